This design comes from an exercise in tuning for small area on the open sky130 flow, not from production work.
RTL that was checked went through simulation tests only; none was proved equivalent to the original.
The runs stand in the order in which they began. Some may have run side by side, so a run need not build on the results above it, and the first need not be the original design.
Not every run is shown, and edits may drop behaviour that the tests do not exercise.
Only the layout flow was run in runs 8 and 9; the RTL was not checked for function there.
Power is estimated from default activity; no workload was simulated.

==> design/flow/design.v <==
`timescale 1ns/1ps
module font8x8_basic (
    input  wire [7:0] char_code,    
    input  wire [2:0] row,          
    output reg  [7:0] row_bits      
);
    always @* begin
        row_bits = 8'b0000_0000;
        case (char_code)
            "0": begin
                case (row)
                    3'd1: row_bits = 8'b0011_1100;
                    3'd2: row_bits = 8'b0100_0010;
                    3'd3: row_bits = 8'b0100_0010;
                    3'd4: row_bits = 8'b0100_0010;
                    3'd5: row_bits = 8'b0100_0010;
                    3'd6: row_bits = 8'b0011_1100;
                    default: ;
                endcase
            end
            "1": begin
                case (row)
                    3'd1: row_bits = 8'b0001_1000;
                    3'd2: row_bits = 8'b0010_1000;
                    3'd3: row_bits = 8'b0000_1000;
                    3'd4: row_bits = 8'b0000_1000;
                    3'd5: row_bits = 8'b0000_1000;
                    3'd6: row_bits = 8'b0011_1110;
                    default: ;
                endcase
            end
            "2": begin
                case (row)
                    3'd1: row_bits = 8'b0011_1100;
                    3'd2: row_bits = 8'b0100_0010;
                    3'd3: row_bits = 8'b0000_0100;
                    3'd4: row_bits = 8'b0000_1000;
                    3'd5: row_bits = 8'b0001_0000;
                    3'd6: row_bits = 8'b0111_1110;
                    default: ;
                endcase
            end
            "3": begin
                case (row)
                    3'd1: row_bits = 8'b0011_1100;
                    3'd2: row_bits = 8'b0100_0010;
                    3'd3: row_bits = 8'b0000_1100;
                    3'd4: row_bits = 8'b0000_1100;
                    3'd5: row_bits = 8'b0100_0010;
                    3'd6: row_bits = 8'b0011_1100;
                    default: ;
                endcase
            end
            "5": begin
                case (row)
                    3'd1: row_bits = 8'b0111_1110;
                    3'd2: row_bits = 8'b0100_0000;
                    3'd3: row_bits = 8'b0111_1100;
                    3'd4: row_bits = 8'b0000_0010;
                    3'd5: row_bits = 8'b0100_0010;
                    3'd6: row_bits = 8'b0011_1100;
                    default: ;
                endcase
            end
            "6": begin
                case (row)
                    3'd1: row_bits = 8'b0011_1100;
                    3'd2: row_bits = 8'b0100_0000;
                    3'd3: row_bits = 8'b0111_1100;
                    3'd4: row_bits = 8'b0100_0010;
                    3'd5: row_bits = 8'b0100_0010;
                    3'd6: row_bits = 8'b0011_1100;
                    default: ;
                endcase
            end
            "7": begin
                case (row)
                    3'd1: row_bits = 8'b0111_1110;
                    3'd2: row_bits = 8'b0000_0010;
                    3'd3: row_bits = 8'b0000_0100;
                    3'd4: row_bits = 8'b0000_1000;
                    3'd5: row_bits = 8'b0001_0000;
                    3'd6: row_bits = 8'b0001_0000;
                    default: ;
                endcase
            end
            "8": begin
                case (row)
                    3'd1: row_bits = 8'b0011_1100;
                    3'd2: row_bits = 8'b0100_0010;
                    3'd3: row_bits = 8'b0011_1100;
                    3'd4: row_bits = 8'b0100_0010;
                    3'd5: row_bits = 8'b0100_0010;
                    3'd6: row_bits = 8'b0011_1100;
                    default: ;
                endcase
            end
            "9": begin
                case (row)
                    3'd1: row_bits = 8'b0011_1100;
                    3'd2: row_bits = 8'b0100_0010;
                    3'd3: row_bits = 8'b0100_0010;
                    3'd4: row_bits = 8'b0011_1110;
                    3'd5: row_bits = 8'b0000_0010;
                    3'd6: row_bits = 8'b0011_1100;
                    default: ;
                endcase
            end
            "T": begin
                case (row)
                    3'd1: row_bits = 8'b0111_1110;
                    3'd2: row_bits = 8'b0001_1000;
                    3'd3: row_bits = 8'b0001_1000;
                    3'd4: row_bits = 8'b0001_1000;
                    3'd5: row_bits = 8'b0001_1000;
                    3'd6: row_bits = 8'b0001_1000;
                    default: ;
                endcase
            end
            "E": begin
                case (row)
                    3'd1: row_bits = 8'b0111_1110;
                    3'd2: row_bits = 8'b0100_0000;
                    3'd3: row_bits = 8'b0111_1100;
                    3'd4: row_bits = 8'b0100_0000;
                    3'd5: row_bits = 8'b0100_0000;
                    3'd6: row_bits = 8'b0111_1110;
                    default: ;
                endcase
            end
            "M": begin
                case (row)
                    3'd1: row_bits = 8'b0100_0010;
                    3'd2: row_bits = 8'b0110_0110;
                    3'd3: row_bits = 8'b0101_1010;
                    3'd4: row_bits = 8'b0100_0010;
                    3'd5: row_bits = 8'b0100_0010;
                    3'd6: row_bits = 8'b0100_0010;
                    default: ;
                endcase
            end
            "P": begin
                case (row)
                    3'd1: row_bits = 8'b0111_1100;
                    3'd2: row_bits = 8'b0100_0010;
                    3'd3: row_bits = 8'b0111_1100;
                    3'd4: row_bits = 8'b0100_0000;
                    3'd5: row_bits = 8'b0100_0000;
                    3'd6: row_bits = 8'b0100_0000;
                    default: ;
                endcase
            end
            "A": begin
                case (row)
                    3'd1: row_bits = 8'b0011_1100;
                    3'd2: row_bits = 8'b0100_0010;
                    3'd3: row_bits = 8'b0100_0010;
                    3'd4: row_bits = 8'b0111_1110;
                    3'd5: row_bits = 8'b0100_0010;
                    3'd6: row_bits = 8'b0100_0010;
                    default: ;
                endcase
            end
            "N": begin
                case (row)
                    3'd1: row_bits = 8'b0100_0010;
                    3'd2: row_bits = 8'b0110_0010;
                    3'd3: row_bits = 8'b0101_0010;
                    3'd4: row_bits = 8'b0100_1010;
                    3'd5: row_bits = 8'b0100_0110;
                    3'd6: row_bits = 8'b0100_0010;
                    default: ;
                endcase
            end
            "I": begin
                case (row)
                    3'd1: row_bits = 8'b0011_1100;
                    3'd2: row_bits = 8'b0001_1000;
                    3'd3: row_bits = 8'b0001_1000;
                    3'd4: row_bits = 8'b0001_1000;
                    3'd5: row_bits = 8'b0001_1000;
                    3'd6: row_bits = 8'b0011_1100;
                    default: ;
                endcase
            end
            "R": begin
                case (row)
                    3'd1: row_bits = 8'b0111_1100;
                    3'd2: row_bits = 8'b0100_0010;
                    3'd3: row_bits = 8'b0111_1100;
                    3'd4: row_bits = 8'b0100_1000;
                    3'd5: row_bits = 8'b0100_0100;
                    3'd6: row_bits = 8'b0100_0010;
                    default: ;
                endcase
            end
            "F": begin
                case (row)
                    3'd1: row_bits = 8'b0111_1110;
                    3'd2: row_bits = 8'b0100_0000;
                    3'd3: row_bits = 8'b0111_1100;
                    3'd4: row_bits = 8'b0100_0000;
                    3'd5: row_bits = 8'b0100_0000;
                    3'd6: row_bits = 8'b0100_0000;
                    default: ;
                endcase
            end
            "O": begin
                case (row)
                    3'd1: row_bits = 8'b0011_1100;
                    3'd2: row_bits = 8'b0100_0010;
                    3'd3: row_bits = 8'b0100_0010;
                    3'd4: row_bits = 8'b0100_0010;
                    3'd5: row_bits = 8'b0100_0010;
                    3'd6: row_bits = 8'b0011_1100;
                    default: ;
                endcase
            end
            "S": begin
                case (row)
                    3'd1: row_bits = 8'b0011_1110;
                    3'd2: row_bits = 8'b0100_0000;
                    3'd3: row_bits = 8'b0011_1100;
                    3'd4: row_bits = 8'b0000_0010;
                    3'd5: row_bits = 8'b0000_0010;
                    3'd6: row_bits = 8'b0111_1100;
                    default: ;
                endcase
            end
            "V": begin
                case (row)
                    3'd1: row_bits = 8'b0100_0010;
                    3'd2: row_bits = 8'b0100_0010;
                    3'd3: row_bits = 8'b0100_0010;
                    3'd4: row_bits = 8'b0010_0100;
                    3'd5: row_bits = 8'b0010_0100;
                    3'd6: row_bits = 8'b0001_1000;
                    default: ;
                endcase
            end
            "Y": begin
                case (row)
                    3'd1: row_bits = 8'b0100_0010;
                    3'd2: row_bits = 8'b0010_0100;
                    3'd3: row_bits = 8'b0001_1000;
                    3'd4: row_bits = 8'b0001_1000;
                    3'd5: row_bits = 8'b0001_1000;
                    3'd6: row_bits = 8'b0001_1000;
                    default: ;
                endcase
            end
           "4": begin
                case (row)
                    3'd1: row_bits = 8'b0000_1100;
                    3'd2: row_bits = 8'b0001_0100;
                    3'd3: row_bits = 8'b0010_0100;
                    3'd4: row_bits = 8'b0111_1110;
                    3'd5: row_bits = 8'b0000_0100;
                    3'd6: row_bits = 8'b0000_0100;
                    default: ;
                endcase
            end
            " ": begin
            end
            default: begin
            end
        endcase
    end
endmodule
`timescale 1ns/1ps
module vga_char_glyph #(
    parameter integer CH_W = 8,
    parameter integer CH_H = 8
)(
    input  wire       clk_pix,
    input  wire       rst_pix,
    input  wire [9:0] hcount,        
    input  wire [9:0] vcount,
    input  wire       active_video,  
    input  wire [9:0] x0,            
    input  wire [9:0] y0,            
    input  wire [7:0] char_code,     
    output reg        pixel_on       
);
    wire in_box =
        active_video &&
        (hcount >= x0) && (hcount < x0 + CH_W) &&
        (vcount >= y0) && (vcount < y0 + CH_H);
    wire [9:0] rel_x = hcount - x0;
    wire [9:0] rel_y = vcount - y0;
    wire [2:0] col = rel_x[2:0];    
    wire [2:0] row = rel_y[2:0];    
    wire [7:0] row_bits;
    font8x8_basic u_font (
        .char_code(char_code),
        .row      (row),
        .row_bits (row_bits)
    );
    wire font_bit = row_bits[7 - col];
    always @(posedge clk_pix) begin
        if (rst_pix) begin
            pixel_on <= 1'b0;
        end else begin
            pixel_on <= in_box && font_bit;
        end
    end
endmodule
`timescale 1ns/1ps
module vga_status_overlay #(
    parameter signed [15:0] TEMP_Q15_COLD = 16'sd4096,    
    parameter signed [15:0] TEMP_Q15_HOT  = 16'sd16384    
)(
    input  wire        pix_clk,
    input  wire        rst,
    input  wire [9:0]  hcount,
    input  wire [9:0]  vcount,
    input  wire        active_video,
    input  wire        frame_tick,    
    input  wire [11:0] rgb_bg,
    input  wire  signed [15:0] sample_q15,    
    input  wire  signed [15:0] duty_q15,      
    input  wire         fan_temp_on,          
    input  wire         fan_manual_on,        
    input  wire         fan_pir_on,           
    input  wire         fan_on,               
    input  wire [7:0]   uart_tx_byte,         
    input  wire         uart_tx_vld,          
    input  wire         byte_accepted,        
    input  wire  signed [15:0] theta_q15,     
    input  wire         pir_active,           
    input  wire         pir_rise,             
    input  wire  signed [15:0] enc_pos,          
    input  wire                enc_step_pulse,   
    input  wire                enc_dir,          
    input  wire        sw_temp_en,       
    input  wire        sw_manual_en,     
    input  wire        sw_pir_en,        
    output reg  [11:0] rgb_out
);
    reg fan_temp_s0,   fan_temp_s1;
    reg fan_manual_s0, fan_manual_s1;
    reg fan_pir_s0,    fan_pir_s1;
    reg fan_on_s0,     fan_on_s1;
    reg sw_temp_s0,   sw_temp_s1,   sw_temp_pix;
    reg sw_manual_s0, sw_manual_s1, sw_manual_pix;
    reg sw_pir_s0,    sw_pir_s1,    sw_pir_pix;
    reg fan_temp_pix;
    reg fan_manual_pix;
    reg fan_pir_pix;
    reg fan_on_pix;
    reg signed [15:0] sample_s0;
    reg signed [15:0] sample_s1;
    reg signed [15:0] sample_q15_pix;
    reg signed [15:0] duty_s0;
    reg signed [15:0] duty_s1;
    reg signed [15:0] duty_q15_pix;
    reg        tx_vld_s0, tx_vld_s1;
    reg        tx_vld_prev;
    wire       tx_vld_sync;
    wire       tx_vld_rise;
    reg  [7:0] tx_byte_s0, tx_byte_s1;
    reg  [7:0] uart_byte_pix;             
    reg  [7:0] uart_byte_accepted_pix;    
    assign tx_vld_sync = tx_vld_s1;
    assign tx_vld_rise = tx_vld_sync & ~tx_vld_prev;   
    reg signed [15:0] theta_s0;
    reg signed [15:0] theta_s1;
    reg signed [15:0] theta_q15_pix;
    reg [8:0]        theta_deg_pix;
    reg pir_act_s0, pir_act_s1;
    reg pir_rise_s0, pir_rise_s1;
    reg pir_rise_prev;
    wire pir_rise_pix;
    assign pir_rise_pix = pir_rise_s1 & ~pir_rise_prev;
    reg ba_s0, ba_s1, ba_prev;
    wire ba_sync  = ba_s1;
    wire ba_rise  = ba_sync & ~ba_prev;
    reg [31:0] uart_byte_count;
    reg [7:0] temp_code_pix;
    reg [7:0] pir_level;
    reg  signed [15:0] enc_pos_s0, enc_pos_s1, enc_pos_pix, enc_pos_prev;
    reg                enc_dir_s0, enc_dir_s1, enc_dir_pix;
    reg                enc_step_s0, enc_step_s1, enc_step_prev;
    wire               enc_step_pix_pulse;
    assign enc_step_pix_pulse = enc_step_s1 & ~enc_step_prev;
    reg [7:0] rot_level;
    function [8:0] q15_to_deg;
        input signed [15:0] th_in;
        reg   signed [15:0] th_clamped;
        reg   [31:0]        mult;
        begin
            th_clamped = th_in;
            if (th_clamped < 0)
                th_clamped = 16'sd0;
            else if (th_clamped > 16'sh7FFF)
                th_clamped = 16'sh7FFF;
            mult       = th_clamped * 9'd360;    
            q15_to_deg = mult >> 15;             
        end
    endfunction
    always @(posedge pix_clk) begin
        if (rst) begin
            fan_temp_s0    <= 1'b0; fan_temp_s1    <= 1'b0;
            fan_manual_s0  <= 1'b0; fan_manual_s1  <= 1'b0;
            fan_pir_s0     <= 1'b0; fan_pir_s1     <= 1'b0;
            fan_on_s0      <= 1'b0; fan_on_s1      <= 1'b0;
            fan_temp_pix   <= 1'b0;
            fan_manual_pix <= 1'b0;
            fan_pir_pix    <= 1'b0;
            fan_on_pix     <= 1'b0;
            sample_s0       <= 16'sd0;
            sample_s1       <= 16'sd0;
            sample_q15_pix  <= 16'sd0;
            temp_code_pix   <= 8'd0;
            duty_s0         <= 16'sd0;
            duty_s1         <= 16'sd0;
            duty_q15_pix    <= 16'sd0;
            tx_vld_s0    <= 1'b0;
            tx_vld_s1    <= 1'b0;
            tx_vld_prev  <= 1'b0;
            tx_byte_s0   <= 8'h00;
            tx_byte_s1   <= 8'h00;
            uart_byte_pix<= 8'h00;
            theta_s0       <= 16'sd0;
            theta_s1       <= 16'sd0;
            theta_q15_pix  <= 16'sd0;
            theta_deg_pix  <= 9'd0;
            pir_act_s0     <= 1'b0;
            pir_act_s1     <= 1'b0;
            pir_rise_s0    <= 1'b0;
            pir_rise_s1    <= 1'b0;
            pir_rise_prev  <= 1'b0;
            pir_level      <= 8'd0;
            ba_s0          <= 1'b0;
            ba_s1          <= 1'b0;
            ba_prev        <= 1'b0;
            uart_byte_count<= 32'd0;
            uart_byte_accepted_pix <= 8'h00;
            enc_pos_s0     <= 16'sd0;
            enc_pos_s1     <= 16'sd0;
            enc_pos_pix    <= 16'sd0;
            enc_pos_prev   <= 16'sd0;
            enc_dir_s0     <= 1'b0;
            enc_dir_s1     <= 1'b0;
            enc_dir_pix    <= 1'b0;
            enc_step_s0    <= 1'b0;
            enc_step_s1    <= 1'b0;
            enc_step_prev  <= 1'b0;
            rot_level      <= 8'd0;
            sw_temp_s0     <= 1'b0; sw_temp_s1   <= 1'b0; sw_temp_pix   <= 1'b0;
            sw_manual_s0   <= 1'b0; sw_manual_s1 <= 1'b0; sw_manual_pix <= 1'b0;
            sw_pir_s0      <= 1'b0; sw_pir_s1    <= 1'b0; sw_pir_pix    <= 1'b0;
        end else begin
            fan_temp_s0   <= fan_temp_on;
            fan_temp_s1   <= fan_temp_s0;
            fan_manual_s0 <= fan_manual_on;
            fan_manual_s1 <= fan_manual_s0;
            fan_pir_s0    <= fan_pir_on;
            fan_pir_s1    <= fan_pir_s0;
            fan_on_s0     <= fan_on;
            fan_on_s1     <= fan_on_s0;
            if (frame_tick) begin
                fan_temp_pix   <= fan_temp_s1;
                fan_manual_pix <= fan_manual_s1;
                fan_pir_pix    <= fan_pir_s1;
                fan_on_pix     <= fan_on_s1;
            end
            sw_temp_s0   <= sw_temp_en;
            sw_temp_s1   <= sw_temp_s0;
            sw_manual_s0 <= sw_manual_en;
            sw_manual_s1 <= sw_manual_s0;
            sw_pir_s0    <= sw_pir_en;
            sw_pir_s1    <= sw_pir_s0;
            if (frame_tick) begin
                sw_temp_pix   <= sw_temp_s1;
                sw_manual_pix <= sw_manual_s1;
                sw_pir_pix    <= sw_pir_s1;
            end
            sample_s0 <= sample_q15;
            sample_s1 <= sample_s0;
            if (frame_tick) begin
                sample_q15_pix <= sample_s1;
                temp_code_pix  <= sample_s1[15:8];  
            end
            duty_s0 <= duty_q15;
            duty_s1 <= duty_s0;
            if (frame_tick) begin
                duty_q15_pix <= duty_s1;
            end
            tx_vld_s0   <= uart_tx_vld;
            tx_vld_s1   <= tx_vld_s0;
            tx_vld_prev <= tx_vld_sync;
            tx_byte_s0  <= uart_tx_byte;
            tx_byte_s1  <= tx_byte_s0;
            if (tx_vld_rise) begin
                uart_byte_pix <= tx_byte_s1;
            end
            theta_s0 <= theta_q15;
            theta_s1 <= theta_s0;
            if (frame_tick) begin
                theta_q15_pix <= theta_s1;
                theta_deg_pix <= q15_to_deg(theta_s1);
            end
            pir_act_s0    <= pir_active;
            pir_act_s1    <= pir_act_s0;
            pir_rise_s0   <= pir_rise;
            pir_rise_s1   <= pir_rise_s0;
            pir_rise_prev <= pir_rise_s1;
            if (pir_rise_pix) begin
                pir_level <= 8'hFF;
            end else if (frame_tick && pir_level != 8'd0) begin
                pir_level <= pir_level - 8'd4;  
            end
            ba_s0   <= byte_accepted;
            ba_s1   <= ba_s0;
            ba_prev <= ba_sync;
            if (ba_rise) begin
                uart_byte_count        <= uart_byte_count + 32'd1;
                uart_byte_accepted_pix <= tx_byte_s1;
            end
            enc_pos_s0    <= enc_pos;
            enc_pos_s1    <= enc_pos_s0;
            enc_pos_pix   <= enc_pos_s1;
            enc_dir_s0    <= enc_dir;
            enc_dir_s1    <= enc_dir_s0;
            enc_dir_pix   <= enc_dir_s1;
            enc_step_s0   <= enc_step_pulse;
            enc_step_s1   <= enc_step_s0;
            enc_step_prev <= enc_step_s1;
            if ((enc_pos_pix != enc_pos_prev) || enc_step_pix_pulse) begin
                rot_level <= 8'hFF;
            end else if (frame_tick && rot_level != 8'd0) begin
                rot_level <= rot_level - 8'd4;    
            end
            enc_pos_prev <= enc_pos_pix;
        end
    end
    localparam [11:0] COL_BLACK   = 12'h000;
    localparam [11:0] COL_RED     = 12'hF00;
    localparam [11:0] COL_DARKRED = 12'h400;
    localparam [11:0] COL_GREEN   = 12'h0F0;
    localparam [11:0] COL_DARKGRN = 12'h060;
    localparam [11:0] COL_GRAY    = 12'h444;
    localparam [11:0] COL_LIGHT   = 12'h888;
    localparam [11:0] COL_TEXT    = 12'hFFF;  
    localparam [11:0] COL_CYAN    = 12'h0FF;  
    localparam [11:0] COL_YELLOW  = 12'hFF0;
    localparam [11:0] COL_BLUE    = 12'h00F;
    localparam [11:0] COL_MAGENTA = 12'hF0F;
    localparam [11:0] COL_DIMGRAY   = 12'h222;
    localparam [11:0] COL_ORANGE    = 12'hF80;
    localparam [11:0] COL_DARKORNG  = 12'h630;
    localparam [11:0] COL_BLUEBRITE = 12'h04F;
    localparam [11:0] COL_BLUEDIM   = 12'h027;
    localparam [11:0] COL_GREENDIM  = 12'h050;
    localparam [9:0] PANEL_X_L = 10'd320;
    localparam [9:0] PANEL_X_R = 10'd639;
    localparam [9:0] PANEL_Y_T = 10'd16;
    localparam [9:0] CELL_H    = 10'd32;    
    localparam [9:0] LEGEND_H  = 10'd16;    
    localparam [9:0] CELL_W    = 10'd80;
    localparam [9:0] COL0_L = PANEL_X_L + 10'd0*CELL_W;
    localparam [9:0] COL0_R = PANEL_X_L + 10'd1*CELL_W - 1;
    localparam [9:0] COL1_L = PANEL_X_L + 10'd1*CELL_W;
    localparam [9:0] COL1_R = PANEL_X_L + 10'd2*CELL_W - 1;
    localparam [9:0] COL2_L = PANEL_X_L + 10'd2*CELL_W;
    localparam [9:0] COL2_R = PANEL_X_L + 10'd3*CELL_W - 1;
    localparam [9:0] COL3_L = PANEL_X_L + 10'd3*CELL_W;
    localparam [9:0] COL3_R = PANEL_X_L + 10'd4*CELL_W - 1;
    localparam [9:0] ROW0_T = PANEL_Y_T;
    localparam [9:0] ROW0_B = PANEL_Y_T + LEGEND_H - 1;   
    localparam [9:0] ROW1_T = ROW0_B + 1;
    localparam [9:0] ROW1_B = ROW1_T + CELL_H - 1;        
    localparam [9:0] ROW2_T = ROW1_B + 1;
    localparam [9:0] ROW2_B = ROW2_T + CELL_H - 1;        
    localparam [9:0] ROW3_T = ROW2_B + 1;
    localparam [9:0] ROW3_B = ROW3_T + CELL_H - 1;        
    localparam [9:0] ROW4_T = ROW3_B + 1;
    localparam [9:0] ROW4_B = ROW4_T + CELL_H - 1;        
    localparam [9:0] ROW5_T = ROW4_B + 1;
    localparam [9:0] ROW5_B = ROW5_T + CELL_H - 1;        
    localparam [9:0] ROW6_T = ROW5_B + 1;
    localparam [9:0] ROW6_B = ROW6_T + CELL_H - 1;        
    wire in_col0 = (hcount >= COL0_L) && (hcount <= COL0_R);
    wire in_col1 = (hcount >= COL1_L) && (hcount <= COL1_R);
    wire in_col2 = (hcount >= COL2_L) && (hcount <= COL2_R);
    wire in_col3 = (hcount >= COL3_L) && (hcount <= COL3_R);
    reg [7:0] uart_level;
    always @(posedge pix_clk) begin
        if (rst) begin
            uart_level <= 8'd0;
        end else begin
            if (tx_vld_rise) begin
                uart_level <= 8'hFF;
            end else if (frame_tick && (uart_level != 8'd0)) begin
                uart_level <= uart_level - 8'd1;
            end
        end
    end
    localparam [9:0] BAR_BOTTOM_Y = 10'd440;   
    localparam integer TEMP_BAR_H      = 10'd160;                
    localparam [9:0]   TEMP_AXIS_TOP_Y = BAR_BOTTOM_Y - TEMP_BAR_H + 1;
    wire signed [16:0] temp_range_q15 = TEMP_Q15_HOT - TEMP_Q15_COLD;
    wire signed [16:0] temp_delta_raw =
        $signed(sample_q15_pix) - $signed(TEMP_Q15_COLD);
    wire [16:0] temp_delta_clamped =
        (temp_delta_raw <= 0)              ? 17'd0 :
        (temp_delta_raw >= temp_range_q15) ? temp_range_q15[16:0] :
                                             temp_delta_raw[16:0];
    wire [31:0] temp_mult = temp_delta_clamped * TEMP_BAR_H;
    wire [7:0] temp_height_raw =
        (temp_range_q15 != 0) ? temp_mult / temp_range_q15[16:0] : 8'd0;
    wire [7:0] temp_height =
        (temp_height_raw > (TEMP_BAR_H-1)) ? (TEMP_BAR_H-1) : temp_height_raw;
    wire [9:0] temp_bar_top_y = BAR_BOTTOM_Y - temp_height;
    localparam integer TEMP_SEG = TEMP_BAR_H / 3;
    wire [7:0] temp_fraction = temp_height;   
    wire       temp_cold  = (temp_fraction < TEMP_SEG);
    wire       temp_mid   = (temp_fraction >= TEMP_SEG) &&
                            (temp_fraction < 2*TEMP_SEG);
    wire       temp_hot   = (temp_fraction >= 2*TEMP_SEG);
    wire signed [15:0] q15_duty_raw = duty_q15_pix;
    wire [15:0] q15_duty_clamped =
        q15_duty_raw[15]           ? 16'd0    :
        (q15_duty_raw > 16'h7FFF)  ? 16'h7FFF :
                                     q15_duty_raw;
    wire [7:0] duty_pix = q15_duty_clamped[14:7];
    wire [9:0] duty_bar_top_y = (BAR_BOTTOM_Y > {2'b00, duty_pix}) ?
                                (BAR_BOTTOM_Y - {2'b00, duty_pix}) :
                                TEMP_AXIS_TOP_Y;
    wire [7:0] duty_pct_raw = q15_duty_clamped[15:8];
    wire [6:0] duty_pct_0_100 =
        (duty_pct_raw > 8'd100) ? 7'd100 : duty_pct_raw[6:0];
    wire in_fan_row = (vcount >= ROW1_T) && (vcount <= ROW1_B);
    wire in_box_temp = in_fan_row && in_col1;    
    wire in_box_man  = in_fan_row && in_col0;    
    wire in_box_pir  = in_fan_row && in_col2;    
    wire in_box_fan  = in_fan_row && in_col3;    
    localparam [9:0] FAN_LABEL_Y = ROW1_T + 10'd8;
    wire temp_lbl_T, temp_lbl_E, temp_lbl_M, temp_lbl_P;
    vga_char_glyph u_lbl_temp_T (
        .clk_pix      (pix_clk),
        .rst_pix      (rst),
        .hcount       (hcount),
        .vcount       (vcount),
        .active_video (active_video),
        .x0           (COL1_L + 10'd8),
        .y0           (FAN_LABEL_Y),
        .char_code    ("T"),
        .pixel_on     (temp_lbl_T)
    );
    vga_char_glyph u_lbl_temp_E (
        .clk_pix      (pix_clk),
        .rst_pix      (rst),
        .hcount       (hcount),
        .vcount       (vcount),
        .active_video (active_video),
        .x0           (COL1_L + 10'd16),
        .y0           (FAN_LABEL_Y),
        .char_code    ("E"),
        .pixel_on     (temp_lbl_E)
    );
    vga_char_glyph u_lbl_temp_M (
        .clk_pix      (pix_clk),
        .rst_pix      (rst),
        .hcount       (hcount),
        .vcount       (vcount),
        .active_video (active_video),
        .x0           (COL1_L + 10'd24),
        .y0           (FAN_LABEL_Y),
        .char_code    ("M"),
        .pixel_on     (temp_lbl_M)
    );
    vga_char_glyph u_lbl_temp_P (
        .clk_pix      (pix_clk),
        .rst_pix      (rst),
        .hcount       (hcount),
        .vcount       (vcount),
        .active_video (active_video),
        .x0           (COL1_L + 10'd32),
        .y0           (FAN_LABEL_Y),
        .char_code    ("P"),
        .pixel_on     (temp_lbl_P)
    );
    wire man_lbl_M, man_lbl_A, man_lbl_N;
    vga_char_glyph u_lbl_man_M (
        .clk_pix      (pix_clk),
        .rst_pix      (rst),
        .hcount       (hcount),
        .vcount       (vcount),
        .active_video (active_video),
        .x0           (COL0_L + 10'd8),
        .y0           (FAN_LABEL_Y),
        .char_code    ("M"),
        .pixel_on     (man_lbl_M)
    );
    vga_char_glyph u_lbl_man_A (
        .clk_pix      (pix_clk),
        .rst_pix      (rst),
        .hcount       (hcount),
        .vcount       (vcount),
        .active_video (active_video),
        .x0           (COL0_L + 10'd16),
        .y0           (FAN_LABEL_Y),
        .char_code    ("A"),
        .pixel_on     (man_lbl_A)
    );
    vga_char_glyph u_lbl_man_N (
        .clk_pix      (pix_clk),
        .rst_pix      (rst),
        .hcount       (hcount),
        .vcount       (vcount),
        .active_video (active_video),
        .x0           (COL0_L + 10'd24),
        .y0           (FAN_LABEL_Y),
        .char_code    ("N"),
        .pixel_on     (man_lbl_N)
    );
    wire pir_lbl_P, pir_lbl_I, pir_lbl_R;
    vga_char_glyph u_lbl_pir_P (
        .clk_pix      (pix_clk),
        .rst_pix      (rst),
        .hcount       (hcount),
        .vcount       (vcount),
        .active_video (active_video),
        .x0           (COL2_L + 10'd8),
        .y0           (FAN_LABEL_Y),
        .char_code    ("P"),
        .pixel_on     (pir_lbl_P)
    );
    vga_char_glyph u_lbl_pir_I (
        .clk_pix      (pix_clk),
        .rst_pix      (rst),
        .hcount       (hcount),
        .vcount       (vcount),
        .active_video (active_video),
        .x0           (COL2_L + 10'd16),
        .y0           (FAN_LABEL_Y),
        .char_code    ("I"),
        .pixel_on     (pir_lbl_I)
    );
    vga_char_glyph u_lbl_pir_R (
        .clk_pix      (pix_clk),
        .rst_pix      (rst),
        .hcount       (hcount),
        .vcount       (vcount),
        .active_video (active_video),
        .x0           (COL2_L + 10'd24),
        .y0           (FAN_LABEL_Y),
        .char_code    ("R"),
        .pixel_on     (pir_lbl_R)
    );
    wire fan_lbl_F, fan_lbl_A, fan_lbl_N;
    vga_char_glyph u_lbl_fan_F (
        .clk_pix      (pix_clk),
        .rst_pix      (rst),
        .hcount       (hcount),
        .vcount       (vcount),
        .active_video (active_video),
        .x0           (COL3_L + 10'd8),
        .y0           (FAN_LABEL_Y),
        .char_code    ("F"),
        .pixel_on     (fan_lbl_F)
    );
    vga_char_glyph u_lbl_fan_A (
        .clk_pix      (pix_clk),
        .rst_pix      (rst),
        .hcount       (hcount),
        .vcount       (vcount),
        .active_video (active_video),
        .x0           (COL3_L + 10'd16),
        .y0           (FAN_LABEL_Y),
        .char_code    ("A"),
        .pixel_on     (fan_lbl_A)
    );
    vga_char_glyph u_lbl_fan_N (
        .clk_pix      (pix_clk),
        .rst_pix      (rst),
        .hcount       (hcount),
        .vcount       (vcount),
        .active_video (active_video),
        .x0           (COL3_L + 10'd24),
        .y0           (FAN_LABEL_Y),
        .char_code    ("N"),
        .pixel_on     (fan_lbl_N)
    );
    wire fan_text_on =
        temp_lbl_T | temp_lbl_E | temp_lbl_M | temp_lbl_P |
        man_lbl_M  | man_lbl_A  | man_lbl_N  |
        pir_lbl_P  | pir_lbl_I  | pir_lbl_R  |
        fan_lbl_F  | fan_lbl_A  | fan_lbl_N;
    localparam [9:0] UART_BAR_Y_TOP = ROW4_T + 10'd2;
    localparam [9:0] UART_BAR_Y_BOT = UART_BAR_Y_TOP + 10'd7;  
    localparam [9:0] UART_BAR_X_L   = PANEL_X_L;
    wire in_uart_bar_y =
        (vcount >= UART_BAR_Y_TOP) && (vcount <= UART_BAR_Y_BOT);
    wire [9:0] uart_bar_x_r =
        (UART_BAR_X_L + {2'b00, uart_level}) > (10'd639>>1) ?
        (10'd639>>1) : (UART_BAR_X_L + {2'b00, uart_level});
    wire in_uart_bar =
        in_uart_bar_y &&
        (hcount >= UART_BAR_X_L) &&
        (hcount <= uart_bar_x_r);
    localparam [9:0] TEMP_BAR_X_L = COL2_L + 10'd8;
    localparam [9:0] TEMP_BAR_X_R = COL2_L + 10'd27;
    wire in_temp_bar_x =
        (hcount >= TEMP_BAR_X_L) && (hcount <= TEMP_BAR_X_R);
    wire in_temp_bar_y =
        (vcount >= temp_bar_top_y) && (vcount <= BAR_BOTTOM_Y);
    wire in_temp_bar = in_temp_bar_x && in_temp_bar_y;
    localparam [9:0] DUTY_BAR_X_L = COL3_L + 10'd8;
    localparam [9:0] DUTY_BAR_X_R = COL3_L + 10'd27;
    wire in_duty_bar_x =
        (hcount >= DUTY_BAR_X_L) && (hcount <= DUTY_BAR_X_R);
    wire in_duty_bar_y =
        (vcount >= duty_bar_top_y) && (vcount <= BAR_BOTTOM_Y);
    wire in_duty_bar = in_duty_bar_x && in_duty_bar_y;
    localparam integer FAN_SEG_COUNT = 8;
    wire [3:0] fan_seg_limit = (duty_pct_0_100 * FAN_SEG_COUNT) / 7'd100;
    localparam [9:0] FAN_Y_TOP1 = ROW6_T + 10'd4;
    localparam [9:0] FAN_Y_BOT1 = FAN_Y_TOP1 + 10'd9;
    localparam [9:0] FAN_Y_TOP2 = FAN_Y_TOP1 + 10'd10;
    localparam [9:0] FAN_Y_BOT2 = FAN_Y_TOP2 + 10'd9;
    localparam [9:0] FAN_X0_L = COL3_L + 10'd24,  FAN_X0_R = FAN_X0_L + 10'd7;
    localparam [9:0] FAN_X1_L = FAN_X0_R + 10'd4, FAN_X1_R = FAN_X1_L + 10'd7;
    localparam [9:0] FAN_X2_L = FAN_X1_R + 10'd4, FAN_X2_R = FAN_X2_L + 10'd7;
    localparam [9:0] FAN_X3_L = FAN_X2_R + 10'd4, FAN_X3_R = FAN_X3_L + 10'd7;
    localparam [9:0] FAN_X4_L = FAN_X0_L;
    localparam [9:0] FAN_X4_R = FAN_X0_R;
    localparam [9:0] FAN_X5_L = FAN_X1_L;
    localparam [9:0] FAN_X5_R = FAN_X1_R;
    localparam [9:0] FAN_X6_L = FAN_X2_L;
    localparam [9:0] FAN_X6_R = FAN_X2_R;
    localparam [9:0] FAN_X7_L = FAN_X3_L;
    localparam [9:0] FAN_X7_R = FAN_X3_R;
    wire seg0_px = (vcount>=FAN_Y_TOP1 && vcount<=FAN_Y_BOT1 &&
                    hcount>=FAN_X0_L   && hcount<=FAN_X0_R);
    wire seg1_px = (vcount>=FAN_Y_TOP1 && vcount<=FAN_Y_BOT1 &&
                    hcount>=FAN_X1_L   && hcount<=FAN_X1_R);
    wire seg2_px = (vcount>=FAN_Y_TOP1 && vcount<=FAN_Y_BOT1 &&
                    hcount>=FAN_X2_L   && hcount<=FAN_X2_R);
    wire seg3_px = (vcount>=FAN_Y_TOP1 && vcount<=FAN_Y_BOT1 &&
                    hcount>=FAN_X3_L   && hcount<=FAN_X3_R);
    wire seg4_px = (vcount>=FAN_Y_TOP2 && vcount<=FAN_Y_BOT2 &&
                    hcount>=FAN_X4_L   && hcount<=FAN_X4_R);
    wire seg5_px = (vcount>=FAN_Y_TOP2 && vcount<=FAN_Y_BOT2 &&
                    hcount>=FAN_X5_L   && hcount<=FAN_X5_R);
    wire seg6_px = (vcount>=FAN_Y_TOP2 && vcount<=FAN_Y_BOT2 &&
                    hcount>=FAN_X6_L   && hcount<=FAN_X6_R);
    wire seg7_px = (vcount>=FAN_Y_TOP2 && vcount<=FAN_Y_BOT2 &&
                    hcount>=FAN_X7_L   && hcount<=FAN_X7_R);
    function [34:0] digit_5x7_bitmap;
        input [3:0] d;
        begin
            case (d)
                4'd0: digit_5x7_bitmap = 35'b01110_10001_10011_10101_11001_10001_01110;
                4'd1: digit_5x7_bitmap = 35'b00100_01100_00100_00100_00100_00100_01110;
                4'd2: digit_5x7_bitmap = 35'b01110_10001_00001_00010_00100_01000_11111;
                4'd3: digit_5x7_bitmap = 35'b01110_10001_00001_00110_00001_10001_01110;
                4'd4: digit_5x7_bitmap = 35'b00010_00110_01010_10010_11111_00010_00010;
                4'd5: digit_5x7_bitmap = 35'b11111_10000_11110_00001_00001_10001_01110;
                4'd6: digit_5x7_bitmap = 35'b00110_01000_10000_11110_10001_10001_01110;
                4'd7: digit_5x7_bitmap = 35'b11111_00001_00010_00100_01000_01000_01000;
                4'd8: digit_5x7_bitmap = 35'b01110_10001_10001_01110_10001_10001_01110;
                4'd9: digit_5x7_bitmap = 35'b01110_10001_10001_01111_00001_00010_01100;
                default: digit_5x7_bitmap = 35'b00000_00000_00000_00000_00000_00000_00000;
            endcase
        end
    endfunction
    function digit_pixel_on;
        input [3:0] d;
        input [2:0] row;    
        input [2:0] col;    
        reg [34:0] bits;
        integer idx;
        begin
            bits = digit_5x7_bitmap(d);
            idx  = (6 - row)*5 + (4 - col);   
            digit_pixel_on = bits[idx];
        end
    endfunction
    localparam integer DIG_W  = 5;
    localparam integer DIG_H  = 7;
    localparam integer DIG_SP = 1;
    localparam integer NUM_MARGIN    = 4;
    localparam [9:0]   TEMP_TX_X_L   = COL2_L + 10'd8;
    localparam [9:0]   TEMP_TX_Y_TOP = BAR_BOTTOM_Y - (DIG_H + NUM_MARGIN);
    wire in_temp_text_box =
        (hcount >= TEMP_TX_X_L) &&
        (hcount <  TEMP_TX_X_L + 3*DIG_W + 2*DIG_SP) &&
        (vcount >= TEMP_TX_Y_TOP) &&
        (vcount <  TEMP_TX_Y_TOP + DIG_H);
    reg  [3:0] temp_d2, temp_d1, temp_d0;
    reg        temp_digit_px_on;
    reg  [3:0] temp_digit_sel;
    reg  [2:0] temp_row, temp_col;
    integer t_val;
    integer temp_xw;
    integer temp_digit_idx;
    integer temp_col_in_digit;
    always @* begin
        t_val = temp_code_pix;
        if (t_val > 999) t_val = 999;
        temp_d2 = t_val / 100;
        t_val   = t_val % 100;
        temp_d1 = t_val / 10;
        temp_d0 = t_val % 10;
    end
    always @* begin
        temp_digit_px_on = 1'b0;
        temp_xw          = 0;
        temp_digit_idx   = -1;
        temp_col_in_digit = 0;
        temp_digit_sel   = 4'd0;
        temp_row         = 3'd0;
        temp_col         = 3'd0;
        if (in_temp_text_box) begin
            temp_row = vcount - TEMP_TX_Y_TOP;
            temp_xw  = hcount - TEMP_TX_X_L;
            if (temp_xw < DIG_W) begin
                temp_digit_idx    = 0;
                temp_col_in_digit = temp_xw;
            end else if (temp_xw < DIG_W + DIG_SP + DIG_W) begin
                if (temp_xw < DIG_W + DIG_SP) begin
                    temp_digit_idx    = -1;
                    temp_col_in_digit = 0;
                end else begin
                    temp_digit_idx    = 1;
                    temp_col_in_digit = temp_xw - (DIG_W + DIG_SP);
                end
            end else begin
                if (temp_xw < 2*DIG_W + 2*DIG_SP) begin
                    temp_digit_idx    = -1;
                    temp_col_in_digit = 0;
                end else begin
                    temp_digit_idx    = 2;
                    temp_col_in_digit = temp_xw - (2*DIG_W + 2*DIG_SP);
                end
            end
            if (temp_digit_idx == 0) begin
                temp_digit_sel   = temp_d2;
                temp_col         = temp_col_in_digit[2:0];
                temp_digit_px_on = digit_pixel_on(temp_digit_sel,
                                                  temp_row,
                                                  temp_col);
            end else if (temp_digit_idx == 1) begin
                temp_digit_sel   = temp_d1;
                temp_col         = temp_col_in_digit[2:0];
                temp_digit_px_on = digit_pixel_on(temp_digit_sel,
                                                  temp_row,
                                                  temp_col);
            end else if (temp_digit_idx == 2) begin
                temp_digit_sel   = temp_d0;
                temp_col         = temp_col_in_digit[2:0];
                temp_digit_px_on = digit_pixel_on(temp_digit_sel,
                                                  temp_row,
                                                  temp_col);
            end
        end
    end
    localparam [9:0] DUTY_TX_X_L   = COL3_L + 10'd8;
    localparam [9:0] DUTY_TX_Y_TOP = BAR_BOTTOM_Y - (DIG_H + NUM_MARGIN);
    wire in_duty_text_box =
        (hcount >= DUTY_TX_X_L) &&
        (hcount <  DUTY_TX_X_L + 3*DIG_W + 2*DIG_SP) &&
        (vcount >= DUTY_TX_Y_TOP) &&
        (vcount <  DUTY_TX_Y_TOP + DIG_H);
    reg  [3:0] duty_d2, duty_d1, duty_d0;
    reg        duty_digit_px_on;
    reg  [3:0] duty_digit_sel;
    reg  [2:0] duty_row, duty_col;
    integer d_val;
    integer duty_xw;
    integer duty_digit_idx;
    integer duty_col_in_digit;
    always @* begin
        d_val = duty_pct_0_100;
        if (d_val > 999) d_val = 999;
        duty_d2 = d_val / 100;
        d_val   = d_val % 100;
        duty_d1 = d_val / 10;
        duty_d0 = d_val % 10;
    end
    always @* begin
        duty_digit_px_on = 1'b0;
        duty_xw          = 0;
        duty_digit_idx   = -1;
        duty_col_in_digit = 0;
        duty_digit_sel   = 4'd0;
        duty_row         = 3'd0;
        duty_col         = 3'd0;
        if (in_duty_text_box) begin
            duty_row = vcount - DUTY_TX_Y_TOP;
            duty_xw  = hcount - DUTY_TX_X_L;
            if (duty_xw < DIG_W) begin
                duty_digit_idx    = 0;
                duty_col_in_digit = duty_xw;
            end else if (duty_xw < DIG_W + DIG_SP + DIG_W) begin
                if (duty_xw < DIG_W + DIG_SP) begin
                    duty_digit_idx    = -1;
                    duty_col_in_digit = 0;
                end else begin
                    duty_digit_idx    = 1;
                    duty_col_in_digit = duty_xw - (DIG_W + DIG_SP);
                end
            end else begin
                if (duty_xw < 2*DIG_W + 2*DIG_SP) begin
                    duty_digit_idx    = -1;
                    duty_col_in_digit = 0;
                end else begin
                    duty_digit_idx    = 2;
                    duty_col_in_digit = duty_xw - (2*DIG_W + 2*DIG_SP);
                end
            end
            if (duty_digit_idx == 0) begin
                duty_digit_sel   = duty_d2;
                duty_col         = duty_col_in_digit[2:0];
                duty_digit_px_on = digit_pixel_on(duty_digit_sel,
                                                  duty_row,
                                                  duty_col);
            end else if (duty_digit_idx == 1) begin
                duty_digit_sel   = duty_d1;
                duty_col         = duty_col_in_digit[2:0];
                duty_digit_px_on = digit_pixel_on(duty_digit_sel,
                                                  duty_row,
                                                  duty_col);
            end else if (duty_digit_idx == 2) begin
                duty_digit_sel   = duty_d0;
                duty_col         = duty_col_in_digit[2:0];
                duty_digit_px_on = digit_pixel_on(duty_digit_sel,
                                                  duty_row,
                                                  duty_col);
            end
        end
    end
    localparam [9:0] TICK_LABEL_X = TEMP_BAR_X_L - 10'd32;  
    localparam [9:0] TICK_BAR_X0  = TEMP_BAR_X_L - 10'd6;   
    localparam [9:0] TICK_BAR_X1  = TEMP_BAR_X_L - 10'd1;
    localparam [9:0] TICK_Y_60 = BAR_BOTTOM_Y - 10'd8;          
    localparam [9:0] TICK_Y_90 = TEMP_AXIS_TOP_Y + 10'd4;       
    localparam [9:0] TICK_Y_75 = (TICK_Y_60 + TICK_Y_90) >> 1;  
    wire tick60_c0, tick60_c1, tick60_c2;
    wire tick75_c0, tick75_c1, tick75_c2;
    wire tick90_c0, tick90_c1, tick90_c2;
    vga_char_glyph u_tick60_6 (
        .clk_pix      (pix_clk),
        .rst_pix      (rst),
        .hcount       (hcount),
        .vcount       (vcount),
        .active_video (active_video),
        .x0           (TICK_LABEL_X),
        .y0           (TICK_Y_60),
        .char_code    ("6"),
        .pixel_on     (tick60_c0)
    );
    vga_char_glyph u_tick60_0 (
        .clk_pix      (pix_clk),
        .rst_pix      (rst),
        .hcount       (hcount),
        .vcount       (vcount),
        .active_video (active_video),
        .x0           (TICK_LABEL_X + 10'd8),
        .y0           (TICK_Y_60),
        .char_code    ("0"),
        .pixel_on     (tick60_c1)
    );
    vga_char_glyph u_tick60_F (
        .clk_pix      (pix_clk),
        .rst_pix      (rst),
        .hcount       (hcount),
        .vcount       (vcount),
        .active_video (active_video),
        .x0           (TICK_LABEL_X + 10'd16),
        .y0           (TICK_Y_60),
        .char_code    ("F"),
        .pixel_on     (tick60_c2)
    );
    vga_char_glyph u_tick75_7 (
        .clk_pix      (pix_clk),
        .rst_pix      (rst),
        .hcount       (hcount),
        .vcount       (vcount),
        .active_video (active_video),
        .x0           (TICK_LABEL_X),
        .y0           (TICK_Y_75),
        .char_code    ("7"),
        .pixel_on     (tick75_c0)
    );
    vga_char_glyph u_tick75_5 (
        .clk_pix      (pix_clk),
        .rst_pix      (rst),
        .hcount       (hcount),
        .vcount       (vcount),
        .active_video (active_video),
        .x0           (TICK_LABEL_X + 10'd8),
        .y0           (TICK_Y_75),
        .char_code    ("5"),
        .pixel_on     (tick75_c1)
    );
    vga_char_glyph u_tick75_F (
        .clk_pix      (pix_clk),
        .rst_pix      (rst),
        .hcount       (hcount),
        .vcount       (vcount),
        .active_video (active_video),
        .x0           (TICK_LABEL_X + 10'd16),
        .y0           (TICK_Y_75),
        .char_code    ("F"),
        .pixel_on     (tick75_c2)
    );
    vga_char_glyph u_tick90_9 (
        .clk_pix      (pix_clk),
        .rst_pix      (rst),
        .hcount       (hcount),
        .vcount       (vcount),
        .active_video (active_video),
        .x0           (TICK_LABEL_X),
        .y0           (TICK_Y_90),
        .char_code    ("9"),
        .pixel_on     (tick90_c0)
    );
    vga_char_glyph u_tick90_0 (
        .clk_pix      (pix_clk),
        .rst_pix      (rst),
        .hcount       (hcount),
        .vcount       (vcount),
        .active_video (active_video),
        .x0           (TICK_LABEL_X + 10'd8),
        .y0           (TICK_Y_90),
        .char_code    ("0"),
        .pixel_on     (tick90_c1)
    );
    vga_char_glyph u_tick90_F (
        .clk_pix      (pix_clk),
        .rst_pix      (rst),
        .hcount       (hcount),
        .vcount       (vcount),
        .active_video (active_video),
        .x0           (TICK_LABEL_X + 10'd16),
        .y0           (TICK_Y_90),
        .char_code    ("F"),
        .pixel_on     (tick90_c2)
    );
    wire tick_text_on =
        tick60_c0 | tick60_c1 | tick60_c2 |
        tick75_c0 | tick75_c1 | tick75_c2 |
        tick90_c0 | tick90_c1 | tick90_c2;
    wire tick_bar_60 = active_video &&
                       (hcount >= TICK_BAR_X0) && (hcount <= TICK_BAR_X1) &&
                       (vcount >= TICK_Y_60 + 10'd3) && (vcount <= TICK_Y_60 + 10'd4);
    wire tick_bar_75 = active_video &&
                       (hcount >= TICK_BAR_X0) && (hcount <= TICK_BAR_X1) &&
                       (vcount >= TICK_Y_75 + 10'd3) && (vcount <= TICK_Y_75 + 10'd4);
    wire tick_bar_90 = active_video &&
                       (hcount >= TICK_BAR_X0) && (hcount <= TICK_BAR_X1) &&
                       (vcount >= TICK_Y_90 + 10'd3) && (vcount <= TICK_Y_90 + 10'd4);
    wire tick_bar_on = tick_bar_60 | tick_bar_75 | tick_bar_90;
    localparam [9:0] UART_BITS_X_L = COL0_L + 10'd4;
    localparam [9:0] UART_BITS_X_R = COL1_R - 10'd4;
    localparam [9:0] UART_BIT_W =
        (UART_BITS_X_R - UART_BITS_X_L + 1) / 8;
    localparam [9:0] UART_B7_X0 = UART_BITS_X_L + 10'd0*UART_BIT_W;
    localparam [9:0] UART_B6_X0 = UART_BITS_X_L + 10'd1*UART_BIT_W;
    localparam [9:0] UART_B5_X0 = UART_BITS_X_L + 10'd2*UART_BIT_W;
    localparam [9:0] UART_B4_X0 = UART_BITS_X_L + 10'd3*UART_BIT_W;
    localparam [9:0] UART_B3_X0 = UART_BITS_X_L + 10'd4*UART_BIT_W;
    localparam [9:0] UART_B2_X0 = UART_BITS_X_L + 10'd5*UART_BIT_W;
    localparam [9:0] UART_B1_X0 = UART_BITS_X_L + 10'd6*UART_BIT_W;
    localparam [9:0] UART_B0_X0 = UART_BITS_X_L + 10'd7*UART_BIT_W;
    localparam [9:0] UART_B7_X1 = UART_B7_X0 + UART_BIT_W - 1;
    localparam [9:0] UART_B6_X1 = UART_B6_X0 + UART_BIT_W - 1;
    localparam [9:0] UART_B5_X1 = UART_B5_X0 + UART_BIT_W - 1;
    localparam [9:0] UART_B4_X1 = UART_B4_X0 + UART_BIT_W - 1;
    localparam [9:0] UART_B3_X1 = UART_B3_X0 + UART_BIT_W - 1;
    localparam [9:0] UART_B2_X1 = UART_B2_X0 + UART_BIT_W - 1;
    localparam [9:0] UART_B1_X1 = UART_B1_X0 + UART_BIT_W - 1;
    localparam [9:0] UART_B0_X1 = UART_BITS_X_R;  
    wire [15:0] uart_cnt16 = uart_byte_count[15:0];
    wire [3:0] uart_hex3 = uart_cnt16[15:12];
    wire [3:0] uart_hex2 = uart_cnt16[11: 8];
    wire [3:0] uart_hex1 = uart_cnt16[ 7: 4];
    wire [3:0] uart_hex0 = uart_cnt16[ 3: 0];
    localparam integer UART_HEX_W = 4*DIG_W + 3*DIG_SP;
    localparam [9:0] UART_TX_X_L =
        UART_BITS_X_L +
        (((UART_BITS_X_R - UART_BITS_X_L + 10'd1) - UART_HEX_W) >> 1);
    localparam [9:0] UART_TX_Y_TOP = ROW3_T + 10'd18;
    wire in_uart_text_box =
        (hcount >= UART_TX_X_L) &&
        (hcount <  UART_TX_X_L + UART_HEX_W) &&
        (vcount >= UART_TX_Y_TOP) &&
        (vcount <  UART_TX_Y_TOP + DIG_H);
    reg  [3:0] uart_digit_sel;
    reg        uart_digit_px_on;
    integer uart_xw;
    integer uart_row;
    integer uart_digit_idx;
    integer uart_col_in_digit;
    always @* begin
        uart_digit_px_on = 1'b0;
        uart_xw          = 0;
        uart_row         = 0;
        uart_digit_idx   = 0;
        uart_col_in_digit = 0;
        uart_digit_sel   = 4'd0;
        if (in_uart_text_box) begin
            uart_xw  = hcount - UART_TX_X_L;
            uart_row = vcount - UART_TX_Y_TOP;
            uart_digit_idx    = uart_xw / (DIG_W + DIG_SP);
            uart_col_in_digit = uart_xw % (DIG_W + DIG_SP);
            if (uart_col_in_digit < DIG_W &&
                uart_digit_idx >= 0 &&
                uart_digit_idx < 4) begin
                case (uart_digit_idx)
                    0: uart_digit_sel = uart_hex3;
                    1: uart_digit_sel = uart_hex2;
                    2: uart_digit_sel = uart_hex1;
                    3: uart_digit_sel = uart_hex0;
                    default: uart_digit_sel = 4'd0;
                endcase
                uart_digit_px_on =
                    digit_pixel_on(uart_digit_sel,
                                   uart_row[2:0],
                                   uart_col_in_digit[2:0]);
            end
        end
    end
    wire dir_N = (theta_deg_pix <  9'd45) || (theta_deg_pix >= 9'd315);
    wire dir_E = (theta_deg_pix >= 9'd45) && (theta_deg_pix < 9'd135);
    wire dir_S = (theta_deg_pix >= 9'd135)&& (theta_deg_pix < 9'd225);
    wire dir_W = (theta_deg_pix >= 9'd225)&& (theta_deg_pix < 9'd315);
    localparam [9:0] THETA_TX_X_L   = COL0_L + 10'd8;
    localparam [9:0] THETA_TX_Y_TOP = ROW4_T + 10'd4;
    wire in_theta_text_box =
        (hcount >= THETA_TX_X_L) &&
        (hcount <  THETA_TX_X_L + 3*DIG_W + 2*DIG_SP) &&
        (vcount >= THETA_TX_Y_TOP) &&
        (vcount <  THETA_TX_Y_TOP + DIG_H);
    reg  [3:0] th_d2, th_d1, th_d0;
    reg        theta_digit_px_on;
    reg  [3:0] theta_digit_sel;
    reg  [2:0] theta_row, theta_col;
    integer th_val;
    integer theta_xw;
    integer theta_digit_idx;
    integer theta_col_in_digit;
    always @* begin
        th_val = theta_deg_pix;        
        if (th_val > 999) th_val = 999;
        th_d2 = th_val / 100;
        th_val= th_val % 100;
        th_d1 = th_val / 10;
        th_d0 = th_val % 10;
    end
    always @* begin
        theta_digit_px_on = 1'b0;
        theta_xw          = 0;
        theta_digit_idx   = -1;
        theta_col_in_digit = 0;
        theta_digit_sel   = 4'd0;
        theta_row         = 3'd0;
        theta_col         = 3'd0;
        if (in_theta_text_box) begin
            theta_row = vcount - THETA_TX_Y_TOP;
            theta_xw  = hcount - THETA_TX_X_L;
            if (theta_xw < DIG_W) begin
                theta_digit_idx    = 0;
                theta_col_in_digit = theta_xw;
            end else if (theta_xw < DIG_W + DIG_SP + DIG_W) begin
                if (theta_xw < DIG_W + DIG_SP) begin
                    theta_digit_idx    = -1;
                    theta_col_in_digit = 0;
                end else begin
                    theta_digit_idx    = 1;
                    theta_col_in_digit = theta_xw - (DIG_W + DIG_SP);
                end
            end else begin
                if (theta_xw < 2*DIG_W + 2*DIG_SP) begin
                    theta_digit_idx    = -1;
                    theta_col_in_digit = 0;
                end else begin
                    theta_digit_idx    = 2;
                    theta_col_in_digit = theta_xw - (2*DIG_W + 2*DIG_SP);
                end
            end
            if (theta_digit_idx == 0) begin
                theta_digit_sel   = th_d2;
                theta_col         = theta_col_in_digit[2:0];
                theta_digit_px_on = digit_pixel_on(theta_digit_sel,
                                                   theta_row,
                                                   theta_col);
            end else if (theta_digit_idx == 1) begin
                theta_digit_sel   = th_d1;
                theta_col         = theta_col_in_digit[2:0];
                theta_digit_px_on = digit_pixel_on(theta_digit_sel,
                                                   theta_row,
                                                   theta_col);
            end else if (theta_digit_idx == 2) begin
                theta_digit_sel   = th_d0;
                theta_col         = theta_col_in_digit[2:0];
                theta_digit_px_on = digit_pixel_on(theta_digit_sel,
                                                   theta_row,
                                                   theta_col);
            end
        end
    end
    localparam integer COMP_TILE_W = 6;
    localparam integer COMP_TILE_H = 6;
    localparam integer COMP_GAP    = 2;
    localparam [9:0] COMP_CENTER_X_L =
        COL3_L + ((CELL_W - COMP_TILE_W) >> 1);
    localparam [9:0] COMP_CENTER_X_R =
        COMP_CENTER_X_L + COMP_TILE_W - 1;
    localparam [9:0] COMP_CENTER_Y_T =
        ROW4_T + ((CELL_H - COMP_TILE_H) >> 1);
    localparam [9:0] COMP_CENTER_Y_B =
        COMP_CENTER_Y_T + COMP_TILE_H - 1;
    localparam [9:0] COMP_N_X_L = COMP_CENTER_X_L;
    localparam [9:0] COMP_N_X_R = COMP_CENTER_X_R;
    localparam [9:0] COMP_N_Y_T = COMP_CENTER_Y_T - (COMP_TILE_H + COMP_GAP);
    localparam [9:0] COMP_N_Y_B = COMP_N_Y_T + COMP_TILE_H - 1;
    localparam [9:0] COMP_S_X_L = COMP_CENTER_X_L;
    localparam [9:0] COMP_S_X_R = COMP_CENTER_X_R;
    localparam [9:0] COMP_S_Y_T = COMP_CENTER_Y_B + COMP_GAP + 1;
    localparam [9:0] COMP_S_Y_B = COMP_S_Y_T + COMP_TILE_H - 1;
    localparam [9:0] COMP_W_X_L = COMP_CENTER_X_L - (COMP_TILE_W + COMP_GAP);
    localparam [9:0] COMP_W_X_R = COMP_W_X_L + COMP_TILE_W - 1;
    localparam [9:0] COMP_W_Y_T = COMP_CENTER_Y_T;
    localparam [9:0] COMP_W_Y_B = COMP_CENTER_Y_B;
    localparam [9:0] COMP_E_X_L = COMP_CENTER_X_R + COMP_GAP + 1;
    localparam [9:0] COMP_E_X_R = COMP_E_X_L + COMP_TILE_W - 1;
    localparam [9:0] COMP_E_Y_T = COMP_CENTER_Y_T;
    localparam [9:0] COMP_E_Y_B = COMP_CENTER_Y_B;
    wire comp_N_px = (hcount >= COMP_N_X_L) && (hcount <= COMP_N_X_R) &&
                     (vcount >= COMP_N_Y_T) && (vcount <= COMP_N_Y_B);
    wire comp_E_px = (hcount >= COMP_E_X_L) && (hcount <= COMP_E_X_R) &&
                     (vcount >= COMP_E_Y_T) && (vcount <= COMP_E_Y_B);
    wire comp_S_px = (hcount >= COMP_S_X_L) && (hcount <= COMP_S_X_R) &&
                     (vcount >= COMP_S_Y_T) && (vcount <= COMP_S_Y_B);
    wire comp_W_px = (hcount >= COMP_W_X_L) && (hcount <= COMP_W_X_R) &&
                     (vcount >= COMP_W_Y_T) && (vcount <= COMP_W_Y_B);
    wire comp_C_px = (hcount >= COMP_CENTER_X_L) && (hcount <= COMP_CENTER_X_R) &&
                     (vcount >= COMP_CENTER_Y_T) && (vcount <= COMP_CENTER_Y_B);
    wire any_comp_px = comp_N_px | comp_E_px | comp_S_px | comp_W_px | comp_C_px;
    wire in_pir_band_y = (vcount >= ROW3_T) && (vcount <= ROW3_B);
    wire [9:0] pir_x_r =
        (COL2_L + {2'b00, pir_level}) > COL3_R ?
        COL3_R : (COL2_L + {2'b00, pir_level});
    wire in_pir_streak =
        in_pir_band_y &&
        (hcount >= COL2_L) &&
        (hcount <= pir_x_r);
    localparam [9:0] UART_BITS_Y_T = ROW3_T + 10'd6;
    localparam [9:0] UART_BITS_Y_B = ROW3_B - 10'd6;
    wire in_uart_bits_y =
        (vcount >= UART_BITS_Y_T) && (vcount <= UART_BITS_Y_B);
    wire uart_bit7_px = in_uart_bits_y &&
                        (hcount >= UART_B7_X0) && (hcount <= UART_B7_X1);
    wire uart_bit6_px = in_uart_bits_y &&
                        (hcount >= UART_B6_X0) && (hcount <= UART_B6_X1);
    wire uart_bit5_px = in_uart_bits_y &&
                        (hcount >= UART_B5_X0) && (hcount <= UART_B5_X1);
    wire uart_bit4_px = in_uart_bits_y &&
                        (hcount >= UART_B4_X0) && (hcount <= UART_B4_X1);
    wire uart_bit3_px = in_uart_bits_y &&
                        (hcount >= UART_B3_X0) && (hcount <= UART_B3_X1);
    wire uart_bit2_px = in_uart_bits_y &&
                        (hcount >= UART_B2_X0) && (hcount <= UART_B2_X1);
    wire uart_bit1_px = in_uart_bits_y &&
                        (hcount >= UART_B1_X0) && (hcount <= UART_B1_X1);
    wire uart_bit0_px = in_uart_bits_y &&
                        (hcount >= UART_B0_X0) && (hcount <= UART_B0_X1);
    wire uart_bit7_val = uart_byte_accepted_pix[7];
    wire uart_bit6_val = uart_byte_accepted_pix[6];
    wire uart_bit5_val = uart_byte_accepted_pix[5];
    wire uart_bit4_val = uart_byte_accepted_pix[4];
    wire uart_bit3_val = uart_byte_accepted_pix[3];
    wire uart_bit2_val = uart_byte_accepted_pix[2];
    wire uart_bit1_val = uart_byte_accepted_pix[1];
    wire uart_bit0_val = uart_byte_accepted_pix[0];
    localparam [9:0] ROT_X_L        = COL3_R - 10'd15;
    localparam [9:0] ROT_X_R        = COL3_R;
    localparam [9:0] ROT_Y_BOTTOM   = 10'd430;
    localparam [7:0] ROT_MAX_HEIGHT = 8'd200;
    wire [15:0] enc_pos_abs =
        enc_pos_pix[15] ? (~enc_pos_pix + 16'sd1) : enc_pos_pix;
    wire [7:0] enc_pos_mag      = enc_pos_abs[15:8];
    wire [7:0] enc_pos_mag_clip =
        (enc_pos_mag > ROT_MAX_HEIGHT) ? ROT_MAX_HEIGHT : enc_pos_mag;
    wire [7:0] rot_height = enc_pos_mag_clip;
    wire [9:0] rot_bar_top_y =
        (ROT_Y_BOTTOM > {2'b00, rot_height}) ?
        (ROT_Y_BOTTOM - {2'b00, rot_height}) :
        ROW1_T;   
    wire in_rot_bar =
        (hcount >= ROT_X_L) && (hcount <= ROT_X_R) &&
        (vcount >= rot_bar_top_y) && (vcount <= ROT_Y_BOTTOM);
    wire in_stat_row = (vcount >= ROW2_T) && (vcount <= ROW2_B);
    wire in_stat_tof = in_stat_row && in_col0;   
    wire in_stat_tmp = in_stat_row && in_col1;   
    wire in_stat_srv = in_stat_row && in_col2;   
    wire in_stat_sys = in_stat_row && in_col3;   
    wire stat_tof_ok = (uart_level != 8'd0);        
    wire stat_tmp_ok = ~temp_hot;                   
    wire stat_srv_on = (rot_level != 8'd0);         
    wire stat_sys_ok = fan_on_pix | pir_act_s1 | ba_sync;  
    localparam [9:0] LEG_H   = 10'd12;                  
    localparam [9:0] LEG_Y_T = ROW0_T;                  
    localparam [9:0] LEG_Y_B = ROW0_T + LEG_H - 1;      
    localparam [9:0] LEG_TEXT_W   = 10'd24;             
    localparam [9:0] LEG_TEXT_PAD = (CELL_W - LEG_TEXT_W) >> 1;
    wire in_legend_band = (vcount >= LEG_Y_T) && (vcount <= LEG_Y_B);
    wire in_leg_temp = in_legend_band && in_col0;
    wire in_leg_duty = in_legend_band && in_col1;
    wire in_leg_uart = in_legend_band && in_col2;
    wire in_leg_rot  = in_legend_band && in_col3;
    function [9:0] stat_label_x;
        input [1:0] col;
        begin
            case (col)
                2'd0: stat_label_x = COL0_L + LEG_TEXT_PAD;
                2'd1: stat_label_x = COL1_L + LEG_TEXT_PAD;
                2'd2: stat_label_x = COL2_L + LEG_TEXT_PAD;
                2'd3: stat_label_x = COL3_L + LEG_TEXT_PAD;
                default: stat_label_x = COL0_L + LEG_TEXT_PAD;
            endcase
        end
    endfunction
    localparam [9:0] STATUS_LEG_Y = ROW0_T + 10'd4;
    wire tof_T_px, tof_O_px, tof_F_px;
    wire tmp_T_px, tmp_M_px, tmp_P_px;
    wire srv_S_px, srv_R_px, srv_V_px;
    wire sys_S_px, sys_Y_px, sys_S2_px;
    vga_char_glyph u_leg_tof_T (
        .clk_pix      (pix_clk),
        .rst_pix      (rst),
        .hcount       (hcount),
        .vcount       (vcount),
        .active_video (active_video),
        .x0           (stat_label_x(2'd0)),
        .y0           (STATUS_LEG_Y),
        .char_code    ("T"),
        .pixel_on     (tof_T_px)
    );
    vga_char_glyph u_leg_tof_O (
        .clk_pix      (pix_clk),
        .rst_pix      (rst),
        .hcount       (hcount),
        .vcount       (vcount),
        .active_video (active_video),
        .x0           (stat_label_x(2'd0) + 10'd8),
        .y0           (STATUS_LEG_Y),
        .char_code    ("O"),
        .pixel_on     (tof_O_px)
    );
    vga_char_glyph u_leg_tof_F (
        .clk_pix      (pix_clk),
        .rst_pix      (rst),
        .hcount       (hcount),
        .vcount       (vcount),
        .active_video (active_video),
        .x0           (stat_label_x(2'd0) + 10'd16),
        .y0           (STATUS_LEG_Y),
        .char_code    ("F"),
        .pixel_on     (tof_F_px)
    );
    vga_char_glyph u_leg_tmp_T (
        .clk_pix      (pix_clk),
        .rst_pix      (rst),
        .hcount       (hcount),
        .vcount       (vcount),
        .active_video (active_video),
        .x0           (stat_label_x(2'd1)),
        .y0           (STATUS_LEG_Y),
        .char_code    ("T"),
        .pixel_on     (tmp_T_px)
    );
    vga_char_glyph u_leg_tmp_M (
        .clk_pix      (pix_clk),
        .rst_pix      (rst),
        .hcount       (hcount),
        .vcount       (vcount),
        .active_video (active_video),
        .x0           (stat_label_x(2'd1) + 10'd8),
        .y0           (STATUS_LEG_Y),
        .char_code    ("M"),
        .pixel_on     (tmp_M_px)
    );
    vga_char_glyph u_leg_tmp_P (
        .clk_pix      (pix_clk),
        .rst_pix      (rst),
        .hcount       (hcount),
        .vcount       (vcount),
        .active_video (active_video),
        .x0           (stat_label_x(2'd1) + 10'd16),
        .y0           (STATUS_LEG_Y),
        .char_code    ("P"),
        .pixel_on     (tmp_P_px)
    );
    vga_char_glyph u_leg_srv_S (
        .clk_pix      (pix_clk),
        .rst_pix      (rst),
        .hcount       (hcount),
        .vcount       (vcount),
        .active_video (active_video),
        .x0           (stat_label_x(2'd2)),
        .y0           (STATUS_LEG_Y),
        .char_code    ("S"),
        .pixel_on     (srv_S_px)
    );
    vga_char_glyph u_leg_srv_R (
        .clk_pix      (pix_clk),
        .rst_pix      (rst),
        .hcount       (hcount),
        .vcount       (vcount),
        .active_video (active_video),
        .x0           (stat_label_x(2'd2) + 10'd8),
        .y0           (STATUS_LEG_Y),
        .char_code    ("R"),
        .pixel_on     (srv_R_px)
    );
    vga_char_glyph u_leg_srv_V (
        .clk_pix      (pix_clk),
        .rst_pix      (rst),
        .hcount       (hcount),
        .vcount       (vcount),
        .active_video (active_video),
        .x0           (stat_label_x(2'd2) + 10'd16),
        .y0           (STATUS_LEG_Y),
        .char_code    ("V"),
        .pixel_on     (srv_V_px)
    );
    vga_char_glyph u_leg_sys_S0 (
        .clk_pix      (pix_clk),
        .rst_pix      (rst),
        .hcount       (hcount),
        .vcount       (vcount),
        .active_video (active_video),
        .x0           (stat_label_x(2'd3)),
        .y0           (STATUS_LEG_Y),
        .char_code    ("S"),
        .pixel_on     (sys_S_px)
    );
    vga_char_glyph u_leg_sys_Y (
        .clk_pix      (pix_clk),
        .rst_pix      (rst),
        .hcount       (hcount),
        .vcount       (vcount),
        .active_video (active_video),
        .x0           (stat_label_x(2'd3) + 10'd8),
        .y0           (STATUS_LEG_Y),
        .char_code    ("Y"),
        .pixel_on     (sys_Y_px)
    );
    vga_char_glyph u_leg_sys_S1 (
        .clk_pix      (pix_clk),
        .rst_pix      (rst),
        .hcount       (hcount),
        .vcount       (vcount),
        .active_video (active_video),
        .x0           (stat_label_x(2'd3) + 10'd16),
        .y0           (STATUS_LEG_Y),
        .char_code    ("S"),
        .pixel_on     (sys_S2_px)
    );
    wire status_legend_on =
        tof_T_px | tof_O_px | tof_F_px |
        tmp_T_px | tmp_M_px | tmp_P_px |
        srv_S_px | srv_R_px | srv_V_px |
        sys_S_px | sys_Y_px | sys_S2_px;
    always @* begin
        if (!active_video) begin
            rgb_out = COL_BLACK;
        end else begin
            rgb_out = rgb_bg;
            if (in_leg_temp) rgb_out = COL_BLUE;      
            if (in_leg_duty) rgb_out = COL_GREEN;     
            if (in_leg_uart) rgb_out = COL_CYAN;      
            if (in_leg_rot)  rgb_out = COL_MAGENTA;   
            if (in_box_man) begin
                if (!sw_manual_pix) begin
                    rgb_out = COL_DIMGRAY;
                end else if (fan_manual_pix) begin
                    rgb_out = COL_BLUEBRITE;
                end else begin
                    rgb_out = COL_BLUEDIM;
                end
            end
            if (in_box_temp) begin
                if (!sw_temp_pix) begin
                    rgb_out = COL_DIMGRAY;
                end else if (fan_temp_pix) begin
                    rgb_out = COL_ORANGE;
                end else begin
                    rgb_out = COL_DARKORNG;
                end
            end
            if (in_box_pir) begin
                if (!sw_pir_pix) begin
                    rgb_out = COL_DIMGRAY;
                end else if (fan_pir_pix) begin
                    rgb_out = COL_GREEN;
                end else begin
                    rgb_out = COL_GREENDIM;
                end
            end
            if (in_box_fan) begin
                rgb_out = fan_on_pix ? COL_TEXT : COL_MAGENTA;
            end
            if (in_stat_tof) begin
                rgb_out = stat_tof_ok ? COL_CYAN : COL_DIMGRAY;
            end
            if (in_stat_tmp) begin
                if (!stat_tmp_ok) begin
                    rgb_out = COL_RED;
                end else if (temp_cold) begin
                    rgb_out = COL_BLUE;
                end else begin
                    rgb_out = COL_GREEN;
                end
            end
            if (in_stat_srv) begin
                rgb_out = stat_srv_on ? COL_GREEN : COL_DIMGRAY;
            end
            if (in_stat_sys) begin
                rgb_out = stat_sys_ok ? COL_MAGENTA : COL_DIMGRAY;
            end
            if (in_uart_bar) begin
                rgb_out = { uart_byte_pix[7:4], uart_byte_pix[3:0], 4'h4 };
            end
            if (in_pir_streak) begin
                rgb_out = pir_act_s1 ? COL_GREEN : COL_YELLOW;
            end
            if (uart_bit7_px) rgb_out = uart_bit7_val ? COL_CYAN : COL_DIMGRAY;
            if (uart_bit6_px) rgb_out = uart_bit6_val ? COL_CYAN : COL_DIMGRAY;
            if (uart_bit5_px) rgb_out = uart_bit5_val ? COL_CYAN : COL_DIMGRAY;
            if (uart_bit4_px) rgb_out = uart_bit4_val ? COL_CYAN : COL_DIMGRAY;
            if (uart_bit3_px) rgb_out = uart_bit3_val ? COL_CYAN : COL_DIMGRAY;
            if (uart_bit2_px) rgb_out = uart_bit2_val ? COL_CYAN : COL_DIMGRAY;
            if (uart_bit1_px) rgb_out = uart_bit1_val ? COL_CYAN : COL_DIMGRAY;
            if (uart_bit0_px) rgb_out = uart_bit0_val ? COL_CYAN : COL_DIMGRAY;
            if (seg0_px) rgb_out = (fan_seg_limit > 4'd0) ? COL_GREEN : COL_DARKGRN;
            if (seg1_px) rgb_out = (fan_seg_limit > 4'd1) ? COL_GREEN : COL_DARKGRN;
            if (seg2_px) rgb_out = (fan_seg_limit > 4'd2) ? COL_GREEN : COL_DARKGRN;
            if (seg3_px) rgb_out = (fan_seg_limit > 4'd3) ? COL_GREEN : COL_DARKGRN;
            if (seg4_px) rgb_out = (fan_seg_limit > 4'd4) ? COL_GREEN : COL_DARKGRN;
            if (seg5_px) rgb_out = (fan_seg_limit > 4'd5) ? COL_GREEN : COL_DARKGRN;
            if (seg6_px) rgb_out = (fan_seg_limit > 4'd6) ? COL_GREEN : COL_DARKGRN;
            if (seg7_px) rgb_out = (fan_seg_limit > 4'd7) ? COL_GREEN : COL_DARKGRN;
            if (in_temp_bar) begin
                if (temp_cold) begin
                    rgb_out = 12'h04F;  
                end else if (temp_mid) begin
                    rgb_out = COL_GREEN;
                end else begin
                    rgb_out = COL_RED;
                end
            end
            if (in_duty_bar) begin
                rgb_out = { 4'h0, duty_pix[7:4], 4'h0 };
            end
            if (temp_digit_px_on) begin
                rgb_out = COL_TEXT;
            end
            if (duty_digit_px_on) begin
                rgb_out = COL_TEXT;
            end
            if (uart_digit_px_on) begin
                rgb_out = COL_CYAN;
            end
            if (theta_digit_px_on) begin
                rgb_out = COL_TEXT;
            end
            if (tick_bar_on) begin
                rgb_out = COL_TEXT;
            end
            if (tick_text_on) begin
                rgb_out = COL_TEXT;
            end
            if (any_comp_px) begin
                rgb_out = COL_LIGHT;
            end
            if (comp_N_px && dir_N) rgb_out = COL_TEXT;
            if (comp_E_px && dir_E) rgb_out = COL_TEXT;
            if (comp_S_px && dir_S) rgb_out = COL_TEXT;
            if (comp_W_px && dir_W) rgb_out = COL_TEXT;
            if (in_rot_bar) begin
                case (enc_dir_pix)
                    1'b1: begin
                        rgb_out = { rot_level[7:4] >> 1,   
                                    rot_level[7:4],        
                                    4'h0 };
                    end
                    1'b0: begin
                        rgb_out = { rot_level[7:4],        
                                    4'h0,
                                    rot_level[7:4] >> 1 };  
                    end
                endcase
            end
            if (status_legend_on) begin
                rgb_out = COL_TEXT;
            end
            if (fan_text_on) begin
                rgb_out = COL_TEXT;
            end
        end
    end
endmodule
==> design/flow/run.sh <==
#!/bin/bash
# synth_recipe.tcl (not shown) runs the flow's synth.tcl, then flattens the netlist and writes it again
# the make line also repeats each setting of config.mk as NAME=value (left out here)
make -C /OpenROAD-flow-scripts/flow DESIGN_CONFIG=/design/flow/config.mk WORK_HOME=/design/flow/orfs CLKGATE_MAP_FILE= SYNTH_SCRIPT=/design/flow/synth_recipe.tcl finish
==> design/flow/config.mk <==
export PLATFORM = sky130hd
export DESIGN_NAME = vga_status_overlay
export DESIGN_NICKNAME = vga_status_overlay
export VERILOG_FILES = /design/flow/design.v
export SDC_FILE = /design/flow/constraint.sdc
export NUM_CORES = 4
export LEC_CHECK = 0
export CAP_MARGIN = 20
export CORE_MARGIN = 2
export CORE_UTILIZATION = 40
export SLEW_MARGIN = 20
==> design/flow/constraint.sdc <==
create_clock -name core_clock -period 20.0 [get_ports {pix_clk}]
set_input_delay 4.0000 -clock core_clock [delete_from_list [all_inputs] [get_ports {pix_clk}]]
set_output_delay 4.0000 -clock core_clock [all_outputs]
set_load 0.01 [all_outputs]
==> results of run 1 <==
==> through the flow <==
step | total power (uW) | worst slack, ns | instances | hold WS, ns
5_1_grt | 3377 | 0.1666 | 6190 | 0.4444
3_3_place_gp | 2351 | 1.349 | 6124 | 0.4173
6_report | 3147 | 1.108 | 6190 | 0.4269
4_1_cts | 3139 | 1.253 | 6190 | 0.4277
3_5_place_dp | 2355 | 1.280 | 6124 | 0.4204
2_1_floorplan | 1948 | 3.131 | 5040 | 0.4138
==> worst register-to-register path, delay by kind of cell, from the launching register on <==
family	cells	cell delay [ns]
AOI/OAI and AO/OA	13	2.42
DFF	1	0.63
muxes	1	0.15
xor gates and xnor gates	1	0.28
and+or+nand+nor	6	0.66
buffers and inverters	3	0.15
adders and majority gates	4	1.43
==> placed cells by master, fill, tap and decap left out, drive strengths merged, types with 50 or more instances in the layout <==
| cell type | n |
|---|---|
| nand3 | 161 |
| and3 | 61 |
| nand4 | 62 |
| o21ai | 344 |
| o31ai | 50 |
| inv | 229 |
| nor2b | 260 |
| a211oi | 58 |
| a21o | 53 |
| nor4 | 53 |
| buf | 81 |
| mux2i | 80 |
| nor3 | 159 |
| a31oi | 83 |
| a21oi | 400 |
| o211ai | 65 |
| nor2 | 470 |
| ha | 327 |
| nand2 | 499 |
| xnor2 | 121 |
| and2 | 57 |
| dfxtp | 322 |
| xor2 | 77 |
| clkdlybuf4s50 | 120 |
| nand2b | 58 |
==> metal layers <==
layer / vias up / part of all wire [%] / track usage, %
met5: - / 0.011 / 0
met2: 1515 / 45 / 39.53
met3: 223 / 6.6 / 3.046
met1: 17590 / 45 / 32.85
li1: 18265 / - / -
met4: 2 / 3.1 / 7.633
==> power groups by stage <==
stage | logic (uW) | registers (uW) | clock network, uW
global placement | 1640 | 714 | 0
detailed placement | 1640 | 714 | 0
CTS | 1650 | 700 | 788
floorplan | 1250 | 701 | 0
global route | 1860 | 705 | 810
finish | 1680 | 700 | 768
==> cell type report <==
| type | count | area (sq um) | share of cell area [%] |
|---|---|---|---|
| flip-flops and latches | 322 | 6446 | 16.22 |
| well taps | 1176 | 1471 | 3.703 |
| clock buffers | 44 | 1023 | 2.576 |
| inverters | 228 | 855.8 | 2.154 |
| repair buffers | 201 | 1807 | 4.547 |
| multi-input cells | 4197 | 27760 | 69.87 |
| clock inverters | 22 | 369.1 | 0.9289 |
==> sequential cells by signal (all words and copies together) (netlist names), 7 cells and up <==
signal                  count
sample_s1                  16
theta_s1                   16
enc_pos_s0                 16
tx_byte_s0                  8
sample_q15_pix             16
theta_deg_pix               9
duty_s0                     9
pir_level                   7
rot_level                   7
duty_q15_pix                9
uart_byte_count            16
uart_level                  8
enc_pos_s1                 16
theta_s0                   16
tx_byte_s1                  8
uart_byte_accepted_pix      8
duty_s1                     9
sample_s0                  16
enc_pos_prev               16
uart_byte_pix               8
enc_pos_pix                16
==> path summary, 6_finish.rpt <==
path                                   start               end  slack [ns]  cells past startpoint
worst max-delay path               hcount[3]        rgb_out[6]        1.11                     42
worst min register to register    duty_s0[9]        duty_s1[9]        0.43                      1
worst min-delay path              duty_s0[9]        duty_s1[9]        0.43                      1
worst max register to register  theta_s1[15]  theta_deg_pix[8]       14.19                     28
==> synthesized netlist by cell type, types with 79 or more instances <==
| library cell | n | area share [%] |
|---|---|---|
| a21oi_1 | 400 | 5.5 |
| clkbuf_1 | 249 | 2.6 |
| dfxtp_1 | 322 | 18 |
| ha_1 | 327 | 11 |
| inv_1 | 216 | 2.2 |
| mux2i_1 | 79 | 2.2 |
| nand2_1 | 499 | 5.2 |
| nand3_1 | 160 | 2.2 |
| nor2_1 | 469 | 4.9 |
| nor2b_1 | 260 | 4.5 |
| nor3_1 | 156 | 2.2 |
| o21ai_0 | 331 | 4.6 |
| xnor2_1 | 118 | 2.9 |
==> kinds of logic (layout without fill, tap and decap cells) <==
| group | after synthesis | after routing | share of synthesized area [%] |
|---|---|---|---|
| XOR/XNOR | 198 | 198 | 4.904 |
| AND/OR/NAND/NOR | 1997 | 1997 | 27.32 |
| other | 2 | 9 | 0.02074 |
| multiplexers | 110 | 110 | 3.238 |
| buffers and inverters | 521 | 495 | 5.647 |
| AO/OA/AOI/OAI | 1521 | 1521 | 27.88 |
| flip-flops | 322 | 322 | 17.81 |
| adder cells (fa/ha/maj) | 362 | 362 | 13.18 |
==> results.tsv, run 1 <==
metric	value	unit
status	complete, no violations	
hold_buf cts	0	
post-layout net count	5468	
Fmax	0.05293	GHz
DP Area	38330	sq um
post-cts resize count	0	
Buf+Inv Stages, Crit Path	7	
TritonCTS clock tree	done	
CP Capture Type	primary output	
Worst Skew	0.02507	ns
Finish-stage setup viols	0	
critical path's top delay family	compound AO/OA/AOI/OAI gates	
Post-CTS Setup Bufs	0	
Site Rows	110	
CP max FO	15	
starting density of the core	40.28	%
GRT Total Usage	24.14	%
CTS Buffer Depth	3	
YS warnings	3	
crit share post-route	94.46	%
Die W	304.8	um
Skew-Pair Late Insertion Delay	0.57	ns
number of global-route vias before repair	34759	
Post-synth ARST share	0	%
part of the power in combinational logic	53.4	%
Syn Std Cell Area	36200	sq um
Worst EP arrival	14.89	ns
Setup TNS Final	0	ns
first-pass GRT wire length	188100	um
CP peak stage delay	0.72	ns
final hold vios	0	
Least-Margin Pin Slew	1.183	ns
startpoint types	input pin	
clock sinks	322	
Non-Filler Cell Area, Final	39730	sq um
Critical-path top delay cell	xor2_1	
grt total ovfl	0	
count of final max-slew check failures	0	
Peak VDD IR	0.06876	mV
Post-Syn Area per Cell	7.193	sq um
Sequential Power Share	22.3	%
worst setup path category	input pin to primary output	
post-DR vias/cell	6.074	
Port Buf Inserts	125	
utilization after layout	44.21	%
flops & latches, synth	322	
Vert. Die Dim	304.8	um
CTS Buf Count	37	
DP HPWL	87430	um
crit path time final	18.89	ns
Core ar.	89870	sq um
Synth Instances	5033	
First DRT Iteration DRCs	4265	
cell mode on critical path	a21oi_1	
Post-synth EDFFs	0	
Net Switching	1376	uW
Final ANT Viol Nets	0	
Routed WL per cell	18.99	um
Yosys cell types	112	
max_cap viols	0	
PD cells	79.21	nW/um^2
Top Ports	133	
DRC	0	
Fillers	9297	
Reg clk slew, reported paths	0.07	ns
Seq/Total Area, Yosys	17.81	%
clock share of power	24.4	%
DRT Wirelength	117500	um
RSZ-0062 raised after global routing	no	
fraction of layout cells with a size suffix above 1	5.405	%
top_reg_cell synth	dfxtp_1	
TritonRoute pass-1 iters	6	
P_leak	0.01599	uW
switching part of the total	43.72	%
Internal Power	1771	uW
GPL Wtd Cong	0.9613	
relative slew slack	20.57	%
largest net degree at the start of global routing	129	
Antenna diodes	0	
vias post-DR	37595	
clock root cell	clkbuf_16	
Worst EP required	16.00	ns
Hold/Removal Path Class	flip-flop to flip-flop	
initial antenna violation count	1	
die area	92930	sq um
Area Growth Syn to Fin	9.757	%
H-tree levels	2	
==> run 2, diff against run 1 <==
==> design/flow/design.v (replaced) <==
`timescale 1ns/1ps
module font8x8_basic (
    input  wire [7:0] char_code,    
    input  wire [2:0] row,          
    output reg  [7:0] row_bits      
);
    always @* begin
        row_bits = 8'b0000_0000;
        case (char_code)
            "0": begin
                case (row)
                    3'd1: row_bits = 8'b0011_1100;
                    3'd2: row_bits = 8'b0100_0010;
                    3'd3: row_bits = 8'b0100_0010;
                    3'd4: row_bits = 8'b0100_0010;
                    3'd5: row_bits = 8'b0100_0010;
                    3'd6: row_bits = 8'b0011_1100;
                    default: ;
                endcase
            end
            "1": begin
                case (row)
                    3'd1: row_bits = 8'b0001_1000;
                    3'd2: row_bits = 8'b0010_1000;
                    3'd3: row_bits = 8'b0000_1000;
                    3'd4: row_bits = 8'b0000_1000;
                    3'd5: row_bits = 8'b0000_1000;
                    3'd6: row_bits = 8'b0011_1110;
                    default: ;
                endcase
            end
            "2": begin
                case (row)
                    3'd1: row_bits = 8'b0011_1100;
                    3'd2: row_bits = 8'b0100_0010;
                    3'd3: row_bits = 8'b0000_0100;
                    3'd4: row_bits = 8'b0000_1000;
                    3'd5: row_bits = 8'b0001_0000;
                    3'd6: row_bits = 8'b0111_1110;
                    default: ;
                endcase
            end
            "3": begin
                case (row)
                    3'd1: row_bits = 8'b0011_1100;
                    3'd2: row_bits = 8'b0100_0010;
                    3'd3: row_bits = 8'b0000_1100;
                    3'd4: row_bits = 8'b0000_1100;
                    3'd5: row_bits = 8'b0100_0010;
                    3'd6: row_bits = 8'b0011_1100;
                    default: ;
                endcase
            end
            "5": begin
                case (row)
                    3'd1: row_bits = 8'b0111_1110;
                    3'd2: row_bits = 8'b0100_0000;
                    3'd3: row_bits = 8'b0111_1100;
                    3'd4: row_bits = 8'b0000_0010;
                    3'd5: row_bits = 8'b0100_0010;
                    3'd6: row_bits = 8'b0011_1100;
                    default: ;
                endcase
            end
            "6": begin
                case (row)
                    3'd1: row_bits = 8'b0011_1100;
                    3'd2: row_bits = 8'b0100_0000;
                    3'd3: row_bits = 8'b0111_1100;
                    3'd4: row_bits = 8'b0100_0010;
                    3'd5: row_bits = 8'b0100_0010;
                    3'd6: row_bits = 8'b0011_1100;
                    default: ;
                endcase
            end
            "7": begin
                case (row)
                    3'd1: row_bits = 8'b0111_1110;
                    3'd2: row_bits = 8'b0000_0010;
                    3'd3: row_bits = 8'b0000_0100;
                    3'd4: row_bits = 8'b0000_1000;
                    3'd5: row_bits = 8'b0001_0000;
                    3'd6: row_bits = 8'b0001_0000;
                    default: ;
                endcase
            end
            "8": begin
                case (row)
                    3'd1: row_bits = 8'b0011_1100;
                    3'd2: row_bits = 8'b0100_0010;
                    3'd3: row_bits = 8'b0011_1100;
                    3'd4: row_bits = 8'b0100_0010;
                    3'd5: row_bits = 8'b0100_0010;
                    3'd6: row_bits = 8'b0011_1100;
                    default: ;
                endcase
            end
            "9": begin
                case (row)
                    3'd1: row_bits = 8'b0011_1100;
                    3'd2: row_bits = 8'b0100_0010;
                    3'd3: row_bits = 8'b0100_0010;
                    3'd4: row_bits = 8'b0011_1110;
                    3'd5: row_bits = 8'b0000_0010;
                    3'd6: row_bits = 8'b0011_1100;
                    default: ;
                endcase
            end
            "T": begin
                case (row)
                    3'd1: row_bits = 8'b0111_1110;
                    3'd2: row_bits = 8'b0001_1000;
                    3'd3: row_bits = 8'b0001_1000;
                    3'd4: row_bits = 8'b0001_1000;
                    3'd5: row_bits = 8'b0001_1000;
                    3'd6: row_bits = 8'b0001_1000;
                    default: ;
                endcase
            end
            "E": begin
                case (row)
                    3'd1: row_bits = 8'b0111_1110;
                    3'd2: row_bits = 8'b0100_0000;
                    3'd3: row_bits = 8'b0111_1100;
                    3'd4: row_bits = 8'b0100_0000;
                    3'd5: row_bits = 8'b0100_0000;
                    3'd6: row_bits = 8'b0111_1110;
                    default: ;
                endcase
            end
            "M": begin
                case (row)
                    3'd1: row_bits = 8'b0100_0010;
                    3'd2: row_bits = 8'b0110_0110;
                    3'd3: row_bits = 8'b0101_1010;
                    3'd4: row_bits = 8'b0100_0010;
                    3'd5: row_bits = 8'b0100_0010;
                    3'd6: row_bits = 8'b0100_0010;
                    default: ;
                endcase
            end
            "P": begin
                case (row)
                    3'd1: row_bits = 8'b0111_1100;
                    3'd2: row_bits = 8'b0100_0010;
                    3'd3: row_bits = 8'b0111_1100;
                    3'd4: row_bits = 8'b0100_0000;
                    3'd5: row_bits = 8'b0100_0000;
                    3'd6: row_bits = 8'b0100_0000;
                    default: ;
                endcase
            end
            "A": begin
                case (row)
                    3'd1: row_bits = 8'b0011_1100;
                    3'd2: row_bits = 8'b0100_0010;
                    3'd3: row_bits = 8'b0100_0010;
                    3'd4: row_bits = 8'b0111_1110;
                    3'd5: row_bits = 8'b0100_0010;
                    3'd6: row_bits = 8'b0100_0010;
                    default: ;
                endcase
            end
            "N": begin
                case (row)
                    3'd1: row_bits = 8'b0100_0010;
                    3'd2: row_bits = 8'b0110_0010;
                    3'd3: row_bits = 8'b0101_0010;
                    3'd4: row_bits = 8'b0100_1010;
                    3'd5: row_bits = 8'b0100_0110;
                    3'd6: row_bits = 8'b0100_0010;
                    default: ;
                endcase
            end
            "I": begin
                case (row)
                    3'd1: row_bits = 8'b0011_1100;
                    3'd2: row_bits = 8'b0001_1000;
                    3'd3: row_bits = 8'b0001_1000;
                    3'd4: row_bits = 8'b0001_1000;
                    3'd5: row_bits = 8'b0001_1000;
                    3'd6: row_bits = 8'b0011_1100;
                    default: ;
                endcase
            end
            "R": begin
                case (row)
                    3'd1: row_bits = 8'b0111_1100;
                    3'd2: row_bits = 8'b0100_0010;
                    3'd3: row_bits = 8'b0111_1100;
                    3'd4: row_bits = 8'b0100_1000;
                    3'd5: row_bits = 8'b0100_0100;
                    3'd6: row_bits = 8'b0100_0010;
                    default: ;
                endcase
            end
            "F": begin
                case (row)
                    3'd1: row_bits = 8'b0111_1110;
                    3'd2: row_bits = 8'b0100_0000;
                    3'd3: row_bits = 8'b0111_1100;
                    3'd4: row_bits = 8'b0100_0000;
                    3'd5: row_bits = 8'b0100_0000;
                    3'd6: row_bits = 8'b0100_0000;
                    default: ;
                endcase
            end
            "O": begin
                case (row)
                    3'd1: row_bits = 8'b0011_1100;
                    3'd2: row_bits = 8'b0100_0010;
                    3'd3: row_bits = 8'b0100_0010;
                    3'd4: row_bits = 8'b0100_0010;
                    3'd5: row_bits = 8'b0100_0010;
                    3'd6: row_bits = 8'b0011_1100;
                    default: ;
                endcase
            end
            "S": begin
                case (row)
                    3'd1: row_bits = 8'b0011_1110;
                    3'd2: row_bits = 8'b0100_0000;
                    3'd3: row_bits = 8'b0011_1100;
                    3'd4: row_bits = 8'b0000_0010;
                    3'd5: row_bits = 8'b0000_0010;
                    3'd6: row_bits = 8'b0111_1100;
                    default: ;
                endcase
            end
            "V": begin
                case (row)
                    3'd1: row_bits = 8'b0100_0010;
                    3'd2: row_bits = 8'b0100_0010;
                    3'd3: row_bits = 8'b0100_0010;
                    3'd4: row_bits = 8'b0010_0100;
                    3'd5: row_bits = 8'b0010_0100;
                    3'd6: row_bits = 8'b0001_1000;
                    default: ;
                endcase
            end
            "Y": begin
                case (row)
                    3'd1: row_bits = 8'b0100_0010;
                    3'd2: row_bits = 8'b0010_0100;
                    3'd3: row_bits = 8'b0001_1000;
                    3'd4: row_bits = 8'b0001_1000;
                    3'd5: row_bits = 8'b0001_1000;
                    3'd6: row_bits = 8'b0001_1000;
                    default: ;
                endcase
            end
           "4": begin
                case (row)
                    3'd1: row_bits = 8'b0000_1100;
                    3'd2: row_bits = 8'b0001_0100;
                    3'd3: row_bits = 8'b0010_0100;
                    3'd4: row_bits = 8'b0111_1110;
                    3'd5: row_bits = 8'b0000_0100;
                    3'd6: row_bits = 8'b0000_0100;
                    default: ;
                endcase
            end
            " ": begin
            end
            default: begin
            end
        endcase
    end
endmodule
`timescale 1ns/1ps
module vga_char_glyph #(
    parameter integer CH_W = 8,
    parameter integer CH_H = 8
)(
    input  wire       clk_pix,
    input  wire       rst_pix,
    input  wire [9:0] hcount,        
    input  wire [9:0] vcount,
    input  wire       active_video,  
    input  wire [9:0] x0,            
    input  wire [9:0] y0,            
    input  wire [7:0] char_code,     
    output reg        pixel_on       
);
    wire in_box =
        active_video &&
        (hcount >= x0) && (hcount < x0 + CH_W) &&
        (vcount >= y0) && (vcount < y0 + CH_H);
    wire [9:0] rel_x = hcount - x0;
    wire [9:0] rel_y = vcount - y0;
    wire [2:0] col = rel_x[2:0];    
    wire [2:0] row = rel_y[2:0];    
    wire [7:0] row_bits;
    font8x8_basic u_font (
        .char_code(char_code),
        .row      (row),
        .row_bits (row_bits)
    );
    wire font_bit = row_bits[7 - col];
    always @(posedge clk_pix) begin
        if (rst_pix) begin
            pixel_on <= 1'b0;
        end else begin
            pixel_on <= in_box && font_bit;
        end
    end
endmodule
`timescale 1ns/1ps
module vga_status_overlay #(
    parameter signed [15:0] TEMP_Q15_COLD = 16'sd4096,
    parameter signed [15:0] TEMP_Q15_HOT  = 16'sd16384
)(
    input  wire        pix_clk,
    input  wire        rst,
    input  wire [9:0]  hcount,
    input  wire [9:0]  vcount,
    input  wire        active_video,
    input  wire        frame_tick,
    input  wire [11:0] rgb_bg,
    input  wire  signed [15:0] sample_q15,
    input  wire  signed [15:0] duty_q15,
    input  wire         fan_temp_on,
    input  wire         fan_manual_on,
    input  wire         fan_pir_on,
    input  wire         fan_on,
    input  wire [7:0]   uart_tx_byte,
    input  wire         uart_tx_vld,
    input  wire         byte_accepted,
    input  wire  signed [15:0] theta_q15,
    input  wire         pir_active,
    input  wire         pir_rise,
    input  wire  signed [15:0] enc_pos,
    input  wire                enc_step_pulse,
    input  wire                enc_dir,
    input  wire        sw_temp_en,
    input  wire        sw_manual_en,
    input  wire        sw_pir_en,
    output reg  [11:0] rgb_out
);
    wire [9:0] h = hcount;
    wire [9:0] v = vcount;
    reg rst_q, rst_qq;
    always @(posedge pix_clk) begin
        rst_q  <= rst;
        rst_qq <= rst_q;
    end
    wire s1_clr = rst_q | rst_qq;         
    wire ld     = frame_tick & ~rst;      
    wire ld_v   = ld & ~s1_clr;           
    reg [6:0]  st_s0, st_s1;       
    reg [15:0] smp_s0, smp_s1;
    reg [8:0]  dty_s0;             
    reg [7:0]  dty_s1;             
    reg [15:0] th_s0;
    reg [8:0]  th_s1;              
    reg        th_s1_neg;
    reg [7:0]  txb_s0, txb_s1;
    reg [4:0]  ev_s0, ev_s1;       
    reg        dir_s0, dir_s1;
    reg [15:0] enc_s0, enc_s1;
    reg [17:0] th_y;
    reg [8:0]  th_deg;
    reg        th_c, th_a;
    integer    tci;
    always @* begin
        th_c = 1'b0;
        for (tci = 0; tci < 18; tci = tci + 1) begin
            th_a = (tci >= 2 && tci < 17) ? th_s0[tci-2] : 1'b0;
            th_y[tci] = (tci < 15 ? th_s0[tci] : 1'b0) ^ th_a ^ th_c;
            th_c = ((tci < 15 ? th_s0[tci] : 1'b0) & th_a) |
                   (th_c & ((tci < 15 ? th_s0[tci] : 1'b0) ^ th_a));
        end
        th_c = 1'b0;
        for (tci = 3; tci < 12; tci = tci + 1)
            th_c = (th_y[tci] & th_y[tci-3]) | (th_c & (th_y[tci] ^ th_y[tci-3]));
        for (tci = 12; tci < 21; tci = tci + 1) begin
            th_a = (tci < 18) ? th_y[tci] : 1'b0;
            th_deg[tci-12] = th_a ^ th_y[tci-3] ^ th_c;
            th_c = (th_a & th_y[tci-3]) | (th_c & (th_a ^ th_y[tci-3]));
        end
    end
    always @(posedge pix_clk) begin
        st_s0  <= {fan_temp_on, fan_manual_on, fan_pir_on, fan_on,
                   sw_temp_en, sw_manual_en, sw_pir_en};
        st_s1  <= st_s0;
        smp_s0 <= sample_q15;
        smp_s1 <= smp_s0;
        dty_s0 <= duty_q15[15:7];
        dty_s1 <= dty_s0[8] ? 8'd0 : dty_s0[7:0];
        th_s0  <= theta_q15;
        th_s1  <= th_deg;
        th_s1_neg <= th_s0[15];
        txb_s0 <= uart_tx_byte;
        txb_s1 <= txb_s0;
        ev_s0  <= {uart_tx_vld, byte_accepted, pir_rise, enc_step_pulse, pir_active};
        ev_s1  <= ev_s0;
        dir_s0 <= enc_dir;
        dir_s1 <= dir_s0;
        enc_s1 <= enc_s0;
    end
    always @(posedge pix_clk)
        enc_s0 <= rst ? 16'd0 : enc_pos;
    wire [4:0] ev = ev_s1 & {5{~s1_clr}};    
    wire tx_vld_sync = ev[4];
    wire ba_sync     = ev[3];
    wire pir_rise_s1 = ev[2];
    wire enc_step_s1 = ev[1];
    wire pir_act_s1  = ev[0];
    reg [3:0] ev_prev;    
    always @(posedge pix_clk)
        ev_prev <= ev[4:1];
    wire tx_vld_rise = tx_vld_sync & ~ev_prev[3];
    wire ba_rise     = ba_sync     & ~ev_prev[2];
    wire pir_rise_px = pir_rise_s1 & ~ev_prev[1];
    wire enc_step_px = enc_step_s1 & ~ev_prev[0];
    reg [6:0] st_pix;
    reg [7:0] temp_code;       
    reg [7:0] temp_h;          
    reg [7:0] duty_pix;        
    reg [8:0] deg;             
    wire [15:0] smp = smp_s1;
    wire        smp_lo = smp[15] | (smp[15:12] == 4'd0) |
                         (smp[15:0] == 16'd4096);
    wire        smp_hi = (smp[15:14] != 2'b00);
    wire [13:0] t_delta = {smp[13] ~^ smp[12], ~smp[12], smp[11:0]};   
    reg  [8:0]  t_q128;
    reg         t_c, t_a;
    integer     tqi;
    always @* begin
        t_c = 1'b0;
        for (tqi = 2; tqi < 7; tqi = tqi + 1)
            t_c = (t_delta[tqi] & t_delta[tqi-2]) | (t_c & (t_delta[tqi] ^ t_delta[tqi-2]));
        for (tqi = 7; tqi < 16; tqi = tqi + 1) begin
            t_a = (tqi < 14) ? t_delta[tqi] : 1'b0;
            t_q128[tqi-7] = t_a ^ t_delta[tqi-2] ^ t_c;
            t_c = (t_a & t_delta[tqi-2]) | (t_c & (t_a ^ t_delta[tqi-2]));
        end
    end
    reg  [7:0]  t_div3;
    reg  [1:0]  t_rem;
    reg  [2:0]  t_x;
    integer     ti;
    always @* begin
        t_rem = 2'd0;
        t_div3 = 8'd0;
        for (ti = 8; ti >= 0; ti = ti - 1) begin
            t_x = {t_rem, t_q128[ti]};
            case (t_x)
                3'd0: begin t_rem = 2'd0; if (ti < 8) t_div3[ti] = 1'b0; end
                3'd1: begin t_rem = 2'd1; if (ti < 8) t_div3[ti] = 1'b0; end
                3'd2: begin t_rem = 2'd2; if (ti < 8) t_div3[ti] = 1'b0; end
                3'd3: begin t_rem = 2'd0; if (ti < 8) t_div3[ti] = 1'b1; end
                3'd4: begin t_rem = 2'd1; if (ti < 8) t_div3[ti] = 1'b1; end
                default: begin t_rem = 2'd2; if (ti < 8) t_div3[ti] = 1'b1; end
            endcase
        end
    end
    wire [7:0]  t_height = smp_lo ? 8'd0 : smp_hi ? 8'd159 : t_div3;
    always @(posedge pix_clk) begin
        if (rst) begin
            st_pix    <= 7'd0;
            temp_code <= 8'd0;
            temp_h    <= 8'd0;
            duty_pix  <= 8'd0;
            deg       <= 9'd0;
        end else if (frame_tick) begin
            st_pix    <= s1_clr ? 7'd0 : st_s1;
            temp_code <= s1_clr ? 8'd0 : smp[15:8];
            temp_h    <= s1_clr ? 8'd0 : t_height;
            duty_pix  <= s1_clr ? 8'd0 : dty_s1;
            deg       <= (s1_clr | th_s1_neg) ? 9'd0 : th_s1;
        end
    end
    wire fan_temp_pix   = st_pix[6];
    wire fan_manual_pix = st_pix[5];
    wire fan_pir_pix    = st_pix[4];
    wire fan_on_pix     = st_pix[3];
    wire sw_temp_pix    = st_pix[2];
    wire sw_manual_pix  = st_pix[1];
    wire sw_pir_pix     = st_pix[0];
    reg [7:0] rot_h;           
    reg       enc_chg_d1, enc_chg;
    reg       enc_dir_pix;
    wire [7:0] enc_mag = enc_s1[15] ? (~enc_s1[15:8] + {7'd0, enc_s1[7:0] == 8'd0})
                                    : enc_s1[15:8];
    always @(posedge pix_clk) begin
        rot_h       <= (rst | rst_q) ? 8'd10 : enc_mag + 8'd10;
        enc_dir_pix <= (rst | s1_clr) ? 1'b0 : dir_s1;
        enc_chg_d1  <= (rst | rst_q) ? 1'b0 : (enc_s0 != enc_s1);
        enc_chg     <= rst ? 1'b0 : enc_chg_d1;
    end
    reg [5:0] pir_cnt;  reg pir_nz;
    reg [5:0] rot_cnt;  reg rot_nz;
    reg [7:0] ul;        
    reg [15:0] ucount;
    reg [7:0]  uart_acc;
    localparam [7:0] UL_SEED = 8'h01;
    function [7:0] ul_step;    
        input [7:0] s;
        ul_step = {s[6:0], s[7] ^ s[5] ^ s[4] ^ s[3]};
    endfunction
    localparam [7:0] UL_LAST = 8'h80;    
    always @(posedge pix_clk) begin
        if (rst) begin
            pir_cnt <= 6'd0; pir_nz <= 1'b0;
            rot_cnt <= 6'd0; rot_nz <= 1'b0;
            ul      <= 8'd0;
            ucount  <= 16'd0;
            uart_acc <= 8'd0;
        end else begin
            if (pir_rise_px) begin
                pir_cnt <= 6'd63; pir_nz <= 1'b1;
            end else if (frame_tick && pir_nz)
                pir_cnt <= pir_cnt - 6'd1;
            if (enc_chg || enc_step_px) begin
                rot_cnt <= 6'd63; rot_nz <= 1'b1;
            end else if (frame_tick && rot_nz)
                rot_cnt <= rot_cnt - 6'd1;
            if (tx_vld_rise)
                ul <= UL_SEED;
            else if (frame_tick && ul != 8'd0)
                ul <= (ul == UL_LAST) ? 8'd0 : ul_step(ul);
            if (ba_rise) begin
                ucount   <= ucount + 16'd1;
                uart_acc <= txb_s1;
            end
        end
    end
    function [7:0] leg_rom;
        input [6:0] hb;
        input [2:0] vr;
        begin
            case ({hb, vr})
                {7'd43, 3'd0}: leg_rom = 8'b00000001;
                {7'd43, 3'd1}: leg_rom = 8'b00000001;
                {7'd43, 3'd2}: leg_rom = 8'b00000001;
                {7'd43, 3'd5}: leg_rom = 8'b00000111;
                {7'd43, 3'd6}: leg_rom = 8'b00000001;
                {7'd43, 3'd7}: leg_rom = 8'b00000001;
                {7'd44, 3'd0}: leg_rom = 8'b10000100;
                {7'd44, 3'd1}: leg_rom = 8'b10000100;
                {7'd44, 3'd2}: leg_rom = 8'b10000011;
                {7'd44, 3'd5}: leg_rom = 8'b11100011;
                {7'd44, 3'd6}: leg_rom = 8'b10000100;
                {7'd44, 3'd7}: leg_rom = 8'b10000100;
                {7'd45, 3'd0}: leg_rom = 8'b00100100;
                {7'd45, 3'd1}: leg_rom = 8'b00100100;
                {7'd45, 3'd2}: leg_rom = 8'b11000100;
                {7'd45, 3'd5}: leg_rom = 8'b11000111;
                {7'd45, 3'd6}: leg_rom = 8'b00100100;
                {7'd45, 3'd7}: leg_rom = 8'b00100111;
                {7'd46, 3'd5}: leg_rom = 8'b11100000;
                {7'd46, 3'd7}: leg_rom = 8'b11000000;
                {7'd53, 3'd0}: leg_rom = 8'b00000001;
                {7'd53, 3'd1}: leg_rom = 8'b00000001;
                {7'd53, 3'd2}: leg_rom = 8'b00000001;
                {7'd53, 3'd5}: leg_rom = 8'b00000111;
                {7'd53, 3'd6}: leg_rom = 8'b00000001;
                {7'd53, 3'd7}: leg_rom = 8'b00000001;
                {7'd54, 3'd0}: leg_rom = 8'b10000100;
                {7'd54, 3'd1}: leg_rom = 8'b10000100;
                {7'd54, 3'd2}: leg_rom = 8'b10000100;
                {7'd54, 3'd5}: leg_rom = 8'b11100100;
                {7'd54, 3'd6}: leg_rom = 8'b10000110;
                {7'd54, 3'd7}: leg_rom = 8'b10000101;
                {7'd55, 3'd0}: leg_rom = 8'b00100100;
                {7'd55, 3'd1}: leg_rom = 8'b00100100;
                {7'd55, 3'd2}: leg_rom = 8'b00100100;
                {7'd55, 3'd5}: leg_rom = 8'b00100111;
                {7'd55, 3'd6}: leg_rom = 8'b01100100;
                {7'd55, 3'd7}: leg_rom = 8'b10100111;
                {7'd56, 3'd5}: leg_rom = 8'b11000000;
                {7'd56, 3'd6}: leg_rom = 8'b00100000;
                {7'd56, 3'd7}: leg_rom = 8'b11000000;
                {7'd63, 3'd2}: leg_rom = 8'b00000111;
                {7'd63, 3'd5}: leg_rom = 8'b00000011;
                {7'd63, 3'd6}: leg_rom = 8'b00000100;
                {7'd63, 3'd7}: leg_rom = 8'b00000011;
                {7'd64, 3'd0}: leg_rom = 8'b00100100;
                {7'd64, 3'd1}: leg_rom = 8'b00100100;
                {7'd64, 3'd2}: leg_rom = 8'b11000100;
                {7'd64, 3'd5}: leg_rom = 8'b11100111;
                {7'd64, 3'd6}: leg_rom = 8'b00000100;
                {7'd64, 3'd7}: leg_rom = 8'b11000111;
                {7'd65, 3'd0}: leg_rom = 8'b10000010;
                {7'd65, 3'd1}: leg_rom = 8'b01000010;
                {7'd65, 3'd2}: leg_rom = 8'b00100001;
                {7'd65, 3'd5}: leg_rom = 8'b11000100;
                {7'd65, 3'd6}: leg_rom = 8'b00100100;
                {7'd65, 3'd7}: leg_rom = 8'b11000100;
                {7'd66, 3'd0}: leg_rom = 8'b01000000;
                {7'd66, 3'd1}: leg_rom = 8'b01000000;
                {7'd66, 3'd2}: leg_rom = 8'b10000000;
                {7'd66, 3'd5}: leg_rom = 8'b00100000;
                {7'd66, 3'd6}: leg_rom = 8'b00100000;
                {7'd66, 3'd7}: leg_rom = 8'b00100000;
                {7'd73, 3'd2}: leg_rom = 8'b00000111;
                {7'd73, 3'd5}: leg_rom = 8'b00000011;
                {7'd73, 3'd6}: leg_rom = 8'b00000100;
                {7'd73, 3'd7}: leg_rom = 8'b00000011;
                {7'd74, 3'd0}: leg_rom = 8'b00100001;
                {7'd74, 3'd1}: leg_rom = 8'b00100001;
                {7'd74, 3'd2}: leg_rom = 8'b11000001;
                {7'd74, 3'd5}: leg_rom = 8'b11100100;
                {7'd74, 3'd6}: leg_rom = 8'b00000010;
                {7'd74, 3'd7}: leg_rom = 8'b11000001;
                {7'd75, 3'd0}: leg_rom = 8'b10000000;
                {7'd75, 3'd1}: leg_rom = 8'b10000000;
                {7'd75, 3'd2}: leg_rom = 8'b10000111;
                {7'd75, 3'd5}: leg_rom = 8'b00100011;
                {7'd75, 3'd6}: leg_rom = 8'b01000100;
                {7'd75, 3'd7}: leg_rom = 8'b10000011;
                {7'd76, 3'd0}: leg_rom = 8'b00100000;
                {7'd76, 3'd1}: leg_rom = 8'b00100000;
                {7'd76, 3'd2}: leg_rom = 8'b11000000;
                {7'd76, 3'd5}: leg_rom = 8'b11100000;
                {7'd76, 3'd7}: leg_rom = 8'b11000000;
                default: leg_rom = 8'b0;
            endcase
        end
    endfunction
    function [7:0] fan_rom;
        input [6:0] hb;
        input [2:0] vr;
        begin
            case ({hb, vr})
                {7'd41, 3'd1}: fan_rom = 8'b01000010;
                {7'd41, 3'd2}: fan_rom = 8'b01100110;
                {7'd41, 3'd3}: fan_rom = 8'b01011010;
                {7'd41, 3'd4}: fan_rom = 8'b01000010;
                {7'd41, 3'd5}: fan_rom = 8'b01000010;
                {7'd41, 3'd6}: fan_rom = 8'b01000010;
                {7'd42, 3'd1}: fan_rom = 8'b00111100;
                {7'd42, 3'd2}: fan_rom = 8'b01000010;
                {7'd42, 3'd3}: fan_rom = 8'b01000010;
                {7'd42, 3'd4}: fan_rom = 8'b01111110;
                {7'd42, 3'd5}: fan_rom = 8'b01000010;
                {7'd42, 3'd6}: fan_rom = 8'b01000010;
                {7'd43, 3'd1}: fan_rom = 8'b01000010;
                {7'd43, 3'd2}: fan_rom = 8'b01100010;
                {7'd43, 3'd3}: fan_rom = 8'b01010010;
                {7'd43, 3'd4}: fan_rom = 8'b01001010;
                {7'd43, 3'd5}: fan_rom = 8'b01000110;
                {7'd43, 3'd6}: fan_rom = 8'b01000010;
                {7'd51, 3'd1}: fan_rom = 8'b01111110;
                {7'd51, 3'd2}: fan_rom = 8'b00011000;
                {7'd51, 3'd3}: fan_rom = 8'b00011000;
                {7'd51, 3'd4}: fan_rom = 8'b00011000;
                {7'd51, 3'd5}: fan_rom = 8'b00011000;
                {7'd51, 3'd6}: fan_rom = 8'b00011000;
                {7'd52, 3'd1}: fan_rom = 8'b01111110;
                {7'd52, 3'd2}: fan_rom = 8'b01000000;
                {7'd52, 3'd3}: fan_rom = 8'b01111100;
                {7'd52, 3'd4}: fan_rom = 8'b01000000;
                {7'd52, 3'd5}: fan_rom = 8'b01000000;
                {7'd52, 3'd6}: fan_rom = 8'b01111110;
                {7'd53, 3'd1}: fan_rom = 8'b01000010;
                {7'd53, 3'd2}: fan_rom = 8'b01100110;
                {7'd53, 3'd3}: fan_rom = 8'b01011010;
                {7'd53, 3'd4}: fan_rom = 8'b01000010;
                {7'd53, 3'd5}: fan_rom = 8'b01000010;
                {7'd53, 3'd6}: fan_rom = 8'b01000010;
                {7'd54, 3'd1}: fan_rom = 8'b01111100;
                {7'd54, 3'd2}: fan_rom = 8'b01000010;
                {7'd54, 3'd3}: fan_rom = 8'b01111100;
                {7'd54, 3'd4}: fan_rom = 8'b01000000;
                {7'd54, 3'd5}: fan_rom = 8'b01000000;
                {7'd54, 3'd6}: fan_rom = 8'b01000000;
                {7'd61, 3'd1}: fan_rom = 8'b01111100;
                {7'd61, 3'd2}: fan_rom = 8'b01000010;
                {7'd61, 3'd3}: fan_rom = 8'b01111100;
                {7'd61, 3'd4}: fan_rom = 8'b01000000;
                {7'd61, 3'd5}: fan_rom = 8'b01000000;
                {7'd61, 3'd6}: fan_rom = 8'b01000000;
                {7'd62, 3'd1}: fan_rom = 8'b00111100;
                {7'd62, 3'd2}: fan_rom = 8'b00011000;
                {7'd62, 3'd3}: fan_rom = 8'b00011000;
                {7'd62, 3'd4}: fan_rom = 8'b00011000;
                {7'd62, 3'd5}: fan_rom = 8'b00011000;
                {7'd62, 3'd6}: fan_rom = 8'b00111100;
                {7'd63, 3'd1}: fan_rom = 8'b01111100;
                {7'd63, 3'd2}: fan_rom = 8'b01000010;
                {7'd63, 3'd3}: fan_rom = 8'b01111100;
                {7'd63, 3'd4}: fan_rom = 8'b01001000;
                {7'd63, 3'd5}: fan_rom = 8'b01000100;
                {7'd63, 3'd6}: fan_rom = 8'b01000010;
                {7'd71, 3'd1}: fan_rom = 8'b01111110;
                {7'd71, 3'd2}: fan_rom = 8'b01000000;
                {7'd71, 3'd3}: fan_rom = 8'b01111100;
                {7'd71, 3'd4}: fan_rom = 8'b01000000;
                {7'd71, 3'd5}: fan_rom = 8'b01000000;
                {7'd71, 3'd6}: fan_rom = 8'b01000000;
                {7'd72, 3'd1}: fan_rom = 8'b00111100;
                {7'd72, 3'd2}: fan_rom = 8'b01000010;
                {7'd72, 3'd3}: fan_rom = 8'b01000010;
                {7'd72, 3'd4}: fan_rom = 8'b01111110;
                {7'd72, 3'd5}: fan_rom = 8'b01000010;
                {7'd72, 3'd6}: fan_rom = 8'b01000010;
                {7'd73, 3'd1}: fan_rom = 8'b01000010;
                {7'd73, 3'd2}: fan_rom = 8'b01100010;
                {7'd73, 3'd3}: fan_rom = 8'b01010010;
                {7'd73, 3'd4}: fan_rom = 8'b01001010;
                {7'd73, 3'd5}: fan_rom = 8'b01000110;
                {7'd73, 3'd6}: fan_rom = 8'b01000010;
                default: fan_rom = 8'b0;
            endcase
        end
    endfunction
    function [7:0] t60_rom;
        input [6:0] hb;
        input [2:0] vr;
        begin
            case ({hb, vr})
                {7'd57, 3'd1}: t60_rom = 8'b00111100;
                {7'd57, 3'd2}: t60_rom = 8'b01000000;
                {7'd57, 3'd3}: t60_rom = 8'b01111100;
                {7'd57, 3'd4}: t60_rom = 8'b01000010;
                {7'd57, 3'd5}: t60_rom = 8'b01000010;
                {7'd57, 3'd6}: t60_rom = 8'b00111100;
                {7'd58, 3'd1}: t60_rom = 8'b00111100;
                {7'd58, 3'd2}: t60_rom = 8'b01000010;
                {7'd58, 3'd3}: t60_rom = 8'b01000010;
                {7'd58, 3'd4}: t60_rom = 8'b01000010;
                {7'd58, 3'd5}: t60_rom = 8'b01000010;
                {7'd58, 3'd6}: t60_rom = 8'b00111100;
                {7'd59, 3'd1}: t60_rom = 8'b01111110;
                {7'd59, 3'd2}: t60_rom = 8'b01000000;
                {7'd59, 3'd3}: t60_rom = 8'b01111100;
                {7'd59, 3'd4}: t60_rom = 8'b01000000;
                {7'd59, 3'd5}: t60_rom = 8'b01000000;
                {7'd59, 3'd6}: t60_rom = 8'b01000000;
                default: t60_rom = 8'b0;
            endcase
        end
    endfunction
    function [7:0] t75_rom;
        input [6:0] hb;
        input [2:0] vr;
        begin
            case ({hb, vr})
                {7'd57, 3'd0}: t75_rom = 8'b00000010;
                {7'd57, 3'd1}: t75_rom = 8'b00000100;
                {7'd57, 3'd2}: t75_rom = 8'b00001000;
                {7'd57, 3'd3}: t75_rom = 8'b00010000;
                {7'd57, 3'd4}: t75_rom = 8'b00010000;
                {7'd57, 3'd7}: t75_rom = 8'b01111110;
                {7'd58, 3'd0}: t75_rom = 8'b01000000;
                {7'd58, 3'd1}: t75_rom = 8'b01111100;
                {7'd58, 3'd2}: t75_rom = 8'b00000010;
                {7'd58, 3'd3}: t75_rom = 8'b01000010;
                {7'd58, 3'd4}: t75_rom = 8'b00111100;
                {7'd58, 3'd7}: t75_rom = 8'b01111110;
                {7'd59, 3'd0}: t75_rom = 8'b01000000;
                {7'd59, 3'd1}: t75_rom = 8'b01111100;
                {7'd59, 3'd2}: t75_rom = 8'b01000000;
                {7'd59, 3'd3}: t75_rom = 8'b01000000;
                {7'd59, 3'd4}: t75_rom = 8'b01000000;
                {7'd59, 3'd7}: t75_rom = 8'b01111110;
                default: t75_rom = 8'b0;
            endcase
        end
    endfunction
    function [7:0] t90_rom;
        input [6:0] hb;
        input [2:0] vr;
        begin
            case ({hb, vr})
                {7'd57, 3'd0}: t90_rom = 8'b01000010;
                {7'd57, 3'd1}: t90_rom = 8'b00111110;
                {7'd57, 3'd2}: t90_rom = 8'b00000010;
                {7'd57, 3'd3}: t90_rom = 8'b00111100;
                {7'd57, 3'd6}: t90_rom = 8'b00111100;
                {7'd57, 3'd7}: t90_rom = 8'b01000010;
                {7'd58, 3'd0}: t90_rom = 8'b01000010;
                {7'd58, 3'd1}: t90_rom = 8'b01000010;
                {7'd58, 3'd2}: t90_rom = 8'b01000010;
                {7'd58, 3'd3}: t90_rom = 8'b00111100;
                {7'd58, 3'd6}: t90_rom = 8'b00111100;
                {7'd58, 3'd7}: t90_rom = 8'b01000010;
                {7'd59, 3'd0}: t90_rom = 8'b01111100;
                {7'd59, 3'd1}: t90_rom = 8'b01000000;
                {7'd59, 3'd2}: t90_rom = 8'b01000000;
                {7'd59, 3'd3}: t90_rom = 8'b01000000;
                {7'd59, 3'd6}: t90_rom = 8'b01111110;
                {7'd59, 3'd7}: t90_rom = 8'b01000000;
                default: t90_rom = 8'b0;
            endcase
        end
    endfunction
    function ge10;    
        input [9:0] a;
        input [9:0] b;
        integer i;
        reg r;
        begin
            r = 1'b1;
            for (i = 0; i < 10; i = i + 1)
                r = b[i] ? (a[i] & r) : (a[i] | r);
            ge10 = r;
        end
    endfunction
    function inr;     
        input [9:0] a;
        input [9:0] lo;
        input [9:0] hi;
        inr = ge10(a, lo) & ge10(hi, a);
    endfunction
    wire in_leg_txt = inr(v, 10'd20, 10'd27);
    wire in_fan_txt = inr(v, 10'd40, 10'd47);
    wire in_t60     = inr(v, 10'd432, 10'd439);
    wire in_t75     = inr(v, 10'd358, 10'd365);
    wire in_t90     = inr(v, 10'd285, 10'd292);
    wire [7:0] txt_bits  = (in_leg_txt ? leg_rom(h[9:3], v[2:0]) : 8'd0) |
                           (in_fan_txt ? fan_rom(h[9:3], v[2:0]) : 8'd0);
    wire [7:0] tick_bits = (in_t60 ? t60_rom(h[9:3], v[2:0]) : 8'd0) |
                           (in_t75 ? t75_rom(h[9:3], v[2:0]) : 8'd0) |
                           (in_t90 ? t90_rom(h[9:3], v[2:0]) : 8'd0);
    reg text_q, tick_q;
    always @(posedge pix_clk) begin
        if (rst) begin
            text_q <= 1'b0;
            tick_q <= 1'b0;
        end else begin
            text_q <= active_video & txt_bits[~h[2:0]];
            tick_q <= active_video & tick_bits[~h[2:0]];
        end
    end
    wire vb_td = inr(v, 10'd429, 10'd435);
    wire box_t = vb_td && inr(h, 10'd488, 10'd504);
    wire box_d = vb_td && inr(h, 10'd568, 10'd584);
    wire box_h = inr(v, 10'd132, 10'd138) && inr(h, 10'd328, 10'd344);
    wire box_u = inr(v, 10'd114, 10'd120) && inr(h, 10'd388, 10'd410);
    wire [6:0] pct = ge10({3'd0, duty_pix[7:1]}, 10'd101) ? 7'd100 : duty_pix[7:1];
    wire [8:0] dval = box_t ? {1'b0, temp_code} :
                      box_d ? {2'b00, pct} : deg;
    function [3:0] add3;
        input [3:0] x;
        case (x)
            4'd5: add3 = 4'd8;
            4'd6: add3 = 4'd9;
            4'd7: add3 = 4'd10;
            4'd8: add3 = 4'd11;
            4'd9: add3 = 4'd12;
            default: add3 = x;
        endcase
    endfunction
    reg [11:0] bcd;
    integer bi;
    always @* begin
        bcd = 12'd0;
        for (bi = 8; bi >= 0; bi = bi - 1) begin
            bcd = {add3(bcd[11:8]), add3(bcd[7:4]), add3(bcd[3:0])};
            bcd = {bcd[10:0], dval[bi]};
        end
    end
    wire [4:0] xw = h[4:0] - (box_u ? 5'd4 : box_d ? 5'd24 : 5'd8);
    reg [1:0] didx;
    reg [2:0] dcol;
    always @* begin
        case (xw)
            5'd0, 5'd1, 5'd2, 5'd3, 5'd4, 5'd5:       didx = 2'd0;
            5'd6, 5'd7, 5'd8, 5'd9, 5'd10, 5'd11:     didx = 2'd1;
            5'd12, 5'd13, 5'd14, 5'd15, 5'd16, 5'd17: didx = 2'd2;
            default:                                  didx = 2'd3;
        endcase
        case (xw)
            5'd0, 5'd6, 5'd12, 5'd18: dcol = 3'd0;
            5'd1, 5'd7, 5'd13, 5'd19: dcol = 3'd1;
            5'd2, 5'd8, 5'd14, 5'd20: dcol = 3'd2;
            5'd3, 5'd9, 5'd15, 5'd21: dcol = 3'd3;
            5'd4, 5'd10, 5'd16, 5'd22: dcol = 3'd4;
            default:                  dcol = 3'd5;
        endcase
    end
    wire [2:0] drow = v[2:0] - (box_u ? 3'd2 : box_h ? 3'd4 : 3'd5);
    reg [3:0] dsel;
    always @* begin
        if (box_u) begin
            case (didx)
                2'd0: dsel = ucount[15:12];
                2'd1: dsel = ucount[11:8];
                2'd2: dsel = ucount[7:4];
                default: dsel = ucount[3:0];
            endcase
        end else begin
            case (didx)
                2'd0: dsel = bcd[11:8];
                2'd1: dsel = bcd[7:4];
                default: dsel = bcd[3:0];
            endcase
        end
    end
    function [34:0] digit_5x7_bitmap;
        input [3:0] d;
        begin
            case (d)
                4'd0: digit_5x7_bitmap = 35'b01110_10001_10011_10101_11001_10001_01110;
                4'd1: digit_5x7_bitmap = 35'b00100_01100_00100_00100_00100_00100_01110;
                4'd2: digit_5x7_bitmap = 35'b01110_10001_00001_00010_00100_01000_11111;
                4'd3: digit_5x7_bitmap = 35'b01110_10001_00001_00110_00001_10001_01110;
                4'd4: digit_5x7_bitmap = 35'b00010_00110_01010_10010_11111_00010_00010;
                4'd5: digit_5x7_bitmap = 35'b11111_10000_11110_00001_00001_10001_01110;
                4'd6: digit_5x7_bitmap = 35'b00110_01000_10000_11110_10001_10001_01110;
                4'd7: digit_5x7_bitmap = 35'b11111_00001_00010_00100_01000_01000_01000;
                4'd8: digit_5x7_bitmap = 35'b01110_10001_10001_01110_10001_10001_01110;
                4'd9: digit_5x7_bitmap = 35'b01110_10001_10001_01111_00001_00010_01100;
                default: digit_5x7_bitmap = 35'd0;
            endcase
        end
    endfunction
    wire [34:0] dbits = digit_5x7_bitmap(dsel);
    reg  [4:0]  drow_bits;
    always @* begin
        case (drow)
            3'd0: drow_bits = dbits[34:30];
            3'd1: drow_bits = dbits[29:25];
            3'd2: drow_bits = dbits[24:20];
            3'd3: drow_bits = dbits[19:15];
            3'd4: drow_bits = dbits[14:10];
            3'd5: drow_bits = dbits[9:5];
            default: drow_bits = dbits[4:0];
        endcase
    end
    reg dpix;
    always @* begin
        case (dcol)
            3'd0: dpix = drow_bits[4];
            3'd1: dpix = drow_bits[3];
            3'd2: dpix = drow_bits[2];
            3'd3: dpix = drow_bits[1];
            3'd4: dpix = drow_bits[0];
            default: dpix = 1'b0;
        endcase
    end
    wire digit_on = (box_t | box_d | box_h | box_u) && dpix;
    wire in_col0 = inr(h, 10'd320, 10'd399);
    wire in_col1 = inr(h, 10'd400, 10'd479);
    wire in_col2 = inr(h, 10'd480, 10'd559);
    wire in_col3 = inr(h, 10'd560, 10'd639);
    wire in_legend = inr(v, 10'd16, 10'd27);
    wire in_fanrow = inr(v, 10'd32, 10'd63);
    wire in_statrow = inr(v, 10'd64, 10'd95);
    wire temp_cold = ~ge10({2'd0, temp_h}, 10'd53);
    wire temp_hot  = ge10({2'd0, temp_h}, 10'd106);
    wire [2:0] hp_hi = h[9:5] == 5'd15 ? 3'd0 : h[9:5] == 5'd16 ? 3'd1 :
                       h[9:5] == 5'd17 ? 3'd2 : h[9:5] == 5'd18 ? 3'd3 : 3'd4;
    wire in_pir = inr(v, 10'd96, 10'd127) && inr(h, 10'd480, 10'd639) &&
                  (pir_nz ? ge10({4'd0, pir_cnt}, {4'd0, hp_hi, h[4:2]}) : (h == 10'd480));
    wire in_ubits = inr(v, 10'd102, 10'd121) && inr(h, 10'd324, 10'd475);
    reg ubit;
    always @* begin
        if (ge10(10'd342, h)) ubit = uart_acc[7];
        else if (ge10(10'd361, h)) ubit = uart_acc[6];
        else if (ge10(10'd380, h)) ubit = uart_acc[5];
        else if (ge10(10'd399, h)) ubit = uart_acc[4];
        else if (ge10(10'd418, h)) ubit = uart_acc[3];
        else if (ge10(10'd437, h)) ubit = uart_acc[2];
        else if (ge10(10'd456, h)) ubit = uart_acc[1];
        else                   ubit = uart_acc[0];
    end
    wire segr1 = inr(v, 10'd196, 10'd205);
    wire segr2 = inr(v, 10'd206, 10'd215);
    wire segc0 = inr(h, 10'd584, 10'd591);
    wire segc1 = inr(h, 10'd595, 10'd602);
    wire segc2 = inr(h, 10'd606, 10'd613);
    wire segc3 = inr(h, 10'd617, 10'd624);
    wire in_seg = (segr1 | segr2) & (segc0 | segc1 | segc2 | segc3);
    wire [6:0] dp = duty_pix[7:1];
    wire [9:0] dpx = {3'd0, dp};
    wire seg_lit = segr1 ? (segc0 ? ge10(dpx, 10'd13) : segc1 ? ge10(dpx, 10'd25) :
                            segc2 ? ge10(dpx, 10'd38) : ge10(dpx, 10'd50))
                         : (segc0 ? ge10(dpx, 10'd63) : segc1 ? ge10(dpx, 10'd75) :
                            segc2 ? ge10(dpx, 10'd88) : ge10(dpx, 10'd100));
    reg [8:0] vu;
    reg       vu_b;
    integer   vui;
    always @* begin
        vu_b = 1'b0;
        for (vui = 0; vui < 9; vui = vui + 1) begin
            vu[vui] = v[vui] ^ vu_b ^ ((9'd440 >> vui) & 1'b1);
            vu_b = ((9'd440 >> vui) & 1'b1) ? (v[vui] & vu_b) : (v[vui] | vu_b);
        end
    end
    wire v_le440 = ge10(10'd440, v);
    wire in_tbar = inr(h, 10'd488, 10'd507) && v_le440 && ge10({2'd0, temp_h}, {1'b0, vu});
    wire in_dbar = inr(h, 10'd568, 10'd587) && v_le440 && ge10({2'd0, duty_pix}, {1'b0, vu});
    wire in_rbar = inr(h, 10'd624, 10'd639) && ge10(10'd430, v) && ge10({2'd0, rot_h}, {1'b0, vu});
    wire in_tick = inr(h, 10'd482, 10'd487) &&
                   ((v == 10'd435) || (v == 10'd436) || (v == 10'd361) ||
                    (v == 10'd362) || (v == 10'd288) || (v == 10'd289));
    wire cx_mid = inr(h, 10'd597, 10'd602);
    wire cy_mid = inr(v, 10'd141, 10'd146);
    wire comp_N = cx_mid && inr(v, 10'd133, 10'd138);
    wire comp_S = cx_mid && inr(v, 10'd149, 10'd154);
    wire comp_W = cy_mid && inr(h, 10'd589, 10'd594);
    wire comp_E = cy_mid && inr(h, 10'd605, 10'd610);
    wire comp_C = cx_mid && cy_mid;
    wire [9:0] degx = {1'b0, deg};
    wire d45 = ge10(degx, 10'd45), d135 = ge10(degx, 10'd135);
    wire d225 = ge10(degx, 10'd225), d315 = ge10(degx, 10'd315);
    wire dir_N = ~d45 | d315;
    wire dir_E = d45 & ~d135;
    wire dir_S = d135 & ~d225;
    wire dir_W = d225 & ~d315;
    wire [3:0] rl = rot_nz ? rot_cnt[5:2] : 4'd0;
    wire stat_sys_ok = fan_on_pix | pir_act_s1 | ba_sync;
    always @* begin
        if (!active_video)
            rgb_out = 12'h000;
        else if (text_q)
            rgb_out = 12'hFFF;
        else if (in_rbar)
            rgb_out = enc_dir_pix ? {1'b0, rl[3:1], rl, 4'h0} : {rl, 4'h0, 1'b0, rl[3:1]};
        else if ((comp_N && dir_N) || (comp_E && dir_E) || (comp_S && dir_S) || (comp_W && dir_W))
            rgb_out = 12'hFFF;
        else if (comp_N | comp_E | comp_S | comp_W | comp_C)
            rgb_out = 12'h888;
        else if (tick_q | in_tick)
            rgb_out = 12'hFFF;
        else if (digit_on)
            rgb_out = box_u ? 12'h0FF : 12'hFFF;
        else if (in_dbar)
            rgb_out = {4'h0, duty_pix[7:4], 4'h0};
        else if (in_tbar)
            rgb_out = temp_cold ? 12'h04F : temp_hot ? 12'hF00 : 12'h0F0;
        else if (in_seg)
            rgb_out = seg_lit ? 12'h0F0 : 12'h060;
        else if (in_ubits)
            rgb_out = ubit ? 12'h0FF : 12'h222;
        else if (in_pir)
            rgb_out = pir_act_s1 ? 12'h0F0 : 12'hFF0;
        else if (in_statrow && in_col0)
            rgb_out = (ul != 8'd0) ? 12'h0FF : 12'h222;
        else if (in_statrow && in_col1)
            rgb_out = temp_hot ? 12'hF00 : temp_cold ? 12'h00F : 12'h0F0;
        else if (in_statrow && in_col2)
            rgb_out = rot_nz ? 12'h0F0 : 12'h222;
        else if (in_statrow && in_col3)
            rgb_out = stat_sys_ok ? 12'hF0F : 12'h222;
        else if (in_fanrow && in_col0)
            rgb_out = !sw_manual_pix ? 12'h222 : fan_manual_pix ? 12'h04F : 12'h027;
        else if (in_fanrow && in_col1)
            rgb_out = !sw_temp_pix ? 12'h222 : fan_temp_pix ? 12'hF80 : 12'h630;
        else if (in_fanrow && in_col2)
            rgb_out = !sw_pir_pix ? 12'h222 : fan_pir_pix ? 12'h0F0 : 12'h050;
        else if (in_fanrow && in_col3)
            rgb_out = fan_on_pix ? 12'hFFF : 12'hF0F;
        else if (in_legend && in_col0)
            rgb_out = 12'h00F;
        else if (in_legend && in_col1)
            rgb_out = 12'h0F0;
        else if (in_legend && in_col2)
            rgb_out = 12'h0FF;
        else if (in_legend && in_col3)
            rgb_out = 12'hF0F;
        else
            rgb_out = rgb_bg;
    end
endmodule
==> results.tsv, run 2 <==
metric	value	unit
status	complete, no violations	
count leader, synth	nand2_1	
largest net degree at the start of global routing	89	
Seq/Total Area, Yosys	30.02	%
fraction of layout cells with a size suffix above 1	5.359	%
die area	44010	sq um
TritonCTS clock tree	done	
Met3 Wirelength	4322	um
reg2reg end	th_s1[7]	
Worst EP required	16.00	ns
GPL Wtd Cong	1.023	
area share of the largest cell type after synthesis	30.02	%
utilization after layout	46.62	%
most frequent cells in the layout	255 x nand2_1, 254 x dfxtp_1, 226 x nor2_1, 178 x a21oi_1, 130 x o21ai_0	
Area Growth Syn to Fin	15.19	%
post-DR vias/cell	5.994	
DRT Wirelength	55490	um
First DRT Iteration DRCs	1518	
PD cells	73.04	nW/um^2
CP peak stage delay	0.68	ns
initial antenna violation count	1	
first-pass GRT wire length	87420	um
final hold vios	0	
M1 wire length	24580	um
Port Buf Inserts	125	
Syn Std Cell Area	16940	sq um
vias post-DR	16993	
Final WS setup	2.248	ns
Synth Instances	2223	
post-layout net count	2477	
final hold slack	0.3032	ns
CTS Buf Count	29	
max_cap viols	0	
hold depth	0	
Hold/Removal Path Class	flip-flop to flip-flop	
met2 wire length	24790	um
Hold Startpoint	ev_s0[3]	
most common cell after layout, fill and taps aside	nand2_1	
TritonRoute pass-1 iters	6	
top_reg_cell synth	dfxtp_1	
clock sinks	254	
grt total ovfl	0	
relative slew slack	24.75	%
Post-synth top cells	255 x nand2_1, 254 x dfxtp_1, 227 x nor2_1	
worst setup path category	input pin to primary output	
CP max FO	15	
DP Area	18470	sq um
worst slack at placement	2.532	ns
Setup TNS Final	0	ns
GRT Total Usage	24.45	%
Routed WL per cell	19.57	um
flops & latches, synth	254	
DRC	0	
Post-Syn Area per Cell	7.620	sq um
Fillers	4172	
Skew-Pair Late Insertion Delay	0.60	ns
Fmax	0.05633	GHz
P_leak	0.007297	uW
Site Rows	75	
Worst EP arrival	13.75	ns
Critical-path top delay cell	a31oi_2	
Final ANT Viol Nets	0	
Die W	209.8	um
Reg clk slew, reported paths	0.07	ns
R2R depth	25	
hold_buf cts	0	
clock root cell	clkbuf_16	
Worst Skew	0.02786	ns
Yosys cell types	108	
Post-CTS Setup Bufs	0	
Peak VDD IR	0.06269	mV
crit path time final	17.75	ns
Hold Path End	ev_s1[3]	
RSZ-0062 raised after global routing	no	
YS warnings	1	
largest cells by area after synthesis	dfxtp_1 30%, nand2_1 5.7%, a21oi_1 5.3%, nor2_1 5.0%, ha_1 4.1%	
count of final max-slew check failures	0	
starting density of the core	40.48	%
RR Startpoint	th_s0[0]	
internal reg-to-reg setup slack	12.42	ns
DP HPWL	41080	um
Top Ports	133	
post-cts resize count	0	
Core ar.	41850	sq um
Finish-stage setup viols	0	
Post-synth EDFFs	0	
H-tree levels	1	
crit share post-route	88.76	%
CP Capture Type	primary output	
largest area contributor in the netlist	dfxtp_1	
Post-synth ARST share	0	%
Top Layer Used	met4	
Least-Margin Pin Slew	1.122	ns
startpoint types	input pin	
Vert. Die Dim	209.8	um
CTS Buffer Depth	3	
Non-Filler Cell Area, Final	19510	sq um
number of global-route vias before repair	16053	
[run 2: changes by cell type in the layout (fill, tap and decap cells not counted), sizes merged, moves of 51 or more]
cell	change
ha	-271
nand2	-243
nor2	-242
a21oi	-218
nor2b	-214
o21ai	-203
inv	-126
nor3	-95
xnor2	-83
dfxtp	-68
buf	-61
mux2i	-60
nand3	-55
xor2	-51
[run 2: report_power, final]
group	internal (uW)	total [uW]	leakage, uW	switching, uW
Clock	341	569	0.000506	228
Combinational	120	300	0.00468	180
Sequential	537	556	0.00211	18.5
Total	998	1430	0.00730	427
[run 2: critical path: cells and delay by family]
family / cells / cell delay (ns)
AND/OR/NAND/NOR: 10 / 2.69
AO/OA/AOI/OAI: 12 / 2.88
buffers and inverters: 6 / 1.88
adder cells (fa/ha/maj): 6 / 2.26
[run 2: per-layer routing]
metal / vias up / GRT usage (%)
met4: 0 / 8.291
li1: 8162 / -
met3: 135 / 4.594
met1: 7965 / 32.81
met2: 731 / 39.49
met5: - / 0
[run 2: how the worst max path moves through the flow]
stage	from	to	slack, ns	cells after the start
2_1_floorplan	vcount[2]	rgb_out[10]	5.33	38
3_3_place_gp	vcount[0]	rgb_out[4]	2.63	34
3_5_place_dp	vcount[0]	rgb_out[4]	2.53	34
4_1_cts	vcount[1]	rgb_out[4]	2.51	34
5_1_grt	vcount[0]	rgb_out[6]	1.61	34
6_report	vcount[0]	rgb_out[1]	2.25	34
[run 2: cells by family (layout without fill, tap and decap cells)]
logic type | after synthesis | count (layout) | synth area share [%]
mux | 22 | 22 | 1.381
fa+ha+maj | 104 | 104 | 8.627
buf+inv | 229 | 301 | 5.443
flops | 254 | 254 | 30.02
xor+xnor | 64 | 64 | 3.309
other cells | 0 | 1 | 0
compound gates | 661 | 661 | 26.02
simple gates | 889 | 889 | 25.20
[run 2: per-stage QoR]
| stage | instances | power [uW] |
|---|---|---|
| after global routing | 2835 | 1497 |
| after detailed placement | 2780 | 860.8 |
| after CTS | 2834 | 1438 |
| final | 2835 | 1425 |
| after floorplan | 2223 | 768.9 |
| after global placement | 2780 | 856.3 |
[run 2: layout make-up]
class / count / area [sq um] / area share [%]
inverters: 103 / 386.6 / 1.981
well taps: 539 / 674.4 / 3.456
clock buffers: 38 / 809.5 / 4.149
diodes: 1 / 2.502 / 0.01282
multi-input cells: 1740 / 10940 / 56.07
repair buffers: 144 / 1391 / 7.130
clock inverters: 16 / 222.7 / 1.141
flip-flops and latches: 254 / 5085 / 26.06
==> run 3, diff against run 2 <==
--- a/design/flow/design.v
+++ b/design/flow/design.v
@@ -528,233 +528,116 @@
     end
-    function [7:0] leg_rom;
-        input [6:0] hb;
-        input [2:0] vr;
-        begin
-            case ({hb, vr})
-                {7'd43, 3'd0}: leg_rom = 8'b00000001;
-                {7'd43, 3'd1}: leg_rom = 8'b00000001;
-                {7'd43, 3'd2}: leg_rom = 8'b00000001;
-                {7'd43, 3'd5}: leg_rom = 8'b00000111;
-                {7'd43, 3'd6}: leg_rom = 8'b00000001;
-                {7'd43, 3'd7}: leg_rom = 8'b00000001;
-                {7'd44, 3'd0}: leg_rom = 8'b10000100;
-                {7'd44, 3'd1}: leg_rom = 8'b10000100;
-                {7'd44, 3'd2}: leg_rom = 8'b10000011;
-                {7'd44, 3'd5}: leg_rom = 8'b11100011;
-                {7'd44, 3'd6}: leg_rom = 8'b10000100;
-                {7'd44, 3'd7}: leg_rom = 8'b10000100;
-                {7'd45, 3'd0}: leg_rom = 8'b00100100;
-                {7'd45, 3'd1}: leg_rom = 8'b00100100;
-                {7'd45, 3'd2}: leg_rom = 8'b11000100;
-                {7'd45, 3'd5}: leg_rom = 8'b11000111;
-                {7'd45, 3'd6}: leg_rom = 8'b00100100;
-                {7'd45, 3'd7}: leg_rom = 8'b00100111;
-                {7'd46, 3'd5}: leg_rom = 8'b11100000;
-                {7'd46, 3'd7}: leg_rom = 8'b11000000;
-                {7'd53, 3'd0}: leg_rom = 8'b00000001;
-                {7'd53, 3'd1}: leg_rom = 8'b00000001;
-                {7'd53, 3'd2}: leg_rom = 8'b00000001;
-                {7'd53, 3'd5}: leg_rom = 8'b00000111;
-                {7'd53, 3'd6}: leg_rom = 8'b00000001;
-                {7'd53, 3'd7}: leg_rom = 8'b00000001;
-                {7'd54, 3'd0}: leg_rom = 8'b10000100;
-                {7'd54, 3'd1}: leg_rom = 8'b10000100;
-                {7'd54, 3'd2}: leg_rom = 8'b10000100;
-                {7'd54, 3'd5}: leg_rom = 8'b11100100;
-                {7'd54, 3'd6}: leg_rom = 8'b10000110;
-                {7'd54, 3'd7}: leg_rom = 8'b10000101;
-                {7'd55, 3'd0}: leg_rom = 8'b00100100;
-                {7'd55, 3'd1}: leg_rom = 8'b00100100;
-                {7'd55, 3'd2}: leg_rom = 8'b00100100;
-                {7'd55, 3'd5}: leg_rom = 8'b00100111;
-                {7'd55, 3'd6}: leg_rom = 8'b01100100;
-                {7'd55, 3'd7}: leg_rom = 8'b10100111;
-                {7'd56, 3'd5}: leg_rom = 8'b11000000;
-                {7'd56, 3'd6}: leg_rom = 8'b00100000;
-                {7'd56, 3'd7}: leg_rom = 8'b11000000;
-                {7'd63, 3'd2}: leg_rom = 8'b00000111;
-                {7'd63, 3'd5}: leg_rom = 8'b00000011;
-                {7'd63, 3'd6}: leg_rom = 8'b00000100;
-                {7'd63, 3'd7}: leg_rom = 8'b00000011;
-                {7'd64, 3'd0}: leg_rom = 8'b00100100;
-                {7'd64, 3'd1}: leg_rom = 8'b00100100;
-                {7'd64, 3'd2}: leg_rom = 8'b11000100;
-                {7'd64, 3'd5}: leg_rom = 8'b11100111;
-                {7'd64, 3'd6}: leg_rom = 8'b00000100;
-                {7'd64, 3'd7}: leg_rom = 8'b11000111;
-                {7'd65, 3'd0}: leg_rom = 8'b10000010;
-                {7'd65, 3'd1}: leg_rom = 8'b01000010;
-                {7'd65, 3'd2}: leg_rom = 8'b00100001;
-                {7'd65, 3'd5}: leg_rom = 8'b11000100;
-                {7'd65, 3'd6}: leg_rom = 8'b00100100;
-                {7'd65, 3'd7}: leg_rom = 8'b11000100;
-                {7'd66, 3'd0}: leg_rom = 8'b01000000;
-                {7'd66, 3'd1}: leg_rom = 8'b01000000;
-                {7'd66, 3'd2}: leg_rom = 8'b10000000;
-                {7'd66, 3'd5}: leg_rom = 8'b00100000;
-                {7'd66, 3'd6}: leg_rom = 8'b00100000;
-                {7'd66, 3'd7}: leg_rom = 8'b00100000;
-                {7'd73, 3'd2}: leg_rom = 8'b00000111;
-                {7'd73, 3'd5}: leg_rom = 8'b00000011;
-                {7'd73, 3'd6}: leg_rom = 8'b00000100;
-                {7'd73, 3'd7}: leg_rom = 8'b00000011;
-                {7'd74, 3'd0}: leg_rom = 8'b00100001;
-                {7'd74, 3'd1}: leg_rom = 8'b00100001;
-                {7'd74, 3'd2}: leg_rom = 8'b11000001;
-                {7'd74, 3'd5}: leg_rom = 8'b11100100;
-                {7'd74, 3'd6}: leg_rom = 8'b00000010;
-                {7'd74, 3'd7}: leg_rom = 8'b11000001;
-                {7'd75, 3'd0}: leg_rom = 8'b10000000;
-                {7'd75, 3'd1}: leg_rom = 8'b10000000;
-                {7'd75, 3'd2}: leg_rom = 8'b10000111;
-                {7'd75, 3'd5}: leg_rom = 8'b00100011;
-                {7'd75, 3'd6}: leg_rom = 8'b01000100;
-                {7'd75, 3'd7}: leg_rom = 8'b10000011;
-                {7'd76, 3'd0}: leg_rom = 8'b00100000;
-                {7'd76, 3'd1}: leg_rom = 8'b00100000;
-                {7'd76, 3'd2}: leg_rom = 8'b11000000;
-                {7'd76, 3'd5}: leg_rom = 8'b11100000;
-                {7'd76, 3'd7}: leg_rom = 8'b11000000;
-                default: leg_rom = 8'b0;
-            endcase
-        end
-    endfunction
-    function [7:0] fan_rom;
-        input [6:0] hb;
-        input [2:0] vr;
-        begin
-            case ({hb, vr})
-                {7'd41, 3'd1}: fan_rom = 8'b01000010;
-                {7'd41, 3'd2}: fan_rom = 8'b01100110;
-                {7'd41, 3'd3}: fan_rom = 8'b01011010;
-                {7'd41, 3'd4}: fan_rom = 8'b01000010;
-                {7'd41, 3'd5}: fan_rom = 8'b01000010;
-                {7'd41, 3'd6}: fan_rom = 8'b01000010;
-                {7'd42, 3'd1}: fan_rom = 8'b00111100;
-                {7'd42, 3'd2}: fan_rom = 8'b01000010;
-                {7'd42, 3'd3}: fan_rom = 8'b01000010;
-                {7'd42, 3'd4}: fan_rom = 8'b01111110;
-                {7'd42, 3'd5}: fan_rom = 8'b01000010;
-                {7'd42, 3'd6}: fan_rom = 8'b01000010;
-                {7'd43, 3'd1}: fan_rom = 8'b01000010;
-                {7'd43, 3'd2}: fan_rom = 8'b01100010;
-                {7'd43, 3'd3}: fan_rom = 8'b01010010;
-                {7'd43, 3'd4}: fan_rom = 8'b01001010;
-                {7'd43, 3'd5}: fan_rom = 8'b01000110;
-                {7'd43, 3'd6}: fan_rom = 8'b01000010;
-                {7'd51, 3'd1}: fan_rom = 8'b01111110;
-                {7'd51, 3'd2}: fan_rom = 8'b00011000;
-                {7'd51, 3'd3}: fan_rom = 8'b00011000;
-                {7'd51, 3'd4}: fan_rom = 8'b00011000;
-                {7'd51, 3'd5}: fan_rom = 8'b00011000;
-                {7'd51, 3'd6}: fan_rom = 8'b00011000;
-                {7'd52, 3'd1}: fan_rom = 8'b01111110;
-                {7'd52, 3'd2}: fan_rom = 8'b01000000;
-                {7'd52, 3'd3}: fan_rom = 8'b01111100;
-                {7'd52, 3'd4}: fan_rom = 8'b01000000;
-                {7'd52, 3'd5}: fan_rom = 8'b01000000;
-                {7'd52, 3'd6}: fan_rom = 8'b01111110;
-                {7'd53, 3'd1}: fan_rom = 8'b01000010;
-                {7'd53, 3'd2}: fan_rom = 8'b01100110;
-                {7'd53, 3'd3}: fan_rom = 8'b01011010;
-                {7'd53, 3'd4}: fan_rom = 8'b01000010;
-                {7'd53, 3'd5}: fan_rom = 8'b01000010;
-                {7'd53, 3'd6}: fan_rom = 8'b01000010;
-                {7'd54, 3'd1}: fan_rom = 8'b01111100;
-                {7'd54, 3'd2}: fan_rom = 8'b01000010;
-                {7'd54, 3'd3}: fan_rom = 8'b01111100;
-                {7'd54, 3'd4}: fan_rom = 8'b01000000;
-                {7'd54, 3'd5}: fan_rom = 8'b01000000;
-                {7'd54, 3'd6}: fan_rom = 8'b01000000;
-                {7'd61, 3'd1}: fan_rom = 8'b01111100;
-                {7'd61, 3'd2}: fan_rom = 8'b01000010;
-                {7'd61, 3'd3}: fan_rom = 8'b01111100;
-                {7'd61, 3'd4}: fan_rom = 8'b01000000;
-                {7'd61, 3'd5}: fan_rom = 8'b01000000;
-                {7'd61, 3'd6}: fan_rom = 8'b01000000;
-                {7'd62, 3'd1}: fan_rom = 8'b00111100;
-                {7'd62, 3'd2}: fan_rom = 8'b00011000;
-                {7'd62, 3'd3}: fan_rom = 8'b00011000;
-                {7'd62, 3'd4}: fan_rom = 8'b00011000;
-                {7'd62, 3'd5}: fan_rom = 8'b00011000;
-                {7'd62, 3'd6}: fan_rom = 8'b00111100;
-                {7'd63, 3'd1}: fan_rom = 8'b01111100;
-                {7'd63, 3'd2}: fan_rom = 8'b01000010;
-                {7'd63, 3'd3}: fan_rom = 8'b01111100;
-                {7'd63, 3'd4}: fan_rom = 8'b01001000;
-                {7'd63, 3'd5}: fan_rom = 8'b01000100;
-                {7'd63, 3'd6}: fan_rom = 8'b01000010;
-                {7'd71, 3'd1}: fan_rom = 8'b01111110;
-                {7'd71, 3'd2}: fan_rom = 8'b01000000;
-                {7'd71, 3'd3}: fan_rom = 8'b01111100;
-                {7'd71, 3'd4}: fan_rom = 8'b01000000;
-                {7'd71, 3'd5}: fan_rom = 8'b01000000;
-                {7'd71, 3'd6}: fan_rom = 8'b01000000;
-                {7'd72, 3'd1}: fan_rom = 8'b00111100;
-                {7'd72, 3'd2}: fan_rom = 8'b01000010;
-                {7'd72, 3'd3}: fan_rom = 8'b01000010;
-                {7'd72, 3'd4}: fan_rom = 8'b01111110;
-                {7'd72, 3'd5}: fan_rom = 8'b01000010;
-                {7'd72, 3'd6}: fan_rom = 8'b01000010;
-                {7'd73, 3'd1}: fan_rom = 8'b01000010;
-                {7'd73, 3'd2}: fan_rom = 8'b01100010;
-                {7'd73, 3'd3}: fan_rom = 8'b01010010;
-                {7'd73, 3'd4}: fan_rom = 8'b01001010;
-                {7'd73, 3'd5}: fan_rom = 8'b01000110;
-                {7'd73, 3'd6}: fan_rom = 8'b01000010;
-                default: fan_rom = 8'b0;
-            endcase
-        end
-    endfunction
-    function [7:0] t60_rom;
-        input [6:0] hb;
-        input [2:0] vr;
-        begin
-            case ({hb, vr})
-                {7'd57, 3'd1}: t60_rom = 8'b00111100;
-                {7'd57, 3'd2}: t60_rom = 8'b01000000;
-                {7'd57, 3'd3}: t60_rom = 8'b01111100;
-                {7'd57, 3'd4}: t60_rom = 8'b01000010;
-                {7'd57, 3'd5}: t60_rom = 8'b01000010;
-                {7'd57, 3'd6}: t60_rom = 8'b00111100;
-                {7'd58, 3'd1}: t60_rom = 8'b00111100;
-                {7'd58, 3'd2}: t60_rom = 8'b01000010;
-                {7'd58, 3'd3}: t60_rom = 8'b01000010;
-                {7'd58, 3'd4}: t60_rom = 8'b01000010;
-                {7'd58, 3'd5}: t60_rom = 8'b01000010;
-                {7'd58, 3'd6}: t60_rom = 8'b00111100;
-                {7'd59, 3'd1}: t60_rom = 8'b01111110;
-                {7'd59, 3'd2}: t60_rom = 8'b01000000;
-                {7'd59, 3'd3}: t60_rom = 8'b01111100;
-                {7'd59, 3'd4}: t60_rom = 8'b01000000;
-                {7'd59, 3'd5}: t60_rom = 8'b01000000;
-                {7'd59, 3'd6}: t60_rom = 8'b01000000;
-                default: t60_rom = 8'b0;
-            endcase
-        end
-    endfunction
-    function [7:0] t75_rom;
-        input [6:0] hb;
-        input [2:0] vr;
-        begin
-            case ({hb, vr})
-                {7'd57, 3'd0}: t75_rom = 8'b00000010;
-                {7'd57, 3'd1}: t75_rom = 8'b00000100;
-                {7'd57, 3'd2}: t75_rom = 8'b00001000;
-                {7'd57, 3'd3}: t75_rom = 8'b00010000;
-                {7'd57, 3'd4}: t75_rom = 8'b00010000;
-                {7'd57, 3'd7}: t75_rom = 8'b01111110;
-                {7'd58, 3'd0}: t75_rom = 8'b01000000;
-                {7'd58, 3'd1}: t75_rom = 8'b01111100;
-                {7'd58, 3'd2}: t75_rom = 8'b00000010;
-                {7'd58, 3'd3}: t75_rom = 8'b01000010;
-                {7'd58, 3'd4}: t75_rom = 8'b00111100;
-                {7'd58, 3'd7}: t75_rom = 8'b01111110;
-                {7'd59, 3'd0}: t75_rom = 8'b01000000;
-                {7'd59, 3'd1}: t75_rom = 8'b01111100;
-                {7'd59, 3'd2}: t75_rom = 8'b01000000;
-                {7'd59, 3'd3}: t75_rom = 8'b01000000;
-                {7'd59, 3'd4}: t75_rom = 8'b01000000;
-                {7'd59, 3'd7}: t75_rom = 8'b01111110;
-                default: t75_rom = 8'b0;
+    function [7:0] font8;
+        input [4:0] c;
+        input [2:0] r;
+        begin
+            case ({c, r})
+                {5'd1, 3'd1}: font8 = 8'b00111100;  
+                {5'd1, 3'd2}: font8 = 8'b01000010;  
+                {5'd1, 3'd3}: font8 = 8'b01000010;  
+                {5'd1, 3'd4}: font8 = 8'b01000010;  
+                {5'd1, 3'd5}: font8 = 8'b01000010;  
+                {5'd1, 3'd6}: font8 = 8'b00111100;  
+                {5'd2, 3'd1}: font8 = 8'b01111110;  
+                {5'd2, 3'd2}: font8 = 8'b01000000;  
+                {5'd2, 3'd3}: font8 = 8'b01111100;  
+                {5'd2, 3'd4}: font8 = 8'b00000010;  
+                {5'd2, 3'd5}: font8 = 8'b01000010;  
+                {5'd2, 3'd6}: font8 = 8'b00111100;  
+                {5'd3, 3'd1}: font8 = 8'b00111100;  
+                {5'd3, 3'd2}: font8 = 8'b01000000;  
+                {5'd3, 3'd3}: font8 = 8'b01111100;  
+                {5'd3, 3'd4}: font8 = 8'b01000010;  
+                {5'd3, 3'd5}: font8 = 8'b01000010;  
+                {5'd3, 3'd6}: font8 = 8'b00111100;  
+                {5'd4, 3'd1}: font8 = 8'b01111110;  
+                {5'd4, 3'd2}: font8 = 8'b00000010;  
+                {5'd4, 3'd3}: font8 = 8'b00000100;  
+                {5'd4, 3'd4}: font8 = 8'b00001000;  
+                {5'd4, 3'd5}: font8 = 8'b00010000;  
+                {5'd4, 3'd6}: font8 = 8'b00010000;  
+                {5'd5, 3'd1}: font8 = 8'b00111100;  
+                {5'd5, 3'd2}: font8 = 8'b01000010;  
+                {5'd5, 3'd3}: font8 = 8'b01000010;  
+                {5'd5, 3'd4}: font8 = 8'b00111110;  
+                {5'd5, 3'd5}: font8 = 8'b00000010;  
+                {5'd5, 3'd6}: font8 = 8'b00111100;  
+                {5'd6, 3'd1}: font8 = 8'b00111100;  
+                {5'd6, 3'd2}: font8 = 8'b01000010;  
+                {5'd6, 3'd3}: font8 = 8'b01000010;  
+                {5'd6, 3'd4}: font8 = 8'b01111110;  
+                {5'd6, 3'd5}: font8 = 8'b01000010;  
+                {5'd6, 3'd6}: font8 = 8'b01000010;  
+                {5'd7, 3'd1}: font8 = 8'b01111110;  
+                {5'd7, 3'd2}: font8 = 8'b01000000;  
+                {5'd7, 3'd3}: font8 = 8'b01111100;  
+                {5'd7, 3'd4}: font8 = 8'b01000000;  
+                {5'd7, 3'd5}: font8 = 8'b01000000;  
+                {5'd7, 3'd6}: font8 = 8'b01111110;  
+                {5'd8, 3'd1}: font8 = 8'b01111110;  
+                {5'd8, 3'd2}: font8 = 8'b01000000;  
+                {5'd8, 3'd3}: font8 = 8'b01111100;  
+                {5'd8, 3'd4}: font8 = 8'b01000000;  
+                {5'd8, 3'd5}: font8 = 8'b01000000;  
+                {5'd8, 3'd6}: font8 = 8'b01000000;  
+                {5'd9, 3'd1}: font8 = 8'b00111100;  
+                {5'd9, 3'd2}: font8 = 8'b00011000;  
+                {5'd9, 3'd3}: font8 = 8'b00011000;  
+                {5'd9, 3'd4}: font8 = 8'b00011000;  
+                {5'd9, 3'd5}: font8 = 8'b00011000;  
+                {5'd9, 3'd6}: font8 = 8'b00111100;  
+                {5'd10, 3'd1}: font8 = 8'b01000010;  
+                {5'd10, 3'd2}: font8 = 8'b01100110;  
+                {5'd10, 3'd3}: font8 = 8'b01011010;  
+                {5'd10, 3'd4}: font8 = 8'b01000010;  
+                {5'd10, 3'd5}: font8 = 8'b01000010;  
+                {5'd10, 3'd6}: font8 = 8'b01000010;  
+                {5'd11, 3'd1}: font8 = 8'b01000010;  
+                {5'd11, 3'd2}: font8 = 8'b01100010;  
+                {5'd11, 3'd3}: font8 = 8'b01010010;  
+                {5'd11, 3'd4}: font8 = 8'b01001010;  
+                {5'd11, 3'd5}: font8 = 8'b01000110;  
+                {5'd11, 3'd6}: font8 = 8'b01000010;  
+                {5'd12, 3'd1}: font8 = 8'b00111100;  
+                {5'd12, 3'd2}: font8 = 8'b01000010;  
+                {5'd12, 3'd3}: font8 = 8'b01000010;  
+                {5'd12, 3'd4}: font8 = 8'b01000010;  
+                {5'd12, 3'd5}: font8 = 8'b01000010;  
+                {5'd12, 3'd6}: font8 = 8'b00111100;  
+                {5'd13, 3'd1}: font8 = 8'b01111100;  
+                {5'd13, 3'd2}: font8 = 8'b01000010;  
+                {5'd13, 3'd3}: font8 = 8'b01111100;  
+                {5'd13, 3'd4}: font8 = 8'b01000000;  
+                {5'd13, 3'd5}: font8 = 8'b01000000;  
+                {5'd13, 3'd6}: font8 = 8'b01000000;  
+                {5'd14, 3'd1}: font8 = 8'b01111100;  
+                {5'd14, 3'd2}: font8 = 8'b01000010;  
+                {5'd14, 3'd3}: font8 = 8'b01111100;  
+                {5'd14, 3'd4}: font8 = 8'b01001000;  
+                {5'd14, 3'd5}: font8 = 8'b01000100;  
+                {5'd14, 3'd6}: font8 = 8'b01000010;  
+                {5'd15, 3'd1}: font8 = 8'b00111110;  
+                {5'd15, 3'd2}: font8 = 8'b01000000;  
+                {5'd15, 3'd3}: font8 = 8'b00111100;  
+                {5'd15, 3'd4}: font8 = 8'b00000010;  
+                {5'd15, 3'd5}: font8 = 8'b00000010;  
+                {5'd15, 3'd6}: font8 = 8'b01111100;  
+                {5'd16, 3'd1}: font8 = 8'b01111110;  
+                {5'd16, 3'd2}: font8 = 8'b00011000;  
+                {5'd16, 3'd3}: font8 = 8'b00011000;  
+                {5'd16, 3'd4}: font8 = 8'b00011000;  
+                {5'd16, 3'd5}: font8 = 8'b00011000;  
+                {5'd16, 3'd6}: font8 = 8'b00011000;  
+                {5'd17, 3'd1}: font8 = 8'b01000010;  
+                {5'd17, 3'd2}: font8 = 8'b01000010;  
+                {5'd17, 3'd3}: font8 = 8'b01000010;  
+                {5'd17, 3'd4}: font8 = 8'b00100100;  
+                {5'd17, 3'd5}: font8 = 8'b00100100;  
+                {5'd17, 3'd6}: font8 = 8'b00011000;  
+                {5'd18, 3'd1}: font8 = 8'b01000010;  
+                {5'd18, 3'd2}: font8 = 8'b00100100;  
+                {5'd18, 3'd3}: font8 = 8'b00011000;  
+                {5'd18, 3'd4}: font8 = 8'b00011000;  
+                {5'd18, 3'd5}: font8 = 8'b00011000;  
+                {5'd18, 3'd6}: font8 = 8'b00011000;  
+                default: font8 = 8'd0;
             endcase
@@ -762,28 +645,77 @@
     endfunction
-    function [7:0] t90_rom;
-        input [6:0] hb;
-        input [2:0] vr;
-        begin
-            case ({hb, vr})
-                {7'd57, 3'd0}: t90_rom = 8'b01000010;
-                {7'd57, 3'd1}: t90_rom = 8'b00111110;
-                {7'd57, 3'd2}: t90_rom = 8'b00000010;
-                {7'd57, 3'd3}: t90_rom = 8'b00111100;
-                {7'd57, 3'd6}: t90_rom = 8'b00111100;
-                {7'd57, 3'd7}: t90_rom = 8'b01000010;
-                {7'd58, 3'd0}: t90_rom = 8'b01000010;
-                {7'd58, 3'd1}: t90_rom = 8'b01000010;
-                {7'd58, 3'd2}: t90_rom = 8'b01000010;
-                {7'd58, 3'd3}: t90_rom = 8'b00111100;
-                {7'd58, 3'd6}: t90_rom = 8'b00111100;
-                {7'd58, 3'd7}: t90_rom = 8'b01000010;
-                {7'd59, 3'd0}: t90_rom = 8'b01111100;
-                {7'd59, 3'd1}: t90_rom = 8'b01000000;
-                {7'd59, 3'd2}: t90_rom = 8'b01000000;
-                {7'd59, 3'd3}: t90_rom = 8'b01000000;
-                {7'd59, 3'd6}: t90_rom = 8'b01111110;
-                {7'd59, 3'd7}: t90_rom = 8'b01000000;
-                default: t90_rom = 8'b0;
-            endcase
-        end
+    function [4:0] leg_char;
+        input [7:0] q;
+        case (q)
+            8'd87: leg_char = 5'd16;
+            8'd88: leg_char = 5'd16;
+            8'd89: leg_char = 5'd12;
+            8'd90: leg_char = 5'd12;
+            8'd91: leg_char = 5'd8;
+            8'd92: leg_char = 5'd8;
+            8'd107: leg_char = 5'd16;
+            8'd108: leg_char = 5'd16;
+            8'd109: leg_char = 5'd10;
+            8'd110: leg_char = 5'd10;
+            8'd111: leg_char = 5'd13;
+            8'd112: leg_char = 5'd13;
+            8'd127: leg_char = 5'd15;
+            8'd128: leg_char = 5'd15;
+            8'd129: leg_char = 5'd14;
+            8'd130: leg_char = 5'd14;
+            8'd131: leg_char = 5'd17;
+            8'd132: leg_char = 5'd17;
+            8'd147: leg_char = 5'd15;
+            8'd148: leg_char = 5'd15;
+            8'd149: leg_char = 5'd18;
+            8'd150: leg_char = 5'd18;
+            8'd151: leg_char = 5'd15;
+            8'd152: leg_char = 5'd15;
+            default: leg_char = 5'd0;
+        endcase
+    endfunction
+    function [4:0] fan_char;
+        input [6:0] q;
+        case (q)
+            7'd41: fan_char = 5'd10;
+            7'd42: fan_char = 5'd6;
+            7'd43: fan_char = 5'd11;
+            7'd51: fan_char = 5'd16;
+            7'd52: fan_char = 5'd7;
+            7'd53: fan_char = 5'd10;
+            7'd54: fan_char = 5'd13;
+            7'd61: fan_char = 5'd13;
+            7'd62: fan_char = 5'd9;
+            7'd63: fan_char = 5'd14;
+            7'd71: fan_char = 5'd8;
+            7'd72: fan_char = 5'd6;
+            7'd73: fan_char = 5'd11;
+            default: fan_char = 5'd0;
+        endcase
+    endfunction
+    function [4:0] t60_char;
+        input [6:0] q;
+        case (q)
+            7'd57: t60_char = 5'd3;
+            7'd58: t60_char = 5'd1;
+            7'd59: t60_char = 5'd8;
+            default: t60_char = 5'd0;
+        endcase
+    endfunction
+    function [4:0] t75_char;
+        input [6:0] q;
+        case (q)
+            7'd57: t75_char = 5'd4;
+            7'd58: t75_char = 5'd2;
+            7'd59: t75_char = 5'd8;
+            default: t75_char = 5'd0;
+        endcase
+    endfunction
+    function [4:0] t90_char;
+        input [6:0] q;
+        case (q)
+            7'd57: t90_char = 5'd5;
+            7'd58: t90_char = 5'd1;
+            7'd59: t90_char = 5'd8;
+            default: t90_char = 5'd0;
+        endcase
     endfunction
@@ -812,7 +744,11 @@
     wire in_t90     = inr(v, 10'd285, 10'd292);
-    wire [7:0] txt_bits  = (in_leg_txt ? leg_rom(h[9:3], v[2:0]) : 8'd0) |
-                           (in_fan_txt ? fan_rom(h[9:3], v[2:0]) : 8'd0);
-    wire [7:0] tick_bits = (in_t60 ? t60_rom(h[9:3], v[2:0]) : 8'd0) |
-                           (in_t75 ? t75_rom(h[9:3], v[2:0]) : 8'd0) |
-                           (in_t90 ? t90_rom(h[9:3], v[2:0]) : 8'd0);
+    wire [4:0] tch = (in_leg_txt ? leg_char(h[9:2]) : 5'd0) |
+                     (in_fan_txt ? fan_char(h[9:3]) : 5'd0) |
+                     (in_t60     ? t60_char(h[9:3]) : 5'd0) |
+                     (in_t75     ? t75_char(h[9:3]) : 5'd0) |
+                     (in_t90     ? t90_char(h[9:3]) : 5'd0);
+    wire [2:0] trow = v[2:0] - (in_leg_txt ? 3'd4 : in_t75 ? 3'd6 : in_t90 ? 3'd5 : 3'd0);
+    wire [2:0] tcol = {h[2] ^ in_leg_txt, h[1:0]};
+    wire [7:0] tbits = font8(tch, trow);
+    wire       tpix  = active_video & tbits[~tcol];
     reg text_q, tick_q;
@@ -823,4 +759,4 @@
         end else begin
-            text_q <= active_video & txt_bits[~h[2:0]];
-            tick_q <= active_video & tick_bits[~h[2:0]];
+            text_q <= tpix & (in_leg_txt | in_fan_txt);
+            tick_q <= tpix & (in_t60 | in_t75 | in_t90);
         end
--- a/design/flow/config.mk
+++ b/design/flow/config.mk
@@ -7,2 +7,3 @@
 export LEC_CHECK = 0
+export ABC_AREA = 1
 export CAP_MARGIN = 20
==> results.tsv, run 3 <==
metric	value	unit
TritonRoute pass-1 iters	5	
Hold Startpoint	ev_s0[4]	
Die W	204.8	um
Site Rows	73	
most common cell after layout, fill and taps aside	nand2_1	
hold depth	0	
Skew-Pair Late Insertion Delay	0.54	ns
Setup TNS Final	0	ns
largest cells by area after synthesis	dfxtp_1 32%, nand2_1 11%, inv_1 9.0%, a21oi_1 6.5%, nor2_1 6.2%	
flops & latches, synth	254	
relative slew slack	23.23	%
RR Startpoint	th_s0[0]	
DP Area	17890	sq um
simple-gate share of the synthesized area	28.40	%
Seq/Total Area, Yosys	31.54	%
adder-cell share of the synthesized area	8.753	%
number of global-route vias before repair	15008	
Post-CTS Setup Bufs	0	
vias post-DR	15881	
Worst EP required	16.00	ns
Final ANT Viol Nets	0	
Fillers	4145	
Final Total Pwr	1361	uW
crit share post-route	81.41	%
clock sinks	254	
internal reg-to-reg setup slack	12.46	ns
Compound-Gate Fraction of Synth Area	19.02	%
largest family of logic cells by synthesized area	simple AND/OR/NAND/NOR gates	
final hold vios	0	
die area	41930	sq um
Non-Filler Cell Area, Final	18800	sq um
CP Capture Type	primary output	
most frequent cells in the layout	487 x nand2_1, 387 x inv_1, 268 x nor2_1, 254 x dfxtp_1, 210 x a21oi_1	
CP peak stage delay	0.82	ns
Worst Skew	0.01759	ns
Post-synth top cells	487 x nand2_1, 387 x inv_1, 268 x nor2_1	
PD cells	72.39	nW/um^2
YS warnings	1	
R2R depth	25	
Post-synth ARST share	0	%
Hold/Removal Path Class	flip-flop to flip-flop	
grt total ovfl	0	
Worst EP arrival	12.28	ns
area share of the largest cell type after synthesis	31.54	%
crit path time final	16.28	ns
initial antenna violation count	0	
Yosys cell types	70	
fraction of layout cells with a size suffix above 1	6.262	%
worst setup path category	input pin to primary output	
status	complete, no violations	
Peak VDD IR	0.1035	mV
Routed WL per cell	15.74	um
RSZ-0062 raised after global routing	no	
startpoint types	input pin	
Reg clk slew, reported paths	0.06	ns
count of final max-slew check failures	0	
CP max FO	12	
post-layout net count	2735	
clock root cell	clkbuf_16	
top_reg_cell synth	dfxtp_1	
first-pass GRT wire length	76930	um
largest net degree at the start of global routing	78	
CTS Buffer Depth	3	
Least-Margin Pin Slew	1.141	ns
Top Ports	133	
Fmax	0.06142	GHz
Vert. Die Dim	204.8	um
Syn Std Cell Area	16120	sq um
GRT Total Usage	22.81	%
count leader, synth	nand2_1	
CTS Buf Count	26	
reg2reg end	th_s1[7]	
post-cts resize count	0	
area occupied by multi-input gates	9264	sq um
H-tree levels	1	
mux cell area share after synthesis	0	%
Port Buf Inserts	125	
Area Growth Syn to Fin	16.57	%
TritonCTS clock tree	done	
hold_buf cts	0	
register area	5085	sq um
Post-Syn Area per Cell	6.710	sq um
XOR/XNOR Fraction of Synth Area	1.195	%
starting density of the core	40.58	%
DP HPWL	38960	um
Critical-path top delay cell	clkdlybuf4s50_1	
Synth Instances	2403	
largest area contributor in the netlist	dfxtp_1	
DRT Wirelength	48230	um
max_cap viols	0	
First DRT Iteration DRCs	1171	
Finish-stage setup viols	0	
post-DR vias/cell	5.183	
Antenna diodes	0	
Core ar.	39730	sq um
cell mode on critical path	nand2_1	
Post-synth EDFFs	0	
P_leak	0.008520	uW
DRC	0	
Hold Path End	ev_s1[4]	
GPL Wtd Cong	0.9696	
## run 3: changes by cell type in the layout (fill, tap and decap cells not counted), moves of 20 or more
cell and change:
mux2i_1 -20, or3_1 -20, nor2_1 +42, xnor2_1 -32, o21ai_0 +25, nand2b_1 -25, a21oi_1 +32, inv_1 +289
nand2_1 +232, a22oi_1 -25, nor2b_1 -46
## run 3: metrics by stage
step	worst slack [ns]	util (%)	std cells	hold slack, ns
floorplan	5.938	-	2403	0.3096
global placement	4.007	45.04	3017	0.3101
detailed placement	4.026	45.04	3017	0.3121
CTS	3.998	47.29	3063	0.3263
global route	3.243	47.31	3064	0.3327
finish	3.718	47.31	3064	0.3223
## run 3: metal layers
layer	share of wire [%]	global-route usage, %	vias to the layer above
li1	-	-	8078
met1	45	29.52	7248
met2	46	38.34	448
met3	5.9	3.595	107
met4	3.5	8.152	0
met5	0	0	-
## run 3: cells by family after synthesis
group,Yosys count
AO/OA/AOI/OAI,527
XOR/XNOR,22
adder cells (fa/ha/maj),96
buffers and inverters,462
flip-flops,254
AND/OR/NAND/NOR,1042
## run 3: where the power goes
group | internal [uW] | switching, uW | total, uW
clock | 300 | 197 | 497
sequential | 543 | 19.9 | 563
combinational | 112 | 189 | 301
## run 3: worst max path at each step
stage | start | end | slack, ns
3_5_place_dp | hcount[7] | rgb_out[11] | 4.03
5_1_grt | hcount[7] | rgb_out[11] | 3.24
6_report | hcount[7] | rgb_out[11] | 3.72
3_3_place_gp | hcount[7] | rgb_out[11] | 4.01
2_1_floorplan | vcount[0] | rgb_out[10] | 5.94
4_1_cts | hcount[7] | rgb_out[11] | 4.00
## run 3: layout make-up
class                   instances  area share, %
multi-input cells            1687          49.28
flip-flops and latches        254          27.05
inverters                     416          8.341
repair buffers                136          7.069
clock buffers                  33          3.927
well taps                     525          3.495
clock inverters                13         0.8321
## run 3: worst max-delay path, delay by kind of cell
family | cells | cell delay [ns]
AND/OR/NAND/NOR | 20 | 3.43
buffers and inverters | 9 | 2.66
adder cells (fa/ha/maj) | 3 | 0.76
AO/OA/AOI/OAI | 5 | 1.25
XOR/XNOR | 1 | 0.16
==> run 4, diff against run 3 <==
==> design/flow/flow/run.sh (new file) <==
#!/bin/bash
# Layout flow: the standard ORFS flow (standard.sh), with
#  - plain buf_1 cells as the port buffers (every input and output port still
#    gets its own buffer; repair_design resizes them where needed), and
#  - clock tree synthesis without dummy loads.
# Each tool's full output goes to a log file in this folder (ORFS also keeps
# its per-step logs under orfs/logs).
set -euo pipefail
export BUFFER_PORTS_ARGS="-buffer_cell sky130_fd_sc_hd__buf_1"
export CTS_ARGS="-sink_clustering_enable -repair_clock_nets -dont_use_dummy_load"
bash standard.sh > flow_standard.log 2>&1
==> design/flow/standard.sh (new file) <==
#!/bin/bash
# synth_recipe.tcl (not shown) runs the flow's synth.tcl, then flattens the netlist and writes it again
# the make line also repeats each setting of config.mk as NAME=value (left out here)
make -C /OpenROAD-flow-scripts/flow DESIGN_CONFIG=/design/flow/config.mk WORK_HOME=/design/flow/orfs CLKGATE_MAP_FILE= SYNTH_SCRIPT=/design/flow/synth_recipe.tcl "${@:-finish}"
removed: design/flow/run.sh
==> results.tsv, run 4 <==
metric	value	unit
status	complete, no violations	
Buf+Inv Stages, Crit Path	9	
DRC	0	
Worst Skew	0.02084	ns
RSZ-0062 raised after global routing	no	
vias post-DR	15942	
Post-CTS Setup Bufs	0	
Seq/Total Area, Yosys	31.54	%
startpoint types	input pin	
Top Ports	133	
crit path time final	15.25	ns
Post-synth top cells	487 x nand2_1, 387 x inv_1, 268 x nor2_1	
largest net degree at the start of global routing	78	
CP max FO	12	
Fillers	4196	
max_cap viols	0	
largest cells by area after synthesis	dfxtp_1 32%, nand2_1 11%, inv_1 9.0%, a21oi_1 6.5%, nor2_1 6.2%	
PD cells	70.35	nW/um^2
First DRT Iteration DRCs	1233	
Hold/Removal Path Class	flip-flop to flip-flop	
Port Buf Inserts	125	
post-DR vias/cell	5.239	
TritonRoute pass-1 iters	5	
grt total ovfl	0	
most common cell after layout, fill and taps aside	nand2_1	
clock sinks	254	
first-pass GRT wire length	75720	um
Finish-stage setup viols	0	
crit share post-route	76.24	%
Fmax	0.06558	GHz
most frequent cells in the layout	487 x nand2_1, 387 x inv_1, 268 x nor2_1, 254 x dfxtp_1, 210 x a21oi_1	
DRT Wirelength	47670	um
GPL Wtd Cong	0.9659	
count of final max-slew check failures	0	
P_leak	0.008062	uW
Final ANT Viol Nets	0	
final hold vios	0	
Yosys cell types	70	
Post-synth ARST share	0	%
Die W	204.8	um
fraction of layout cells with a size suffix above 1	5.600	%
Post-synth EDFFs	0	
post-layout net count	2734	
YS warnings	1	
CP Capture Type	primary output	
cell mode on critical path	nand2_1	
largest area contributor in the netlist	dfxtp_1	
Site Rows	73	
flops & latches, synth	254	
top_reg_cell synth	dfxtp_1	
Routed WL per cell	15.67	um
Worst EP arrival	11.25	ns
Vert. Die Dim	204.8	um
Reg clk slew, reported paths	0.06	ns
Antenna diodes	0	
Critical-path top delay cell	nor2_1	
Core ar.	39730	sq um
Skew-Pair Late Insertion Delay	0.53	ns
Post-Syn Area per Cell	6.710	sq um
DP HPWL	38440	um
GRT Total Usage	22.42	%
critical path's top delay family	simple AND/OR/NAND/NOR gates	
CP peak stage delay	0.54	ns
Peak VDD IR	0.07391	mV
CTS Buffer Depth	3	
number of global-route vias before repair	15042	
final hold slack	0.3226	ns
die area	41930	sq um
count leader, synth	nand2_1	
post-cts resize count	0	
H-tree levels	1	
Synth Instances	2403	
Area Growth Syn to Fin	10.23	%
relative slew slack	28.09	%
area share of the largest cell type after synthesis	31.54	%
CTS Buf Count	26	
worst setup path category	input pin to primary output	
Least-Margin Pin Slew	1.051	ns
TritonCTS clock tree	done	
clock root cell	clkbuf_16	
Setup TNS Final	0	ns
hold_buf cts	0	
Worst EP required	16.00	ns
initial antenna violation count	0	
Syn Std Cell Area	16120	sq um
starting density of the core	40.58	%
## run 4: cell counts after synthesis
No cell type changed its count.
## run 4: layer usage
metal	global-route usage, %	vias to the layer above	share of wire (%)
met1	28.41	7346	44
met2	38.78	449	48
met4	8.463	0	3.4
met3	2.784	90	5.1
met5	0	-	0
li1	-	8057	-
## run 4: layout make-up
class,count,area [sq um],share of cell area [%]
Multi-Input combinational cell,1687,9270,52.16
Timing Repair Buffer,135,543.0,3.055
Sequential cell,254,5085,28.61
Inverter,416,1568,8.821
Clock buffer,26,650.6,3.661
Tap cell,525,656.9,3.696
## run 4: power by group
part | switching [uW] | internal (uW) | leakage, uW
clock network | 174 | 227 | 0.000320
registers | 20.1 | 543 | 0.00211
logic | 190 | 96.4 | 0.00563
total | 384 | 866 | 0.00806
## run 4: path summary, 6_finish.rpt
kind	start	endpoint	slack (ns)	cells past startpoint
hold / removal	st_s0[2]	st_s1[2]	0.32	0
hold reg to reg	st_s0[2]	st_s1[2]	0.32	0
setup reg to reg	th_s0[2]	th_s1[7]	12.42	25
setup / recovery	hcount[7]	rgb_out[11]	4.75	39
## run 4: logic make-up (layout without fill, tap and decap cells)
family	after synthesis	after routing	synth area share, %
AND/OR/NAND/NOR	1042	1042	28.40
AO/OA/AOI/OAI	527	527	19.02
buffers and inverters	462	577	11.10
flip-flops	254	254	31.54
adder cells (fa/ha/maj)	96	96	8.753
XOR/XNOR	22	22	1.195
## run 4: per-stage QoR
step / instances / util (%) / cell area, sq um / total power (uW) / worst slack (ns)
2_1_floorplan: 2403 / - / 16120 / 776.3 / 5.938
3_3_place_gp: 3016 / 43.07 / 17110 / 850.1 / 4.991
3_5_place_dp: 3016 / 43.07 / 17110 / 857.8 / 4.987
4_1_cts: 3042 / 44.70 / 17760 / 1264 / 4.938
5_1_grt: 3043 / 44.73 / 17770 / 1334 / 4.304
6_report: 3043 / 44.73 / 17770 / 1250 / 4.751
==> run 5, diff against run 4 <==
==> design/flow/flow/run.sh (replaced) <==
#!/bin/bash
# Layout flow: the standard ORFS flow (standard.sh) with three changes:
#  - synthesis maps with an area-oriented ABC script (dc2; dch -f; map -a).
#    Everything else in synthesis is the standard script, so the registers
#    and their names are those of the standard synthesis;
#  - plain buf_1 cells as port buffers (every input and output port still
#    gets its own buffer; repair_design resizes them where needed);
#  - clock tree synthesis with small clock buffers and no dummy loads.
# Each tool's full output goes to a log file in this folder (ORFS also keeps
# its per-step logs under orfs/logs).
set -euo pipefail
here=$(pwd)
rm -rf "$here/scripts_area"
cp -r "$FLOW_HOME/scripts" "$here/scripts_area"
printf 'strash\ndc2\ndch -f\nmap -a\ntopo\nstime -c\n' > "$here/scripts_area/abc_area.script"
cp "$here/scripts_area/abc_area.script" "$here/scripts_area/abc_speed.script"
SCRIPTS_DIR="$here/scripts_area" bash standard.sh synth > flow_synth.log 2>&1
export BUFFER_PORTS_ARGS="-buffer_cell sky130_fd_sc_hd__buf_1"
export CTS_ARGS="-sink_clustering_enable -repair_clock_nets -dont_use_dummy_load -buf_list sky130_fd_sc_hd__clkbuf_16 -sink_clustering_size 20 -sink_clustering_max_diameter 80"
bash standard.sh > flow_layout.log 2>&1
==> results.tsv, run 5 <==
metric	value	unit
area share of the largest cell type after synthesis	34.61	%
Hold/Removal Path Class	flip-flop to flip-flop	
GPL Wtd Cong	0.9700	
CP Capture Type	primary output	
status	complete, no violations	
most frequent cells in the layout	385 x clkinv_1, 359 x nor2_1, 254 x dfxtp_1, 231 x nand2_1, 186 x a21oi_1	
first-pass GRT wire length	68320	um
Worst Skew	0.03852	ns
reg2reg end	th_s1[7]	
Top Ports	133	
crit path time final	18.20	ns
cell mode on critical path	nor2_1	
Post-synth top cells	385 x clkinv_1, 359 x nor2_1, 254 x dfxtp_1	
Finish-stage setup viols	0	
DRT Wirelength	42220	um
number of global-route vias before repair	13426	
GRT Total Usage	21.83	%
CP peak stage delay	0.55	ns
Area Growth Syn to Fin	10.82	%
die area	38280	sq um
Least-Margin Pin Slew	1.070	ns
Final Total Pwr	1144	uW
DP HPWL	34240	um
CTS Buffer Depth	3	
H-tree levels	1	
Die W	195.7	um
starting density of the core	40.42	%
post-layout net count	2459	
Reg clk slew, reported paths	0.08	ns
crit share post-route	90.98	%
RR Startpoint	th_s0[2]	
clock root cell	clkbuf_16	
Post-CTS Setup Bufs	0	
relative slew slack	28.14	%
Non-Filler Cell Area, Final	16280	sq um
TritonRoute pass-1 iters	6	
Synth Instances	2092	
Final WS setup	1.803	ns
Fmax	0.05495	GHz
Site Rows	70	
post-DR vias/cell	5.329	
YS warnings	1	
Critical-path top delay cell	buf_1	
Worst EP arrival	14.20	ns
PD cells	70.25	nW/um^2
post-cts resize count	0	
R2R depth	25	
DRC	0	
initial antenna violation count	1	
clock sinks	254	
CTS Buf Count	19	
internal reg-to-reg setup slack	12.41	ns
worst slack at placement	2.020	ns
Yosys cell types	48	
fraction of layout cells with a size suffix above 1	2.452	%
RSZ-0062 raised after global routing	no	
Fillers	3803	
Post-Syn Area per Cell	7.023	sq um
First DRT Iteration DRCs	1108	
Peak VDD IR	0.05833	mV
Setup TNS Final	0	ns
vias post-DR	14448	
count of final max-slew check failures	0	
Syn Std Cell Area	14690	sq um
Worst EP required	16.00	ns
DP Area	15810	sq um
Port Buf Inserts	125	
final hold vios	0	
Routed WL per cell	15.57	um
Post-synth EDFFs	0	
startpoint types	input pin	
Seq/Total Area, Yosys	34.61	%
P_leak	0.006017	uW
TritonCTS clock tree	done	
Skew-Pair Late Insertion Delay	0.51	ns
flops & latches, synth	254	
max_cap viols	0	
Post-synth ARST share	0	%
Core ar.	36350	sq um
count leader, synth	clkinv_1	
hold_buf cts	0	
top_reg_cell synth	dfxtp_1	
Vert. Die Dim	195.7	um
grt total ovfl	0	
worst setup path category	input pin to primary output	
CP Launch Point	hcount[5]	
CP max FO	14	
largest cells by area after synthesis	dfxtp_1 35%, clkinv_1 9.8%, nor2_1 9.2%, a21oi_1 6.3%, nand2_1 5.9%	
largest area contributor in the netlist	dfxtp_1	
Final ANT Viol Nets	0	
largest net degree at the start of global routing	55	
utilization after layout	44.80	%
Antenna diodes	0	
most common cell after layout, fill and taps aside	clkinv_1	
end point of the critical path	rgb_out[9]	
==> run 5: cell types whose count changed after synthesis, sizes merged, moves of 9 or more <==
cell and change:
a21oi -28, a22oi +46, a31oi +19, buf -13
clkbuf -33, clkinv +377, inv -408, nand2 -284
nand3 -55, nor2 +78, nor3 +9
==> run 5: final cells by class <==
| type | count | area (sq um) | share of cell area [%] |
|---|---|---|---|
| multi-input cells | 1453 | 8169 | 50.17 |
| flip-flops and latches | 254 | 5085 | 31.23 |
| inverters | 385 | 1445 | 8.875 |
| well taps | 468 | 585.6 | 3.596 |
| repair buffers | 132 | 523.0 | 3.212 |
| clock buffers | 19 | 475.5 | 2.920 |
==> run 5: cells by family (layout without fill, tap and decap cells) <==
logic type / Yosys count / after routing / share of synthesized area [%]
adder cells (fa/ha/maj): 93 / 93 / 9.401
XOR/XNOR: 24 / 24 / 1.431
buffers and inverters: 385 / 536 / 9.836
multiplexers: 1 / 1 / 0.07664
flip-flops: 254 / 254 / 34.61
AO/OA/AOI/OAI: 560 / 560 / 22.68
AND/OR/NAND/NOR: 775 / 775 / 21.97
==> run 5: per-stage QoR <==
step           hold slack (ns)  instances
2_1_floorplan           0.3096       2092
3_3_place_gp            0.3112       2692
3_5_place_dp            0.3128       2692
4_1_cts                 0.3099       2711
5_1_grt                 0.3135       2711
6_report                0.3065       2711
==> run 5: per-layer routing <==
layer	up-vias	GRT usage [%]	part of all wire (%)
met4	2	5.696	2.3
met1	6589	28.93	45
met2	436	37.82	47
li1	7367	-	-
met5	-	0	0.021
met3	54	2.579	5.9
==> run 5: worst min path at each step <==
stage,start,endpoint,slack [ns],cells past startpoint
6_report,smp_s0[11],smp_s1[11],0.31,0
3_5_place_dp,smp_s0[9],smp_s1[9],0.31,0
5_1_grt,smp_s0[11],smp_s1[11],0.31,0
3_3_place_gp,th_s0[15],th_s1_neg,0.31,0
4_1_cts,smp_s0[13],smp_s1[13],0.31,0
2_1_floorplan,dir_s0,dir_s1,0.31,0
==> run 5: where the power goes <==
group / switching [uW] / leakage [uW] / internal, uW / total, uW
clock: 162 / 0.000234 / 168 / 330
combinational: 165 / 0.00368 / 88.6 / 254
sequential: 19.2 / 0.00211 / 541 / 560
==> run 5: critical path: cells and delay by family <==
family | cells | cell delay (ns)
and+or+nand+nor | 18 | 4.11
AOI/OAI and AO/OA | 15 | 3.32
buffers and inverters | 10 | 2.73
==> run 6, diff against run 5 <==
--- a/design/flow/flow/run.sh
+++ b/design/flow/flow/run.sh
@@ -18,3 +18,3 @@
 export BUFFER_PORTS_ARGS="-buffer_cell sky130_fd_sc_hd__buf_1"
-export CTS_ARGS="-sink_clustering_enable -repair_clock_nets -dont_use_dummy_load -buf_list sky130_fd_sc_hd__clkbuf_16 -sink_clustering_size 20 -sink_clustering_max_diameter 80"
+export CTS_ARGS="-sink_clustering_enable -repair_clock_nets -dont_use_dummy_load -buf_list sky130_fd_sc_hd__clkbuf_8 -sink_clustering_size 12 -sink_clustering_max_diameter 60"
 bash standard.sh > flow_layout.log 2>&1
==> results.tsv, run 6 <==
metric	value	unit
Fmax	0.05462	GHz
Buf+Inv Stages, Crit Path	10	
status	complete, no violations	
Port Buf Inserts	125	
most common cell after layout, fill and taps aside	clkinv_1	
GRT Total Usage	21.79	%
largest cells by area after synthesis	dfxtp_1 35%, clkinv_1 9.8%, nor2_1 9.2%, a21oi_1 6.3%, nand2_1 5.9%	
Worst Skew	0.04655	ns
Post-synth EDFFs	0	
starting density of the core	40.42	%
Hold Startpoint	smp_s0[5]	
final non-filler cell total	2719	
die area	38280	sq um
RR Startpoint	th_s0[2]	
CP Capture Type	primary output	
crit share post-route	91.54	%
RSZ-0062 raised after global routing	no	
Hold Path End	smp_s1[5]	
TritonCTS clock tree	done	
Reg clk slew, reported paths	0.05	ns
Top Ports	133	
fraction of layout cells with a size suffix above 1	2.799	%
most frequent cells in the layout	385 x clkinv_1, 359 x nor2_1, 254 x dfxtp_1, 231 x nand2_1, 186 x a21oi_1	
hold depth	0	
post-cts resize count	0	
DP HPWL	34240	um
max_cap viols	0	
Vert. Die Dim	195.7	um
post-DR vias/cell	5.302	
number of global-route vias before repair	13514	
Placed Instances	2692	
Non-Filler Cell Area, Final	16180	sq um
Post-synth top cells	385 x clkinv_1, 359 x nor2_1, 254 x dfxtp_1	
internal reg-to-reg setup slack	12.43	ns
grt total ovfl	0	
DRT Wirelength	42110	um
Least-Margin Pin Slew	1.034	ns
R2R depth	25	
cell mode on critical path	nor2_1	
DP Area	15810	sq um
Site Rows	70	
P_leak	0.005977	uW
H-tree levels	1	
Routed WL per cell	15.49	um
count leader, synth	clkinv_1	
Peak VDD IR	0.06490	mV
vias post-DR	14415	
Antenna diodes	0	
Area Growth Syn to Fin	10.12	%
Post-Syn Area per Cell	7.023	sq um
CTS Buffer Depth	3	
first-pass GRT wire length	68100	um
Finish-stage setup viols	0	
Fillers	3810	
Critical-path top delay cell	clkinv_1	
register area	5085	sq um
top_reg_cell synth	dfxtp_1	
Yosys cell types	48	
PD cells	67.29	nW/um^2
DRC	0	
flops & latches, synth	254	
TritonRoute pass-1 iters	8	
Synth Instances	2092	
clock root cell	clkbuf_8	
final hold vios	0	
Final ANT Viol Nets	0	
hold_buf cts	0	
largest area contributor in the netlist	dfxtp_1	
count of final max-slew check failures	0	
Skew-Pair Late Insertion Delay	0.57	ns
Setup TNS Final	0	ns
area share of the largest cell type after synthesis	34.61	%
Syn Std Cell Area	14690	sq um
crit path time final	18.31	ns
area occupied by multi-input gates	8169	sq um
Seq/Total Area, Yosys	34.61	%
CP max FO	14	
GPL Wtd Cong	0.9700	
CP peak stage delay	0.53	ns
Worst EP arrival	14.31	ns
initial antenna violation count	1	
CTS Buf Count	27	
Post-CTS Setup Bufs	0	
YS warnings	1	
critical path's top delay family	simple AND/OR/NAND/NOR gates	
post-layout net count	2467	
worst setup path category	input pin to primary output	
Core ar.	36350	sq um
clock sinks	254	
largest net degree at the start of global routing	55	
Post-synth ARST share	0	%
Die W	195.7	um
reg2reg end	th_s1[7]	
Worst EP required	16.00	ns
relative slew slack	30.53	%
First DRT Iteration DRCs	1006	
Hold/Removal Path Class	flip-flop to flip-flop	
startpoint types	input pin	
[run 6: through the flow]
stage                     hold WS, ns  utilization (%)  setup WS, ns  power [uW]
after detailed placement       0.3128            43.49         2.020       824.7
after global placement         0.3112            43.49         2.022       819.7
final                          0.3236            44.51         1.691        1089
after global routing           0.3366            44.51        0.4378        1166
after floorplan                0.3096                -         5.038       748.1
after CTS                      0.3268            44.51         2.006        1104
[run 6: final cells by class]
cell class              count  area share, %
clock buffers              27          2.297
multi-input cells        1453          50.49
inverters                 385          8.932
well taps                 468          3.619
flip-flops and latches    254          31.43
repair buffers            132          3.233
[run 6: routing by layer]
layer	GRT usage (%)	up-vias	share of wire, %
met5	0	-	0.021
met1	28.69	6525	45
met2	37.79	444	47
met4	5.892	2	2.3
li1	-	7380	-
met3	2.682	64	5.9
[run 6: worst reg2reg max path: stages, from the launching register on]
cell and delay [ns]:
dfxtp_1 0.35, ha_1 0.15, clkinv_1 0.07, fa_1 0.37
fa_1 0.39, fa_1 0.39, fa_1 0.40, fa_1 0.39
fa_1 0.39, fa_1 0.39, fa_1 0.37, clkinv_1 0.06
fa_1 0.17, clkinv_1 0.08, fa_1 0.48, clkinv_1 0.13
fa_1 0.45, fa_1 0.39, fa_1 0.39, fa_1 0.39
fa_1 0.37, clkinv_1 0.06, fa_1 0.15, clkinv_1 0.06
ha_1 0.18, fa_1 0.43
[run 6: worst max-delay path by stage]
stage | start | to | slack, ns | cells after the start
2_1_floorplan | vcount[0] | rgb_out[9] | 5.04 | 53
3_3_place_gp | hcount[6] | rgb_out[9] | 2.02 | 45
3_5_place_dp | hcount[5] | rgb_out[9] | 2.02 | 43
4_1_cts | hcount[5] | rgb_out[9] | 2.01 | 43
5_1_grt | hcount[7] | rgb_out[9] | 0.44 | 47
6_report | hcount[6] | rgb_out[9] | 1.69 | 43
[run 6: kinds of logic (layout without fill, tap and decap cells)]
| logic type | count (synthesis) | count (layout) | synth area share (%) |
|---|---|---|---|
| buf+inv | 385 | 544 | 9.836 |
| mux | 1 | 1 | 0.07664 |
| flops | 254 | 254 | 34.61 |
| simple gates | 775 | 775 | 21.97 |
| compound gates | 560 | 560 | 22.68 |
| fa+ha+maj | 93 | 93 | 9.401 |
| xor+xnor | 24 | 24 | 1.431 |
[run 6: power by group]
group	leakage, uW	internal, uW	switching (uW)
combinational	0.00368	88.5	165
clock	0.000194	119	156
sequential	0.00211	541	19.2
==> run 7, diff against run 6 <==
--- a/design/flow/design.v
+++ b/design/flow/design.v
@@ -353,2 +353,3 @@
     reg [7:0]  dty_s1;             
+    reg        dty_s1_neg;
     reg [15:0] th_s0;
@@ -388,3 +389,4 @@
         dty_s0 <= duty_q15[15:7];
-        dty_s1 <= dty_s0[8] ? 8'd0 : dty_s0[7:0];
+        dty_s1 <= dty_s0[7:0];
+        dty_s1_neg <= dty_s0[8];
         th_s0  <= theta_q15;
@@ -398,6 +400,5 @@
         dir_s1 <= dir_s0;
+        enc_s0 <= enc_pos;
         enc_s1 <= enc_s0;
     end
-    always @(posedge pix_clk)
-        enc_s0 <= rst ? 16'd0 : enc_pos;
     wire [4:0] ev = ev_s1 & {5{~s1_clr}};    
@@ -469,3 +470,3 @@
             temp_h    <= s1_clr ? 8'd0 : t_height;
-            duty_pix  <= s1_clr ? 8'd0 : dty_s1;
+            duty_pix  <= (s1_clr | dty_s1_neg) ? 8'd0 : dty_s1;
             deg       <= (s1_clr | th_s1_neg) ? 9'd0 : th_s1;
@@ -483,8 +484,18 @@
     reg       enc_dir_pix;
-    wire [7:0] enc_mag = enc_s1[15] ? (~enc_s1[15:8] + {7'd0, enc_s1[7:0] == 8'd0})
-                                    : enc_s1[15:8];
+    reg [7:0] enc_h10;
+    reg       enc_c, enc_a;
+    integer   ei;
+    always @* begin
+        enc_c = enc_s1[15] & (enc_s1[7:0] == 8'd0);
+        for (ei = 0; ei < 8; ei = ei + 1) begin
+            enc_a = enc_s1[8+ei] ^ enc_s1[15];
+            enc_h10[ei] = enc_a ^ enc_c ^ ((8'd10 >> ei) & 1'b1);
+            enc_c = ((8'd10 >> ei) & 1'b1) ? (enc_a | enc_c) : (enc_a & enc_c);
+        end
+    end
     always @(posedge pix_clk) begin
-        rot_h       <= (rst | rst_q) ? 8'd10 : enc_mag + 8'd10;
+        rot_h       <= (rst | s1_clr) ? 8'd10 : enc_h10;
         enc_dir_pix <= (rst | s1_clr) ? 1'b0 : dir_s1;
-        enc_chg_d1  <= (rst | rst_q) ? 1'b0 : (enc_s0 != enc_s1);
+        enc_chg_d1  <= (rst | rst_q) ? 1'b0 :
+                       rst_qq ? (enc_s0 != 16'd0) : (enc_s0 != enc_s1);
         enc_chg     <= rst ? 1'b0 : enc_chg_d1;
==> design/flow/flow/run.sh (replaced) <==
#!/bin/bash
# Layout flow: the standard ORFS flow (standard.sh) with these changes:
#  - synthesis: no adder/half-adder cell extraction (ADDER_MAP_FILE empty),
#    and an area-oriented ABC mapping script (five rounds of
#    dc2; &dch -f; &nf -a). The rest of synthesis is the standard script
#    (synth_recipe.tcl), so the registers and their names are those of the
#    standard synthesis;
#  - plain buf_1 cells as port buffers (every input and output port still
#    gets its own buffer; repair_design resizes them where needed);
#  - clock tree synthesis with clkbuf_8 cells, small clusters and no dummy
#    loads.
# Each tool's full output goes to a log file in this folder (ORFS also keeps
# its per-step logs under orfs/logs).
set -euo pipefail
here=$(pwd)
rm -rf "$here/scripts_area"
cp -r "$FLOW_HOME/scripts" "$here/scripts_area"
round='strash\ndc2\n&get -n\n&st\n&dch -f\n&nf -R 1000 -a\n&put\n'
printf "${round}${round}${round}${round}${round}topo\nstime -c\n" > "$here/scripts_area/abc_area.script"
cp "$here/scripts_area/abc_area.script" "$here/scripts_area/abc_speed.script"
SCRIPTS_DIR="$here/scripts_area" ADDER_MAP_FILE= bash standard.sh synth > flow_synth.log 2>&1
export BUFFER_PORTS_ARGS="-buffer_cell sky130_fd_sc_hd__buf_1"
export CTS_ARGS="-sink_clustering_enable -repair_clock_nets -dont_use_dummy_load -buf_list sky130_fd_sc_hd__clkbuf_8 -sink_clustering_size 12 -sink_clustering_max_diameter 60"
bash standard.sh > flow_layout.log 2>&1
--- a/design/flow/config.mk
+++ b/design/flow/config.mk
@@ -10,3 +10,3 @@
 export CORE_MARGIN = 2
-export CORE_UTILIZATION = 40
+export CORE_UTILIZATION = 30
 export SLEW_MARGIN = 20
==> results.tsv, run 7 <==
metric	value	unit
Area Growth Syn to Fin	13.48	%
initial antenna violation count	0	
cell mode on critical path	nand2_1	
R2R depth	30	
Yosys cell types	62	
Syn Std Cell Area	13350	sq um
startpoint types	input pin	
post-cts resize count	0	
clock share of power	26.5	%
Placed Instances	2493	
post-layout net count	2051	
Reg clk slew, reported paths	0.08	ns
vias post-DR	13803	
reg2reg end	th_s1[7]	
mux cell area share after synthesis	0.9936	%
grt total ovfl	0	
GRT Total Usage	17.74	%
Vert. Die Dim	214.9	um
Top Layer Used	met4	
largest cells by area after synthesis	dfxtp_1 38%, nand2_1 7.0%, nor2_1 6.5%, a21oi_1 6.3%, o21ai_0 5.1%	
Site Rows	77	
YS warnings	1	
Post-synth top cells	255 x dfxtp_1, 248 x nand2_1, 232 x nor2_1	
Internal Power	739.6	uW
RR Startpoint	th_s0[2]	
critical path's top delay family	compound AO/OA/AOI/OAI gates	
Buf+Inv Stages, Crit Path	5	
Worst EP arrival	13.68	ns
starting density of the core	30.32	%
Post-Syn Area per Cell	7.623	sq um
H-tree levels	1	
TritonRoute pass-1 iters	6	
Die W	214.9	um
fraction of layout cells with a size suffix above 1	3.008	%
Routed WL per cell	16.78	um
met2 wire length	18800	um
DP Area	14770	sq um
XOR/XNOR Fraction of Synth Area	5.118	%
Compound-Gate Fraction of Synth Area	26.51	%
final hold vios	0	
utilization after layout	34.40	%
final non-filler cell total	2520	
largest net degree at the start of global routing	62	
Hold/Removal Path Class	flip-flop to flip-flop	
Synth Instances	1751	
DRC	0	
Finish-stage setup viols	0	
Antenna diodes	0	
CP Capture Type	primary output	
part of the power in combinational logic	20.4	%
clock sinks	255	
Worst EP required	16.00	ns
CP peak stage delay	0.73	ns
first-pass GRT wire length	67540	um
DRT Wirelength	42290	um
Critical-path top delay cell	a2111oi_0	
TritonCTS clock tree	done	
final hold slack	0.3112	ns
simple-gate share of the synthesized area	26.30	%
most frequent cells in the layout	255 x dfxtp_1, 248 x nand2_1, 232 x nor2_1, 167 x a21oi_1, 136 x o21ai_0	
Setup TNS Final	0	ns
PD cells	69.51	nW/um^2
Port Buf Inserts	125	
area share of the largest cell type after synthesis	38.25	%
max_cap viols	0	
M1 wire length	19100	um
top_reg_cell synth	dfxtp_1	
Worst Skew	0.03439	ns
Net Switching	313.3	uW
Fmax	0.05657	GHz
Top Ports	133	
Non-Filler Cell Area, Final	15150	sq um
flops & latches, synth	255	
Peak VDD IR	0.07072	mV
Post-synth EDFFs	0	
largest area contributor in the netlist	dfxtp_1	
Post-CTS Setup Bufs	0	
CTS Buf Count	27	
internal reg-to-reg setup slack	13.27	ns
Post-synth ARST share	0	%
post-DR vias/cell	5.477	
hold depth	0	
number of global-route vias before repair	12983	
CTS Buffer Depth	3	
worst setup path category	input pin to primary output	
GPL Wtd Cong	0.9530	
switching part of the total	29.75	%
Sequential Power Share	53.0	%
most common cell after layout, fill and taps aside	dfxtp_1	
status	complete, no violations	
RSZ-0062 raised after global routing	no	
First DRT Iteration DRCs	1451	
DP HPWL	32790	um
Met3 Wirelength	2664	um
largest family of logic cells by synthesized area	compound AO/OA/AOI/OAI gates	
adder-cell share of the synthesized area	1.425	%
crit share post-route	88.39	%
die area	46190	sq um
Hold Startpoint	ev_s0[1]	
count leader, synth	dfxtp_1	
clock root cell	clkbuf_8	
P_leak	0.005421	uW
relative slew slack	32.88	%
Seq/Total Area, Yosys	38.25	%
Core ar.	44030	sq um
hold_buf cts	0	
CP max FO	18	
count of final max-slew check failures	0	
Hold Path End	ev_s1[1]	
crit path time final	17.68	ns
Least-Margin Pin Slew	1.004	ns
Skew-Pair Late Insertion Delay	0.58	ns
Final ANT Viol Nets	0	
==> run 7: cell count changes after synthesis, sizes merged, moves of 29 or more <==
cell	delta
clkinv	-335
nor2	-127
ha	-64
xnor2	+40
and2	+30
o21ai	-30
fa	-29
==> run 7: worst max-delay path by stage <==
stage | startpoint | to | slack (ns) | cells after the start
after global placement | vcount[1] | rgb_out[11] | 2.86 | 46
after detailed placement | vcount[1] | rgb_out[11] | 2.78 | 46
after global routing | vcount[1] | rgb_out[11] | 1.52 | 46
final | vcount[1] | rgb_out[11] | 2.32 | 46
after CTS | vcount[1] | rgb_out[11] | 2.70 | 46
after floorplan | vcount[1] | rgb_out[11] | 4.38 | 42
==> run 7: layout make-up <==
type,count,area [sq um]
inverters,50,187.7
well taps,592,740.7
clock buffers,27,371.6
flip-flops and latches,255,5105
fillers,4730,28880
repair buffers,150,658.1
multi-input cells,1446,8084
==> run 7: layer usage <==
layer / track usage, % / vias up
li1: - / 6758
met1: 23.62 / 6461
met2: 28.92 / 483
met3: 2.194 / 101
met4: 7.523 / 0
met5: 0 / -
==> run 7: through the flow <==
| stage | setup slack [ns] | total power, uW |
|---|---|---|
| floorplan | 4.380 | 712.0 |
| global placement | 2.856 | 779.2 |
| finish | 2.323 | 1053 |
| CTS | 2.704 | 1066 |
| detailed placement | 2.777 | 781.9 |
| global route | 1.517 | 1118 |
==> run 7: cells by family after synthesis <==
kind of cell / Yosys count
simple gates: 771
compound gates: 565
flops: 255
xor+xnor: 78
buf+inv: 50
fa+ha+maj: 19
mux: 13
==> run 7: power groups by stage <==
stage                     clock network, uW  logic, uW  registers, uW
after floorplan                           0        149            563
final                                   279        215            558
after global routing                    315        241            562
after CTS                               295        213            558
after global placement                    0        210            569
after detailed placement                  0        212            570
==> run 8, diff against run 7 <==
--- a/design/flow/design.v
+++ b/design/flow/design.v
@@ -953,2 +953,41 @@
     wire stat_sys_ok = fan_on_pix | pir_act_s1 | ba_sync;
+    wire comp_dir = (comp_N && dir_N) || (comp_E && dir_E) ||
+                    (comp_S && dir_S) || (comp_W && dir_W);
+    wire comp_any = comp_N | comp_E | comp_S | comp_W | comp_C;
+    wire [11:0] rot_c = enc_dir_pix ? {1'b0, rl[3:1], rl, 4'h0} : {rl, 4'h0, 1'b0, rl[3:1]};
+    wire        grp_b = in_rbar | comp_any;
+    wire [11:0] col_b = ({12{in_rbar}} & rot_c) |
+                        ({12{comp_any}} & (comp_dir ? 12'hFFF : 12'h888));
+    wire st0 = in_statrow && in_col0, st1 = in_statrow && in_col1;
+    wire st2 = in_statrow && in_col2, st3 = in_statrow && in_col3;
+    wire fn0 = in_fanrow && in_col0,  fn1 = in_fanrow && in_col1;
+    wire fn2 = in_fanrow && in_col2,  fn3 = in_fanrow && in_col3;
+    wire lg0 = in_legend && in_col0,  lg1 = in_legend && in_col1;
+    wire lg2 = in_legend && in_col2,  lg3 = in_legend && in_col3;
+    wire [11:0] c_tbar = temp_cold ? 12'h04F : temp_hot ? 12'hF00 : 12'h0F0;
+    wire [11:0] c_seg  = seg_lit ? 12'h0F0 : 12'h060;
+    wire [11:0] c_ubit = ubit ? 12'h0FF : 12'h222;
+    wire [11:0] c_pir  = pir_act_s1 ? 12'h0F0 : 12'hFF0;
+    wire [11:0] c_st0  = (ul != 8'd0) ? 12'h0FF : 12'h222;
+    wire [11:0] c_st1  = temp_hot ? 12'hF00 : temp_cold ? 12'h00F : 12'h0F0;
+    wire [11:0] c_st2  = rot_nz ? 12'h0F0 : 12'h222;
+    wire [11:0] c_st3  = stat_sys_ok ? 12'hF0F : 12'h222;
+    wire [11:0] c_fn0  = !sw_manual_pix ? 12'h222 : fan_manual_pix ? 12'h04F : 12'h027;
+    wire [11:0] c_fn1  = !sw_temp_pix ? 12'h222 : fan_temp_pix ? 12'hF80 : 12'h630;
+    wire [11:0] c_fn2  = !sw_pir_pix ? 12'h222 : fan_pir_pix ? 12'h0F0 : 12'h050;
+    wire [11:0] c_fn3  = fan_on_pix ? 12'hFFF : 12'hF0F;
+    wire low_any = in_tbar | in_seg | in_ubits | in_pir |
+                   st0 | st1 | st2 | st3 | fn0 | fn1 | fn2 | fn3 |
+                   lg0 | lg1 | lg2 | lg3;
+    wire [11:0] low_c = ({12{in_tbar}}  & c_tbar) | ({12{in_seg}} & c_seg) |
+                        ({12{in_ubits}} & c_ubit) | ({12{in_pir}} & c_pir) |
+                        ({12{st0}} & c_st0) | ({12{st1}} & c_st1) |
+                        ({12{st2}} & c_st2) | ({12{st3}} & c_st3) |
+                        ({12{fn0}} & c_fn0) | ({12{fn1}} & c_fn1) |
+                        ({12{fn2}} & c_fn2) | ({12{fn3}} & c_fn3) |
+                        ({12{lg0}} & 12'h00F) | ({12{lg1}} & 12'h0F0) |
+                        ({12{lg2}} & 12'h0FF) | ({12{lg3}} & 12'hF0F);
+    wire        grp_d = digit_on | in_dbar | low_any;
+    wire [11:0] col_d = digit_on ? (box_u ? 12'h0FF : 12'hFFF) :
+                        in_dbar  ? {4'h0, duty_pix[7:4], 4'h0} : low_c;
     always @* begin
@@ -958,46 +997,8 @@
             rgb_out = 12'hFFF;
-        else if (in_rbar)
-            rgb_out = enc_dir_pix ? {1'b0, rl[3:1], rl, 4'h0} : {rl, 4'h0, 1'b0, rl[3:1]};
-        else if ((comp_N && dir_N) || (comp_E && dir_E) || (comp_S && dir_S) || (comp_W && dir_W))
-            rgb_out = 12'hFFF;
-        else if (comp_N | comp_E | comp_S | comp_W | comp_C)
-            rgb_out = 12'h888;
+        else if (grp_b)
+            rgb_out = col_b;
         else if (tick_q | in_tick)
             rgb_out = 12'hFFF;
-        else if (digit_on)
-            rgb_out = box_u ? 12'h0FF : 12'hFFF;
-        else if (in_dbar)
-            rgb_out = {4'h0, duty_pix[7:4], 4'h0};
-        else if (in_tbar)
-            rgb_out = temp_cold ? 12'h04F : temp_hot ? 12'hF00 : 12'h0F0;
-        else if (in_seg)
-            rgb_out = seg_lit ? 12'h0F0 : 12'h060;
-        else if (in_ubits)
-            rgb_out = ubit ? 12'h0FF : 12'h222;
-        else if (in_pir)
-            rgb_out = pir_act_s1 ? 12'h0F0 : 12'hFF0;
-        else if (in_statrow && in_col0)
-            rgb_out = (ul != 8'd0) ? 12'h0FF : 12'h222;
-        else if (in_statrow && in_col1)
-            rgb_out = temp_hot ? 12'hF00 : temp_cold ? 12'h00F : 12'h0F0;
-        else if (in_statrow && in_col2)
-            rgb_out = rot_nz ? 12'h0F0 : 12'h222;
-        else if (in_statrow && in_col3)
-            rgb_out = stat_sys_ok ? 12'hF0F : 12'h222;
-        else if (in_fanrow && in_col0)
-            rgb_out = !sw_manual_pix ? 12'h222 : fan_manual_pix ? 12'h04F : 12'h027;
-        else if (in_fanrow && in_col1)
-            rgb_out = !sw_temp_pix ? 12'h222 : fan_temp_pix ? 12'hF80 : 12'h630;
-        else if (in_fanrow && in_col2)
-            rgb_out = !sw_pir_pix ? 12'h222 : fan_pir_pix ? 12'h0F0 : 12'h050;
-        else if (in_fanrow && in_col3)
-            rgb_out = fan_on_pix ? 12'hFFF : 12'hF0F;
-        else if (in_legend && in_col0)
-            rgb_out = 12'h00F;
-        else if (in_legend && in_col1)
-            rgb_out = 12'h0F0;
-        else if (in_legend && in_col2)
-            rgb_out = 12'h0FF;
-        else if (in_legend && in_col3)
-            rgb_out = 12'hF0F;
+        else if (grp_d)
+            rgb_out = col_d;
         else
==> results.tsv, run 8 <==
metric	value	unit
status	complete, no violations	
Area Growth Syn to Fin	13.51	%
part of the power in combinational logic	19.6	%
relative slew slack	32.00	%
worst setup path category	input pin to primary output	
Fillers	4653	
first-pass GRT wire length	63090	um
die area	45070	sq um
fraction of layout cells with a size suffix above 1	2.735	%
CTS Buffer Depth	3	
Skew-Pair Late Insertion Delay	0.61	ns
Worst Skew	0.07748	ns
Post-CTS Setup Bufs	0	
top_reg_cell synth	dfxtp_1	
count of final max-slew check failures	0	
final non-filler cell total	2451	
largest area contributor in the netlist	dfxtp_1	
Worst EP required	16.00	ns
Post-synth top cells	255 x dfxtp_1, 243 x nor2_1, 224 x nand2_1	
Net Switching	315.3	uW
most common cell after layout, fill and taps aside	dfxtp_1	
starting density of the core	30.28	%
CP Capture Type	primary output	
Reg clk slew, reported paths	0.07	ns
Sequential Power Share	52.8	%
switching part of the total	29.76	%
Syn Std Cell Area	13020	sq um
vias post-DR	13136	
Seq/Total Area, Yosys	39.22	%
clock share of power	27.6	%
Least-Margin Pin Slew	1.018	ns
DRT Wirelength	40050	um
CP peak stage delay	0.59	ns
Final Total Pwr	1060	uW
CP max FO	14	
Finish-stage setup viols	0	
worst slack at placement	2.427	ns
area share of the largest cell type after synthesis	39.22	%
Site Rows	76	
Core ar.	42980	sq um
GPL Wtd Cong	0.9227	
Internal Power	744.4	uW
post-cts resize count	0	
utilization after layout	34.37	%
startpoint types	input pin	
number of global-route vias before repair	12023	
Post-Syn Area per Cell	7.693	sq um
final hold vios	0	
Setup TNS Final	0	ns
RSZ-0062 raised after global routing	no	
Synth Instances	1692	
Peak VDD IR	0.05457	mV
CTS Buf Count	29	
flops & latches, synth	255	
YS warnings	1	
initial antenna violation count	1	
Hold/Removal Path Class	flip-flop to flip-flop	
post-DR vias/cell	5.359	
TritonCTS clock tree	done	
PD cells	71.73	nW/um^2
grt total ovfl	0	
Final ANT Viol Nets	0	
largest cells by area after synthesis	dfxtp_1 39%, nor2_1 7.0%, nand2_1 6.5%, a21oi_1 5.2%, o21ai_0 4.8%	
Critical-path top delay cell	nor2_1	
GRT Total Usage	17.28	%
H-tree levels	1	
Port Buf Inserts	125	
Yosys cell types	60	
Post-synth ARST share	0	%
DP HPWL	31280	um
TritonRoute pass-1 iters	7	
most frequent cells in the layout	255 x dfxtp_1, 243 x nor2_1, 224 x nand2_1, 136 x a21oi_1	
P_leak	0.005342	uW
Vert. Die Dim	212.3	um
Top Ports	133	
largest net degree at the start of global routing	67	
Die W	212.3	um
Worst EP arrival	13.89	ns
count leader, synth	dfxtp_1	
hold_buf cts	0	
Final WS setup	2.105	ns
Post-synth EDFFs	0	
max_cap viols	0	
crit path time final	17.89	ns
DRC	0	
First DRT Iteration DRCs	1107	
Routed WL per cell	16.34	um
clock root cell	clkbuf_8	
Placed Instances	2421	
clock sinks	255	
crit share post-route	89.47	%
Fmax	0.05588	GHz
post-layout net count	1988	
[run 8: cell types whose count changed in the layout (fill, tap and decap cells not counted), moves of 7 or more]
cell      change
clkinv_1      +8
o22ai_1      +11
nor2_1       +11
nor4_1       +11
nand2_1      -24
a21oi_1      -31
o21ai_0      -12
nand3_1      +10
a211oi_1      +7
nor3_1       -16
[run 8: final timing paths]
check        startpoint         end  slack (ns)  cells after the start
max           vcount[2]  rgb_out[9]        2.11                     41
min reg2reg   smp_s0[2]   smp_s1[2]        0.29                      0
min           smp_s0[2]   smp_s1[2]        0.29                      0
max reg2reg   smp_s1[1]   temp_h[0]       13.81                     27
[run 8: logic make-up after synthesis]
| group | synth area share (%) |
|---|---|
| flip-flops | 39.22 |
| AND/OR/NAND/NOR | 26.21 |
| adder cells (fa/ha/maj) | 1.692 |
| buffers and inverters | 1.673 |
| AO/OA/AOI/OAI | 24.84 |
| XOR/XNOR | 5.431 |
| multiplexers | 0.9325 |
[run 8: worst max-delay path: cells and delay by family]
kind	cells	cell delay, ns
AO/OA/AOI/OAI	20	5.68
buffers and inverters	6	1.42
AND/OR/NAND/NOR	15	2.76
[run 8: stage by stage]
| stage | hold slack, ns | instance area (sq um) |
|---|---|---|
| 2_1_floorplan | 0.3096 | 13020 |
| 3_3_place_gp | 0.3116 | 14370 |
| 3_5_place_dp | 0.3121 | 14370 |
| 4_1_cts | 0.2681 | 14770 |
| 5_1_grt | 0.2892 | 14770 |
| 6_report | 0.2888 | 14770 |
[run 8: layout make-up]
| cell class | count | area, sq um | area share (%) |
|---|---|---|---|
| Multi-Input combinational cell | 1379 | 7705 | 52.15 |
| Tap cell | 585 | 732.0 | 4.954 |
| Timing Repair Buffer | 144 | 613.1 | 4.150 |
| Antenna cell | 1 | 2.502 | 0.01694 |
| Sequential cell | 255 | 5105 | 34.55 |
| Inverter | 58 | 217.7 | 1.474 |
| Clock buffer | 29 | 399.1 | 2.702 |
[run 8: layer usage]
metal | share of wire [%] | vias to the layer above | global-route usage (%)
met5 | 0.032 | - | 0
met1 | 46 | 6110 | 23.96
met2 | 45 | 451 | 27.81
met3 | 6.0 | 75 | 2.304
li1 | - | 6498 | -
met4 | 2.7 | 2 | 5.401
[run 8: power by group through the flow]
stage	clock network (uW)	registers (uW)	logic, uW
2_1_floorplan	0	563	148
3_3_place_gp	0	571	204
3_5_place_dp	0	571	206
4_1_cts	307	559	207
5_1_grt	325	563	233
6_report	292	560	208
==> run 9, diff against run 8 <==
--- a/design/flow/flow/run.sh
+++ b/design/flow/flow/run.sh
@@ -22,3 +22,3 @@
 export BUFFER_PORTS_ARGS="-buffer_cell sky130_fd_sc_hd__buf_1"
-export CTS_ARGS="-sink_clustering_enable -repair_clock_nets -dont_use_dummy_load -buf_list sky130_fd_sc_hd__clkbuf_8 -sink_clustering_size 12 -sink_clustering_max_diameter 60"
+export CTS_ARGS="-sink_clustering_enable -repair_clock_nets -dont_use_dummy_load -buf_list sky130_fd_sc_hd__clkbuf_8 -sink_clustering_size 16 -sink_clustering_max_diameter 60"
 bash standard.sh > flow_layout.log 2>&1
--- a/design/flow/config.mk
+++ b/design/flow/config.mk
@@ -10,3 +10,3 @@
 export CORE_MARGIN = 2
-export CORE_UTILIZATION = 30
+export CORE_UTILIZATION = 40
 export SLEW_MARGIN = 20
==> results.tsv, run 9 <==
metric	value	unit
Worst EP required	16.00	ns
post-cts resize count	0	
hold_buf cts	0	
largest area contributor in the netlist	dfxtp_1	
Least-Margin Pin Slew	1.035	ns
largest net degree at the start of global routing	64	
Worst Skew	0.1155	ns
Reg clk slew, reported paths	0.09	ns
GPL Wtd Cong	0.9815	
CP Capture Type	primary output	
grt total ovfl	0	
Fmax	0.05622	GHz
most common cell after layout, fill and taps aside	dfxtp_1	
CTS Buffer Depth	3	
RR Startpoint	th_s0[3]	
count leader, synth	dfxtp_1	
relative slew slack	30.40	%
Finish-stage setup viols	0	
Critical-path top delay cell	nor2_1	
worst setup path category	input pin to primary output	
Non-Filler Cell Area, Final	14530	sq um
flops & latches, synth	255	
Post-synth ARST share	0	%
hold depth	0	
Yosys cell types	60	
Routed WL per cell	17.14	um
crit path time final	17.79	ns
most frequent cells in the layout	255 x dfxtp_1, 243 x nor2_1, 224 x nand2_1, 136 x a21oi_1	
final hold vios	0	
cell mode on critical path	nand2_1	
max_cap viols	0	
first-pass GRT wire length	61800	um
P_leak	0.005304	uW
TritonCTS clock tree	done	
Post-Syn Area per Cell	7.693	sq um
count of final max-slew check failures	0	
internal reg-to-reg setup slack	13.83	ns
GRT Total Usage	22.73	%
Top Ports	133	
Area Growth Syn to Fin	11.60	%
clock root cell	clkbuf_8	
PD cells	71.04	nW/um^2
H-tree levels	1	
DP Area	14190	sq um
post-DR vias/cell	5.680	
crit share post-route	88.93	%
Final Total Pwr	1032	uW
DP HPWL	30430	um
Syn Std Cell Area	13020	sq um
startpoint types	input pin	
reg2reg end	th_s1[8]	
Post-synth top cells	255 x dfxtp_1, 243 x nor2_1, 224 x nand2_1	
post-layout net count	1983	
starting density of the core	40.31	%
die area	34000	sq um
number of global-route vias before repair	11993	
Synth Instances	1692	
DRC	0	
largest cells by area after synthesis	dfxtp_1 39%, nor2_1 7.0%, nand2_1 6.5%, a21oi_1 5.2%, o21ai_0 4.8%	
vias post-DR	13082	
CP peak stage delay	0.76	ns
fraction of layout cells with a size suffix above 1	2.473	%
Hold Path End	st_s1[2]	
Placed Instances	2278	
initial antenna violation count	1	
Seq/Total Area, Yosys	39.22	%
CP max FO	19	
Worst EP arrival	13.79	ns
Core ar.	32290	sq um
Skew-Pair Late Insertion Delay	0.60	ns
Peak VDD IR	0.05952	mV
Post-CTS Setup Bufs	0	
DRT Wirelength	39470	um
Port Buf Inserts	125	
Post-synth EDFFs	0	
Hold Startpoint	st_s0[2]	
RSZ-0062 raised after global routing	no	
CTS Buf Count	24	
top_reg_cell synth	dfxtp_1	
Hold/Removal Path Class	flip-flop to flip-flop	
final non-filler cell total	2303	
R2R depth	30	
Setup TNS Final	0	ns
clock sinks	255	
First DRT Iteration DRCs	1129	
status	complete, no violations	
YS warnings	1	
Die W	184.4	um
Final ANT Viol Nets	0	
TritonRoute pass-1 iters	7	
area share of the largest cell type after synthesis	39.22	%
Site Rows	66	
Vert. Die Dim	184.4	um
==> run 9: layout make-up <==
type	instances	area, sq um
well taps	442	553.0
inverters	58	217.7
clock buffers	24	330.3
diodes	1	2.502
fillers	3339	17760
flip-flops and latches	255	5105
multi-input cells	1379	7705
repair buffers	144	613.1
==> run 9: cells by family (layout without fill, tap and decap cells) <==
| kind of cell | count (synthesis) | after routing | share of synthesized area (%) |
|---|---|---|---|
| other | 0 | 1 | 0 |
| AND/OR/NAND/NOR | 750 | 750 | 26.21 |
| buffers and inverters | 58 | 226 | 1.673 |
| XOR/XNOR | 79 | 79 | 5.431 |
| AO/OA/AOI/OAI | 516 | 516 | 24.84 |
| multiplexers | 12 | 12 | 0.9325 |
| adder cells (fa/ha/maj) | 22 | 22 | 1.692 |
| flip-flops | 255 | 255 | 39.22 |
==> run 9: how the worst max path moves through the flow <==
stage               from         end  cells after the start
3_3_place_gp   hcount[5]  rgb_out[9]                     42
3_5_place_dp   hcount[5]  rgb_out[9]                     43
5_1_grt        hcount[5]  rgb_out[9]                     43
6_report       hcount[5]  rgb_out[9]                     43
2_1_floorplan  hcount[8]  rgb_out[9]                     39
4_1_cts        hcount[5]  rgb_out[9]                     43
==> run 9: per-layer routing <==
layer | global-route usage (%) | part of all wire (%) | vias up | routed length, um
met4 | 8.576 | 3.5 | 0 | 1363
met5 | 0 | 0 | - | 0
li1 | - | - | 6499 | -
met3 | 3.418 | 6.6 | 79 | 2591
met2 | 37.34 | 45 | 468 | 17800
met1 | 30.14 | 45 | 6036 | 17710
==> run 9: critical path, delay by kind of cell <==
family | cells | cell delay (ns)
AOI/OAI and AO/OA | 21 | 5.65
and+or+nand+nor | 15 | 2.61
buffers and inverters | 7 | 1.47
==> run 9: metrics by stage <==
step | utilization [%] | worst slack [ns] | hold WS, ns
finish | 44.99 | 2.214 | 0.3262
global route | 44.99 | 1.411 | 0.3331
global placement | 43.96 | 2.658 | 0.3115
detailed placement | 43.96 | 2.564 | 0.3121
CTS | 44.98 | 2.484 | 0.3290
floorplan | - | 4.620 | 0.3096
==> run 9: power by group <==
part / internal, uW / switching [uW] / total, uW
registers: 538 / 20.3 / 559
logic: 78.6 / 131 / 210
clock network: 106 / 157 / 263
total: 723 / 308 / 1030
==> run 10, diff against run 9 <==
--- a/design/flow/design.v
+++ b/design/flow/design.v
@@ -350,3 +350,5 @@
     reg [6:0]  st_s0, st_s1;       
-    reg [15:0] smp_s0, smp_s1;
+    reg [15:0] smp_s0;
+    reg [7:0]  smp_s1;             
+    reg [3:0]  smp_s1_fb;          
     reg [8:0]  dty_s0;             
@@ -382,2 +384,16 @@
     end
+    reg [3:0] smp_fb;
+    reg       fb_c, fb_a;
+    integer   fbi;
+    always @* begin
+        fb_c = 1'b0;
+        for (fbi = 2; fbi < 7; fbi = fbi + 1)
+            fb_c = (smp_s0[fbi] & smp_s0[fbi-2]) | (fb_c & (smp_s0[fbi] ^ smp_s0[fbi-2]));
+        for (fbi = 7; fbi < 11; fbi = fbi + 1) begin
+            fb_a = (fbi < 8) ? smp_s0[fbi] : 1'b0;
+            smp_fb[fbi-7] = fb_a ^ ((fbi - 2 < 8) ? smp_s0[fbi-2] : 1'b0) ^ fb_c;
+            fb_c = (fb_a & ((fbi - 2 < 8) ? smp_s0[fbi-2] : 1'b0)) |
+                   (fb_c & (fb_a ^ ((fbi - 2 < 8) ? smp_s0[fbi-2] : 1'b0)));
+        end
+    end
     always @(posedge pix_clk) begin
@@ -387,3 +403,4 @@
         smp_s0 <= sample_q15;
-        smp_s1 <= smp_s0;
+        smp_s1 <= smp_s0[15:8];
+        smp_s1_fb <= smp_fb;
         dty_s0 <= duty_q15[15:7];
@@ -418,26 +435,27 @@
     reg [7:0] temp_code;       
-    reg [7:0] temp_h;          
+    reg [3:0] temp_fb;         
     reg [7:0] duty_pix;        
     reg [8:0] deg;             
-    wire [15:0] smp = smp_s1;
-    wire        smp_lo = smp[15] | (smp[15:12] == 4'd0) |
-                         (smp[15:0] == 16'd4096);
-    wire        smp_hi = (smp[15:14] != 2'b00);
-    wire [13:0] t_delta = {smp[13] ~^ smp[12], ~smp[12], smp[11:0]};   
-    reg  [8:0]  t_q128;
-    reg         t_c, t_a;
-    integer     tqi;
-    always @* begin
-        t_c = 1'b0;
-        for (tqi = 2; tqi < 7; tqi = tqi + 1)
-            t_c = (t_delta[tqi] & t_delta[tqi-2]) | (t_c & (t_delta[tqi] ^ t_delta[tqi-2]));
-        for (tqi = 7; tqi < 16; tqi = tqi + 1) begin
-            t_a = (tqi < 14) ? t_delta[tqi] : 1'b0;
-            t_q128[tqi-7] = t_a ^ t_delta[tqi-2] ^ t_c;
-            t_c = (t_a & t_delta[tqi-2]) | (t_c & (t_a ^ t_delta[tqi-2]));
+    always @(posedge pix_clk) begin
+        if (rst) begin
+            st_pix    <= 7'd0;
+            temp_code <= 8'd0;
+            temp_fb   <= 4'd0;
+            duty_pix  <= 8'd0;
+            deg       <= 9'd0;
+        end else if (frame_tick) begin
+            st_pix    <= s1_clr ? 7'd0 : st_s1;
+            temp_code <= s1_clr ? 8'd0 : smp_s1;
+            temp_fb   <= s1_clr ? 4'd0 : smp_s1_fb;
+            duty_pix  <= (s1_clr | dty_s1_neg) ? 8'd0 : dty_s1;
+            deg       <= (s1_clr | th_s1_neg) ? 9'd0 : th_s1;
         end
     end
+    wire        t_lo = temp_code[7] | (temp_code[6:4] == 3'd0);
+    wire        t_hi = temp_code[6];
+    wire [5:0]  t_c6 = {temp_code[5:4] - 2'd1, temp_code[3:0]};    
+    wire [8:0]  t_x  = {t_c6, 3'd0} + {2'd0, t_c6, 1'b0} + {5'd0, temp_fb};
     reg  [7:0]  t_div3;
     reg  [1:0]  t_rem;
-    reg  [2:0]  t_x;
+    reg  [2:0]  t_xx;
     integer     ti;
@@ -447,4 +465,4 @@
         for (ti = 8; ti >= 0; ti = ti - 1) begin
-            t_x = {t_rem, t_q128[ti]};
-            case (t_x)
+            t_xx = {t_rem, t_x[ti]};
+            case (t_xx)
                 3'd0: begin t_rem = 2'd0; if (ti < 8) t_div3[ti] = 1'b0; end
@@ -458,18 +476,3 @@
     end
-    wire [7:0]  t_height = smp_lo ? 8'd0 : smp_hi ? 8'd159 : t_div3;
-    always @(posedge pix_clk) begin
-        if (rst) begin
-            st_pix    <= 7'd0;
-            temp_code <= 8'd0;
-            temp_h    <= 8'd0;
-            duty_pix  <= 8'd0;
-            deg       <= 9'd0;
-        end else if (frame_tick) begin
-            st_pix    <= s1_clr ? 7'd0 : st_s1;
-            temp_code <= s1_clr ? 8'd0 : smp[15:8];
-            temp_h    <= s1_clr ? 8'd0 : t_height;
-            duty_pix  <= (s1_clr | dty_s1_neg) ? 8'd0 : dty_s1;
-            deg       <= (s1_clr | th_s1_neg) ? 9'd0 : th_s1;
-        end
-    end
+    wire [7:0]  temp_h = t_lo ? 8'd0 : t_hi ? 8'd159 : t_div3;
     wire fan_temp_pix   = st_pix[6];
--- a/design/flow/config.mk
+++ b/design/flow/config.mk
@@ -11,2 +11,3 @@
 export CORE_UTILIZATION = 40
+export GPL_TIMING_DRIVEN = 0
 export SLEW_MARGIN = 20
==> results.tsv, run 10 <==
metric	value	unit
status	complete, no violations	
Routed WL per cell	17.20	um
Post-synth EDFFs	0	
Net Switching	343.9	uW
startpoint types	input pin	
starting density of the core	40.73	%
Critical-path top delay cell	clkdlybuf4s15_1	
Least-Margin Pin Slew	1.154	ns
worst setup path category	input pin to primary output	
final hold vios	0	
Core ar.	31720	sq um
TritonRoute pass-1 iters	8	
R2R depth	29	
CP peak stage delay	0.81	ns
P_leak	0.005157	uW
relative slew slack	22.47	%
most frequent cells in the layout	251 x nand2_1, 247 x dfxtp_1, 228 x nor2_1, 142 x a21oi_1, 122 x buf_1	
post-cts resize count	0	
Skew-Pair Late Insertion Delay	0.56	ns
hold_buf cts	0	
count of final max-slew check failures	0	
Port Buf Inserts	125	
largest net degree at the start of global routing	49	
Fmax	0.05292	GHz
crit share post-route	94.49	%
CTS Buffer Depth	3	
YS warnings	1	
CP Capture Type	primary output	
fraction of layout cells with a size suffix above 1	1.934	%
count leader, synth	nand2_1	
DP HPWL	30070	um
TritonCTS clock tree	done	
Peak VDD IR	0.05494	mV
H-tree levels	1	
Setup TNS Final	0	ns
Die W	183.7	um
first-pass GRT wire length	62280	um
Final ANT Viol Nets	0	
Top Ports	133	
RR Startpoint	th_s0[3]	
Hold Path End	txb_s1[7]	
hold depth	0	
vias post-DR	13099	
Internal Power	721.8	uW
PD cells	74.41	nW/um^2
GPL Wtd Cong	0.9718	
post-layout net count	1984	
area share of the largest cell type after synthesis	38.28	%
max_cap viols	0	
worst slack at placement	1.040	ns
cell mode on critical path	o21ai_0	
switching part of the total	32.27	%
Worst EP arrival	14.90	ns
largest area contributor in the netlist	dfxtp_1	
flops & latches, synth	247	
First DRT Iteration DRCs	963	
Final Total Pwr	1066	uW
Site Rows	65	
Sequential Power Share	51.3	%
grt total ovfl	0	
top_reg_cell synth	dfxtp_1	
initial antenna violation count	1	
DRC	0	
Syn Std Cell Area	12920	sq um
Synth Instances	1707	
Post-Syn Area per Cell	7.567	sq um
CTS Buf Count	23	
Hold Startpoint	txb_s0[7]	
Worst EP required	16.00	ns
CP max FO	24	
RSZ-0062 raised after global routing	no	
clock sinks	247	
Worst Skew	0.03664	ns
most common cell after layout, fill and taps aside	nand2_1	
Area Growth Syn to Fin	10.87	%
Yosys cell types	62	
GRT Total Usage	22.70	%
Buf+Inv Stages, Crit Path	5	
crit path time final	18.90	ns
post-DR vias/cell	5.786	
Post-CTS Setup Bufs	0	
clock share of power	24.3	%
Post-synth top cells	251 x nand2_1, 247 x dfxtp_1, 229 x nor2_1	
DRT Wirelength	38930	um
largest cells by area after synthesis	dfxtp_1 38%, nand2_1 7.3%, nor2_1 6.7%, a21oi_1 5.5%, o21ai_0 4.5%	
reg2reg end	th_s1[8]	
critical path's top delay family	simple AND/OR/NAND/NOR gates	
Hold/Removal Path Class	flip-flop to flip-flop	
Reg clk slew, reported paths	0.03	ns
Final WS setup	1.103	ns
Seq/Total Area, Yosys	38.28	%
number of global-route vias before repair	12219	
internal reg-to-reg setup slack	13.92	ns
die area	33750	sq um
part of the power in combinational logic	24.4	%
Vert. Die Dim	183.7	um
clock root cell	clkbuf_8	
Post-synth ARST share	0	%
Finish-stage setup viols	0	
-- run 10: how the worst max path moves through the flow --
stage               from         end  depth (start not counted)
6_report       hcount[5]  rgb_out[5]                         46
2_1_floorplan  hcount[8]  rgb_out[5]                         44
3_5_place_dp   hcount[5]  rgb_out[5]                         46
5_1_grt        hcount[5]  rgb_out[5]                         46
3_3_place_gp   hcount[5]  rgb_out[5]                         45
4_1_cts        hcount[5]  rgb_out[5]                         46
-- run 10: cell type report --
class | instances | area [sq um]
Timing Repair Buffer | 131 | 558.0
Clock buffer | 23 | 316.6
Sequential cell | 247 | 4945
Multi-Input combinational cell | 1381 | 7700
Tap cell | 402 | 503.0
Fill cell | 3314 | 17400
Antenna cell | 1 | 2.502
Inverter | 79 | 296.5
-- run 10: per-stage QoR --
step           util (%)  cells  hold slack [ns]  area, sq um
3_5_place_dp      44.09   2240           0.3121        13990
5_1_grt           45.15   2264           0.3303        14320
6_report          45.15   2264           0.3256        14320
4_1_cts           45.09   2263           0.3266        14300
3_3_place_gp      43.79   2234           0.3117        13890
2_1_floorplan         -   1707           0.3096        12920
-- run 10: power by group through the flow --
stage,Combinational [uW],Sequential (uW),Clock (uW)
2_1_floorplan,187,550,0
5_1_grt,291,551,291
6_report,260,547,259
4_1_cts,256,547,272
3_3_place_gp,252,558,0
3_5_place_dp,255,558,0
-- run 10: per-layer routing --
metal	part of all wire, %	track usage (%)
met1	45	30.30
met2	45	37.18
met3	6.3	3.625
met4	3.5	8.000
met5	0	0
-- run 10: logic make-up (layout without fill, tap and decap cells) --
kind of cell             count (synthesis)  in the layout  share of synthesized area, %
AND/OR/NAND/NOR                        768            768                         27.10
multiplexers                            14             14                         1.085
other                                    0              1                             0
adder cells (fa/ha/maj)                  9              9                        0.6974
XOR/XNOR                                76             76                         5.153
AO/OA/AOI/OAI                          514            514                         25.39
buffers and inverters                   79            233                         2.296
flip-flops                             247            247                         38.28
==> run 11, diff against run 10 <==
--- a/design/flow/config.mk
+++ b/design/flow/config.mk
@@ -11,3 +11,2 @@
 export CORE_UTILIZATION = 40
-export GPL_TIMING_DRIVEN = 0
 export SLEW_MARGIN = 20
==> results.tsv, run 11 <==
metric	value	unit
Yosys cell types	62	
Port Buf Inserts	125	
CP Capture Type	primary output	
Fmax	0.05551	GHz
flops & latches, synth	247	
Post-CTS Setup Bufs	0	
fraction of layout cells with a size suffix above 1	2.404	%
Seq/Total Area, Yosys	38.28	%
count leader, synth	nand2_1	
DP HPWL	29200	um
Finish-stage setup viols	0	
YS warnings	1	
Peak VDD IR	0.07783	mV
Area Growth Syn to Fin	11.11	%
final hold vios	0	
largest cells by area after synthesis	dfxtp_1 38%, nand2_1 7.3%, nor2_1 6.7%, a21oi_1 5.5%, o21ai_0 4.5%	
Post-synth ARST share	0	%
Post-synth top cells	251 x nand2_1, 247 x dfxtp_1, 229 x nor2_1	
clock sinks	247	
Buf+Inv Stages, Crit Path	4	
DRC	0	
Hold/Removal Path Class	flip-flop to flip-flop	
status	complete, no violations	
TritonRoute pass-1 iters	6	
Top Ports	133	
Final WS setup	1.987	ns
number of global-route vias before repair	11874	
largest area contributor in the netlist	dfxtp_1	
register area	4945	sq um
H-tree levels	1	
startpoint types	input pin	
hold_buf cts	0	
post-layout net count	1995	
area occupied by multi-input gates	7692	sq um
count of final max-slew check failures	0	
PD cells	74.54	nW/um^2
GPL Wtd Cong	0.9798	
Worst Skew	0.09027	ns
post-cts resize count	0	
die area	33750	sq um
worst slack at placement	2.143	ns
starting density of the core	40.73	%
Least-Margin Pin Slew	1.068	ns
GRT Total Usage	22.11	%
Antenna diodes	0	
most frequent cells in the layout	251 x nand2_1, 247 x dfxtp_1, 229 x nor2_1, 142 x a21oi_1, 123 x buf_1	
Post-Syn Area per Cell	7.567	sq um
First DRT Iteration DRCs	952	
P_leak	0.005196	uW
Critical-path top delay cell	buf_1	
area share of the largest cell type after synthesis	38.28	%
Post-synth EDFFs	0	
RSZ-0062 raised after global routing	no	
utilization after layout	45.25	%
Site Rows	65	
Vert. Die Dim	183.7	um
Reg clk slew, reported paths	0.05	ns
critical path's top delay family	compound AO/OA/AOI/OAI gates	
Worst EP arrival	14.01	ns
most common cell after layout, fill and taps aside	nand2_1	
first-pass GRT wire length	60630	um
max_cap viols	0	
grt total ovfl	0	
crit path time final	18.01	ns
vias post-DR	12971	
cell mode on critical path	o21ai_0	
Skew-Pair Late Insertion Delay	0.60	ns
Final Total Pwr	1070	uW
worst setup path category	input pin to primary output	
Fillers	3247	
Routed WL per cell	16.80	um
clock root cell	clkbuf_8	
top_reg_cell synth	dfxtp_1	
CTS Buffer Depth	3	
post-DR vias/cell	5.704	
DRT Wirelength	38200	um
largest net degree at the start of global routing	86	
Die W	183.7	um
Setup TNS Final	0	ns
Synth Instances	1707	
CTS Buf Count	23	
Core ar.	31720	sq um
Syn Std Cell Area	12920	sq um
CP peak stage delay	0.54	ns
TritonCTS clock tree	done	
Worst EP required	16.00	ns
crit share post-route	90.07	%
CP max FO	13	
initial antenna violation count	0	
relative slew slack	28.27	%
Final ANT Viol Nets	0	
## run 11: worst register-to-register path: cells and delay by family (launching register included)
| kind | cells | cell delay, ns |
|---|---|---|
| xor+xnor | 2 | 0.56 |
| flops | 1 | 0.46 |
| compound gates | 11 | 2.21 |
| mux | 1 | 0.22 |
| fa+ha+maj | 3 | 1.23 |
| simple gates | 12 | 1.45 |
## run 11: final timing paths
path,slack (ns),startpoint,depth (start not counted),endpoint
min,0.33,st_s0[5],0,st_s1[5]
max,1.99,vcount[2],44,rgb_out[2]
max reg2reg,13.82,th_s0[3],29,th_s1[7]
min reg2reg,0.33,st_s0[5],0,st_s1[5]
## run 11: power breakdown
group | leakage (uW) | internal, uW | switching (uW)
clock | 0.000165 | 102 | 160
combinational | 0.00297 | 95.8 | 165
sequential | 0.00206 | 524 | 22.9
total | 0.00520 | 722 | 348
## run 11: final cells by class
| cell class | instances | share of cell area, % |
|---|---|---|
| repair buffers | 142 | 4.176 |
| clock buffers | 23 | 2.206 |
| flip-flops and latches | 247 | 34.45 |
| well taps | 402 | 3.504 |
| inverters | 79 | 2.066 |
| multi-input cells | 1381 | 53.60 |
## run 11: layer usage
metal  GRT usage (%)  vias to the layer above  part of all wire, %
li1                -                     6524                    -
met1           29.97                     5921                   45
met2           36.21                      459                   45
met3           2.575                       67                  6.5
met4           8.128                        0                  3.5
met5               0                        -                    0
## run 11: per-stage QoR
stage          cell area, sq um  std cells  hold WS (ns)
2_1_floorplan             12920       1707        0.3096
3_3_place_gp              14030       2251        0.3109
3_5_place_dp              14030       2251        0.3128
4_1_cts                   14350       2274        0.3275
5_1_grt                   14350       2274        0.3352
6_report                  14350       2274        0.3254
## run 11: kinds of logic after synthesis
kind of cell               Yosys count  synth area share, %
AOI/OAI and AO/OA                  514                25.39
xor gates and xnor gates            76                5.153
and+or+nand+nor                    768                27.10
muxes                               14                1.085
buffers and inverters               79                2.296
adders and majority gates            9               0.6974
DFF                                247                38.28
==> run 12, diff against run 11 <==
--- a/design/flow/flow/run.sh
+++ b/design/flow/flow/run.sh
@@ -4,3 +4,3 @@
 #    and an area-oriented ABC mapping script (five rounds of
-#    dc2; &dch -f; &nf -a). The rest of synthesis is the standard script
+#    dc2; &dch -f; &nf -a -R 3000 -F 12 -A 12). The rest of synthesis is the standard script
 #    (synth_recipe.tcl), so the registers and their names are those of the
@@ -17,3 +17,3 @@
 cp -r "$FLOW_HOME/scripts" "$here/scripts_area"
-round='strash\ndc2\n&get -n\n&st\n&dch -f\n&nf -R 1000 -a\n&put\n'
+round='strash\ndc2\n&get -n\n&st\n&dch -f\n&nf -R 3000 -a -F 12 -A 12\n&put\n'
 printf "${round}${round}${round}${round}${round}topo\nstime -c\n" > "$here/scripts_area/abc_area.script"
==> results.tsv, run 12 <==
metric	value	unit
top_reg_cell synth	dfxtp_1	
GRT Total Usage	21.66	%
post-layout net count	1986	
Post-CTS Setup Bufs	0	
DP HPWL	28560	um
initial antenna violation count	1	
TritonRoute pass-1 iters	8	
RSZ-0062 raised after global routing	no	
vias post-DR	13124	
TritonCTS clock tree	done	
Critical-path top delay cell	nor2_1	
final hold slack	0.3131	ns
startpoint types	input pin	
Vert. Die Dim	183.5	um
most frequent cells in the layout	252 x nand2_1, 247 x dfxtp_1, 200 x nor2_1, 143 x a21oi_1, 129 x o21ai_0	
post-DR vias/cell	5.792	
first-pass GRT wire length	59950	um
hold_buf cts	0	
Core ar.	31640	sq um
Top Ports	133	
Die W	183.5	um
crit path time final	17.72	ns
CTS Buffer Depth	3	
Reg clk slew, reported paths	0.09	ns
Non-Filler Cell Area, Final	14410	sq um
PD cells	74.43	nW/um^2
CTS Buf Count	25	
Post-synth EDFFs	0	
count of final max-slew check failures	0	
DRT Wirelength	37670	um
area share of the largest cell type after synthesis	38.35	%
relative slew slack	33.45	%
cell mode on critical path	o21ai_0	
register area	4945	sq um
R2R depth	30	
YS warnings	1	
Final Total Pwr	1073	uW
P_leak	0.005200	uW
Worst Skew	0.08457	ns
status	complete, no violations	
largest net degree at the start of global routing	86	
Port Buf Inserts	125	
fraction of layout cells with a size suffix above 1	2.899	%
worst setup path category	input pin to primary output	
Synth Instances	1690	
starting density of the core	40.76	%
Least-Margin Pin Slew	0.9878	ns
Final ANT Viol Nets	0	
First DRT Iteration DRCs	1010	
Seq/Total Area, Yosys	38.35	%
DP Area	14060	sq um
clock sinks	247	
count leader, synth	nand2_1	
Fillers	3249	
Post-synth top cells	252 x nand2_1, 247 x dfxtp_1, 200 x nor2_1	
Syn Std Cell Area	12890	sq um
Post-Syn Area per Cell	7.629	sq um
max_cap viols	0	
Finish-stage setup viols	0	
flops & latches, synth	247	
Yosys cell types	59	
DRC	0	
Area Growth Syn to Fin	11.76	%
CP max FO	19	
final hold vios	0	
Fmax	0.05645	GHz
Worst EP arrival	13.72	ns
Site Rows	65	
Hold/Removal Path Class	flip-flop to flip-flop	
Post-synth ARST share	0	%
largest area contributor in the netlist	dfxtp_1	
crit share post-route	88.58	%
number of global-route vias before repair	11906	
post-cts resize count	0	
Peak VDD IR	0.05281	mV
hold depth	0	
H-tree levels	1	
worst slack at placement	2.614	ns
area occupied by multi-input gates	7709	sq um
die area	33690	sq um
GPL Wtd Cong	0.9818	
Worst EP required	16.00	ns
CP peak stage delay	0.64	ns
clock root cell	clkbuf_8	
Skew-Pair Late Insertion Delay	0.61	ns
Routed WL per cell	16.62	um
most common cell after layout, fill and taps aside	nand2_1	
Setup TNS Final	0	ns
Final WS setup	2.284	ns
CP Capture Type	primary output	
largest cells by area after synthesis	dfxtp_1 38%, nand2_1 7.3%, nor2_1 5.8%, a21oi_1 5.6%, o21ai_0 5.0%	
grt total ovfl	0	
## run 12: cell count changes after synthesis, sizes merged, moves of 5 or more
cell	delta
a22oi	+6
a31oi	+14
clkinv	-9
nor2	-29
o21ai	+13
a31o	-5
or3	-6
nand2b	-6
nor2b	+11
## run 12: critical path, delay by kind of cell
kind | cells | cell delay (ns)
compound gates | 24 | 4.60
buf+inv | 6 | 1.06
mux | 1 | 0.21
simple gates | 18 | 3.84
## run 12: routing by layer
layer,global-route usage (%),wire length (um)
met4,7.072,1222
met3,3.823,2795
met2,36.27,17050
met1,28.25,16600
met5,0,0
## run 12: cell families (layout without fill, tap and decap cells)
family	after synthesis	after routing	synth area share [%]
AND/OR/NAND/NOR	730	730	25.85
flip-flops	247	247	38.35
AO/OA/AOI/OAI	542	542	26.63
multiplexers	14	14	1.097
buffers and inverters	70	243	2.038
adder cells (fa/ha/maj)	13	13	1.009
other	0	1	0
XOR/XNOR	74	74	5.027
## run 12: worst paths after layout
path	from	endpoint	slack [ns]
worst max-delay path	hcount[4]	rgb_out[2]	2.28
worst min-delay path	txb_s0[2]	txb_s1[2]	0.31
worst max register to register	th_s0[3]	th_s1[8]	13.80
worst min register to register	txb_s0[2]	txb_s1[2]	0.31
## run 12: report_power, final
part	internal [uW]	switching, uW	leakage, uW
clock network	110	158	0.000180
logic	95.8	162	0.00296
registers	524	22.8	0.00206
## run 12: per-stage QoR
stage | utilization [%] | instances
finish | 45.55 | 2266
detailed placement | 44.44 | 2240
floorplan | - | 1690
global placement | 44.44 | 2240
global route | 45.55 | 2266
CTS | 45.53 | 2265
## run 12: area by class of cell
cell class | instances | share of cell area [%]
multi-input combinational | 1373 | 53.49
sequential | 247 | 34.31
timing repair buffer | 148 | 4.472
tap | 402 | 3.490
clock buffer | 25 | 2.388
inverter | 70 | 1.823
antenna | 1 | 0.01737
==> run 13, diff against run 12 <==
--- a/design/flow/config.mk
+++ b/design/flow/config.mk
@@ -10,3 +10,3 @@
 export CORE_MARGIN = 2
-export CORE_UTILIZATION = 40
+export CORE_UTILIZATION = 55
 export SLEW_MARGIN = 20
==> results.tsv, run 13 <==
metric	value	unit
Post-synth EDFFs	0	
Post-Syn Area per Cell	7.629	sq um
XOR/XNOR Fraction of Synth Area	5.027	%
Core ar.	23260	sq um
Top Ports	133	
Peak VDD IR	0.07659	mV
die area	24680	sq um
hold depth	0	
startpoint types	input pin	
Met3 Wirelength	2663	um
Yosys cell types	59	
met2 wire length	16660	um
Least-Margin Pin Slew	1.040	ns
post-layout net count	1980	
Die W	157.1	um
relative slew slack	29.94	%
final non-filler cell total	2176	
final hold slack	0.3101	ns
cell mode on critical path	o21ai_0	
DRT Wirelength	36670	um
worst slack at placement	2.549	ns
worst setup path category	input pin to primary output	
Worst EP required	16.00	ns
area share of the largest cell type after synthesis	38.35	%
GRT Total Usage	29.10	%
CTS Buf Count	23	
fraction of layout cells with a size suffix above 1	2.531	%
DP HPWL	27580	um
Worst Skew	0.09076	ns
Hold/Removal Path Class	flip-flop to flip-flop	
first-pass GRT wire length	58850	um
flops & latches, synth	247	
adder-cell share of the synthesized area	1.009	%
reg2reg end	th_s1[8]	
most frequent cells in the layout	252 x nand2_1, 247 x dfxtp_1, 200 x nor2_1, 143 x a21oi_1, 129 x o21ai_0	
P_leak	0.005164	uW
Final WS setup	2.160	ns
internal reg-to-reg setup slack	13.65	ns
max_cap viols	0	
clock sinks	247	
CP peak stage delay	0.72	ns
Vert. Die Dim	157.1	um
Port Buf Inserts	125	
Synth Instances	1690	
post-cts resize count	0	
clock root cell	clkbuf_8	
vias post-DR	13162	
Reg clk slew, reported paths	0.09	ns
Compound-Gate Fraction of Synth Area	26.63	%
largest net degree at the start of global routing	74	
Critical-path top delay cell	a21oi_1	
largest family of logic cells by synthesized area	compound AO/OA/AOI/OAI gates	
Top Layer Used	met4	
starting density of the core	55.43	%
H-tree levels	1	
grt total ovfl	0	
TritonCTS clock tree	done	
Post-synth ARST share	0	%
GPL Wtd Cong	1.020	
mux cell area share after synthesis	1.097	%
largest cells by area after synthesis	dfxtp_1 38%, nand2_1 7.3%, nor2_1 5.8%, a21oi_1 5.6%, o21ai_0 5.0%	
Area Growth Syn to Fin	10.45	%
status	complete, no violations	
YS warnings	1	
Placed Instances	2153	
Syn Std Cell Area	12890	sq um
Worst EP arrival	13.84	ns
simple-gate share of the synthesized area	25.85	%
hold_buf cts	0	
crit path time final	17.84	ns
CP Capture Type	primary output	
M1 wire length	16000	um
end point of the critical path	rgb_out[2]	
count of final max-slew check failures	0	
First DRT Iteration DRCs	1444	
Fmax	0.05605	GHz
DRC	0	
Site Rows	56	
Setup TNS Final	0	ns
post-DR vias/cell	6.049	
crit share post-route	89.20	%
Post-synth top cells	252 x nand2_1, 247 x dfxtp_1, 200 x nor2_1	
largest area contributor in the netlist	dfxtp_1	
initial antenna violation count	0	
CTS Buffer Depth	3	
final hold vios	0	
RR Startpoint	th_s0[3]	
utilization after layout	61.22	%
RSZ-0062 raised after global routing	no	
Finish-stage setup viols	0	
PD cells	74.30	nW/um^2
R2R depth	30	
TritonRoute pass-1 iters	5	
most common cell after layout, fill and taps aside	nand2_1	
Seq/Total Area, Yosys	38.35	%
Antenna diodes	0	
CP max FO	18	
Skew-Pair Late Insertion Delay	0.58	ns
count leader, synth	nand2_1	
number of global-route vias before repair	11873	
top_reg_cell synth	dfxtp_1	
Final ANT Viol Nets	0	
CP Launch Point	hcount[3]	
Routed WL per cell	16.85	um
Post-CTS Setup Bufs	0	
-- run 13: cell counts after synthesis --
Identical to the previous run, type by type.
-- run 13: how the worst min path moves through the flow --
stage / from / endpoint / slack, ns
floorplan: dir_s0 / dir_s1 / 0.31
finish: txb_s0[0] / txb_s1[0] / 0.31
global placement: dty_s0[0] / dty_s1[0] / 0.31
CTS: txb_s0[0] / txb_s1[0] / 0.31
global route: txb_s0[0] / txb_s1[0] / 0.32
detailed placement: th_s0[15] / th_s1_neg / 0.31
-- run 13: metal layers --
metal	global-route usage, %	vias to the layer above
met2	48.62	517
met3	4.047	83
met4	11.00	0
li1	-	6515
met5	0	-
met1	38.32	6047
-- run 13: cell families after synthesis --
family / count (synthesis)
AND/OR/NAND/NOR: 730
buffers and inverters: 70
multiplexers: 14
AO/OA/AOI/OAI: 542
adder cells (fa/ha/maj): 13
flip-flops: 247
XOR/XNOR: 74
-- run 13: through the flow --
step	power (uW)	instance area [sq um]
after floorplan	734.2	12890
after global placement	804.3	13920
after detailed placement	809.3	13920
after CTS	1062	14240
after global routing	1118	14240
final	1058	14240
-- run 13: critical path, delay by kind of cell --
kind | cells | cell delay, ns
compound gates | 23 | 4.83
simple gates | 17 | 3.71
buf+inv | 7 | 1.27
-- run 13: final cells by class --
cell class | instances | area [sq um]
timing repair buffer | 144 | 614.3
sequential | 247 | 4945
inverter | 70 | 262.8
fill | 2206 | 9021
multi-input combinational | 1373 | 7704
tap | 319 | 399.1
clock buffer | 23 | 316.6
-- run 13: power by group --
part           internal [uW]  total (uW)  switching [uW]  leakage (uW)
Sequential               524         547            22.8       0.00206
Combinational           94.7         257             162       0.00294
Clock                    102         255             153      0.000165
==> run 14, diff against run 13 <==
--- a/design/flow/design.v
+++ b/design/flow/design.v
@@ -613,8 +613,8 @@
                 {5'd11, 3'd6}: font8 = 8'b01000010;  
-                {5'd12, 3'd1}: font8 = 8'b00111100;  
+                {5'd12, 3'd1}: font8 = 8'b01111100;  
                 {5'd12, 3'd2}: font8 = 8'b01000010;  
-                {5'd12, 3'd3}: font8 = 8'b01000010;  
-                {5'd12, 3'd4}: font8 = 8'b01000010;  
-                {5'd12, 3'd5}: font8 = 8'b01000010;  
-                {5'd12, 3'd6}: font8 = 8'b00111100;  
+                {5'd12, 3'd3}: font8 = 8'b01111100;  
+                {5'd12, 3'd4}: font8 = 8'b01000000;  
+                {5'd12, 3'd5}: font8 = 8'b01000000;  
+                {5'd12, 3'd6}: font8 = 8'b01000000;  
                 {5'd13, 3'd1}: font8 = 8'b01111100;  
@@ -622,35 +622,29 @@
                 {5'd13, 3'd3}: font8 = 8'b01111100;  
-                {5'd13, 3'd4}: font8 = 8'b01000000;  
-                {5'd13, 3'd5}: font8 = 8'b01000000;  
-                {5'd13, 3'd6}: font8 = 8'b01000000;  
-                {5'd14, 3'd1}: font8 = 8'b01111100;  
-                {5'd14, 3'd2}: font8 = 8'b01000010;  
-                {5'd14, 3'd3}: font8 = 8'b01111100;  
-                {5'd14, 3'd4}: font8 = 8'b01001000;  
-                {5'd14, 3'd5}: font8 = 8'b01000100;  
-                {5'd14, 3'd6}: font8 = 8'b01000010;  
-                {5'd15, 3'd1}: font8 = 8'b00111110;  
-                {5'd15, 3'd2}: font8 = 8'b01000000;  
-                {5'd15, 3'd3}: font8 = 8'b00111100;  
-                {5'd15, 3'd4}: font8 = 8'b00000010;  
-                {5'd15, 3'd5}: font8 = 8'b00000010;  
-                {5'd15, 3'd6}: font8 = 8'b01111100;  
-                {5'd16, 3'd1}: font8 = 8'b01111110;  
-                {5'd16, 3'd2}: font8 = 8'b00011000;  
-                {5'd16, 3'd3}: font8 = 8'b00011000;  
-                {5'd16, 3'd4}: font8 = 8'b00011000;  
-                {5'd16, 3'd5}: font8 = 8'b00011000;  
+                {5'd13, 3'd4}: font8 = 8'b01001000;  
+                {5'd13, 3'd5}: font8 = 8'b01000100;  
+                {5'd13, 3'd6}: font8 = 8'b01000010;  
+                {5'd14, 3'd1}: font8 = 8'b00111110;  
+                {5'd14, 3'd2}: font8 = 8'b01000000;  
+                {5'd14, 3'd3}: font8 = 8'b00111100;  
+                {5'd14, 3'd4}: font8 = 8'b00000010;  
+                {5'd14, 3'd5}: font8 = 8'b00000010;  
+                {5'd14, 3'd6}: font8 = 8'b01111100;  
+                {5'd15, 3'd1}: font8 = 8'b01111110;  
+                {5'd15, 3'd2}: font8 = 8'b00011000;  
+                {5'd15, 3'd3}: font8 = 8'b00011000;  
+                {5'd15, 3'd4}: font8 = 8'b00011000;  
+                {5'd15, 3'd5}: font8 = 8'b00011000;  
+                {5'd15, 3'd6}: font8 = 8'b00011000;  
+                {5'd16, 3'd1}: font8 = 8'b01000010;  
+                {5'd16, 3'd2}: font8 = 8'b01000010;  
+                {5'd16, 3'd3}: font8 = 8'b01000010;  
+                {5'd16, 3'd4}: font8 = 8'b00100100;  
+                {5'd16, 3'd5}: font8 = 8'b00100100;  
                 {5'd16, 3'd6}: font8 = 8'b00011000;  
                 {5'd17, 3'd1}: font8 = 8'b01000010;  
-                {5'd17, 3'd2}: font8 = 8'b01000010;  
-                {5'd17, 3'd3}: font8 = 8'b01000010;  
-                {5'd17, 3'd4}: font8 = 8'b00100100;  
-                {5'd17, 3'd5}: font8 = 8'b00100100;  
+                {5'd17, 3'd2}: font8 = 8'b00100100;  
+                {5'd17, 3'd3}: font8 = 8'b00011000;  
+                {5'd17, 3'd4}: font8 = 8'b00011000;  
+                {5'd17, 3'd5}: font8 = 8'b00011000;  
                 {5'd17, 3'd6}: font8 = 8'b00011000;  
-                {5'd18, 3'd1}: font8 = 8'b01000010;  
-                {5'd18, 3'd2}: font8 = 8'b00100100;  
-                {5'd18, 3'd3}: font8 = 8'b00011000;  
-                {5'd18, 3'd4}: font8 = 8'b00011000;  
-                {5'd18, 3'd5}: font8 = 8'b00011000;  
-                {5'd18, 3'd6}: font8 = 8'b00011000;  
                 default: font8 = 8'd0;
@@ -662,26 +656,26 @@
         case (q)
-            8'd87: leg_char = 5'd16;
-            8'd88: leg_char = 5'd16;
-            8'd89: leg_char = 5'd12;
-            8'd90: leg_char = 5'd12;
+            8'd87: leg_char = 5'd15;
+            8'd88: leg_char = 5'd15;
+            8'd89: leg_char = 5'd1;
+            8'd90: leg_char = 5'd1;
             8'd91: leg_char = 5'd8;
             8'd92: leg_char = 5'd8;
-            8'd107: leg_char = 5'd16;
-            8'd108: leg_char = 5'd16;
+            8'd107: leg_char = 5'd15;
+            8'd108: leg_char = 5'd15;
             8'd109: leg_char = 5'd10;
             8'd110: leg_char = 5'd10;
-            8'd111: leg_char = 5'd13;
-            8'd112: leg_char = 5'd13;
-            8'd127: leg_char = 5'd15;
-            8'd128: leg_char = 5'd15;
-            8'd129: leg_char = 5'd14;
-            8'd130: leg_char = 5'd14;
-            8'd131: leg_char = 5'd17;
-            8'd132: leg_char = 5'd17;
-            8'd147: leg_char = 5'd15;
-            8'd148: leg_char = 5'd15;
-            8'd149: leg_char = 5'd18;
-            8'd150: leg_char = 5'd18;
-            8'd151: leg_char = 5'd15;
-            8'd152: leg_char = 5'd15;
+            8'd111: leg_char = 5'd12;
+            8'd112: leg_char = 5'd12;
+            8'd127: leg_char = 5'd14;
+            8'd128: leg_char = 5'd14;
+            8'd129: leg_char = 5'd13;
+            8'd130: leg_char = 5'd13;
+            8'd131: leg_char = 5'd16;
+            8'd132: leg_char = 5'd16;
+            8'd147: leg_char = 5'd14;
+            8'd148: leg_char = 5'd14;
+            8'd149: leg_char = 5'd17;
+            8'd150: leg_char = 5'd17;
+            8'd151: leg_char = 5'd14;
+            8'd152: leg_char = 5'd14;
             default: leg_char = 5'd0;
@@ -695,9 +689,9 @@
             7'd43: fan_char = 5'd11;
-            7'd51: fan_char = 5'd16;
+            7'd51: fan_char = 5'd15;
             7'd52: fan_char = 5'd7;
             7'd53: fan_char = 5'd10;
-            7'd54: fan_char = 5'd13;
-            7'd61: fan_char = 5'd13;
+            7'd54: fan_char = 5'd12;
+            7'd61: fan_char = 5'd12;
             7'd62: fan_char = 5'd9;
-            7'd63: fan_char = 5'd14;
+            7'd63: fan_char = 5'd13;
             7'd71: fan_char = 5'd8;
==> results.tsv, run 14 <==
metric	value	unit
Worst EP arrival	14.05	ns
Fillers	2122	
Seq/Total Area, Yosys	38.51	%
GRT Total Usage	27.74	%
cell mode on critical path	nor2_1	
Vert. Die Dim	156.8	um
max_cap viols	0	
count of final max-slew check failures	0	
grt total ovfl	0	
Critical-path top delay cell	nor2_1	
count leader, synth	dfxtp_1	
internal reg-to-reg setup slack	13.53	ns
TritonCTS clock tree	done	
Fmax	0.05540	GHz
Die W	156.8	um
number of global-route vias before repair	11667	
Finish-stage setup viols	0	
Worst EP required	16.00	ns
PD cells	72.03	nW/um^2
H-tree levels	1	
CP Capture Type	primary output	
Core ar.	22780	sq um
TritonRoute pass-1 iters	6	
largest cells by area after synthesis	dfxtp_1 39%, nor2_1 6.5%, nand2_1 6.2%, a21oi_1 5.4%, o21ai_0 4.8%	
starting density of the core	56.36	%
CP peak stage delay	0.46	ns
initial antenna violation count	0	
Post-synth ARST share	0	%
Synth Instances	1672	
path length in cells of the critical path	51	
hold depth	0	
Yosys cell types	62	
clock sinks	247	
area share of the largest cell type after synthesis	38.51	%
RR Startpoint	th_s0[3]	
Post-CTS Setup Bufs	0	
Hold Path End	smp_s1[4]	
relative slew slack	34.35	%
most common cell after layout, fill and taps aside	dfxtp_1	
Site Rows	55	
clock root cell	clkbuf_8	
Least-Margin Pin Slew	0.9744	ns
Post-synth EDFFs	0	
Peak VDD IR	0.06480	mV
Area Growth Syn to Fin	10.07	%
startpoint types	input pin	
post-layout net count	1958	
status	complete, no violations	
Routed WL per cell	16.11	um
post-cts resize count	0	
First DRT Iteration DRCs	1260	
GPL Wtd Cong	1.020	
crit share post-route	90.26	%
Buf+Inv Stages, Crit Path	5	
utilization after layout	62.04	%
Final ANT Viol Nets	0	
Reg clk slew, reported paths	0.09	ns
Setup TNS Final	0	ns
largest net degree at the start of global routing	86	
DP HPWL	26290	um
R2R depth	25	
YS warnings	1	
critical path's top delay family	simple AND/OR/NAND/NOR gates	
Top Ports	133	
final hold vios	0	
most frequent cells in the layout	247 x dfxtp_1, 222 x nor2_1, 213 x nand2_1, 139 x a21oi_1	
vias post-DR	12924	
Hold Startpoint	smp_s0[12]	
flops & latches, synth	247	
CP max FO	11	
Worst Skew	0.06882	ns
RSZ-0062 raised after global routing	no	
P_leak	0.005103	uW
die area	24580	sq um
Hold/Removal Path Class	flip-flop to flip-flop	
Post-Syn Area per Cell	7.679	sq um
Antenna diodes	0	
fraction of layout cells with a size suffix above 1	2.234	%
DRC	0	
Port Buf Inserts	125	
first-pass GRT wire length	56570	um
DRT Wirelength	34610	um
hold_buf cts	0	
CTS Buffer Depth	3	
CP Launch Point	hcount[7]	
Skew-Pair Late Insertion Delay	0.54	ns
largest area contributor in the netlist	dfxtp_1	
worst setup path category	input pin to primary output	
crit path time final	18.05	ns
Post-synth top cells	247 x dfxtp_1, 222 x nor2_1, 213 x nand2_1	
reg2reg end	th_s1[8]	
top_reg_cell synth	dfxtp_1	
post-DR vias/cell	6.017	
Syn Std Cell Area	12840	sq um
CTS Buf Count	22	
run 14: cell types whose count changed in the layout (fill, tap and decap cells not counted), sizes merged, moves of 6 or more:
cell,change
or3,+7
a22oi,-7
maj3,+7
o32ai,+8
o31a,+7
nor2,+22
clkinv,+7
o22ai,-8
o21ai,-6
nand2,-39
nand2b,+9
run 14: worst max path at each step:
stage	to
final	rgb_out[2]
after global routing	rgb_out[2]
after CTS	rgb_out[2]
after detailed placement	rgb_out[2]
after global placement	rgb_out[2]
after floorplan	rgb_out[2]
run 14: cells by family (layout without fill, tap and decap cells):
family	Yosys count	count (layout)	share of synthesized area (%)
AOI/OAI and AO/OA	509	509	25.11
buffers and inverters	77	240	2.251
DFF	247	247	38.51
adders and majority gates	20	20	1.559
and+or+nand+nor	728	728	26.22
xor gates and xnor gates	79	79	5.389
muxes	12	12	0.9551
run 14: area by class of cell:
| type | count | area, sq um | area share [%] |
|---|---|---|---|
| multi-input cells | 1348 | 7611 | 53.86 |
| repair buffers | 141 | 591.8 | 4.188 |
| well taps | 313 | 391.6 | 2.771 |
| clock buffers | 22 | 302.8 | 2.143 |
| inverters | 77 | 289.0 | 2.045 |
| flip-flops and latches | 247 | 4945 | 34.99 |
run 14: power by group:
part | leakage [uW] | internal, uW | switching, uW
sequential | 0.00206 | 524 | 21.8
combinational | 0.00289 | 85.2 | 141
clock | 0.000158 | 98.1 | 147
total | 0.00510 | 707 | 311
run 14: through the flow:
step | instances | power (uW) | hold WS, ns | setup slack (ns) | area [sq um]
6_report | 2148 | 1018 | 0.2925 | 1.948 | 14130
5_1_grt | 2148 | 1076 | 0.2953 | 0.9447 | 14130
2_1_floorplan | 1672 | 712.0 | 0.3096 | 4.441 | 12840
4_1_cts | 2148 | 1023 | 0.2933 | 2.266 | 14130
3_5_place_dp | 2126 | 779.2 | 0.3121 | 2.286 | 13830
3_3_place_gp | 2126 | 775.6 | 0.3098 | 2.375 | 13830
run 14: routing by layer:
layer	global-route usage (%)	vias up	share of wire, %	wire [um]
met5	0	-	0	0
met4	7.907	0	2.6	888
met3	4.486	84	8.4	2912
met2	45.68	540	45	15510
met1	37.56	5879	44	15310
li1	-	6421	-	-
==> run 15, diff against run 14 <==
--- a/design/flow/flow/run.sh
+++ b/design/flow/flow/run.sh
@@ -22,3 +22,3 @@
 export BUFFER_PORTS_ARGS="-buffer_cell sky130_fd_sc_hd__buf_1"
-export CTS_ARGS="-sink_clustering_enable -repair_clock_nets -dont_use_dummy_load -buf_list sky130_fd_sc_hd__clkbuf_8 -sink_clustering_size 16 -sink_clustering_max_diameter 60"
+export CTS_ARGS="-sink_clustering_enable -repair_clock_nets -dont_use_dummy_load -buf_list sky130_fd_sc_hd__clkbuf_8 -sink_clustering_size 20 -sink_clustering_max_diameter 60"
 bash standard.sh > flow_layout.log 2>&1
==> results.tsv, run 15 <==
metric	value	unit
Post-CTS Setup Bufs	0	
number of global-route vias before repair	11565	
hold_buf cts	0	
CP max FO	11	
Skew-Pair Late Insertion Delay	0.56	ns
count of final max-slew check failures	0	
fraction of layout cells with a size suffix above 1	2.181	%
Post-synth ARST share	0	%
cell mode on critical path	nor2_1	
reg2reg end	th_s1[8]	
crit share post-route	90.44	%
Die W	156.8	um
R2R depth	25	
DP HPWL	26290	um
first-pass GRT wire length	56530	um
Worst EP arrival	14.09	ns
top_reg_cell synth	dfxtp_1	
Site Rows	55	
GPL Wtd Cong	1.020	
area occupied by multi-input gates	7611	sq um
Post-synth top cells	247 x dfxtp_1, 222 x nor2_1, 213 x nand2_1	
Routed WL per cell	16.15	um
RSZ-0062 raised after global routing	no	
relative slew slack	35.44	%
GRT Total Usage	27.78	%
CP Capture Type	primary output	
DRC	0	
Setup TNS Final	0	ns
end point of the critical path	rgb_out[2]	
TritonRoute pass-1 iters	8	
clock root cell	clkbuf_8	
flops & latches, synth	247	
Synth Instances	1672	
Hold/Removal Path Class	flip-flop to flip-flop	
Yosys cell types	62	
internal reg-to-reg setup slack	13.55	ns
final hold slack	0.3158	ns
Peak VDD IR	0.07082	mV
P_leak	0.005096	uW
post-layout net count	1957	
most frequent cells in the layout	247 x dfxtp_1, 222 x nor2_1, 213 x nand2_1, 139 x a21oi_1	
Post-synth EDFFs	0	
DRT Wirelength	34680	um
Critical-path top delay cell	nor2_1	
worst setup path category	input pin to primary output	
CTS Buffer Depth	3	
Vert. Die Dim	156.8	um
vias post-DR	12950	
PD cells	71.78	nW/um^2
crit path time final	18.09	ns
Worst Skew	0.07171	ns
Fmax	0.05528	GHz
YS warnings	1	
Final ANT Viol Nets	0	
most common cell after layout, fill and taps aside	dfxtp_1	
grt total ovfl	0	
Fillers	2134	
largest net degree at the start of global routing	86	
clock sinks	247	
Worst EP required	16.00	ns
Post-Syn Area per Cell	7.679	sq um
Least-Margin Pin Slew	0.9582	ns
post-DR vias/cell	6.032	
count leader, synth	dfxtp_1	
largest cells by area after synthesis	dfxtp_1 39%, nor2_1 6.5%, nand2_1 6.2%, a21oi_1 5.4%, o21ai_0 4.8%	
Area Growth Syn to Fin	9.960	%
CP Launch Point	hcount[7]	
TritonCTS clock tree	done	
Port Buf Inserts	125	
final hold vios	0	
register area	4945	sq um
die area	24580	sq um
Antenna diodes	0	
RR Startpoint	th_s0[1]	
H-tree levels	1	
starting density of the core	56.36	%
Seq/Total Area, Yosys	38.51	%
status	complete, no violations	
Finish-stage setup viols	0	
max_cap viols	0	
Reg clk slew, reported paths	0.11	ns
area share of the largest cell type after synthesis	38.51	%
CP peak stage delay	0.45	ns
startpoint types	input pin	
Syn Std Cell Area	12840	sq um
Core ar.	22780	sq um
Top Ports	133	
initial antenna violation count	0	
First DRT Iteration DRCs	1150	
post-cts resize count	0	
CTS Buf Count	21	
largest area contributor in the netlist	dfxtp_1	
-- run 15: cell counts after synthesis --
Identical to the previous run, type by type.
-- run 15: per-stage QoR --
step / total power, uW / setup slack [ns] / cells / util [%] / cell area, sq um
after floorplan: 712.0 / 4.441 / 1672 / - / 12840
after global placement: 775.6 / 2.375 / 2126 / 60.71 / 13830
after detailed placement: 779.2 / 2.286 / 2126 / 60.71 / 13830
after CTS: 1019 / 2.260 / 2147 / 61.98 / 14120
after global routing: 1072 / 0.9473 / 2147 / 61.98 / 14120
final: 1013 / 1.912 / 2147 / 61.98 / 14120
-- run 15: cell type report --
class | instances | share of cell area (%)
multi-input combinational | 1348 | 53.91
sequential | 247 | 35.03
timing repair buffer | 141 | 4.192
tap | 313 | 2.774
clock buffer | 21 | 2.047
inverter | 77 | 2.047
-- run 15: logic make-up (layout without fill, tap and decap cells) --
group	after synthesis	count (layout)	share of synthesized area, %
DFF	247	247	38.51
xor gates and xnor gates	79	79	5.389
AOI/OAI and AO/OA	509	509	25.11
adders and majority gates	20	20	1.559
and+or+nand+nor	728	728	26.22
muxes	12	12	0.9551
buffers and inverters	77	239	2.251
-- run 15: worst min path at each step --
stage | start | endpoint | slack [ns] | depth (start not counted)
6_report | st_s0[2] | st_s1[2] | 0.32 | 0
3_5_place_dp | dty_s0[4] | dty_s1[4] | 0.31 | 0
5_1_grt | txb_s0[3] | txb_s1[3] | 0.33 | 0
4_1_cts | st_s0[2] | st_s1[2] | 0.32 | 0
3_3_place_gp | ev_s0[4] | ev_s1[4] | 0.31 | 0
2_1_floorplan | dir_s0 | dir_s1 | 0.31 | 0
-- run 15: critical path: cells and delay by family --
family	cells	cell delay [ns]
AOI/OAI and AO/OA	20	3.94
and+or+nand+nor	26	5.23
buffers and inverters	5	0.89
-- run 15: power by group --
group	leakage (uW)	internal, uW	switching (uW)
Combinational	0.00289	85.2	141
Clock	0.000151	93.6	147
Sequential	0.00206	524	21.9
-- run 15: per-layer routing --
| layer | vias to the layer above | wire length, um | GRT usage, % |
|---|---|---|---|
| met5 | - | 0 | 0 |
| met4 | 0 | 781 | 7.252 |
| met3 | 66 | 3038 | 4.403 |
| met2 | 585 | 15650 | 45.99 |
| met1 | 5889 | 15220 | 37.74 |
| li1 | 6410 | - | - |
==> run 16, diff against run 15 <==
--- a/design/flow/flow/run.sh
+++ b/design/flow/flow/run.sh
@@ -3,3 +3,4 @@
 #  - synthesis: no adder/half-adder cell extraction (ADDER_MAP_FILE empty),
-#    and an area-oriented ABC mapping script (five rounds of
+#    and an area-oriented ABC mapping script (AIG optimisation with
+#    &deepsyn -J 100 -S 1, a fixed seed and stop rule, then five rounds of
 #    dc2; &dch -f; &nf -a -R 3000 -F 12 -A 12). The rest of synthesis is the standard script
@@ -18,3 +19,3 @@
 round='strash\ndc2\n&get -n\n&st\n&dch -f\n&nf -R 3000 -a -F 12 -A 12\n&put\n'
-printf "${round}${round}${round}${round}${round}topo\nstime -c\n" > "$here/scripts_area/abc_area.script"
+printf "strash\n&get -n\n&deepsyn -J 100 -S 1\n&put\n${round}${round}${round}${round}${round}topo\nstime -c\n" > "$here/scripts_area/abc_area.script"
 cp "$here/scripts_area/abc_area.script" "$here/scripts_area/abc_speed.script"
==> results.tsv, run 16 <==
metric	value	unit
Site Rows	54	
PD cells	71.68	nW/um^2
post-layout net count	1789	
grt total ovfl	0	
max_cap viols	0	
worst setup path category	input pin to primary output	
Post-synth top cells	247 x dfxtp_1, 165 x nand2_1, 159 x nor2_1	
Post-synth ARST share	0	%
post-cts resize count	0	
final hold slack	0.2812	ns
TritonCTS clock tree	done	
most frequent cells in the layout	247 x dfxtp_1, 165 x nand2_1, 158 x nor2_1, 126 x a21oi_1, 125 x buf_1	
YS warnings	1	
Critical-path top delay cell	and2_0	
Vert. Die Dim	152.5	um
largest family of logic cells by synthesized area	compound AO/OA/AOI/OAI gates	
initial antenna violation count	0	
Core ar.	21760	sq um
Fmax	0.05339	GHz
Area Growth Syn to Fin	10.34	%
worst slack at placement	1.818	ns
Setup TNS Final	0	ns
Yosys cell types	62	
relative slew slack	25.73	%
P_leak	0.004855	uW
top_reg_cell synth	dfxtp_1	
CTS Buffer Depth	3	
Net Switching	276.0	uW
TritonRoute pass-1 iters	6	
XOR/XNOR Fraction of Synth Area	5.634	%
largest net degree at the start of global routing	38	
Compound-Gate Fraction of Synth Area	27.38	%
DRT Wirelength	33120	um
Port Buf Inserts	125	
first-pass GRT wire length	53620	um
flops & latches, synth	247	
Seq/Total Area, Yosys	40.78	%
GPL Wtd Cong	0.9915	
adder-cell share of the synthesized area	0.8254	%
Worst Skew	0.06786	ns
simple-gate share of the synthesized area	23.22	%
RSZ-0062 raised after global routing	no	
Antenna diodes	0	
Final ANT Viol Nets	0	
clock share of power	25.3	%
mux cell area share after synthesis	0.3405	%
Hold Startpoint	smp_s0[11]	
Die W	152.5	um
starting density of the core	55.74	%
status	complete, no violations	
CTS Buf Count	21	
Skew-Pair Late Insertion Delay	0.56	ns
DP HPWL	24770	um
number of global-route vias before repair	10917	
hold depth	0	
Fillers	2042	
largest cells by area after synthesis	dfxtp_1 41%, a21oi_1 5.2%, nand2_1 5.1%, nor2_1 4.9%, o21ai_0 4.8%	
CP Capture Type	primary output	
post-DR vias/cell	6.102	
DRC	0	
Post-CTS Setup Bufs	0	
GRT Total Usage	27.44	%
Syn Std Cell Area	12130	sq um
Worst EP required	16.00	ns
hold_buf cts	0	
count leader, synth	dfxtp_1	
clock root cell	clkbuf_8	
Post-Syn Area per Cell	8.079	sq um
Final WS setup	1.269	ns
Synth Instances	1501	
vias post-DR	11874	
crit path time final	18.73	ns
H-tree levels	1	
Peak VDD IR	0.06778	mV
Worst EP arrival	14.73	ns
Reg clk slew, reported paths	0.11	ns
register area	4945	sq um
Hold/Removal Path Class	flip-flop to flip-flop	
Top Ports	133	
CP max FO	14	
clock sinks	247	
switching part of the total	28.77	%
Placed Instances	1925	
final non-filler cell total	1946	
RR Startpoint	th_s0[3]	
Routed WL per cell	17.02	um
First DRT Iteration DRCs	1089	
most common cell after layout, fill and taps aside	dfxtp_1	
internal reg-to-reg setup slack	14.12	ns
die area	23250	sq um
crit share post-route	93.66	%
startpoint types	input pin	
utilization after layout	61.50	%
reg2reg end	th_s1[7]	
Least-Margin Pin Slew	1.104	ns
final hold vios	0	
Internal Power	683.1	uW
Post-synth EDFFs	0	
Finish-stage setup viols	0	
count of final max-slew check failures	0	
CP peak stage delay	0.60	ns
part of the power in combinational logic	18.5	%
largest area contributor in the netlist	dfxtp_1	
area occupied by multi-input gates	6963	sq um
Sequential Power Share	56.2	%
Hold Path End	smp_s1[3]	
R2R depth	30	
fraction of layout cells with a size suffix above 1	2.461	%
area share of the largest cell type after synthesis	40.78	%
[run 16: cell types whose count changed after synthesis, sizes merged, moves of 8 or more]
cell    before  now
nor2       222  159
a22o         2   54
nand2      213  165
a211oi      39   18
clkinv      77   59
nor3        65   50
a21oi      139  126
o32ai       18    5
a22oi       13   24
maj3        20   10
nand3       54   46
o21a        19   11
or2         12   20
[run 16: worst max path at each step]
| stage | slack, ns | end | startpoint |
|---|---|---|---|
| 6_report | 1.27 | rgb_out[2] | hcount[1] |
| 3_5_place_dp | 1.82 | rgb_out[2] | hcount[1] |
| 2_1_floorplan | 3.67 | rgb_out[2] | vcount[8] |
| 3_3_place_gp | 1.96 | rgb_out[2] | hcount[1] |
| 5_1_grt | 0.38 | rgb_out[2] | hcount[1] |
| 4_1_cts | 1.73 | rgb_out[2] | hcount[1] |
[run 16: critical path: cells and delay by family]
family | cells | cell delay (ns)
AOI/OAI and AO/OA | 22 | 4.90
xor gates and xnor gates | 3 | 0.56
buffers and inverters | 5 | 1.04
and+or+nand+nor | 19 | 4.24
[run 16: logic make-up after synthesis]
group | Yosys count
AND/OR/NAND/NOR | 593
AO/OA/AOI/OAI | 510
flip-flops | 247
XOR/XNOR | 78
buffers and inverters | 59
adder cells (fa/ha/maj) | 10
multiplexers | 4
[run 16: power by group through the flow]
stage	sequential [uW]	combinational (uW)	clock (uW)
after global placement	549	172	0
after detailed placement	550	174	0
after global routing	542	197	267
final	539	177	243
after floorplan	544	123	0
after CTS	539	175	251
[run 16: layer usage]
layer / up-vias / routed length (um) / global-route usage [%]
li1: 5891 / - / -
met2: 484 / 14500 / 43.95
met5: - / 0 / 0
met1: 5407 / 14810 / 37.82
met4: 0 / 1138 / 9.524
met3: 92 / 2678 / 4.465
[run 16: area by class of cell]
class	instances	area share (%)
sequential	247	36.96
clock buffer	21	2.160
inverter	59	1.655
multi-input combinational	1195	52.04
timing repair buffer	144	4.573
tap	280	2.618
[run 16: per-stage QoR]
step,instance area [sq um],total power (uW)
after floorplan,12130,667.7
after global placement,13090,720.7
after detailed placement,13090,723.8
after CTS,13380,964.6
after global routing,13380,1006
final,13380,959.0
==> run 17, diff against run 16 <==
--- a/design/flow/flow/run.sh
+++ b/design/flow/flow/run.sh
@@ -3,5 +3,6 @@
 #  - synthesis: no adder/half-adder cell extraction (ADDER_MAP_FILE empty),
-#    and an area-oriented ABC mapping script (AIG optimisation with
-#    &deepsyn -J 100 -S 1, a fixed seed and stop rule, then five rounds of
-#    dc2; &dch -f; &nf -a -R 3000 -F 12 -A 12). The rest of synthesis is the standard script
+#    and an area-oriented ABC mapping script: five rounds of
+#    dc2; &dch -f; &nf -a -R 3000 -F 12 -A 12 (area mapping), with AIG
+#    optimisation by &deepsyn -J 100 -S 1 (fixed seed and stop rule) before
+#    the first and the third. The rest of synthesis is the standard script
 #    (synth_recipe.tcl), so the registers and their names are those of the
@@ -19,3 +20,4 @@
 round='strash\ndc2\n&get -n\n&st\n&dch -f\n&nf -R 3000 -a -F 12 -A 12\n&put\n'
-printf "strash\n&get -n\n&deepsyn -J 100 -S 1\n&put\n${round}${round}${round}${round}${round}topo\nstime -c\n" > "$here/scripts_area/abc_area.script"
+deep='strash\n&get -n\n&deepsyn -J 100 -S 1\n&put\n'
+printf "${deep}${round}${round}${deep}${round}${round}${round}topo\nstime -c\n" > "$here/scripts_area/abc_area.script"
 cp "$here/scripts_area/abc_area.script" "$here/scripts_area/abc_speed.script"
==> results.tsv, run 17 <==
metric	value	unit
Post-Syn Area per Cell	8.192	sq um
vias post-DR	11663	
post-cts resize count	0	
crit share post-route	93.61	%
DRC	0	
final hold vios	0	
TritonRoute pass-1 iters	8	
flops & latches, synth	247	
largest area contributor in the netlist	dfxtp_1	
most frequent cells in the layout	247 x dfxtp_1, 154 x nand2_1, 153 x nor2_1, 124 x buf_1, 121 x a21oi_1	
Critical-path top delay cell	a211oi_1	
RSZ-0062 raised after global routing	no	
Hold/Removal Path Class	flip-flop to flip-flop	
clock root cell	clkbuf_8	
Port Buf Inserts	125	
hold_buf cts	0	
PD cells	70.57	nW/um^2
most common cell after layout, fill and taps aside	dfxtp_1	
YS warnings	1	
max_cap viols	0	
Syn Std Cell Area	12170	sq um
Final Total Pwr	943.5	uW
CP max FO	14	
largest cells by area after synthesis	dfxtp_1 41%, a21oi_1 5.0%, nand2_1 4.8%, nor2_1 4.8%, o21ai_0 4.1%	
Post-synth top cells	247 x dfxtp_1, 154 x nand2_1, 154 x nor2_1	
Worst Skew	0.05659	ns
status	complete, no violations	
Vert. Die Dim	152.7	um
Non-Filler Cell Area, Final	13370	sq um
Die W	152.7	um
Least-Margin Pin Slew	0.9757	ns
DRT Wirelength	32620	um
Post-synth EDFFs	0	
Site Rows	54	
Fmax	0.05342	GHz
startpoint types	input pin	
Synth Instances	1485	
first-pass GRT wire length	53150	um
relative slew slack	34.46	%
Skew-Pair Late Insertion Delay	0.53	ns
DP Area	13110	sq um
Post-CTS Setup Bufs	0	
utilization after layout	61.46	%
H-tree levels	1	
largest net degree at the start of global routing	43	
Worst EP arrival	14.72	ns
Setup TNS Final	0	ns
Top Ports	133	
Routed WL per cell	16.94	um
Fillers	2012	
initial antenna violation count	1	
CTS Buf Count	19	
GPL Wtd Cong	1.023	
DP HPWL	25140	um
Area Growth Syn to Fin	9.904	%
worst setup path category	input pin to primary output	
final hold slack	0.3213	ns
crit path time final	18.72	ns
CP peak stage delay	0.69	ns
post-DR vias/cell	6.059	
count of final max-slew check failures	0	
Buf+Inv Stages, Crit Path	3	
critical path's top delay family	compound AO/OA/AOI/OAI gates	
area share of the largest cell type after synthesis	40.65	%
internal reg-to-reg setup slack	13.54	ns
Peak VDD IR	0.07226	mV
Worst EP required	16.00	ns
Yosys cell types	64	
P_leak	0.004938	uW
Final ANT Viol Nets	0	
grt total ovfl	0	
Reg clk slew, reported paths	0.09	ns
starting density of the core	55.92	%
TritonCTS clock tree	done	
top_reg_cell synth	dfxtp_1	
CTS Buffer Depth	3	
Core ar.	21760	sq um
clock sinks	247	
count leader, synth	dfxtp_1	
CP Capture Type	primary output	
cell mode on critical path	a21oi_1	
Finish-stage setup viols	0	
post-layout net count	1767	
number of global-route vias before repair	10725	
GRT Total Usage	27.06	%
First DRT Iteration DRCs	1180	
Post-synth ARST share	0	%
die area	23320	sq um
fraction of layout cells with a size suffix above 1	2.251	%
Seq/Total Area, Yosys	40.65	%
run 17: cell types whose count changed after synthesis, moves of 6 or more:
cell | before | now
a22o_1 | 54 | 38
a22oi_1 | 24 | 17
a31oi_1 | 36 | 28
a32o_1 | 0 | 18
maj3_1 | 10 | 22
nand2_1 | 165 | 154
o21ai_0 | 117 | 100
o31ai_1 | 5 | 11
xor2_1 | 35 | 29
run 17: final timing paths:
kind	start	to	cells after the start
worst min-delay path	smp_s0[8]	smp_s1[0]	0
worst max register to register	th_s0[3]	th_s1[7]	24
worst max-delay path	hcount[1]	rgb_out[11]	44
worst min register to register	smp_s0[8]	smp_s1[0]	0
run 17: cell families (layout without fill, tap and decap cells):
| kind of cell | after synthesis | in the layout | synth area share, % |
|---|---|---|---|
| xor+xnor | 77 | 77 | 5.657 |
| flops | 247 | 247 | 40.65 |
| compound gates | 482 | 482 | 26.13 |
| fa+ha+maj | 22 | 22 | 1.810 |
| buf+inv | 64 | 223 | 1.975 |
| simple gates | 589 | 589 | 23.44 |
| other cells | 0 | 1 | 0 |
| mux | 4 | 4 | 0.3394 |
run 17: report_power, final:
part,switching [uW],internal [uW],total [uW]
clock network,144,85.5,229
logic,106,69.8,176
registers,17.7,521,539
run 17: layout make-up:
cell class | count | area, sq um | area share [%]
clock buffers | 19 | 261.5 | 1.956
well taps | 280 | 350.3 | 2.620
multi-input cells | 1174 | 6988 | 52.26
diodes | 1 | 2.502 | 0.01872
inverters | 64 | 240.2 | 1.797
repair buffers | 140 | 583.1 | 4.361
flip-flops and latches | 247 | 4945 | 36.98
run 17: routing by layer:
layer  global-route usage, %  wire length, um
met1                   37.43            14520
met2                   43.97            14730
met3                   3.641             2404
met4                   8.774              969
met5                       0                0
run 17: through the flow:
| stage | std cells | setup slack (ns) |
|---|---|---|
| global route | 1925 | 0.2692 |
| floorplan | 1485 | 3.588 |
| CTS | 1924 | 1.542 |
| global placement | 1905 | 1.677 |
| detailed placement | 1905 | 1.554 |
| finish | 1925 | 1.279 |
run 17: worst reg2reg max path: cells and delay by family, from the launching register on:
family                     cells  cell delay [ns]
adders and majority gates     10             4.08
AOI/OAI and AO/OA              5             0.83
and+or+nand+nor                6             0.56
xor gates and xnor gates       2             0.48
DFF                            1             0.37
buffers and inverters          1             0.06

## separate check: timing with driven ports
How much do the figures lean on ideal ports? The routed layouts below were timed once more, with nothing changed but the port constraints. Step 1, drivers: a clkbuf_16 drives pix_clk and a buf_2 each remaining input, both assumed. Step 2 adds t to the input delays and takes it off the output delays; t is the mean of the earliest and latest rising clock arrival at the registers after step 1. Input paths then give back, and output paths get back, about the clock's delay inside the block. Slacks: ideal ports / drivers / drivers and shift; pairs: ideal ports / drivers.
run | shift t [ns] | setup WS [ns] | worst setup path after step 2 | slew at the worst register clock pin (ns) | cell pins on the clock port's net
run 1 | 0.630 | 1.108 / 1.085 / 1.085 | input to output | 0.08 / 0.08 | 1
run 2 | 0.630 | 2.248 / 2.217 / 2.217 | input to output | 0.07 / 0.07 | 1
run 3 | 0.584 | 3.718 / 3.689 / 3.689 | input to output | 0.08 / 0.08 | 1
run 4 | 0.572 | 4.751 / 4.682 / 4.682 | input to output | 0.06 / 0.06 | 1
run 5 | 0.551 | 1.803 / 1.769 / 1.769 | input to output | 0.08 / 0.08 | 1
run 6 | 0.593 | 1.691 / 1.665 / 1.665 | input to output | 0.08 / 0.08 | 1
run 7 | 0.617 | 2.323 / 2.291 / 2.291 | input to output | 0.08 / 0.08 | 1
run 8 | 0.623 | 2.105 / 2.030 / 2.030 | input to output | 0.09 / 0.09 | 1
run 9 | 0.594 | 2.214 / 2.184 / 2.185 | input to output | 0.10 / 0.10 | 1
run 10 | 0.603 | 1.103 / 1.067 / 1.067 | input to output | 0.10 / 0.10 | 1
run 11 | 0.598 | 1.987 / 1.951 / 1.951 | input to output | 0.10 / 0.10 | 1
run 12 | 0.615 | 2.284 / 2.260 / 2.260 | input to output | 0.10 / 0.10 | 1
run 13 | 0.578 | 2.160 / 2.134 / 2.134 | input to output | 0.10 / 0.10 | 1
run 14 | 0.559 | 1.948 / 1.881 / 1.881 | input to output | 0.10 / 0.10 | 1
run 15 | 0.568 | 1.912 / 1.843 / 1.843 | input to output | 0.11 / 0.11 | 1
run 16 | 0.579 | 1.269 / 1.235 / 1.235 | input to output | 0.11 / 0.11 | 1
run 17 | 0.548 | 1.279 / 1.247 / 1.247 | input to output | 0.11 / 0.11 | 1
After both steps every run listed still meets setup and hold. The setup slack of run 8, which loses most, moves by -0.075 ns with the drivers and by -0.075 ns with both steps.
